This design comes from an exercise in tuning for small area, a short achievable clock period and few clock cycles on the open sky130 flow, not from production work. Where RTL was checked, it was by simulation tests only, not by an equivalence proof against the original. The runs stand in the order in which they began. Some may have run side by side, so a run need not build on the results above it, and the first need not be the original design. Some runs may be left out. An edit can pass the tests and still lose a function that they never use. Only the layout flow was run in runs 1 to 4; the RTL was not checked for function there.

[run.sh]
#!/bin/bash
# synth_recipe.tcl (not shown) runs the flow's synth.tcl, then flattens the netlist and writes it again
# the make line also repeats each setting of config.mk as NAME=value (left out here)
make -C /OpenROAD-flow-scripts/flow DESIGN_CONFIG=/design/flow/config.mk WORK_HOME=/design/flow/orfs CLKGATE_MAP_FILE= SYNTH_SCRIPT=/design/flow/synth_recipe.tcl finish
[constraint.sdc]
create_clock -name core_clock -period 12.0 [get_ports {clk}]
set_input_delay 2.4000 -clock core_clock [delete_from_list [all_inputs] [get_ports {clk}]]
set_output_delay 2.4000 -clock core_clock [all_outputs]
set_load 0.01 [all_outputs]
[config.mk]
export PLATFORM = sky130hd
export DESIGN_NAME = RV32ICM
export DESIGN_NICKNAME = RV32ICM
export VERILOG_FILES = /design/flow/design.v
export SDC_FILE = /design/flow/constraint.sdc
export NUM_CORES = 4
export LEC_CHECK = 0
export CAP_MARGIN = 20
export CORE_MARGIN = 2
export CORE_UTILIZATION = 40
export PLACE_DENSITY = 0.6
export SLEW_MARGIN = 20
[design.v]
module Controller 
(input [6:0] i_Opcode,
 input [2:0] i_Funct3,
 output reg [2:0] o_ctrl_Mem_Mode,
 output reg o_ctrl_MemRead,
 output reg o_ctrl_MemWrite,
 output reg o_ctrl_RegWrite,
 output reg o_ctrl_MemToReg,
 output reg [2:0] o_ctrl_ImmSel,
 output reg [7:0] o_ctrl_Br_Mask,
 output reg [1:0] o_ctrl_ALUop,
 output reg o_ctrl_LUI,
 output reg o_ctrl_AUIPC,
 output reg o_ctrl_Imme
 );
 always@(*) begin
	o_ctrl_Mem_Mode = i_Funct3;
	o_ctrl_MemRead = (i_Opcode == 7'b0000011)?1'b1:1'b0;
	o_ctrl_MemWrite = (i_Opcode == 7'b0100011)?1'b1:1'b0;
	o_ctrl_RegWrite = (i_Opcode == 7'b1100011 || i_Opcode == 7'b0100011)?1'b0:1'b1;
	o_ctrl_MemToReg = (i_Opcode == 7'b0000011)?1'b1:1'b0;
	o_ctrl_ImmSel = (i_Opcode == 7'b0000011 || i_Opcode == 7'b1100111 || i_Opcode == 7'b0010011)?3'b000:(i_Opcode == 7'b0100011)?3'b001:(i_Opcode == 7'b1100011)?3'b010:(i_Opcode == 7'b0010111 || i_Opcode == 7'b0110111)?3'b011:(i_Opcode == 7'b1101111)?3'b100:3'b000;
	o_ctrl_Br_Mask[7] = (i_Opcode == 7'b1101111)?1'b1:1'b0;
	o_ctrl_Br_Mask[6] = (i_Opcode == 7'b1100111)?1'b1:1'b0;
	o_ctrl_Br_Mask[5] = (i_Opcode == 7'b1100011 && i_Funct3 == 3'b111)?1'b1:1'b0;
	o_ctrl_Br_Mask[4] = (i_Opcode == 7'b1100011 && i_Funct3 == 3'b110)?1'b1:1'b0;
	o_ctrl_Br_Mask[3] = (i_Opcode == 7'b1100011 && i_Funct3 == 3'b101)?1'b1:1'b0;
	o_ctrl_Br_Mask[2] = (i_Opcode == 7'b1100011 && i_Funct3 == 3'b001)?1'b1:1'b0;
	o_ctrl_Br_Mask[1] = (i_Opcode == 7'b1100011 && i_Funct3 == 3'b100)?1'b1:1'b0;
	o_ctrl_Br_Mask[0] = (i_Opcode == 7'b1100011 && i_Funct3 == 3'b000)?1'b1:1'b0;
	o_ctrl_ALUop = (i_Opcode == 7'b0000011 || i_Opcode == 7'b0100011 || i_Opcode == 7'b1100011 || i_Opcode == 7'b0010111 || i_Opcode == 7'b1100111)?2'b00:(i_Opcode == 7'b0110011)?2'b01:(i_Opcode == 7'b0010011)?2'b10:2'b00;
	o_ctrl_LUI = (i_Opcode == 7'b0110111)?1'b1:1'b0;
	o_ctrl_AUIPC = (i_Opcode == 7'b0010111)?1'b1:1'b0;
	o_ctrl_Imme = (i_Opcode == 7'b0110011)?1'b0:1'b1;
 end
endmodule 
module ALU_Control
(input [1:0] i_ctrl_ALUop,
 input [2:0] i_Funct3,
 input [6:0] i_Funct7,
 output reg [3:0] o_ctrl_ALU_Sel,
 output reg o_ctrl_Unsigned,
 output reg o_ctrl_HSU,
 output reg o_ctrl_Start_Mul,
 output reg o_ctrl_Start_Div
 );	
 wire w_ADD, w_SUB, w_XOR, w_OR, w_AND, w_SLL, w_SRL, w_SRA, w_SLT, w_SLTU, w_MUL, w_MULH, w_MULHSU, w_MULHU, w_DIV, w_DIVU, w_REM, w_REMU;
 assign w_ADD = ((i_ctrl_ALUop == 2'b01 && i_Funct7 == 7'b0000000 && i_Funct3 == 3'b000) || (i_ctrl_ALUop == 2'b10 && i_Funct3 == 3'b000));
 assign w_SUB = (i_ctrl_ALUop == 2'b01 && i_Funct7 == 7'b0100000 && i_Funct3 == 3'b000);
 assign w_XOR = ((i_ctrl_ALUop == 2'b01 && i_Funct7 == 7'b0000000 && i_Funct3 == 3'b100) || (i_ctrl_ALUop == 2'b10 && i_Funct3 == 3'b100));
 assign w_OR = ((i_ctrl_ALUop == 2'b01 && i_Funct7 == 7'b0000000 && i_Funct3 == 3'b110) || (i_ctrl_ALUop == 2'b10 && i_Funct3 == 3'b110));
 assign w_AND = ((i_ctrl_ALUop == 2'b01 && i_Funct7 == 7'b0000000 && i_Funct3 == 3'b111) || (i_ctrl_ALUop == 2'b10 && i_Funct3 == 3'b111));
 assign w_SLL = ((i_ctrl_ALUop == 2'b01 && i_Funct7 == 7'b0000000 && i_Funct3 == 3'b001) || (i_ctrl_ALUop == 2'b10 && i_Funct7 == 7'b0000000 && i_Funct3 == 3'b001));
 assign w_SRL = ((i_ctrl_ALUop == 2'b01 && i_Funct7 == 7'b0000000 && i_Funct3 == 3'b101) || (i_ctrl_ALUop == 2'b10 && i_Funct7 == 7'b0000000 && i_Funct3 == 3'b101));
 assign w_SRA = ((i_ctrl_ALUop == 2'b01 && i_Funct7 == 7'b0100000 && i_Funct3 == 3'b101) || (i_ctrl_ALUop == 2'b10 && i_Funct7 == 7'b0100000 && i_Funct3 == 3'b101));
 assign w_SLT = ((i_ctrl_ALUop == 2'b01 && i_Funct7 == 7'b0000000 && i_Funct3 == 3'b010) || (i_ctrl_ALUop == 2'b10 && i_Funct3 == 3'b010));
 assign w_SLTU = ((i_ctrl_ALUop == 2'b01 && i_Funct7 == 7'b0000000 && i_Funct3 == 3'b011) || (i_ctrl_ALUop == 2'b10 && i_Funct3 == 3'b011));
 assign w_MUL = (i_ctrl_ALUop == 2'b01 && i_Funct7 == 7'b0000001 && i_Funct3 == 3'b000);
 assign w_MULH = (i_ctrl_ALUop == 2'b01 && i_Funct7 == 7'b0000001 && i_Funct3 == 3'b001);
 assign w_MULHSU = (i_ctrl_ALUop == 2'b01 && i_Funct7 == 7'b0000001 && i_Funct3 == 3'b010);
 assign w_MULHU = (i_ctrl_ALUop == 2'b01 && i_Funct7 == 7'b0000001 && i_Funct3 == 3'b011);
 assign w_DIV = (i_ctrl_ALUop == 2'b01 && i_Funct7 == 7'b0000001 && i_Funct3 == 3'b100);
 assign w_DIVU = (i_ctrl_ALUop == 2'b01 && i_Funct7 == 7'b0000001 && i_Funct3 == 3'b101);
 assign w_REM = (i_ctrl_ALUop == 2'b01 && i_Funct7 == 7'b0000001 && i_Funct3 == 3'b110);
 assign w_REMU = (i_ctrl_ALUop == 2'b01 && i_Funct7 == 7'b0000001 && i_Funct3 == 3'b111);
 always@(*) begin
	if(i_ctrl_ALUop == 2'b00 || w_ADD) begin
		o_ctrl_ALU_Sel = 4'b0000;
	end else if (w_SUB) begin
		o_ctrl_ALU_Sel = 4'b0001;		
	end else if (w_XOR) begin
		o_ctrl_ALU_Sel = 4'b0010;
	end else if (w_OR) begin
		o_ctrl_ALU_Sel = 4'b0011;
	end else if (w_AND) begin 
		o_ctrl_ALU_Sel = 4'b0100;
	end else if (w_SLL) begin
		o_ctrl_ALU_Sel = 4'b0101;
	end else if (w_SRL) begin
		o_ctrl_ALU_Sel = 4'b0110;
	end else if (w_SRA) begin
		o_ctrl_ALU_Sel = 4'b0111;
	end else if (w_SLT) begin
		o_ctrl_ALU_Sel = 4'b1000;
	end else if (w_SLTU) begin
		o_ctrl_ALU_Sel = 4'b1001;
	end else if (w_MUL) begin 
		o_ctrl_ALU_Sel = 4'b1010;
	end else if(w_MULH) begin
		o_ctrl_ALU_Sel = 4'b1011;
	end else if(w_MULHSU) begin
		o_ctrl_ALU_Sel = 4'b1011;
	end else if(w_MULHU) begin
		o_ctrl_ALU_Sel = 4'b1011;
	end else if(w_DIV) begin
		o_ctrl_ALU_Sel = 4'b1100;
	end else if(w_DIVU) begin
		o_ctrl_ALU_Sel = 4'b1100;
	end else if(w_REM) begin
		o_ctrl_ALU_Sel = 4'b1101;
	end else if(w_REMU) begin
		o_ctrl_ALU_Sel = 4'b1101;
	end else begin
		o_ctrl_ALU_Sel = 4'b0000;
	end
	o_ctrl_Unsigned = w_MULHU | w_DIVU | w_REMU;
	o_ctrl_HSU = w_MULHSU | w_MULHU;
	o_ctrl_Start_Mul = w_MUL | w_MULH | w_MULHSU | w_MULHU;
	o_ctrl_Start_Div = w_DIV | w_DIVU | w_REM | w_REMU;
 end
endmodule
module ImmGen 
#(parameter WIDTH = 32)
(input wire [2:0] i_ctrl_ImmSel,
 input wire i_Funct7,
 input wire [31:7] i_Imme,
 output reg [31:0] o_Imme
 );
always @(*) begin
	case(i_ctrl_ImmSel)
	  3'b000: o_Imme = (i_Funct7)?{{22{i_Imme[31]}}, i_Imme[29:20]}:{{21{i_Imme[31]}}, i_Imme[30:20]};
	  3'b001: o_Imme = {{21{i_Imme[31]}}, i_Imme[30:25], i_Imme[11:8], i_Imme[7]};
	  3'b010: o_Imme = {{20{i_Imme[31]}}, i_Imme[7], i_Imme[30:25], i_Imme[11:8], 1'b0};
	  3'b011: o_Imme = {i_Imme[31:12], 12'h0};
	  3'b100: o_Imme = {{12{i_Imme[31]}}, i_Imme[19:12], i_Imme[20], i_Imme[30:21], 1'b0};
	  default: o_Imme = 32'h0;
	 endcase
end
endmodule
module Br_Comp 
#(parameter DATA_WIDTH = 32)
(input [DATA_WIDTH-1:0] i_Read1,
 input [DATA_WIDTH-1:0] i_Read2,
 output reg o_ctrl_LT,
 output reg o_ctrl_LTU,
 output reg o_ctrl_EQ
 );
 wire w_ctrl_EQ, w_ctrl_LTU, w_ctrl_LT;
 reg signed [DATA_WIDTH-1:0] r_sign_Read1, r_sign_Read2;
 assign w_ctrl_LTU = (i_Read1 < i_Read2)?1'b1:1'b0;
 assign w_ctrl_LT = (r_sign_Read1 < r_sign_Read2)?1'b1:1'b0;
 assign w_ctrl_EQ = (i_Read1 == i_Read2)?1'b1:1'b0;
 always@(*) begin
   r_sign_Read1 = i_Read1;
	r_sign_Read2 = i_Read2;
	o_ctrl_LTU = w_ctrl_LTU;
	o_ctrl_LT = w_ctrl_LT;
	o_ctrl_EQ = w_ctrl_EQ; 
 end
endmodule
module Forwarding_Unit
(input [4:0] i_Rs1,
 input [4:0] i_Rs2,
 input [4:0] i_MEM_Rd,
 input       i_ctrl_MEM_RegWrite,
 input [4:0] i_WB_Rd,
 input       i_ctrl_WB_RegWrite,
 output reg [1:0] o_ctrl_ForwardA,
 output reg [1:0] o_ctrl_ForwardB
 );
 always@(*) begin
	if (i_ctrl_MEM_RegWrite && (i_MEM_Rd != 0) && (i_MEM_Rd == i_Rs1)) begin
		o_ctrl_ForwardA = 2'b10;
	end else if (i_ctrl_WB_RegWrite && (i_WB_Rd != 0) && (i_WB_Rd == i_Rs1)) begin
		o_ctrl_ForwardA = 2'b11;
	end else begin
		o_ctrl_ForwardA = 2'b00;
	end
	if (i_ctrl_MEM_RegWrite && (i_MEM_Rd != 0) && (i_MEM_Rd == i_Rs2)) begin
		o_ctrl_ForwardB = 2'b10;
	end else if (i_ctrl_WB_RegWrite && (i_WB_Rd != 0) && (i_WB_Rd == i_Rs2)) begin
		o_ctrl_ForwardB = 2'b11;
	end else begin
		o_ctrl_ForwardB = 2'b00;
	end
 end
endmodule 
module Hazard_Detection 
(input [4:0] i_rs1,
 input [4:0] i_rs2,
 input i_ctrl_EX_MemRead,
 input i_ctrl_MEM_MemRead,
 input [4:0] i_EX_rd,
 input [4:0] i_MEM_rd,
 input i_ctrl_EX_Br_taken,
 input i_ctrl_Jump,
 input i_ctrl_Branch,
 input i_ctrl_JALR,
 input i_ctrl_EX_RegWrite,
 input i_ctrl_EX_Busy,
 output reg o_ctrl_PC_Write,
 output reg o_ctrl_IFID_Write,
 output reg o_ctrl_flush,
 output reg o_ctrl_kill,
 output reg o_ctrl_IDEX_Write,
 output reg o_ctrl_EXMEM_Write,
 output reg o_ctrl_MEMWB_Write 
 );
 wire w_ctrl_Branch_Hazard_EX_DataNotReady;
 wire w_ctrl_Branch_Hazard_MEM_MemDataNotReady;
 wire w_ctrl_JALR_Hazard_EX_DataNotReady;
 wire w_ctrl_JALR_Hazard_MEM_MemDataNotRead;
 wire w_ctrl_Br_taken, w_ctrl_DataNotReady;
 wire w_ctrl_Data_Hazard_EX_LoadNotReady;
 assign w_ctrl_Br_taken = (i_ctrl_EX_Br_taken || i_ctrl_Jump);
 assign w_ctrl_Branch_Hazard_MEM_MemDataNotReady = (i_ctrl_Branch && i_ctrl_MEM_MemRead && i_MEM_rd != 5'd0 && (i_MEM_rd == i_rs1 || i_MEM_rd == i_rs2));
 assign w_ctrl_Branch_Hazard_EX_DataNotReady = (i_ctrl_Branch && (i_ctrl_EX_RegWrite || i_ctrl_MEM_MemRead) && i_EX_rd != 5'd0 && (i_EX_rd == i_rs1 || i_EX_rd == i_rs2));
 assign w_ctrl_JALR_Hazard_EX_DataNotReady = (i_ctrl_JALR && i_ctrl_EX_RegWrite && i_EX_rd != 5'd0 && i_EX_rd == i_rs1);
 assign w_ctrl_JALR_Hazard_MEM_MemDataNotRead = (i_ctrl_JALR && i_ctrl_MEM_MemRead && i_MEM_rd != 5'd0 && i_MEM_rd == i_rs1);
 assign w_ctrl_Data_Hazard_EX_LoadNotReady = (i_ctrl_EX_MemRead && i_EX_rd != 5'd0 && (i_EX_rd == i_rs1 || i_EX_rd == i_rs2));
 assign w_ctrl_DataNotReady = w_ctrl_Data_Hazard_EX_LoadNotReady | w_ctrl_Branch_Hazard_MEM_MemDataNotReady | w_ctrl_Branch_Hazard_EX_DataNotReady | w_ctrl_JALR_Hazard_EX_DataNotReady | w_ctrl_JALR_Hazard_MEM_MemDataNotRead;
 always@(*) begin 
	if(i_ctrl_EX_Br_taken) begin
		o_ctrl_PC_Write = 1'b1;
		o_ctrl_IFID_Write = 1'b1;
		o_ctrl_flush = 1'b1;
		o_ctrl_kill = 1'b1;
	end else if(w_ctrl_DataNotReady) begin
		o_ctrl_PC_Write = 1'b0;
		o_ctrl_IFID_Write = 1'b0;
		o_ctrl_flush = 1'b1;
		o_ctrl_kill = 1'b0;
	end else if(w_ctrl_Br_taken && !i_ctrl_EX_Busy) begin
		o_ctrl_PC_Write = 1'b1;
		o_ctrl_IFID_Write = 1'b1;
		o_ctrl_flush = 1'b1;
		o_ctrl_kill = 1'b1;
	end else begin
		o_ctrl_PC_Write = ~i_ctrl_EX_Busy;
		o_ctrl_IFID_Write = ~i_ctrl_EX_Busy;
		o_ctrl_flush = 1'b0;
		o_ctrl_kill = 1'b0;
	end
	if(i_ctrl_EX_Busy) begin
		o_ctrl_IDEX_Write = 1'b0;
		o_ctrl_EXMEM_Write = 1'b0;
		o_ctrl_MEMWB_Write = 1'b0;
	end else begin
		o_ctrl_IDEX_Write = 1'b1;
		o_ctrl_EXMEM_Write = 1'b1;
		o_ctrl_MEMWB_Write = 1'b1;
	end
 end
endmodule 
module RegisterFile
#(parameter DATA_WIDTH = 32,
  parameter MEMORY_DEPTH = 32)
(input wire clk, n_rst,
 input wire [4:0] i_rs1,
 input wire [4:0] i_rs2,
 input wire [4:0] i_rd,
 input wire [DATA_WIDTH-1:0] i_WriteData,
 input wire i_ctrl_RegWrite,
 output reg [DATA_WIDTH-1:0] o_Read1,
 output reg [DATA_WIDTH-1:0] o_Read2
 );
reg [DATA_WIDTH-1:0] memory [1:MEMORY_DEPTH-1];
always@(*) begin
	o_Read1 = (i_rs1 == 5'h0) ? {DATA_WIDTH{1'b0}} : memory[i_rs1];
	o_Read2 = (i_rs2 == 5'h0) ? {DATA_WIDTH{1'b0}} : memory[i_rs2];
end
always@(posedge clk) begin
	if (n_rst) begin
		if(i_ctrl_RegWrite && i_rd != 5'h0) begin
			memory[i_rd] <= i_WriteData;
		end
	end
end
endmodule
module Decompression_Unit (input [15:0] i_low_inst,
									input [15:0] i_high_inst,
                           output reg [31:0] o_inst,
									output reg        o_ctrl_is_C_inst);
always @(*) begin
	if (i_low_inst[1:0] == 2'b00) begin 
		o_ctrl_is_C_inst = 1'b1;
		case (i_low_inst[15:13]) 
			3'b000: begin 
				if (i_low_inst[12:5] == 0) o_inst = 0;  
				else begin  
					o_inst[6:0] = 7'b0010011;  
					o_inst[11:7] = {2'b01,i_low_inst[4:2]};  
					o_inst[14:12] = 3'b000;  
					o_inst[19:15] = 5'b00010;  
					o_inst[31:20] = {2'b00, i_low_inst[10:7], i_low_inst[12:11], i_low_inst[5], i_low_inst[6], 2'b00};  
				end
			end
			3'b010: begin  
				o_inst[6:0] = 7'b0000011;  
				o_inst[11:7] = {2'b01,i_low_inst[4:2]};  
				o_inst[14:12] = 3'b010;  
				o_inst[19:15] = {2'b01,i_low_inst[9:7]};  
				o_inst[31:20] = {5'h0,i_low_inst[5], i_low_inst[12:10], i_low_inst[6], 2'b00};  
			end
			3'b110: begin  
				o_inst[6:0] = 7'b0100011;  
				o_inst[11:7] = {i_low_inst[11:10], i_low_inst[6], 2'b00};  
				o_inst[14:12] = 3'b010;  
				o_inst[19:15] = {2'b01,i_low_inst[9:7]};  
				o_inst[24:20] = {2'b01,i_low_inst[4:2]};  
				o_inst[31:25] = {5'h0,i_low_inst[5], i_low_inst[12]};  
			end
			default o_inst = 32'h0;
		endcase			
	end 
	else if (i_low_inst[1:0] == 2'b01) begin 
		o_ctrl_is_C_inst = 1'b1;
		case (i_low_inst[15:13]) 
			3'b000: begin  
				o_inst[6:0] = 7'b0010011;  
				o_inst[11:7] = i_low_inst[11:7];  
				o_inst[14:12] = 3'b000;  
				o_inst[19:15] = i_low_inst[11:7];  
				o_inst[31:20] = {{7{i_low_inst[12]}}, i_low_inst[6:2]};  
			end
			3'b001: begin  
				o_inst[6:0] = 7'b1101111;  
				o_inst[11:7] = 5'b00001;  
				o_inst[31:12] = {i_low_inst[12], i_low_inst[8], i_low_inst[10:9], i_low_inst[6], i_low_inst[7], i_low_inst[2], i_low_inst[11], i_low_inst[5:3], {9{i_low_inst[12]}}};
			end
			3'b010: begin  
				o_inst[6:0] = 7'b0010011;  
				o_inst[11:7] = i_low_inst[11:7];  
				o_inst[14:12] = 3'b000;  
				o_inst[19:15] = 5'h0;  
				o_inst[31:20] = {{7{i_low_inst[12]}}, i_low_inst[6:2]};  
			end
			3'b011: begin  
				if (i_low_inst[11:7] == 5'h2) begin  
					o_inst[6:0] = 7'b0010011;  
					o_inst[11:7] = i_low_inst[11:7];  
					o_inst[14:12] = 3'b000;  
					o_inst[19:15] = i_low_inst[11:7];  
					o_inst[31:20] = {{3{i_low_inst[12]}}, i_low_inst[4:3], i_low_inst[5], i_low_inst[2], i_low_inst[6], 4'h0};  
				end else begin  
					o_inst[6:0] = 7'b0110111;  
					o_inst[11:7] = i_low_inst[11:7];  
					o_inst[31:12] = {{15{i_low_inst[12]}}, i_low_inst[6:2]};  
				end
			end
			3'b100: begin  
				if (i_low_inst[11:10] == 2'b00) begin  
					o_inst[6:0] = 7'b0010011;  
					o_inst[11:7] = {2'b01,i_low_inst[9:7]};  
					o_inst[14:12] = 3'b101;  
					o_inst[19:15] = {2'b01,i_low_inst[9:7]};  
					o_inst[24:20] = i_low_inst[6:2];  
					o_inst[31:25] = 7'h0;  
				end else if (i_low_inst[11:10] == 2'b01) begin  
					o_inst[6:0] = 7'b0010011;  
					o_inst[11:7] = {2'b01,i_low_inst[9:7]};  
					o_inst[14:12] = 3'b101;  
					o_inst[19:15] = {2'b01,i_low_inst[9:7]};  
					o_inst[24:20] = {i_low_inst[6:2]};  
					o_inst[31:25] = 7'b0100000;  
				end else if (i_low_inst[11:10] == 2'b10) begin  
					o_inst[6:0] = 7'b0010011;  
					o_inst[11:7] = {2'b01,i_low_inst[9:7]};  
					o_inst[14:12] = 3'b111;  
					o_inst[19:15] = {2'b01,i_low_inst[9:7]};  
					o_inst[31:20] = {{7{i_low_inst[12]}}, i_low_inst[6:2]};  
				end else begin
					if (i_low_inst[12] == 1'b0) begin  
						if (i_low_inst[6:5] == 2'b00) begin  
							o_inst[6:0] = 7'b0110011;  
							o_inst[11:7] = {2'b01,i_low_inst[9:7]};  
							o_inst[14:12] = 3'b000;  
							o_inst[19:15] = {2'b01,i_low_inst[9:7]};  
							o_inst[24:20] = {2'b01,i_low_inst[4:2]};  
							o_inst[31:25] = 7'b0100000;  
						end else if (i_low_inst[6:5] == 2'b01) begin  
							o_inst[6:0] = 7'b0110011;  
							o_inst[11:7] = {2'b01,i_low_inst[9:7]};  
							o_inst[14:12] = 3'b100;  
							o_inst[19:15] = {2'b01,i_low_inst[9:7]};  
							o_inst[24:20] = {2'b01,i_low_inst[4:2]};  
							o_inst[31:25] = 7'b0000000;  
						end else if (i_low_inst[6:5] == 2'b10) begin  
							o_inst[6:0] = 7'b0110011;  
							o_inst[11:7] = {2'b01,i_low_inst[9:7]};  
							o_inst[14:12] = 3'b110;  
							o_inst[19:15] = {2'b01,i_low_inst[9:7]};  
							o_inst[24:20] = {2'b01,i_low_inst[4:2]};  
							o_inst[31:25] = 7'b0000000;  
						end else begin  
							o_inst[6:0] = 7'b0110011;  
							o_inst[11:7] = {2'b01,i_low_inst[9:7]};  
							o_inst[14:12] = 3'b111;  
							o_inst[19:15] = {2'b01,i_low_inst[9:7]};  
							o_inst[24:20] = {2'b01,i_low_inst[4:2]};  
							o_inst[31:25] = 7'b0000000;  
						end
					end else o_inst = 32'h0;
				end	
			end
			3'b101: begin  
				o_inst[6:0] = 7'b1101111;  
				o_inst[11:7] = 5'b00000;  
				o_inst[31:12] = {i_low_inst[12], i_low_inst[8], i_low_inst[10:9], i_low_inst[6], i_low_inst[7], i_low_inst[2], i_low_inst[11], i_low_inst[5:3], {9{i_low_inst[12]}}};
			end
			3'b110: begin  
				o_inst[6:0] = 7'b1100011;  
				o_inst[11:7] = {i_low_inst[11:10], i_low_inst[4:3], i_low_inst[12]};  
				o_inst[14:12] = 3'b000;  
				o_inst[19:15] = {2'b01,i_low_inst[9:7]};  
				o_inst[24:20] = 5'h0;  
				o_inst[31:25] = {{4{i_low_inst[12]}}, i_low_inst[6:5], i_low_inst[2]};  
			end
			3'b111: begin  
				o_inst[6:0] = 7'b1100011;  
				o_inst[11:7] = {i_low_inst[11:10], i_low_inst[4:3], i_low_inst[12]};  
				o_inst[14:12] = 3'b001;  
				o_inst[19:15] = {2'b01,i_low_inst[9:7]};  
				o_inst[24:20] = 5'h0;  
				o_inst[31:25] = {{4{i_low_inst[12]}}, i_low_inst[6:5], i_low_inst[2]};  
			end
			default o_inst = 32'h0;
		endcase
	end
	else if (i_low_inst[1:0] == 2'b10) begin  
		o_ctrl_is_C_inst = 1'b1;
		case (i_low_inst[15:13]) 
			3'b000: begin  
				o_inst[6:0] = 7'b0010011;  
				o_inst[11:7] = i_low_inst[11:7];  
				o_inst[14:12] = 3'b001;  
				o_inst[19:15] = i_low_inst[11:7];  
				o_inst[24:20] = {i_low_inst[6:2]};  
				o_inst[31:25] = 7'b0000000;  
			end
			3'b010: begin  
				o_inst[6:0] = 7'b0000011;  
				o_inst[11:7] = i_low_inst[11:7];  
				o_inst[14:12] = 3'b010;  
				o_inst[19:15] = 5'd2;  
				o_inst[31:20] = {4'b0, i_low_inst[3:2], i_low_inst[12], i_low_inst[6:4], 2'b00};  
			end
			3'b100: begin 
				if (i_low_inst[12] == 1'b0 && i_low_inst[6:2] == 5'd0) begin 
					o_inst[6:0] = 7'b1100111;  
					o_inst[11:7] = 5'd0;  
					o_inst[14:12] = 3'b000;  
					o_inst[19:15] = i_low_inst[11:7];  
					o_inst[31:20] = 12'h0;  
				end
				else if (i_low_inst[12] == 1'b0 && i_low_inst[6:2] != 5'd0) begin 
					o_inst[6:0] = 7'b0110011;  
					o_inst[11:7] = i_low_inst[11:7];  
					o_inst[14:12] = 3'b000;  
					o_inst[19:15] = 5'd0;  
					o_inst[24:20] = i_low_inst[6:2];  
					o_inst[31:25] = 7'b0000000;  
				end
				else if (i_low_inst[12] == 1'b1 && i_low_inst[6:2] == 5'd0) begin 
					o_inst[6:0] = 7'b1100111;  
					o_inst[11:7] = 5'd1;  
					o_inst[14:12] = 3'b000;  
					o_inst[19:15] = i_low_inst[11:7];  
					o_inst[31:20] = 12'h0;  
				end
				else begin  
					o_inst[6:0] = 7'b0110011;  
					o_inst[11:7] = i_low_inst[11:7];  
					o_inst[14:12] = 3'b000;  
					o_inst[19:15] = i_low_inst[11:7];  
					o_inst[24:20] = i_low_inst[6:2];  
					o_inst[31:25] = 7'b0000000;  
				end
			end
			3'b110: begin  
				o_inst[6:0] = 7'b0100011;  
				o_inst[11:7] = {i_low_inst[11:9], 2'b00};  
				o_inst[14:12] = 3'b010;  
				o_inst[19:15] = 5'd2;  
				o_inst[24:20] = i_low_inst[6:2];  
				o_inst[31:25] = {4'h0,i_low_inst[8:7], i_low_inst[12]};  
			end
			default o_inst = 32'h0;
		endcase
	end
	else begin
		o_ctrl_is_C_inst = 1'b0;
		o_inst = {i_high_inst,i_low_inst};
	end
end									
endmodule
module Multiplier
#(parameter DATA_WIDTH = 32)
(input clk,
 input n_rst,
 input i_ctrl_Start,
 input i_ctrl_Unsigned,
 input i_ctrl_HSU,
 input [DATA_WIDTH-1:0] i_A,
 input [DATA_WIDTH-1:0] i_B,
 output reg [2*DATA_WIDTH-1:0] o_Product,
 output reg o_ctrl_Done
 );
 reg [DATA_WIDTH-1:0] r_Multiplier;
 reg [2*DATA_WIDTH-1:0] r_Multiplicand;
 reg [6:0] r_Counter;
 wire w_ctrl_Start;
 wire [2*DATA_WIDTH-1:0] w_2s_Multiplicand;
 assign w_2s_Multiplicand = ~r_Multiplicand + {{(2*DATA_WIDTH-1){1'b0}}, 1'b1};
 always@(posedge clk or negedge n_rst) begin
	if(!n_rst) begin
		r_Counter <= 0;
	end else if(r_Counter == 0) begin
		r_Counter <= {6'b0, i_ctrl_Start};
	end else if(r_Counter + 7'd1 == 7'd34) begin
		r_Counter <= 0;
	end else begin
		r_Counter <= r_Counter + 7'd1;
	end
 end 
 always@(*) begin
	if(r_Counter == 0) begin
		o_ctrl_Done = ~i_ctrl_Start;
	end else if(r_Counter == 33) begin
		o_ctrl_Done = 1'b1;
	end else begin
		o_ctrl_Done = 1'b0;
	end 
 end
 always@(posedge clk or negedge n_rst) begin
	if(!n_rst) begin
		o_Product <= 0;
		r_Multiplier <= 0;
		r_Multiplicand <= 0;
	end else if(r_Counter == 0) begin
		r_Multiplicand <= (i_ctrl_Unsigned)?{{(DATA_WIDTH){1'b0}}, i_A}:{{(DATA_WIDTH){i_A[DATA_WIDTH-1]}}, i_A};
		r_Multiplier <= i_B;
		o_Product <= 0;
	end else begin
		r_Multiplicand <= r_Multiplicand << 1;
		r_Multiplier <= r_Multiplier >> 1;
		if(r_Counter == 33 && i_ctrl_HSU) begin
			if(r_Multiplier[0]) o_Product <= o_Product + w_2s_Multiplicand;
			else o_Product <= o_Product;	
		end else begin
			if(r_Multiplier[0]) o_Product <= o_Product + r_Multiplicand;
			else o_Product <= o_Product;
		end
	end
 end
endmodule 
module Divider 
#(parameter DATA_WIDTH = 32)
(input clk,
 input n_rst,
 input i_ctrl_Start,
 input i_ctrl_Unsigned,
 input [DATA_WIDTH-1:0] i_A,
 input [DATA_WIDTH-1:0] i_B,
 output reg [DATA_WIDTH-1:0] o_Remainder,
 output reg [DATA_WIDTH-1:0] o_Quotient,
 output reg o_ctrl_Done
 );
	reg [2*DATA_WIDTH-1:0] r_Divisor, r_Remainder;
	reg [DATA_WIDTH-1:0] r_Quotient;
	wire [DATA_WIDTH-1:0] w_absA, w_absB;
	reg [6:0] r_Counter;
	wire w_ctrl_Start;
	function signed [DATA_WIDTH-1:0] ABS;
		input signed [DATA_WIDTH-1:0] i_In;
		begin
			ABS = (i_In < 0)?-i_In:i_In;
		end
	endfunction 
	assign w_absA = ABS(i_A);
	assign w_absB = ABS(i_B);
	assign w_ctrl_Start = (r_Counter == 0)?i_ctrl_Start:1'b0;
	always@(posedge clk or negedge n_rst) begin
		if(!n_rst) begin
			r_Counter <= 0;
		end else if(w_ctrl_Start) begin
			r_Counter <= 7'd1;
		end else if(r_Counter != 0) begin
			if(r_Counter + 7'd1 == 7'd35) begin
				r_Counter <= 0;
			end else begin
				r_Counter <= r_Counter + 7'd1;
			end
		end
	end 
	 always@(*) begin
		if(r_Counter == 0) begin
			o_ctrl_Done = ~w_ctrl_Start;
		end else if(r_Counter == 7'd34) begin
			o_ctrl_Done = 1'b1;
		end else begin
			o_ctrl_Done = 1'b0;
		end 
	 end
	always@(posedge clk or negedge n_rst) begin
		if(!n_rst) begin
			r_Divisor <= 0;
			r_Remainder <= 0;
			r_Quotient <= 0;
		end else if(w_ctrl_Start) begin
			if(i_ctrl_Unsigned) begin
				r_Remainder <= {{DATA_WIDTH{1'b0}}, i_A};
				r_Divisor <= {i_B, {DATA_WIDTH{1'b0}}};
			end else begin
				r_Remainder <= (i_A[DATA_WIDTH-1])?{{DATA_WIDTH{1'b0}}, w_absA}:{{DATA_WIDTH{1'b0}}, i_A};
				r_Divisor <= (i_B[DATA_WIDTH-1])?{w_absB, {DATA_WIDTH{1'b0}}}:{i_B, {DATA_WIDTH{1'b0}}};
			end
		end else begin
			if(r_Remainder < r_Divisor) begin
				r_Quotient <= r_Quotient << 1;
				r_Divisor <= r_Divisor >> 1;
			end else begin
				r_Remainder <= r_Remainder - r_Divisor;
				r_Quotient <= {r_Quotient[DATA_WIDTH-2:0], 1'b1};
				r_Divisor <= r_Divisor >> 1;
			end
		end
	end
	always@(*) begin
		if(i_ctrl_Unsigned) begin
			o_Remainder = r_Remainder[DATA_WIDTH-1:0];
			o_Quotient = r_Quotient;
		end else begin
			o_Remainder = (i_A[DATA_WIDTH-1])?(-1*r_Remainder[DATA_WIDTH-1:0]):r_Remainder[DATA_WIDTH-1:0];
			o_Quotient = (i_A[DATA_WIDTH-1] ^ i_B[DATA_WIDTH-1])?(-1*r_Quotient):r_Quotient;
		end
	end
endmodule 
module ALU
#(parameter DATA_WIDTH = 32)
(input clk,
 input n_rst,
 input [3:0] i_ctrl_ALU_Sel,
 input [DATA_WIDTH-1:0] i_A,
 input [DATA_WIDTH-1:0] i_B,
 input i_ctrl_Unsigned,
 input i_ctrl_HSU,
 input i_ctrl_Start_Mul,
 input i_ctrl_Start_Div,
 output reg [DATA_WIDTH-1:0] o_ALU_Result,
 output reg o_ctrl_Done
 ); 
reg signed [DATA_WIDTH-1:0] r_sign_A, r_sign_B;
reg [DATA_WIDTH-1:0] r_mux1, r_mux2;
wire [2*DATA_WIDTH-1:0] w_Product;
wire [DATA_WIDTH-1:0] w_Remainder, w_Quotient;
wire w_ctrl_Done_Mul, w_ctrl_Done_Div;
 Multiplier mul1 (.clk(clk),
					   .n_rst(n_rst),
					   .i_ctrl_Start(i_ctrl_Start_Mul),
					   .i_ctrl_Unsigned(i_ctrl_Unsigned),
					   .i_ctrl_HSU(i_ctrl_HSU),
					   .i_A(i_A),
					   .i_B(i_B),
					   .o_Product(w_Product),
					   .o_ctrl_Done(w_ctrl_Done_Mul)
					   );
 Divider div1 (.clk(clk),
				   .n_rst(n_rst),
				   .i_ctrl_Start(i_ctrl_Start_Div),
				   .i_ctrl_Unsigned(i_ctrl_Unsigned),
				   .i_A(i_A),
				   .i_B(i_B),
				   .o_Remainder(w_Remainder),
				   .o_Quotient(w_Quotient),
				   .o_ctrl_Done(w_ctrl_Done_Div)
				   );
always@(*) begin
	r_sign_A = i_A;
	r_sign_B = i_B;
	case(i_ctrl_ALU_Sel) 
		4'b0000: o_ALU_Result = i_A + i_B;												 
		4'b0001: o_ALU_Result = i_A - i_B;												 
		4'b0010: o_ALU_Result = i_A ^ i_B;												 
		4'b0011: o_ALU_Result = i_A | i_B;												 
		4'b0100: o_ALU_Result = i_A & i_B;												 
		4'b0101: o_ALU_Result = i_A << i_B;												 
		4'b0110: o_ALU_Result = i_A >> i_B;												 
		4'b0111: o_ALU_Result = r_sign_A >>> i_B;										 
		4'b1000: o_ALU_Result = (r_sign_A < r_sign_B)?1:0;							 
		4'b1001: o_ALU_Result = (i_A < i_B)?1:0;										 
		4'b1010: o_ALU_Result = w_Product[DATA_WIDTH-1:0];							 
		4'b1011: o_ALU_Result = w_Product[2*DATA_WIDTH-1:DATA_WIDTH];			 
		4'b1100: o_ALU_Result = w_Quotient;												 
		4'b1101: o_ALU_Result = w_Remainder;											 
		default: o_ALU_Result = 32'd0;
	endcase
	o_ctrl_Done = w_ctrl_Done_Mul & w_ctrl_Done_Div;
end
endmodule
module DataMem
#(parameter DATA_WIDTH = 32)
(input clk,
 input n_rst,
 input i_ctrl_MemRead,
 input i_ctrl_MemWrite,
 input [2:0] i_ctrl_Mem_Mode,
 input [DATA_WIDTH-1:0] i_Addr,
 input [DATA_WIDTH-1:0] i_WriteData,
 output reg [DATA_WIDTH-1:0] o_MemOut,
 output [DATA_WIDTH-1:0] o_dmem_addr,
 output reg [DATA_WIDTH-1:0] o_dmem_wdata,
 output reg [3:0] o_dmem_wstrb,
 input [DATA_WIDTH-1:0] i_dmem_rdata
 );
wire [1:0] offset;
wire [DATA_WIDTH-1:0] word;
wire [1:0] w_ctrl_Mode;
wire w_ctrl_UnsignLoad;
assign offset = i_Addr[1:0];
assign w_ctrl_Mode = i_ctrl_Mem_Mode[1:0];
assign w_ctrl_UnsignLoad = i_ctrl_Mem_Mode[2];
assign o_dmem_addr = i_Addr;
assign word = i_dmem_rdata;
always@(*) begin
	if(i_ctrl_MemRead) begin
		case(w_ctrl_Mode)
			2'b00: 
				begin
					case(offset)
						2'b00: o_MemOut = (w_ctrl_UnsignLoad)?{24'b0, word[7:0]}:{{24{word[7]}}, word[7:0]};
						2'b01: o_MemOut = (w_ctrl_UnsignLoad)?{24'b0, word[15:8]}:{{24{word[15]}}, word[15:8]};
						2'b10: o_MemOut = (w_ctrl_UnsignLoad)?{24'b0, word[23:16]}:{{24{word[23]}}, word[23:16]};
						2'b11: o_MemOut = (w_ctrl_UnsignLoad)?{24'b0, word[31:24]}:{{24{word[31]}}, word[31:24]};
					endcase
				end
			2'b01: 
				begin
					case(offset[1])
						1'b0: o_MemOut = (w_ctrl_UnsignLoad)?{16'b0, word[15:0]}:{{16{word[15]}}, word[15:0]};
						1'b1: o_MemOut = (w_ctrl_UnsignLoad)?{16'b0, word[31:16]}:{{16{word[31]}}, word[31:16]};
					endcase
				end
			2'b10: o_MemOut = word;
			default: o_MemOut = 32'b0;
		endcase
	end else begin
		o_MemOut = 32'b0;
	end
end
always@(*) begin
	o_dmem_wstrb = 4'b0000;
	o_dmem_wdata = 32'b0;
	if(i_ctrl_MemWrite) begin
		case(w_ctrl_Mode)
			2'b00: 
				begin
					o_dmem_wdata = {4{i_WriteData[7:0]}};
					case(offset)
						2'b00: o_dmem_wstrb = 4'b0001;
						2'b01: o_dmem_wstrb = 4'b0010;
						2'b10: o_dmem_wstrb = 4'b0100;
						2'b11: o_dmem_wstrb = 4'b1000;
					endcase
				end
			2'b01: 
				begin
					o_dmem_wdata = {2{i_WriteData[15:0]}};
					case(offset[1])
						1'b0: o_dmem_wstrb = 4'b0011;
						1'b1: o_dmem_wstrb = 4'b1100;
					endcase
				end
			2'b10:
				begin
					o_dmem_wdata = i_WriteData;
					o_dmem_wstrb = 4'b1111;
				end
			default: o_dmem_wstrb = 4'b0000;
		endcase
	end
end
endmodule
module IF
#(parameter DATA_WIDTH = 32,
  parameter MEMORY_WIDTH = 16,
  parameter MEMORY_DEPTH = 2**10)
 (input clk, 
  input n_rst,
  input i_ctrl_PC_Write,
  input i_ctrl_Jump,
  input i_ctrl_EX_Br_taken,
  input [DATA_WIDTH-1:0] i_PC_Jump,
  input [DATA_WIDTH-1:0] i_PC_Branch,
  input i_ctrl_Busy,
  output reg [DATA_WIDTH-1:0] o_PC,
  output reg [DATA_WIDTH-1:0] o_Inst,
  output reg o_ctrl_is_C_inst,
  output [DATA_WIDTH-1:0] o_imem_addr,
  input  [DATA_WIDTH-1:0] i_imem_rdata
  );
  wire [DATA_WIDTH-1:0] w_Mux_Branch, w_Mux_Jump, w_not_branch_PC;
  wire [DATA_WIDTH-1:0] w_memout, w_Inst;
  wire w_ctrl_is_C_inst;
  assign w_not_branch_PC = o_PC + ((w_ctrl_is_C_inst)?2:4);
  assign w_Mux_Jump = (i_ctrl_Jump)?i_PC_Jump:w_not_branch_PC;
  assign w_Mux_Branch = (i_ctrl_EX_Br_taken)?i_PC_Branch:w_Mux_Jump;
  always@(posedge clk or negedge n_rst) begin
	 if (!n_rst) begin
		o_PC <= 0;
	 end else begin
		if (i_ctrl_PC_Write || ~i_ctrl_Busy) o_PC <= w_Mux_Branch;
	 end
  end
  assign o_imem_addr = o_PC;
  assign w_memout = i_imem_rdata;
  Decompression_Unit Decomp (.i_low_inst(w_memout[15:0]),
									  .i_high_inst(w_memout[31:16]),
									  .o_ctrl_is_C_inst(w_ctrl_is_C_inst),
									  .o_inst(w_Inst)
									  );
  always@(*) begin
	 o_Inst = w_Inst;
	 o_ctrl_is_C_inst = w_ctrl_is_C_inst;
  end
endmodule
module ID
#(parameter DATA_WIDTH = 32)
(input clk, n_rst,
 input [DATA_WIDTH-1:0] i_Inst,
 input [DATA_WIDTH-1:0] i_PC,
 input [DATA_WIDTH-1:0] i_WB_WriteData,
 input [DATA_WIDTH-1:0] i_MEM_WriteData,
 input i_ctrl_MEM_MemRead,
 input i_ctrl_MEM_RegWrite,
 input [4:0] i_MEM_Rd,
 input i_ctrl_WB_RegWrite,
 input [4:0] i_WB_Rd,
 input i_ctrl_EX_MemRead,
 input i_ctrl_EX_RegWrite,  
 input [4:0] i_EX_Rd,
 input i_ctrl_EX_Br_taken,
 input i_ctrl_is_C_inst,
 input i_ctrl_EX_Busy,
 output reg o_ctrl_PC_Write,
 output reg o_ctrl_IFID_Write,
 output reg o_ctrl_IDEX_Write,
 output reg o_ctrl_EXMEM_Write,
 output reg o_ctrl_MEMWB_Write,
 output reg o_ctrl_MemRead,
 output reg o_ctrl_MemWrite,
 output reg o_ctrl_RegWrite,
 output reg o_ctrl_MemToReg,
 output reg o_ctrl_LUI,
 output reg o_ctrl_AUIPC,
 output reg o_ctrl_Imme,
 output reg o_ctrl_LT,
 output reg o_ctrl_LTU,
 output reg o_ctrl_EQ,
 output reg o_ctrl_kill,
 output reg o_ctrl_Jump,
 output reg o_ctrl_is_C_inst,
 output reg [5:0] o_ctrl_Br_Mask,
 output reg [1:0] o_ctrl_ALUop,
 output reg [2:0] o_ctrl_Mem_Mode,
 output reg [4:0] o_Rs1,
 output reg [4:0] o_Rs2,
 output reg [4:0] o_Rd,
 output reg [2:0] o_Funct3,
 output reg [6:0] o_Funct7,
 output reg [DATA_WIDTH-1:0] o_PC_Jump,
 output reg [DATA_WIDTH-1:0] o_PC,
 output reg [DATA_WIDTH-1:0] o_Imme,
 output reg [DATA_WIDTH-1:0] o_Read1,
 output reg [DATA_WIDTH-1:0] o_Read2
 );
 wire [4:0] w_Rs1, w_Rs2, w_Rd;
 wire [31:7] w_Imme;
 wire [6:0] w_Opcode, w_Funct7;
 wire [2:0] w_Funct3;
 wire w_ctrl_PC_Sel, w_ctrl_MemRead, w_ctrl_MemWrite, w_ctrl_RegWrite, w_ctrl_MemToReg, w_ctrl_LUI, w_ctrl_AUIPC, w_ctrl_Imme;
 wire [1:0] w_ctrl_ALUop, w_ctrl_ForwardA, w_ctrl_ForwardB;
 wire [7:0] w_ctrl_Br_Mask;
 wire [2:0] w_ctrl_Mem_Mode, w_ctrl_ImmSel;
 wire w_ctrl_PC_Write, w_ctrl_IFID_Write, w_ctrl_flush, w_ctrl_LT, w_ctrl_LTU, w_ctrl_EQ, w_ctrl_kill, w_ctrl_Jump, w_ctrl_Branch;
 wire w_ctrl_IDEX_Write, w_ctrl_EXMEM_Write, w_ctrl_MEMWB_Write;
 wire [DATA_WIDTH-1:0] w_ImmeExtend, w_Read1, w_Read2, w_PC_Branch, w_Mux_JALR, w_PC_Jump;
 reg [DATA_WIDTH-1:0] r_ForwardA, r_ForwardB;
 assign w_Rs1 = i_Inst[19:15];
 assign w_Rs2 = i_Inst[24:20];
 assign w_Rd = i_Inst[11:7];
 assign w_Imme = i_Inst[31:7];
 assign w_Opcode = i_Inst[6:0];
 assign w_Funct7 = i_Inst[31:25];
 assign w_Funct3 = i_Inst[14:12];
 assign w_ctrl_Jump = (|w_ctrl_Br_Mask[7:6]) & ~i_ctrl_EX_Br_taken;
 assign w_ctrl_Branch = |w_ctrl_Br_Mask[5:0];
 assign w_Mux_JALR = (w_ctrl_Br_Mask[6])?r_ForwardA:i_PC;
 assign w_PC_Jump = w_ImmeExtend + w_Mux_JALR;
 always@(*) begin
	case(w_ctrl_ForwardA)
		2'b00: r_ForwardA = w_Read1;
		2'b10: r_ForwardA = i_MEM_WriteData;
		2'b11: r_ForwardA = i_WB_WriteData;
		default: r_ForwardA = w_Read1;
	endcase
	case(w_ctrl_ForwardB)
		2'b00: r_ForwardB = w_Read2;
		2'b10: r_ForwardB = i_MEM_WriteData;
		2'b11: r_ForwardB = i_WB_WriteData;
		default: r_ForwardB = w_Read2;
	endcase
 end
 Controller Ctrler (.i_Opcode(w_Opcode),
						  .i_Funct3(w_Funct3),
						  .o_ctrl_Mem_Mode(w_ctrl_Mem_Mode),
						  .o_ctrl_MemRead(w_ctrl_MemRead),
						  .o_ctrl_MemWrite(w_ctrl_MemWrite),
						  .o_ctrl_RegWrite(w_ctrl_RegWrite),
						  .o_ctrl_MemToReg(w_ctrl_MemToReg),
						  .o_ctrl_ImmSel(w_ctrl_ImmSel),
						  .o_ctrl_Br_Mask(w_ctrl_Br_Mask),
						  .o_ctrl_ALUop(w_ctrl_ALUop),
						  .o_ctrl_LUI(w_ctrl_LUI),
						  .o_ctrl_AUIPC(w_ctrl_AUIPC),
						  .o_ctrl_Imme(w_ctrl_Imme)
						  );
 ImmGen immgen1(.i_Imme(w_Imme),
					 .i_ctrl_ImmSel(w_ctrl_ImmSel),
					 .i_Funct7(w_Funct7[5]),
					 .o_Imme(w_ImmeExtend)
					 );
 RegisterFile RegFile1(.clk(clk),
							  .n_rst(n_rst),
							  .i_rs1(w_Rs1),
							  .i_rs2(w_Rs2),
							  .i_rd(i_WB_Rd),
							  .i_WriteData(i_WB_WriteData),
							  .i_ctrl_RegWrite(i_ctrl_WB_RegWrite),
							  .o_Read1(w_Read1),
							  .o_Read2(w_Read2)
							  );
 Hazard_Detection HazardDetection1 (.i_rs1(w_Rs1),
												.i_rs2(w_Rs2),
												.i_ctrl_EX_MemRead(i_ctrl_EX_MemRead),
												.i_ctrl_MEM_MemRead(i_ctrl_MEM_MemRead),
												.i_EX_rd(i_EX_Rd),
												.i_MEM_rd(i_MEM_Rd),
												.i_ctrl_EX_Br_taken(i_ctrl_EX_Br_taken),
												.i_ctrl_Jump(w_ctrl_Jump),
												.i_ctrl_Branch(w_ctrl_Branch),
												.i_ctrl_JALR(w_ctrl_Br_Mask[6]),
												.i_ctrl_EX_RegWrite(i_ctrl_EX_RegWrite),
												.i_ctrl_EX_Busy(i_ctrl_EX_Busy),
												.o_ctrl_PC_Write(w_ctrl_PC_Write),
												.o_ctrl_IFID_Write(w_ctrl_IFID_Write),
												.o_ctrl_flush(w_ctrl_flush),
												.o_ctrl_kill(w_ctrl_kill),
												.o_ctrl_IDEX_Write(w_ctrl_IDEX_Write),
												.o_ctrl_EXMEM_Write(w_ctrl_EXMEM_Write),
												.o_ctrl_MEMWB_Write(w_ctrl_MEMWB_Write)
												);
 Forwarding_Unit FU1 (.i_Rs1(w_Rs1),
							 .i_Rs2(w_Rs2),
							 .i_MEM_Rd(i_MEM_Rd),
							 .i_ctrl_MEM_RegWrite(i_ctrl_MEM_RegWrite),
							 .i_WB_Rd(i_WB_Rd),
							 .i_ctrl_WB_RegWrite(i_ctrl_WB_RegWrite),
							 .o_ctrl_ForwardA(w_ctrl_ForwardA),
							 .o_ctrl_ForwardB(w_ctrl_ForwardB)
							 );
 Br_Comp BrComp1 (.i_Read1(r_ForwardA),
						.i_Read2(r_ForwardB),
						.o_ctrl_LT(w_ctrl_LT),
						.o_ctrl_LTU(w_ctrl_LTU),
						.o_ctrl_EQ(w_ctrl_EQ)
						);
 always@(*) begin
	if(w_ctrl_flush) begin
		o_ctrl_Br_Mask = {6'b0};
		o_ctrl_ALUop = 2'b00;
		o_ctrl_LUI = 1'b0;
		o_ctrl_AUIPC = 1'b0;
		o_ctrl_Mem_Mode = 3'b000;
		o_ctrl_MemRead = 1'b0;
		o_ctrl_MemWrite = 1'b0;
		o_ctrl_MemToReg = 1'b0;
		o_ctrl_RegWrite = w_ctrl_Jump;
		o_ctrl_Imme = 1'b0;
		o_ctrl_LT = 1'b0;
		o_ctrl_LTU = 1'b0;
		o_ctrl_EQ = 1'b0;
		o_Funct3 = 3'b000;
		o_Funct7 = 7'b0000000;
	end else begin
		o_ctrl_Br_Mask = w_ctrl_Br_Mask[5:0];
		o_ctrl_ALUop = w_ctrl_ALUop;
		o_ctrl_LUI = w_ctrl_LUI;
		o_ctrl_AUIPC = w_ctrl_AUIPC;
		o_ctrl_Mem_Mode = w_ctrl_Mem_Mode;
		o_ctrl_MemRead = w_ctrl_MemRead;
		o_ctrl_MemWrite = w_ctrl_MemWrite;
		o_ctrl_MemToReg = w_ctrl_MemToReg;
		o_ctrl_RegWrite = w_ctrl_RegWrite;
		o_ctrl_Imme = w_ctrl_Imme;
		o_ctrl_LT = w_ctrl_LT;
		o_ctrl_LTU = w_ctrl_LTU;
		o_ctrl_EQ = w_ctrl_EQ;
		o_Funct3 = w_Funct3;
		o_Funct7 = w_Funct7;
	end
	o_Read1 = r_ForwardA;
	o_Read2 = r_ForwardB;
	o_Rs1 = w_Rs1;
	o_Rs2 = w_Rs2;
	o_Rd = w_Rd;
	o_Imme = w_ImmeExtend;
	o_PC = i_PC;
	o_ctrl_PC_Write = w_ctrl_PC_Write;
	o_ctrl_IFID_Write = w_ctrl_IFID_Write;
	o_ctrl_IDEX_Write = w_ctrl_IDEX_Write;
	o_ctrl_EXMEM_Write = w_ctrl_EXMEM_Write;
	o_ctrl_MEMWB_Write = w_ctrl_MEMWB_Write;
	o_PC_Jump = w_PC_Jump;
	o_ctrl_kill = w_ctrl_kill;
	o_ctrl_Jump = w_ctrl_Jump;
	o_ctrl_is_C_inst = i_ctrl_is_C_inst;
 end
endmodule
module EX
#(parameter DATA_WIDTH = 32)
(input clk,
 input n_rst,
 input [DATA_WIDTH-1:0] i_Read1,
 input [DATA_WIDTH-1:0] i_Read2,
 input [DATA_WIDTH-1:0] i_PC,
 input [DATA_WIDTH-1:0] i_Imme,
 input [DATA_WIDTH-1:0] i_MEM_WriteData,
 input [DATA_WIDTH-1:0] i_WB_WriteData,
 input [4:0] i_Rs1,
 input [4:0] i_Rs2,
 input [4:0] i_Rd,
 input [4:0] i_MEM_Rd,
 input [2:0] i_Funct3,
 input [6:0] i_Funct7,
 input i_ctrl_MEM_RegWrite,
 input i_ctrl_MemRead,
 input i_ctrl_MemWrite,
 input i_ctrl_RegWrite,
 input i_ctrl_MemToReg,
 input i_ctrl_LUI,
 input i_ctrl_AUIPC,
 input i_ctrl_Imme,
 input i_ctrl_LT,
 input i_ctrl_LTU,
 input i_ctrl_EQ,
 input i_ctrl_Jump,
 input i_ctrl_WB_RegWrite,
 input i_ctrl_is_C_inst,
 input [1:0] i_ctrl_ALUop,
 input [2:0] i_ctrl_Mem_Mode,
 input [5:0] i_ctrl_Br_Mask,
 input [4:0] i_WB_Rd,
 output reg [DATA_WIDTH-1:0] o_nPC,
 output reg [DATA_WIDTH-1:0] o_Imme,
 output reg o_ctrl_LUI,
 output reg o_ctrl_Br_taken,
 output reg [DATA_WIDTH-1:0] o_WriteData,
 output reg [DATA_WIDTH-1:0] o_PC_Branch,
 output reg [DATA_WIDTH-1:0] o_Mem_WriteData,
 output reg [4:0] o_Rd,
 output reg o_ctrl_MemRead,
 output reg o_ctrl_MemWrite,
 output reg o_ctrl_RegWrite,
 output reg o_ctrl_MemToReg,
 output reg o_ctrl_Jump,
 output reg [2:0] o_ctrl_Mem_Mode,
 output reg o_ctrl_Busy
 );
 wire w_ctrl_Br_taken, w_ctrl_BEQ, w_ctrl_BLT, w_ctrl_BNE, w_ctrl_BGE, w_ctrl_BLTU, w_ctrl_BGEU;
 wire w_ctrl_ALU_Done, w_ctrl_Start_Mul, w_ctrl_Start_Div, w_ctrl_Unsigned, w_ctrl_HSU;
 wire [1:0] w_ctrl_ForwardA, w_ctrl_ForwardB;
 wire [3:0] w_ctrl_ALU_Sel;
 wire [DATA_WIDTH-1:0] w_ALUresult, w_nPC;
 reg [DATA_WIDTH-1:0] r_ForwardA, r_ForwardB, r_ALU_OperandA, r_ALU_OperandB;
 assign w_nPC = i_PC + ((i_ctrl_is_C_inst)?2:4);
 assign w_ctrl_BEQ = i_ctrl_EQ & i_ctrl_Br_Mask[0];
 assign w_ctrl_BLT = i_ctrl_LT & i_ctrl_Br_Mask[1];
 assign w_ctrl_BNE = ~i_ctrl_EQ & i_ctrl_Br_Mask[2];
 assign w_ctrl_BGE = ~i_ctrl_LT & i_ctrl_Br_Mask[3];
 assign w_ctrl_BLTU = i_ctrl_LTU & i_ctrl_Br_Mask[4];
 assign w_ctrl_BGEU = ~i_ctrl_LTU & i_ctrl_Br_Mask[5];
 assign w_ctrl_Br_taken = w_ctrl_BEQ | w_ctrl_BLT | w_ctrl_BNE | w_ctrl_BGE | w_ctrl_BLTU | w_ctrl_BGEU;
 always@(*) begin
	case(w_ctrl_ForwardA)
		2'b00: r_ForwardA = i_Read1;
		2'b10: r_ForwardA = i_MEM_WriteData;
		2'b11: r_ForwardA = i_WB_WriteData;
		default: r_ForwardA = i_Read1;
	endcase
	case(w_ctrl_ForwardB)
		2'b00: r_ForwardB = i_Read2;
		2'b10: r_ForwardB = i_MEM_WriteData;
		2'b11: r_ForwardB = i_WB_WriteData;
		default: r_ForwardB = i_Read2;
	endcase
	case(i_ctrl_AUIPC)
		1'b0: r_ALU_OperandA = r_ForwardA;
		1'b1: r_ALU_OperandA = i_PC;
		default: r_ALU_OperandA = r_ForwardA;
	endcase
	case(i_ctrl_Imme)
		1'b0: r_ALU_OperandB = r_ForwardB;
		1'b1: r_ALU_OperandB = i_Imme;
		default: r_ALU_OperandB = r_ForwardB;
	endcase
 end
 ALU_Control ALUctrl1 (.i_ctrl_ALUop(i_ctrl_ALUop),
							  .i_Funct3(i_Funct3),
							  .i_Funct7(i_Funct7),
							  .o_ctrl_ALU_Sel(w_ctrl_ALU_Sel),
							  .o_ctrl_Unsigned(w_ctrl_Unsigned),
							  .o_ctrl_HSU(w_ctrl_HSU),
							  .o_ctrl_Start_Mul(w_ctrl_Start_Mul),
							  .o_ctrl_Start_Div(w_ctrl_Start_Div)
							  );
 ALU alu1 (.clk(clk),
			  .n_rst(n_rst),
			  .i_ctrl_ALU_Sel(w_ctrl_ALU_Sel),
			  .i_A(r_ALU_OperandA),
			  .i_B(r_ALU_OperandB),
			  .i_ctrl_Unsigned(w_ctrl_Unsigned),
			  .i_ctrl_HSU(w_ctrl_HSU),
			  .i_ctrl_Start_Mul(w_ctrl_Start_Mul),
			  .i_ctrl_Start_Div(w_ctrl_Start_Div),
			  .o_ALU_Result(w_ALUresult),
			  .o_ctrl_Done(w_ctrl_ALU_Done)
			  );
 Forwarding_Unit FU1 (.i_Rs1(i_Rs1),
							 .i_Rs2(i_Rs2),
							 .i_MEM_Rd(i_MEM_Rd),
							 .i_ctrl_MEM_RegWrite(i_ctrl_MEM_RegWrite),
							 .i_WB_Rd(i_WB_Rd),
							 .i_ctrl_WB_RegWrite(i_ctrl_WB_RegWrite),
							 .o_ctrl_ForwardA(w_ctrl_ForwardA),
							 .o_ctrl_ForwardB(w_ctrl_ForwardB)
							 );
 always@(*) begin
	o_nPC = w_nPC;
	o_Imme = i_Imme;
	o_ctrl_LUI = i_ctrl_LUI;
	o_ctrl_Br_taken = w_ctrl_Br_taken;
	o_WriteData = w_ALUresult;
	o_PC_Branch = i_PC + i_Imme;
	o_Rd = i_Rd;
	o_ctrl_MemRead = i_ctrl_MemRead;
	o_ctrl_MemWrite = i_ctrl_MemWrite;
	o_ctrl_RegWrite = i_ctrl_RegWrite;
	o_ctrl_MemToReg = i_ctrl_MemToReg;
	o_ctrl_Mem_Mode = i_ctrl_Mem_Mode;
	o_Mem_WriteData = r_ForwardB;
	o_ctrl_Jump = i_ctrl_Jump;
	o_ctrl_Busy = ~w_ctrl_ALU_Done;
 end
endmodule
module MEM 
#(parameter DATA_WIDTH = 32)
 (input             		clk,
  input             		n_rst,
  input 					i_ctrl_MemRead,
  input 					i_ctrl_MemWrite,
  input 					i_ctrl_RegWrite,
  input						i_ctrl_MemToReg,
  input [2:0]       		i_ctrl_Mem_Mode,
  input [4:0]       		i_Rd,
  input [DATA_WIDTH-1:0] 	i_Addr,
  input [DATA_WIDTH-1:0] 	i_WriteData,
  input [DATA_WIDTH-1:0] i_nPC,
  input [DATA_WIDTH-1:0] i_Imme,
  input i_ctrl_LUI,
  input i_ctrl_Jump,
  output reg [4:0]       	o_Rd,
  output reg [DATA_WIDTH-1:0] o_MemOut,
  output reg [DATA_WIDTH-1:0] o_DataOut,
  output reg				o_ctrl_RegWrite,
  output reg 				o_ctrl_MemToReg,
  output [DATA_WIDTH-1:0] o_dmem_addr,
  output [DATA_WIDTH-1:0] o_dmem_wdata,
  output [3:0] o_dmem_wstrb,
  input [DATA_WIDTH-1:0] i_dmem_rdata
 );
wire [DATA_WIDTH-1:0] w_MemOut, w_mux_LUI, w_Addr;
assign w_mux_LUI = (i_ctrl_LUI)?i_Imme:i_Addr;
assign w_Addr = (i_ctrl_Jump)?i_nPC:w_mux_LUI;
DataMem DMEM(.clk(clk),
			    .n_rst(n_rst),
			    .i_ctrl_MemRead(i_ctrl_MemRead),
			    .i_ctrl_MemWrite(i_ctrl_MemWrite),
			    .i_ctrl_Mem_Mode(i_ctrl_Mem_Mode),
			    .i_Addr(w_Addr),
			    .i_WriteData(i_WriteData),
			    .o_MemOut(w_MemOut),
			    .o_dmem_addr(o_dmem_addr),
			    .o_dmem_wdata(o_dmem_wdata),
			    .o_dmem_wstrb(o_dmem_wstrb),
			    .i_dmem_rdata(i_dmem_rdata)
			    );
always@(*) begin
	o_Rd = i_Rd;
	o_MemOut = w_MemOut;
	o_DataOut = w_Addr;
	o_ctrl_RegWrite = i_ctrl_RegWrite;
	o_ctrl_MemToReg = i_ctrl_MemToReg;
end
endmodule
module WB
#(parameter DATA_WIDTH = 32)
(input [DATA_WIDTH-1:0] i_ALU_Data,
 input [DATA_WIDTH-1:0] i_Mem_Data,
 input i_ctrl_MemToReg,
 input i_ctrl_RegWrite,
 input [4:0] i_Rd,
 output reg [DATA_WIDTH-1:0] o_WriteData,
 output reg o_ctrl_RegWrite,
 output reg [4:0] o_Rd
 );
 always@(*) begin
	o_WriteData = (i_ctrl_MemToReg)?i_Mem_Data:i_ALU_Data;
	o_Rd = i_Rd;
	o_ctrl_RegWrite = i_ctrl_RegWrite;
 end
endmodule 
module RV32ICM
#(parameter DATA_WIDTH = 32)
(input clk,
 input n_rst,
 output [DATA_WIDTH-1:0] o_imem_addr,
 input  [DATA_WIDTH-1:0] i_imem_rdata,
 output [DATA_WIDTH-1:0] o_dmem_addr,
 output [DATA_WIDTH-1:0] o_dmem_wdata,
 output [3:0] o_dmem_wstrb,
 input  [DATA_WIDTH-1:0] i_dmem_rdata
 );
 wire [DATA_WIDTH-1:0] w_IF_PC, w_IF_Inst;
 wire w_IF_ctrl_is_C_inst;
 reg  [DATA_WIDTH-1:0] r_IFID_PC, r_IFID_Inst;
 reg  r_IFID_ctrl_is_C_inst, r_IFID_Busy;
 wire w_ID_ctrl_PC_Write, w_ID_ctrl_IFID_Write, w_ID_ctrl_IDEX_Write, w_ID_ctrl_EXMEM_Write, w_ID_ctrl_MEMWB_Write, w_ID_ctrl_MemRead, w_ID_ctrl_MemWrite;
 wire w_ID_ctrl_RegWrite, w_ID_ctrl_MemToReg, w_ID_ctrl_LUI, w_ID_ctrl_AUIPC, w_ID_ctrl_Imme, w_ID_ctrl_LT;
 wire w_ID_ctrl_LTU, w_ID_ctrl_EQ, w_ID_ctrl_kill, w_ID_ctrl_Jump, w_ID_ctrl_is_C_inst;
 wire [5:0] w_ID_ctrl_Br_Mask;
 wire [1:0] w_ID_ctrl_ALUop;
 wire [2:0] w_ID_ctrl_Mem_Mode, w_ID_Funct3;
 wire [4:0] w_ID_Rs1, w_ID_Rs2, w_ID_Rd;
 wire [6:0] w_ID_Funct7;
 wire [DATA_WIDTH-1:0] w_ID_PC_Jump, w_ID_PC, w_ID_Imme, w_ID_Read1, w_ID_Read2;
 reg r_IDEX_ctrl_MemRead, r_IDEX_ctrl_MemWrite, r_IDEX_ctrl_RegWrite, r_IDEX_ctrl_MemToReg;
 reg r_IDEX_ctrl_LUI, r_IDEX_ctrl_AUIPC, r_IDEX_ctrl_Imme, r_IDEX_ctrl_LT, r_IDEX_ctrl_LTU, r_IDEX_ctrl_EQ, r_IDEX_ctrl_Jump, r_IDEX_ctrl_is_C_inst; 
 reg [1:0] r_IDEX_ctrl_ALUop;
 reg [2:0] r_IDEX_ctrl_Mem_Mode, r_IDEX_Funct3;
 reg [4:0] r_IDEX_Rs1, r_IDEX_Rs2, r_IDEX_Rd;
 reg [5:0] r_IDEX_ctrl_Br_Mask;
 reg [6:0] r_IDEX_Funct7;
 reg [DATA_WIDTH-1:0] r_IDEX_Read1, r_IDEX_Read2, r_IDEX_PC, r_IDEX_Imme;
 wire w_EX_ctrl_LUI, w_EX_ctrl_Br_taken, w_EX_ctrl_MemRead, w_EX_ctrl_MemWrite, w_EX_ctrl_RegWrite, w_EX_ctrl_MemToReg, w_EX_ctrl_Jump, w_EX_ctrl_Busy;
 wire [2:0] w_EX_ctrl_Mem_Mode;
 wire [4:0] w_EX_Rd; 
 wire [DATA_WIDTH-1:0] w_EX_nPC, w_EX_Imme, w_EX_WriteData, w_EX_PC_Branch, w_EX_Mem_WriteData;
 reg r_EXMEM_ctrl_MemRead, r_EXMEM_ctrl_MemWrite, r_EXMEM_ctrl_RegWrite, r_EXMEM_ctrl_MemToReg, r_EXMEM_ctrl_LUI, r_EXMEM_ctrl_Jump;
 reg [2:0] r_EXMEM_ctrl_Mem_Mode;
 reg [4:0] r_EXMEM_Rd; 
 reg [DATA_WIDTH-1:0] r_EXMEM_WriteData, r_EXMEM_Mem_WriteData, r_EXMEM_nPC, r_EXMEM_Imme;
 wire w_MEM_ctrl_RegWrite, w_MEM_ctrl_MemToReg;
 wire [4:0] w_MEM_Rd;
 wire [DATA_WIDTH-1:0] w_MEM_MemOut, w_MEM_DataOut;
 reg r_MEMWB_ctrl_RegWrite, r_MEMWB_ctrl_MemToReg;
 reg [4:0] r_MEMWB_Rd;
 reg [DATA_WIDTH-1:0] r_MEMWB_MemOut, r_MEMWB_DataOut;
 wire w_MEMWB_ctrl_RegWrite, w_MEMWB_ctrl_MemToReg;
 wire [4:0] w_MEMWB_Rd;
 wire [DATA_WIDTH-1:0] w_MEMWB_MemOut, w_MEMWB_DataOut;
 wire w_WB_ctrl_RegWrite;
 wire [4:0] w_WB_Rd;
 wire [DATA_WIDTH-1:0] w_WB_WriteData;
 always@(posedge clk or negedge n_rst) begin
    if(!n_rst) begin
        r_IFID_Inst <= 32'd0;
        r_IFID_PC <= 32'd0;
		  r_IFID_ctrl_is_C_inst <= 1'b0;
		  r_IFID_Busy <= 1'b0;
        r_IDEX_ctrl_MemRead <= 1'b0;
        r_IDEX_ctrl_MemWrite <= 1'b0; 
        r_IDEX_ctrl_Imme <= 1'b0;
        r_IDEX_ctrl_RegWrite <= 1'b0; 
        r_IDEX_ctrl_MemToReg <= 1'b0;
        r_IDEX_ctrl_LUI <= 1'b0;
        r_IDEX_ctrl_AUIPC <= 1'b0;
		  r_IDEX_ctrl_LT <= 1'b0;
		  r_IDEX_ctrl_LTU <= 1'b0;
		  r_IDEX_ctrl_EQ <= 1'b0;
		  r_IDEX_ctrl_Jump <= 1'b0;
		  r_IDEX_ctrl_is_C_inst <= 1'b0;
        r_IDEX_ctrl_ALUop <= 2'b00;
        r_IDEX_ctrl_Mem_Mode <= 3'b000;
        r_IDEX_Funct3 <= 3'b000;
        r_IDEX_Rs1 <= 5'b00000;
        r_IDEX_Rs2 <= 5'b00000;
        r_IDEX_Rd <= 5'b00000;
        r_IDEX_ctrl_Br_Mask <= 6'b000000;
        r_IDEX_Funct7 <= 7'b0000000;
        r_IDEX_Read1 <= 32'd0;
        r_IDEX_Read2 <= 32'd0;
        r_IDEX_PC <= 32'd0;
        r_IDEX_Imme <= 32'd0;
        r_EXMEM_ctrl_Mem_Mode <= 3'b000;
        r_EXMEM_ctrl_MemRead <= 1'b0;
        r_EXMEM_ctrl_MemToReg <= 1'b0;
        r_EXMEM_ctrl_MemWrite <= 1'b0;
        r_EXMEM_ctrl_RegWrite <= 1'b0;
        r_EXMEM_Mem_WriteData <= 32'd0;
        r_EXMEM_Rd <= 5'b00000;
        r_EXMEM_WriteData <= 32'd0;
		  r_EXMEM_nPC <= 32'd0;
		  r_EXMEM_Imme <= 32'd0;
		  r_EXMEM_ctrl_LUI <= 1'b0;
		  r_EXMEM_ctrl_Jump <= 1'b0;
        r_MEMWB_ctrl_MemToReg <= 1'b0;
        r_MEMWB_ctrl_RegWrite <= 1'b0;
        r_MEMWB_DataOut <= 32'd0;
        r_MEMWB_MemOut <= 32'd0;
        r_MEMWB_Rd <= 5'b00000;
    end else begin
        if (w_ID_ctrl_kill) begin
            r_IFID_Inst <= 32'd0;
            r_IFID_PC <= 32'd0;
				r_IFID_ctrl_is_C_inst <= 1'b0;
				r_IFID_Busy <= 1'b0;
        end else if (w_ID_ctrl_IFID_Write || ~r_IFID_Busy) begin
            r_IFID_Inst <= w_IF_Inst;
            r_IFID_PC <= w_IF_PC;
				r_IFID_ctrl_is_C_inst <= w_IF_ctrl_is_C_inst;
				r_IFID_Busy <= 1'b1;
        end
		  if(w_ID_ctrl_IDEX_Write) begin
			  r_IDEX_ctrl_MemRead <= w_ID_ctrl_MemRead; 
			  r_IDEX_ctrl_MemWrite <= w_ID_ctrl_MemWrite; 
			  r_IDEX_ctrl_Imme <= w_ID_ctrl_Imme;
			  r_IDEX_ctrl_RegWrite <= w_ID_ctrl_RegWrite; 
			  r_IDEX_ctrl_MemToReg <= w_ID_ctrl_MemToReg;
			  r_IDEX_ctrl_LUI <= w_ID_ctrl_LUI;
			  r_IDEX_ctrl_AUIPC <= w_ID_ctrl_AUIPC;
			  r_IDEX_ctrl_LT <= w_ID_ctrl_LT;
			  r_IDEX_ctrl_LTU <= w_ID_ctrl_LTU;
			  r_IDEX_ctrl_EQ <= w_ID_ctrl_EQ;
			  r_IDEX_ctrl_Jump <= w_ID_ctrl_Jump;
			  r_IDEX_ctrl_is_C_inst <= w_ID_ctrl_is_C_inst;
			  r_IDEX_ctrl_ALUop <= w_ID_ctrl_ALUop;
			  r_IDEX_ctrl_Mem_Mode <= w_ID_ctrl_Mem_Mode;
			  r_IDEX_Funct3 <= w_ID_Funct3;
			  r_IDEX_Rs1 <= w_ID_Rs1;
			  r_IDEX_Rs2 <= w_ID_Rs2;
			  r_IDEX_Rd <= w_ID_Rd;
			  r_IDEX_ctrl_Br_Mask <= w_ID_ctrl_Br_Mask;
			  r_IDEX_Funct7 <= w_ID_Funct7;
			  r_IDEX_Read1 <= w_ID_Read1;
			  r_IDEX_Read2 <= w_ID_Read2;
			  r_IDEX_PC <= w_ID_PC;
			  r_IDEX_Imme <= w_ID_Imme;
		  end
		  if(w_ID_ctrl_EXMEM_Write) begin
			  r_EXMEM_ctrl_Mem_Mode <= w_EX_ctrl_Mem_Mode;
			  r_EXMEM_ctrl_MemRead <= w_EX_ctrl_MemRead;
			  r_EXMEM_ctrl_MemToReg <= w_EX_ctrl_MemToReg;
			  r_EXMEM_ctrl_MemWrite <= w_EX_ctrl_MemWrite;
			  r_EXMEM_ctrl_RegWrite <= w_EX_ctrl_RegWrite;
			  r_EXMEM_Mem_WriteData <= w_EX_Mem_WriteData;
			  r_EXMEM_Rd <= w_EX_Rd;
			  r_EXMEM_WriteData <= w_EX_WriteData;
			  r_EXMEM_nPC <= w_EX_nPC;
			  r_EXMEM_Imme <= w_EX_Imme;
			  r_EXMEM_ctrl_LUI <= w_EX_ctrl_LUI;
			  r_EXMEM_ctrl_Jump <= w_EX_ctrl_Jump;
		  end
		  if(w_ID_ctrl_MEMWB_Write) begin
			  r_MEMWB_ctrl_MemToReg <= w_MEM_ctrl_MemToReg;
			  r_MEMWB_ctrl_RegWrite <= w_MEM_ctrl_RegWrite;
			  r_MEMWB_DataOut <= w_MEM_DataOut;
			  r_MEMWB_MemOut <= w_MEM_MemOut;
			  r_MEMWB_Rd <= w_MEM_Rd;
		  end	
    end
 end
 IF IF1 (.clk(clk),
         .n_rst(n_rst),
         .i_ctrl_PC_Write(w_ID_ctrl_PC_Write),
			.i_ctrl_Jump(w_ID_ctrl_Jump),
			.i_ctrl_EX_Br_taken(w_EX_ctrl_Br_taken),
         .i_PC_Jump(w_ID_PC_Jump),
			.i_PC_Branch(w_EX_PC_Branch),
			.i_ctrl_Busy(r_IFID_Busy),
         .o_PC(w_IF_PC),
         .o_Inst(w_IF_Inst),
			.o_ctrl_is_C_inst(w_IF_ctrl_is_C_inst),
			.o_imem_addr(o_imem_addr),
			.i_imem_rdata(i_imem_rdata)
         );
 ID ID1 (.clk(clk),
         .n_rst(n_rst),
         .i_Inst(r_IFID_Inst),
         .i_PC(r_IFID_PC),
         .i_WB_WriteData(w_WB_WriteData),
			.i_MEM_WriteData(w_MEM_DataOut),
			.i_ctrl_MEM_MemRead(r_EXMEM_ctrl_MemRead),
			.i_ctrl_MEM_RegWrite(w_MEM_ctrl_RegWrite),
			.i_MEM_Rd(w_MEM_Rd),
         .i_ctrl_WB_RegWrite(w_WB_ctrl_RegWrite),
         .i_WB_Rd(w_WB_Rd),
         .i_ctrl_EX_MemRead(r_IDEX_ctrl_MemRead),
			.i_ctrl_EX_RegWrite(r_IDEX_ctrl_RegWrite),
         .i_EX_Rd(r_IDEX_Rd),
			.i_ctrl_EX_Br_taken(w_EX_ctrl_Br_taken),
			.i_ctrl_is_C_inst(r_IFID_ctrl_is_C_inst),
			.i_ctrl_EX_Busy(w_EX_ctrl_Busy),
         .o_ctrl_PC_Write(w_ID_ctrl_PC_Write),
         .o_ctrl_IFID_Write(w_ID_ctrl_IFID_Write),
			.o_ctrl_IDEX_Write(w_ID_ctrl_IDEX_Write),
			.o_ctrl_EXMEM_Write(w_ID_ctrl_EXMEM_Write),
			.o_ctrl_MEMWB_Write(w_ID_ctrl_MEMWB_Write),
			.o_ctrl_MemRead(w_ID_ctrl_MemRead),
         .o_ctrl_MemWrite(w_ID_ctrl_MemWrite),
         .o_ctrl_RegWrite(w_ID_ctrl_RegWrite),
         .o_ctrl_MemToReg(w_ID_ctrl_MemToReg),
			.o_ctrl_LUI(w_ID_ctrl_LUI),
         .o_ctrl_AUIPC(w_ID_ctrl_AUIPC),
         .o_ctrl_Imme(w_ID_ctrl_Imme),
			.o_ctrl_LT(w_ID_ctrl_LT),
			.o_ctrl_LTU(w_ID_ctrl_LTU),
			.o_ctrl_EQ(w_ID_ctrl_EQ),
			.o_ctrl_kill(w_ID_ctrl_kill),
			.o_ctrl_Jump(w_ID_ctrl_Jump),
			.o_ctrl_is_C_inst(w_ID_ctrl_is_C_inst),
         .o_ctrl_Br_Mask(w_ID_ctrl_Br_Mask),
         .o_ctrl_ALUop(w_ID_ctrl_ALUop),
         .o_ctrl_Mem_Mode(w_ID_ctrl_Mem_Mode),
         .o_Rs1(w_ID_Rs1),
         .o_Rs2(w_ID_Rs2),
			.o_Rd(w_ID_Rd),
			.o_Funct3(w_ID_Funct3),
         .o_Funct7(w_ID_Funct7),
         .o_PC_Jump(w_ID_PC_Jump),
			.o_PC(w_ID_PC),
         .o_Imme(w_ID_Imme),
         .o_Read1(w_ID_Read1),
         .o_Read2(w_ID_Read2)
         );
 EX EX1 (.clk(clk),
			.n_rst(n_rst),
			.i_Read1(r_IDEX_Read1),
         .i_Read2(r_IDEX_Read2),
         .i_PC(r_IDEX_PC),
         .i_Imme(r_IDEX_Imme),
         .i_MEM_WriteData(w_MEM_DataOut),
			.i_WB_WriteData(w_WB_WriteData),
         .i_Rs1(r_IDEX_Rs1),
         .i_Rs2(r_IDEX_Rs2),
         .i_Rd(r_IDEX_Rd),
         .i_MEM_Rd(r_EXMEM_Rd),
         .i_Funct3(r_IDEX_Funct3),
         .i_Funct7(r_IDEX_Funct7),
         .i_ctrl_MEM_RegWrite(r_EXMEM_ctrl_RegWrite),
         .i_ctrl_MemRead(r_IDEX_ctrl_MemRead),
         .i_ctrl_MemWrite(r_IDEX_ctrl_MemWrite),
         .i_ctrl_RegWrite(r_IDEX_ctrl_RegWrite),
         .i_ctrl_MemToReg(r_IDEX_ctrl_MemToReg),
         .i_ctrl_LUI(r_IDEX_ctrl_LUI),
         .i_ctrl_AUIPC(r_IDEX_ctrl_AUIPC),
         .i_ctrl_Imme(r_IDEX_ctrl_Imme),
			.i_ctrl_LT(r_IDEX_ctrl_LT),
			.i_ctrl_LTU(r_IDEX_ctrl_LTU),
			.i_ctrl_EQ(r_IDEX_ctrl_EQ),
			.i_ctrl_Jump(r_IDEX_ctrl_Jump),
			.i_ctrl_WB_RegWrite(w_WB_ctrl_RegWrite),
			.i_ctrl_is_C_inst(r_IDEX_ctrl_is_C_inst),
         .i_ctrl_ALUop(r_IDEX_ctrl_ALUop),
         .i_ctrl_Mem_Mode(r_IDEX_ctrl_Mem_Mode),
         .i_ctrl_Br_Mask(r_IDEX_ctrl_Br_Mask[5:0]),
			.i_WB_Rd(w_WB_Rd),
			.o_nPC(w_EX_nPC),
			.o_Imme(w_EX_Imme),
			.o_ctrl_LUI(w_EX_ctrl_LUI),
         .o_ctrl_Br_taken(w_EX_ctrl_Br_taken),
         .o_WriteData(w_EX_WriteData),
         .o_PC_Branch(w_EX_PC_Branch),
         .o_Mem_WriteData(w_EX_Mem_WriteData),
         .o_Rd(w_EX_Rd),
         .o_ctrl_MemRead(w_EX_ctrl_MemRead),
         .o_ctrl_MemWrite(w_EX_ctrl_MemWrite),
         .o_ctrl_RegWrite(w_EX_ctrl_RegWrite),
         .o_ctrl_MemToReg(w_EX_ctrl_MemToReg),
			.o_ctrl_Jump(w_EX_ctrl_Jump),
         .o_ctrl_Mem_Mode(w_EX_ctrl_Mem_Mode),
			.o_ctrl_Busy(w_EX_ctrl_Busy)
         );
 MEM MEM1 (.clk(clk),
           .n_rst(n_rst),
           .i_ctrl_MemRead(r_EXMEM_ctrl_MemRead),
           .i_ctrl_MemWrite(r_EXMEM_ctrl_MemWrite),
           .i_ctrl_RegWrite(r_EXMEM_ctrl_RegWrite),
           .i_ctrl_MemToReg(r_EXMEM_ctrl_MemToReg),
           .i_ctrl_Mem_Mode(r_EXMEM_ctrl_Mem_Mode),
           .i_Rd(r_EXMEM_Rd),
           .i_Addr(r_EXMEM_WriteData),
           .i_WriteData(r_EXMEM_Mem_WriteData),
			  .i_nPC(r_EXMEM_nPC),
			  .i_Imme(r_EXMEM_Imme),
			  .i_ctrl_LUI(r_EXMEM_ctrl_LUI),
			  .i_ctrl_Jump(r_EXMEM_ctrl_Jump),
           .o_Rd(w_MEM_Rd),
           .o_MemOut(w_MEM_MemOut),
           .o_DataOut(w_MEM_DataOut),
           .o_ctrl_RegWrite(w_MEM_ctrl_RegWrite),
           .o_ctrl_MemToReg(w_MEM_ctrl_MemToReg),
           .o_dmem_addr(o_dmem_addr),
           .o_dmem_wdata(o_dmem_wdata),
           .o_dmem_wstrb(o_dmem_wstrb),
           .i_dmem_rdata(i_dmem_rdata)
           );
 WB WB1 (.i_ALU_Data(r_MEMWB_DataOut),
         .i_Mem_Data(r_MEMWB_MemOut),
         .i_ctrl_MemToReg(r_MEMWB_ctrl_MemToReg),
         .i_ctrl_RegWrite(r_MEMWB_ctrl_RegWrite),
         .i_Rd(r_MEMWB_Rd),
         .o_WriteData(w_WB_WriteData),
         .o_ctrl_RegWrite(w_WB_ctrl_RegWrite),
         .o_Rd(w_WB_Rd)
         );
endmodule 
==> results of run 1 <==
## state kept, by name, indices dropped and copies added, names as in the netlist, 64 cells and up
| register | cells |
|---|---|
| EX1.alu1.mul1.o_Product | 64 |
| EX1.alu1.div1.r_Remainder | 64 |
| EX1.alu1.div1.r_Divisor | 64 |
| ID1.RegFile1.memory | 992 |
| EX1.alu1.mul1.r_Multiplicand | 64 |
## worst min-delay path: stages (launching register included)
cell	delay (ns)
dfrtp_1	0.32
nand2_1	0.04
o21ai_0	0.08
## layout make-up
type                            count  area, um^2
Inverter                          444        1670
Clock inverter                    117        1080
Multi-Input combinational cell   7924       58800
Sequential cell                  1808       50300
Clock buffer                      270        5740
Tap cell                         3743        4680
Antenna cell                       23        57.6
Fill cell                       26500      155000
Timing Repair Buffer              494        4340
## worst paths after layout
path	to	cells after the start	start	slack, ns
worst max register to register	IF1.o_PC[30]$_DFFE_PN0P_	22	r_IFID_Inst[16]$_DFFE_PN0P_	4.22
worst min register to register	EX1.alu1.mul1.r_Multiplier[23]$_DFF_PN0_	2	EX1.alu1.mul1.r_Multiplier[24]$_DFF_PN0_	0.40
max in group asynchronous	EX1.alu1.div1.r_Quotient[24]$_DFFE_PN0N_	4	n_rst	7.96
worst max-delay path	IF1.o_PC[30]$_DFFE_PN0P_	22	r_IFID_Inst[16]$_DFFE_PN0P_	4.22
min in group asynchronous	r_MEMWB_MemOut[7]$_DFFE_PN0P_	1	n_rst	1.37
worst min-delay path	EX1.alu1.mul1.r_Multiplier[23]$_DFF_PN0_	2	EX1.alu1.mul1.r_Multiplier[24]$_DFF_PN0_	0.40
## kinds of logic after synthesis
kind of cell / after synthesis / share of synthesized area
AO/OA/AOI/OAI: 3026 / 0.174
XOR/XNOR: 392 / 0.0303
buffers and inverters: 1212 / 0.0435
adder cells (fa/ha/maj): 405 / 0.0453
AND/OR/NAND/NOR: 3116 / 0.122
flip-flops: 1808 / 0.443
multiplexers: 985 / 0.142
## placed cells by master (no fill, tap or decap), types with 112 or more instances in the layout
cell type	instances
a211oi_1	127
a21o_1	143
a21oi_1	749
buf_4	313
clkbuf_16	215
clkdlybuf4s50_1	164
dfrtp_1	800
edfxtp_1	992
ha_1	396
inv_1	414
mux2i_1	432
mux4_2	492
nand2_1	1432
nand3_1	171
nor2_1	743
nor3_1	170
o21ai_0	770
o221ai_1	137
o22ai_1	112
xnor2_1	288
## through the flow
stage                     std cells  area, um^2  utilization
final                         14800      127000        0.449
after global routing          14800      127000        0.449
after CTS                     14800      126000        0.448
after detailed placement      14400      120000        0.424
after global placement        14400      120000        0.424
after floorplan               10900      113000            -
## metal layers
| metal | wire length [um] | up-vias |
|---|---|---|
| li1 | - | 40800 |
| met1 | 193000 | 47900 |
| met2 | 230000 | 5346 |
| met3 | 43500 | 1402 |
| met4 | 46800 | 20 |
| met5 | 140 | - |
==> impl_metrics.tcl, run 1 <==
set metrics [dict create \
    run_status "no timing/DRC/antenna violations" \
    clock-skew-final_ns 0.0995 \
    route.detailed.vias_per_inst 6.44 \
    synth_common_cells "nand2_1 (1,436), edfxtp_1 (992), dfrtp_1 (816)" \
    grt_start_max_net_pins 151 \
    finalCriticalPeriod_ns 7.78 \
    design.core.area_um2 282000 \
    ctsHoldBuffers 0 \
    critical_path_buf_inv_count 2 \
    synth_seq_cells 1808 \
    setup.worst_path.end_class "flop" \
    ys_seq_area_frac 0.443 \
    max_freq_mhz 129 \
    die_width_um 536 \
    io_buffer_count 165 \
    finalSetupTns_ns 0 \
    netlist_instances 10900 \
    ctsRootBufferMaster "clkbuf_16" \
    hold_violations 0 \
    cts_post_setup_buffers_inserted 0 \
    tritoncts "done" \
    number_of_cts_inserted_buffers 210 \
    fin_nets 11400 \
    finalSetupViolations 0 \
    io_pins 166 \
    synth_top_cell_by_area "edfxtp_1" \
    path_cells "buf_4 > buf_4 > mux4_2 > mux4_2 > mux2i_1 > o221ai_1 > o21ai_0 > o21ai_0 > ha_1 > a21o_1 > a21oi_1 > nor2b_1 > o31ai_1 > a21oi_1 > a311o_1 > a31o_2 > o21a_1 > o21a_1 > nor2_1 > o21ai_0 > mux2_2 > a2bb2oi_1" \
    antenna_found_initial 38 \
    synthesis.area_um2 113000 \
    gp_congestion 1.04 \
    grt_util_met1 0.435 \
    globalRouteTotalUtil 0.349 \
    dieArea_um2 288000 \
    dp_hpwl_mm 364 \
    clock_latency_ns 0.93 \
    htreeDepth 4 \
    clock_sinks 1808 \
    busiest_layer "met2" \
    main_synth_ff_type "edfxtp_1" \
    netlist-cell-type-count 129 \
    cap_viol_max_count 0 \
    cts.clk_slew.worst_paths_ns 0.06 \
    drc_errors 0 \
    final_max_slew_viol_count 0 \
    synthDominantCellAreaShare 0.263 \
    post-route-period-util 0.648 \
    cts.repair.resized 0 \
    worst-endpoint-required_ns 12.85 \
    gr-usage-met2 0.542 \
    whs_ns 0.404 \
    groute.layer.met3.usage 0.0649 \
    critical-path-top-delay-family "compound AO/OA/AOI/OAI gates" \
    number_of_placement_rows 195 \
    tightest_slew_ns 1.20 \
    synth_enable_flop_cells 992 \
    buffers_from_clock_root_to_sink_at_most 4 \
    worst_path_largest_cell_delay_ns 0.77 \
    timing.critical_path.mode_cell "o21ai_0" \
    synth-async-reset-ratio 0.451 \
    avgRoutedWirePerCell_um 34.6 \
    postRouteAntennaNets 0 \
    number_of_warnings_printed_during_yosys_synthesis 18 \
    share_of_post_route_cells_with_drive_strength_above_1 0.132 \
    initial_utilization 0.402 \
    holdCritPathClass "reg2reg" \
    area.growth.synth_to_final_pct 11.6 \
    setup_slack_after_placement_ns 4.32 \
    yosysMostFrequentCell "nand2_1" \
    critical_path_start_end_classification "reg2reg" \
    postSynthAreaPerCell_um2 10.4 \
    crit_fanout 55 \
    fin_ws_ns 4.22 \
    vias 95400 \
    global_route_wire_length_before_repair_mm 718 \
    routed_wirelength_mm 513 \
    drt-initial-drc-count 12500 \
    grt_pass1_vias 92500 \
    grt.overflow.total 0 \
    timing.max_slew.rel_slack 0.192 \
    critical_path.slowest_cell "buf_4" \
    crit_arrival_ns 8.63 \
    drt_pre_antenna_iters 6 \
    die_height_um 536 \
    mappedNetlistNets 11400 \
    unrepaired_setup_endpoints_after_global_routing "no" \
    synth.top_cells.by_area "edfxtp_1 (26%), dfrtp_1 (18%), mux4_2 (9.8%), nand2_1 (4.8%), ha_1 (4.4%)" \
    setup.worst_path.start_class "flop" \
]
Power of run 1 is not shown: the default activity estimate is doubtful for this run.
==> run 2, diff against run 1 <==
==> design.v (replaced) <==
module Controller 
(input [6:0] i_Opcode,
 input [2:0] i_Funct3,
 output reg [2:0] o_ctrl_Mem_Mode,
 output reg o_ctrl_MemRead,
 output reg o_ctrl_MemWrite,
 output reg o_ctrl_RegWrite,
 output reg o_ctrl_MemToReg,
 output reg [2:0] o_ctrl_ImmSel,
 output reg [7:0] o_ctrl_Br_Mask,
 output reg [1:0] o_ctrl_ALUop,
 output reg o_ctrl_LUI,
 output reg o_ctrl_AUIPC,
 output reg o_ctrl_Imme
 );
 always@(*) begin
	o_ctrl_Mem_Mode = i_Funct3;
	o_ctrl_MemRead = (i_Opcode == 7'b0000011)?1'b1:1'b0;
	o_ctrl_MemWrite = (i_Opcode == 7'b0100011)?1'b1:1'b0;
	o_ctrl_RegWrite = (i_Opcode == 7'b1100011 || i_Opcode == 7'b0100011)?1'b0:1'b1;
	o_ctrl_MemToReg = (i_Opcode == 7'b0000011)?1'b1:1'b0;
	o_ctrl_ImmSel = (i_Opcode == 7'b0000011 || i_Opcode == 7'b1100111 || i_Opcode == 7'b0010011)?3'b000:(i_Opcode == 7'b0100011)?3'b001:(i_Opcode == 7'b1100011)?3'b010:(i_Opcode == 7'b0010111 || i_Opcode == 7'b0110111)?3'b011:(i_Opcode == 7'b1101111)?3'b100:3'b000;
	o_ctrl_Br_Mask[7] = (i_Opcode == 7'b1101111)?1'b1:1'b0;
	o_ctrl_Br_Mask[6] = (i_Opcode == 7'b1100111)?1'b1:1'b0;
	o_ctrl_Br_Mask[5] = (i_Opcode == 7'b1100011 && i_Funct3 == 3'b111)?1'b1:1'b0;
	o_ctrl_Br_Mask[4] = (i_Opcode == 7'b1100011 && i_Funct3 == 3'b110)?1'b1:1'b0;
	o_ctrl_Br_Mask[3] = (i_Opcode == 7'b1100011 && i_Funct3 == 3'b101)?1'b1:1'b0;
	o_ctrl_Br_Mask[2] = (i_Opcode == 7'b1100011 && i_Funct3 == 3'b001)?1'b1:1'b0;
	o_ctrl_Br_Mask[1] = (i_Opcode == 7'b1100011 && i_Funct3 == 3'b100)?1'b1:1'b0;
	o_ctrl_Br_Mask[0] = (i_Opcode == 7'b1100011 && i_Funct3 == 3'b000)?1'b1:1'b0;
	o_ctrl_ALUop = (i_Opcode == 7'b0000011 || i_Opcode == 7'b0100011 || i_Opcode == 7'b1100011 || i_Opcode == 7'b0010111 || i_Opcode == 7'b1100111)?2'b00:(i_Opcode == 7'b0110011)?2'b01:(i_Opcode == 7'b0010011)?2'b10:2'b00;
	o_ctrl_LUI = (i_Opcode == 7'b0110111)?1'b1:1'b0;
	o_ctrl_AUIPC = (i_Opcode == 7'b0010111)?1'b1:1'b0;
	o_ctrl_Imme = (i_Opcode == 7'b0110011)?1'b0:1'b1;
 end
endmodule 
module ALU_Control
(input [1:0] i_ctrl_ALUop,
 input [2:0] i_Funct3,
 input [6:0] i_Funct7,
 output reg [3:0] o_ctrl_ALU_Sel,
 output reg o_ctrl_Unsigned,
 output reg o_ctrl_HSU,
 output reg o_ctrl_Start_Mul,
 output reg o_ctrl_Start_Div
 );	
 wire w_ADD, w_SUB, w_XOR, w_OR, w_AND, w_SLL, w_SRL, w_SRA, w_SLT, w_SLTU, w_MUL, w_MULH, w_MULHSU, w_MULHU, w_DIV, w_DIVU, w_REM, w_REMU;
 assign w_ADD = ((i_ctrl_ALUop == 2'b01 && i_Funct7 == 7'b0000000 && i_Funct3 == 3'b000) || (i_ctrl_ALUop == 2'b10 && i_Funct3 == 3'b000));
 assign w_SUB = (i_ctrl_ALUop == 2'b01 && i_Funct7 == 7'b0100000 && i_Funct3 == 3'b000);
 assign w_XOR = ((i_ctrl_ALUop == 2'b01 && i_Funct7 == 7'b0000000 && i_Funct3 == 3'b100) || (i_ctrl_ALUop == 2'b10 && i_Funct3 == 3'b100));
 assign w_OR = ((i_ctrl_ALUop == 2'b01 && i_Funct7 == 7'b0000000 && i_Funct3 == 3'b110) || (i_ctrl_ALUop == 2'b10 && i_Funct3 == 3'b110));
 assign w_AND = ((i_ctrl_ALUop == 2'b01 && i_Funct7 == 7'b0000000 && i_Funct3 == 3'b111) || (i_ctrl_ALUop == 2'b10 && i_Funct3 == 3'b111));
 assign w_SLL = ((i_ctrl_ALUop == 2'b01 && i_Funct7 == 7'b0000000 && i_Funct3 == 3'b001) || (i_ctrl_ALUop == 2'b10 && i_Funct7 == 7'b0000000 && i_Funct3 == 3'b001));
 assign w_SRL = ((i_ctrl_ALUop == 2'b01 && i_Funct7 == 7'b0000000 && i_Funct3 == 3'b101) || (i_ctrl_ALUop == 2'b10 && i_Funct7 == 7'b0000000 && i_Funct3 == 3'b101));
 assign w_SRA = ((i_ctrl_ALUop == 2'b01 && i_Funct7 == 7'b0100000 && i_Funct3 == 3'b101) || (i_ctrl_ALUop == 2'b10 && i_Funct7 == 7'b0100000 && i_Funct3 == 3'b101));
 assign w_SLT = ((i_ctrl_ALUop == 2'b01 && i_Funct7 == 7'b0000000 && i_Funct3 == 3'b010) || (i_ctrl_ALUop == 2'b10 && i_Funct3 == 3'b010));
 assign w_SLTU = ((i_ctrl_ALUop == 2'b01 && i_Funct7 == 7'b0000000 && i_Funct3 == 3'b011) || (i_ctrl_ALUop == 2'b10 && i_Funct3 == 3'b011));
 assign w_MUL = (i_ctrl_ALUop == 2'b01 && i_Funct7 == 7'b0000001 && i_Funct3 == 3'b000);
 assign w_MULH = (i_ctrl_ALUop == 2'b01 && i_Funct7 == 7'b0000001 && i_Funct3 == 3'b001);
 assign w_MULHSU = (i_ctrl_ALUop == 2'b01 && i_Funct7 == 7'b0000001 && i_Funct3 == 3'b010);
 assign w_MULHU = (i_ctrl_ALUop == 2'b01 && i_Funct7 == 7'b0000001 && i_Funct3 == 3'b011);
 assign w_DIV = (i_ctrl_ALUop == 2'b01 && i_Funct7 == 7'b0000001 && i_Funct3 == 3'b100);
 assign w_DIVU = (i_ctrl_ALUop == 2'b01 && i_Funct7 == 7'b0000001 && i_Funct3 == 3'b101);
 assign w_REM = (i_ctrl_ALUop == 2'b01 && i_Funct7 == 7'b0000001 && i_Funct3 == 3'b110);
 assign w_REMU = (i_ctrl_ALUop == 2'b01 && i_Funct7 == 7'b0000001 && i_Funct3 == 3'b111);
 always@(*) begin
	if(i_ctrl_ALUop == 2'b00 || w_ADD) begin
		o_ctrl_ALU_Sel = 4'b0000;
	end else if (w_SUB) begin
		o_ctrl_ALU_Sel = 4'b0001;		
	end else if (w_XOR) begin
		o_ctrl_ALU_Sel = 4'b0010;
	end else if (w_OR) begin
		o_ctrl_ALU_Sel = 4'b0011;
	end else if (w_AND) begin 
		o_ctrl_ALU_Sel = 4'b0100;
	end else if (w_SLL) begin
		o_ctrl_ALU_Sel = 4'b0101;
	end else if (w_SRL) begin
		o_ctrl_ALU_Sel = 4'b0110;
	end else if (w_SRA) begin
		o_ctrl_ALU_Sel = 4'b0111;
	end else if (w_SLT) begin
		o_ctrl_ALU_Sel = 4'b1000;
	end else if (w_SLTU) begin
		o_ctrl_ALU_Sel = 4'b1001;
	end else if (w_MUL) begin 
		o_ctrl_ALU_Sel = 4'b1010;
	end else if(w_MULH) begin
		o_ctrl_ALU_Sel = 4'b1011;
	end else if(w_MULHSU) begin
		o_ctrl_ALU_Sel = 4'b1011;
	end else if(w_MULHU) begin
		o_ctrl_ALU_Sel = 4'b1011;
	end else if(w_DIV) begin
		o_ctrl_ALU_Sel = 4'b1100;
	end else if(w_DIVU) begin
		o_ctrl_ALU_Sel = 4'b1100;
	end else if(w_REM) begin
		o_ctrl_ALU_Sel = 4'b1101;
	end else if(w_REMU) begin
		o_ctrl_ALU_Sel = 4'b1101;
	end else begin
		o_ctrl_ALU_Sel = 4'b0000;
	end
	o_ctrl_Unsigned = w_MULHU | w_DIVU | w_REMU;
	o_ctrl_HSU = w_MULHSU | w_MULHU;
	o_ctrl_Start_Mul = w_MUL | w_MULH | w_MULHSU | w_MULHU;
	o_ctrl_Start_Div = w_DIV | w_DIVU | w_REM | w_REMU;
 end
endmodule
module ImmGen 
#(parameter WIDTH = 32)
(input wire [2:0] i_ctrl_ImmSel,
 input wire i_Funct7,
 input wire [31:7] i_Imme,
 output reg [31:0] o_Imme
 );
always @(*) begin
	case(i_ctrl_ImmSel)
	  3'b000: o_Imme = (i_Funct7)?{{22{i_Imme[31]}}, i_Imme[29:20]}:{{21{i_Imme[31]}}, i_Imme[30:20]};
	  3'b001: o_Imme = {{21{i_Imme[31]}}, i_Imme[30:25], i_Imme[11:8], i_Imme[7]};
	  3'b010: o_Imme = {{20{i_Imme[31]}}, i_Imme[7], i_Imme[30:25], i_Imme[11:8], 1'b0};
	  3'b011: o_Imme = {i_Imme[31:12], 12'h0};
	  3'b100: o_Imme = {{12{i_Imme[31]}}, i_Imme[19:12], i_Imme[20], i_Imme[30:21], 1'b0};
	  default: o_Imme = 32'h0;
	 endcase
end
endmodule
module RegisterFile
#(parameter DATA_WIDTH = 32,
  parameter MEMORY_DEPTH = 32)
(input wire clk, n_rst,
 input wire [4:0] i_rs1,
 input wire [4:0] i_rs2,
 input wire [4:0] i_rd,
 input wire [DATA_WIDTH-1:0] i_WriteData,
 input wire i_ctrl_RegWrite,
 output reg [DATA_WIDTH-1:0] o_Read1,
 output reg [DATA_WIDTH-1:0] o_Read2
 );
reg [DATA_WIDTH-1:0] memory [1:MEMORY_DEPTH-1];
always@(*) begin
	o_Read1 = (i_rs1 == 5'h0) ? {DATA_WIDTH{1'b0}} : memory[i_rs1];
	o_Read2 = (i_rs2 == 5'h0) ? {DATA_WIDTH{1'b0}} : memory[i_rs2];
end
always@(posedge clk) begin
	if (n_rst) begin
		if(i_ctrl_RegWrite && i_rd != 5'h0) begin
			memory[i_rd] <= i_WriteData;
		end
	end
end
endmodule
module Decompression_Unit (input [15:0] i_low_inst,
									input [15:0] i_high_inst,
                           output reg [31:0] o_inst,
									output reg        o_ctrl_is_C_inst);
always @(*) begin
	if (i_low_inst[1:0] == 2'b00) begin 
		o_ctrl_is_C_inst = 1'b1;
		case (i_low_inst[15:13]) 
			3'b000: begin 
				if (i_low_inst[12:5] == 0) o_inst = 0;  
				else begin  
					o_inst[6:0] = 7'b0010011;  
					o_inst[11:7] = {2'b01,i_low_inst[4:2]};  
					o_inst[14:12] = 3'b000;  
					o_inst[19:15] = 5'b00010;  
					o_inst[31:20] = {2'b00, i_low_inst[10:7], i_low_inst[12:11], i_low_inst[5], i_low_inst[6], 2'b00};  
				end
			end
			3'b010: begin  
				o_inst[6:0] = 7'b0000011;  
				o_inst[11:7] = {2'b01,i_low_inst[4:2]};  
				o_inst[14:12] = 3'b010;  
				o_inst[19:15] = {2'b01,i_low_inst[9:7]};  
				o_inst[31:20] = {5'h0,i_low_inst[5], i_low_inst[12:10], i_low_inst[6], 2'b00};  
			end
			3'b110: begin  
				o_inst[6:0] = 7'b0100011;  
				o_inst[11:7] = {i_low_inst[11:10], i_low_inst[6], 2'b00};  
				o_inst[14:12] = 3'b010;  
				o_inst[19:15] = {2'b01,i_low_inst[9:7]};  
				o_inst[24:20] = {2'b01,i_low_inst[4:2]};  
				o_inst[31:25] = {5'h0,i_low_inst[5], i_low_inst[12]};  
			end
			default o_inst = 32'h0;
		endcase			
	end 
	else if (i_low_inst[1:0] == 2'b01) begin 
		o_ctrl_is_C_inst = 1'b1;
		case (i_low_inst[15:13]) 
			3'b000: begin  
				o_inst[6:0] = 7'b0010011;  
				o_inst[11:7] = i_low_inst[11:7];  
				o_inst[14:12] = 3'b000;  
				o_inst[19:15] = i_low_inst[11:7];  
				o_inst[31:20] = {{7{i_low_inst[12]}}, i_low_inst[6:2]};  
			end
			3'b001: begin  
				o_inst[6:0] = 7'b1101111;  
				o_inst[11:7] = 5'b00001;  
				o_inst[31:12] = {i_low_inst[12], i_low_inst[8], i_low_inst[10:9], i_low_inst[6], i_low_inst[7], i_low_inst[2], i_low_inst[11], i_low_inst[5:3], {9{i_low_inst[12]}}};
			end
			3'b010: begin  
				o_inst[6:0] = 7'b0010011;  
				o_inst[11:7] = i_low_inst[11:7];  
				o_inst[14:12] = 3'b000;  
				o_inst[19:15] = 5'h0;  
				o_inst[31:20] = {{7{i_low_inst[12]}}, i_low_inst[6:2]};  
			end
			3'b011: begin  
				if (i_low_inst[11:7] == 5'h2) begin  
					o_inst[6:0] = 7'b0010011;  
					o_inst[11:7] = i_low_inst[11:7];  
					o_inst[14:12] = 3'b000;  
					o_inst[19:15] = i_low_inst[11:7];  
					o_inst[31:20] = {{3{i_low_inst[12]}}, i_low_inst[4:3], i_low_inst[5], i_low_inst[2], i_low_inst[6], 4'h0};  
				end else begin  
					o_inst[6:0] = 7'b0110111;  
					o_inst[11:7] = i_low_inst[11:7];  
					o_inst[31:12] = {{15{i_low_inst[12]}}, i_low_inst[6:2]};  
				end
			end
			3'b100: begin  
				if (i_low_inst[11:10] == 2'b00) begin  
					o_inst[6:0] = 7'b0010011;  
					o_inst[11:7] = {2'b01,i_low_inst[9:7]};  
					o_inst[14:12] = 3'b101;  
					o_inst[19:15] = {2'b01,i_low_inst[9:7]};  
					o_inst[24:20] = i_low_inst[6:2];  
					o_inst[31:25] = 7'h0;  
				end else if (i_low_inst[11:10] == 2'b01) begin  
					o_inst[6:0] = 7'b0010011;  
					o_inst[11:7] = {2'b01,i_low_inst[9:7]};  
					o_inst[14:12] = 3'b101;  
					o_inst[19:15] = {2'b01,i_low_inst[9:7]};  
					o_inst[24:20] = {i_low_inst[6:2]};  
					o_inst[31:25] = 7'b0100000;  
				end else if (i_low_inst[11:10] == 2'b10) begin  
					o_inst[6:0] = 7'b0010011;  
					o_inst[11:7] = {2'b01,i_low_inst[9:7]};  
					o_inst[14:12] = 3'b111;  
					o_inst[19:15] = {2'b01,i_low_inst[9:7]};  
					o_inst[31:20] = {{7{i_low_inst[12]}}, i_low_inst[6:2]};  
				end else begin
					if (i_low_inst[12] == 1'b0) begin  
						if (i_low_inst[6:5] == 2'b00) begin  
							o_inst[6:0] = 7'b0110011;  
							o_inst[11:7] = {2'b01,i_low_inst[9:7]};  
							o_inst[14:12] = 3'b000;  
							o_inst[19:15] = {2'b01,i_low_inst[9:7]};  
							o_inst[24:20] = {2'b01,i_low_inst[4:2]};  
							o_inst[31:25] = 7'b0100000;  
						end else if (i_low_inst[6:5] == 2'b01) begin  
							o_inst[6:0] = 7'b0110011;  
							o_inst[11:7] = {2'b01,i_low_inst[9:7]};  
							o_inst[14:12] = 3'b100;  
							o_inst[19:15] = {2'b01,i_low_inst[9:7]};  
							o_inst[24:20] = {2'b01,i_low_inst[4:2]};  
							o_inst[31:25] = 7'b0000000;  
						end else if (i_low_inst[6:5] == 2'b10) begin  
							o_inst[6:0] = 7'b0110011;  
							o_inst[11:7] = {2'b01,i_low_inst[9:7]};  
							o_inst[14:12] = 3'b110;  
							o_inst[19:15] = {2'b01,i_low_inst[9:7]};  
							o_inst[24:20] = {2'b01,i_low_inst[4:2]};  
							o_inst[31:25] = 7'b0000000;  
						end else begin  
							o_inst[6:0] = 7'b0110011;  
							o_inst[11:7] = {2'b01,i_low_inst[9:7]};  
							o_inst[14:12] = 3'b111;  
							o_inst[19:15] = {2'b01,i_low_inst[9:7]};  
							o_inst[24:20] = {2'b01,i_low_inst[4:2]};  
							o_inst[31:25] = 7'b0000000;  
						end
					end else o_inst = 32'h0;
				end	
			end
			3'b101: begin  
				o_inst[6:0] = 7'b1101111;  
				o_inst[11:7] = 5'b00000;  
				o_inst[31:12] = {i_low_inst[12], i_low_inst[8], i_low_inst[10:9], i_low_inst[6], i_low_inst[7], i_low_inst[2], i_low_inst[11], i_low_inst[5:3], {9{i_low_inst[12]}}};
			end
			3'b110: begin  
				o_inst[6:0] = 7'b1100011;  
				o_inst[11:7] = {i_low_inst[11:10], i_low_inst[4:3], i_low_inst[12]};  
				o_inst[14:12] = 3'b000;  
				o_inst[19:15] = {2'b01,i_low_inst[9:7]};  
				o_inst[24:20] = 5'h0;  
				o_inst[31:25] = {{4{i_low_inst[12]}}, i_low_inst[6:5], i_low_inst[2]};  
			end
			3'b111: begin  
				o_inst[6:0] = 7'b1100011;  
				o_inst[11:7] = {i_low_inst[11:10], i_low_inst[4:3], i_low_inst[12]};  
				o_inst[14:12] = 3'b001;  
				o_inst[19:15] = {2'b01,i_low_inst[9:7]};  
				o_inst[24:20] = 5'h0;  
				o_inst[31:25] = {{4{i_low_inst[12]}}, i_low_inst[6:5], i_low_inst[2]};  
			end
			default o_inst = 32'h0;
		endcase
	end
	else if (i_low_inst[1:0] == 2'b10) begin  
		o_ctrl_is_C_inst = 1'b1;
		case (i_low_inst[15:13]) 
			3'b000: begin  
				o_inst[6:0] = 7'b0010011;  
				o_inst[11:7] = i_low_inst[11:7];  
				o_inst[14:12] = 3'b001;  
				o_inst[19:15] = i_low_inst[11:7];  
				o_inst[24:20] = {i_low_inst[6:2]};  
				o_inst[31:25] = 7'b0000000;  
			end
			3'b010: begin  
				o_inst[6:0] = 7'b0000011;  
				o_inst[11:7] = i_low_inst[11:7];  
				o_inst[14:12] = 3'b010;  
				o_inst[19:15] = 5'd2;  
				o_inst[31:20] = {4'b0, i_low_inst[3:2], i_low_inst[12], i_low_inst[6:4], 2'b00};  
			end
			3'b100: begin 
				if (i_low_inst[12] == 1'b0 && i_low_inst[6:2] == 5'd0) begin 
					o_inst[6:0] = 7'b1100111;  
					o_inst[11:7] = 5'd0;  
					o_inst[14:12] = 3'b000;  
					o_inst[19:15] = i_low_inst[11:7];  
					o_inst[31:20] = 12'h0;  
				end
				else if (i_low_inst[12] == 1'b0 && i_low_inst[6:2] != 5'd0) begin 
					o_inst[6:0] = 7'b0110011;  
					o_inst[11:7] = i_low_inst[11:7];  
					o_inst[14:12] = 3'b000;  
					o_inst[19:15] = 5'd0;  
					o_inst[24:20] = i_low_inst[6:2];  
					o_inst[31:25] = 7'b0000000;  
				end
				else if (i_low_inst[12] == 1'b1 && i_low_inst[6:2] == 5'd0) begin 
					o_inst[6:0] = 7'b1100111;  
					o_inst[11:7] = 5'd1;  
					o_inst[14:12] = 3'b000;  
					o_inst[19:15] = i_low_inst[11:7];  
					o_inst[31:20] = 12'h0;  
				end
				else begin  
					o_inst[6:0] = 7'b0110011;  
					o_inst[11:7] = i_low_inst[11:7];  
					o_inst[14:12] = 3'b000;  
					o_inst[19:15] = i_low_inst[11:7];  
					o_inst[24:20] = i_low_inst[6:2];  
					o_inst[31:25] = 7'b0000000;  
				end
			end
			3'b110: begin  
				o_inst[6:0] = 7'b0100011;  
				o_inst[11:7] = {i_low_inst[11:9], 2'b00};  
				o_inst[14:12] = 3'b010;  
				o_inst[19:15] = 5'd2;  
				o_inst[24:20] = i_low_inst[6:2];  
				o_inst[31:25] = {4'h0,i_low_inst[8:7], i_low_inst[12]};  
			end
			default o_inst = 32'h0;
		endcase
	end
	else begin
		o_ctrl_is_C_inst = 1'b0;
		o_inst = {i_high_inst,i_low_inst};
	end
end									
endmodule
module MulDiv
(input clk,
 input n_rst,
 input i_start_mul,
 input i_start_div,
 input [2:0] i_funct3,
 input [31:0] i_A,
 input [31:0] i_B,
 output [31:0] o_result,
 output o_busy
 );
 localparam S_IDLE = 3'd0, S_MUL = 3'd1, S_DNORM = 3'd2, S_DITER = 3'd3, S_FIN = 3'd4;
 reg [2:0] r_state;
 reg [4:0] r_cnt;
 reg [33:0] r_acc;    
 reg [31:0] r_lo;     
 reg [31:0] r_D;      
 assign o_busy = (i_start_mul | i_start_div) & (r_state != S_FIN);
 wire w_mul_signed = (i_funct3[1:0] != 2'b11);
 wire [32:0] w_A33 = {w_mul_signed & i_A[31], i_A};
 wire w_first = (r_state == S_IDLE);
 wire [1:0] w_bsel = w_first ? 2'd0 : r_cnt[1:0];
 reg [7:0] w_byte;
 always @(*) begin
	case (w_bsel)
		2'd0: w_byte = i_B[7:0];
		2'd1: w_byte = i_B[15:8];
		2'd2: w_byte = i_B[23:16];
		default: w_byte = i_B[31:24];
	endcase
 end
 wire [41:0] w_Aext = {{9{w_A33[32]}}, w_A33};
 wire [41:0] w_accin = w_first ? 42'd0 : {{8{r_acc[33]}}, r_acc};
 wire [41:0] pp0 = w_byte[0] ? w_Aext       : 42'd0;
 wire [41:0] pp1 = w_byte[1] ? w_Aext << 1  : 42'd0;
 wire [41:0] pp2 = w_byte[2] ? w_Aext << 2  : 42'd0;
 wire [41:0] pp3 = w_byte[3] ? w_Aext << 3  : 42'd0;
 wire [41:0] pp4 = w_byte[4] ? w_Aext << 4  : 42'd0;
 wire [41:0] pp5 = w_byte[5] ? w_Aext << 5  : 42'd0;
 wire [41:0] pp6 = w_byte[6] ? w_Aext << 6  : 42'd0;
 wire [41:0] pp7 = w_byte[7] ? w_Aext << 7  : 42'd0;
 wire [41:0] s1 = w_accin ^ pp0 ^ pp1;
 wire [41:0] c1 = ((w_accin & pp0) | (w_accin & pp1) | (pp0 & pp1)) << 1;
 wire [41:0] s2 = pp2 ^ pp3 ^ pp4;
 wire [41:0] c2 = ((pp2 & pp3) | (pp2 & pp4) | (pp3 & pp4)) << 1;
 wire [41:0] s3 = pp5 ^ pp6 ^ pp7;
 wire [41:0] c3 = ((pp5 & pp6) | (pp5 & pp7) | (pp6 & pp7)) << 1;
 wire [41:0] s4 = s1 ^ c1 ^ s2;
 wire [41:0] c4 = ((s1 & c1) | (s1 & s2) | (c1 & s2)) << 1;
 wire [41:0] s5 = c2 ^ s3 ^ c3;
 wire [41:0] c5 = ((c2 & s3) | (c2 & c3) | (s3 & c3)) << 1;
 wire [41:0] s6 = s4 ^ c4 ^ s5;
 wire [41:0] c6 = ((s4 & c4) | (s4 & s5) | (c4 & s5)) << 1;
 wire [41:0] s7 = s6 ^ c6 ^ c5;
 wire [41:0] c7 = ((s6 & c6) | (s6 & c5) | (c6 & c5)) << 1;
 wire [41:0] w_msum = s7 + c7;
 wire w_div_signed = ~i_funct3[0];
 wire [31:0] w_absA = (w_div_signed & i_A[31]) ? -i_A : i_A;
 wire [31:0] w_absB = (w_div_signed & i_B[31]) ? -i_B : i_B;
 reg [5:0] w_zr, w_zd;
 integer k;
 always @(*) begin
	w_zr = 6'd32;
	for (k = 0; k < 32; k = k + 1) if (r_acc[k]) w_zr = 6'd31 - k;
	w_zd = 6'd32;
	for (k = 0; k < 32; k = k + 1) if (r_D[k]) w_zd = 6'd31 - k;
 end
 wire [5:0] w_shift = w_zd - w_zr;
 wire [32:0] w_diff = {1'b0, r_acc[31:0]} - {1'b0, r_D};
 always @(posedge clk or negedge n_rst) begin
	if (!n_rst) begin
		r_state <= S_IDLE;
		r_cnt <= 5'd0;
	end else begin
		case (r_state)
			S_IDLE: begin
				if (i_start_mul) begin
					r_state <= S_MUL;
					r_cnt <= 5'd1;
				end else if (i_start_div) begin
					r_state <= S_DNORM;
				end
			end
			S_MUL: begin
				r_cnt <= r_cnt + 5'd1;
				if (r_cnt[1:0] == 2'd3) r_state <= S_FIN;
			end
			S_DNORM: begin
				r_cnt <= w_shift[4:0];
				if (r_D == 32'd0 || w_zd < w_zr) r_state <= S_FIN;
				else r_state <= S_DITER;
			end
			S_DITER: begin
				r_cnt <= r_cnt - 5'd1;
				if (r_cnt == 5'd0) r_state <= S_FIN;
			end
			default: r_state <= S_IDLE;
		endcase
	end
 end
 always @(posedge clk) begin
	case (r_state)
		S_IDLE: begin
			if (i_start_mul) begin
				r_acc <= w_msum[41:8];
				r_lo <= {w_msum[7:0], r_lo[31:8]};
			end else begin
				r_acc <= {2'b00, w_absA};
				r_D <= w_absB;
			end
		end
		S_MUL: begin
			r_acc <= w_msum[41:8];
			r_lo <= {w_msum[7:0], r_lo[31:8]};
		end
		S_DNORM: begin
			r_D <= r_D << w_shift[4:0];
			r_lo <= (r_D == 32'd0) ? 32'hFFFFFFFF : 32'd0;
		end
		S_DITER: begin
			if (!w_diff[32]) r_acc[31:0] <= w_diff[31:0];
			r_lo <= {r_lo[30:0], ~w_diff[32]};
			r_D <= r_D >> 1;
		end
		default: ;
	endcase
 end
 wire [31:0] w_dval = i_funct3[1] ? r_acc[31:0] : r_lo;
 wire w_dneg = w_div_signed & (i_funct3[1] ? i_A[31] : (i_A[31] ^ i_B[31]));
 wire [31:0] w_dres = w_dneg ? -w_dval : w_dval;
 assign o_result = i_funct3[2] ? w_dres : ((i_funct3[1:0] == 2'b00) ? r_lo : r_acc[31:0]);
endmodule
module ALU
#(parameter DATA_WIDTH = 32)
(input [3:0] i_ctrl_ALU_Sel,
 input i_ctrl_Sub,
 input [DATA_WIDTH-1:0] i_A,
 input [DATA_WIDTH-1:0] i_B,
 input [DATA_WIDTH-1:0] i_MD_Result,
 output reg [DATA_WIDTH-1:0] o_ALU_Result,
 output [DATA_WIDTH-1:0] o_Sum,
 output o_EQ,
 output o_LT,
 output o_LTU
 );
 wire [DATA_WIDTH:0] w_sum = {1'b0, i_A} + {1'b0, i_B ^ {DATA_WIDTH{i_ctrl_Sub}}} + {{DATA_WIDTH{1'b0}}, i_ctrl_Sub};
 assign o_Sum = w_sum[DATA_WIDTH-1:0];
 assign o_LTU = ~w_sum[DATA_WIDTH];
 assign o_LT = (i_A[DATA_WIDTH-1] ^ i_B[DATA_WIDTH-1]) ? i_A[DATA_WIDTH-1] : w_sum[DATA_WIDTH-1];
 assign o_EQ = (i_A == i_B);
 wire w_left = (i_ctrl_ALU_Sel == 4'b0101);
 wire w_fill = (i_ctrl_ALU_Sel == 4'b0111) & i_A[DATA_WIDTH-1];
 reg [DATA_WIDTH-1:0] w_shin, w_shres;
 wire [DATA_WIDTH-1:0] w_shout;
 integer k;
 always @(*) begin
	for (k = 0; k < DATA_WIDTH; k = k + 1) w_shin[k] = w_left ? i_A[DATA_WIDTH-1-k] : i_A[k];
 end
 wire [2*DATA_WIDTH-1:0] w_shext = {{DATA_WIDTH{w_fill}}, w_shin} >> i_B[4:0];
 assign w_shout = (|i_B[DATA_WIDTH-1:5]) ? {DATA_WIDTH{w_fill}} : w_shext[DATA_WIDTH-1:0];
 always @(*) begin
	for (k = 0; k < DATA_WIDTH; k = k + 1) w_shres[k] = w_left ? w_shout[DATA_WIDTH-1-k] : w_shout[k];
 end
 always @(*) begin
	case (i_ctrl_ALU_Sel)
		4'b0000, 4'b0001: o_ALU_Result = o_Sum;
		4'b0010: o_ALU_Result = i_A ^ i_B;
		4'b0011: o_ALU_Result = i_A | i_B;
		4'b0100: o_ALU_Result = i_A & i_B;
		4'b0101, 4'b0110, 4'b0111: o_ALU_Result = w_shres;
		4'b1000: o_ALU_Result = {{(DATA_WIDTH-1){1'b0}}, o_LT};
		4'b1001: o_ALU_Result = {{(DATA_WIDTH-1){1'b0}}, o_LTU};
		4'b1010, 4'b1011, 4'b1100, 4'b1101: o_ALU_Result = i_MD_Result;
		default: o_ALU_Result = {DATA_WIDTH{1'b0}};
	endcase
 end
endmodule
module DataMem
#(parameter DATA_WIDTH = 32)
(input clk,
 input n_rst,
 input i_ctrl_MemRead,
 input i_ctrl_MemWrite,
 input [2:0] i_ctrl_Mem_Mode,
 input [DATA_WIDTH-1:0] i_Addr,
 input [DATA_WIDTH-1:0] i_WriteData,
 output reg [DATA_WIDTH-1:0] o_MemOut,
 output [DATA_WIDTH-1:0] o_dmem_addr,
 output reg [DATA_WIDTH-1:0] o_dmem_wdata,
 output reg [3:0] o_dmem_wstrb,
 input [DATA_WIDTH-1:0] i_dmem_rdata
 );
wire [1:0] offset;
wire [DATA_WIDTH-1:0] word;
wire [1:0] w_ctrl_Mode;
wire w_ctrl_UnsignLoad;
assign offset = i_Addr[1:0];
assign w_ctrl_Mode = i_ctrl_Mem_Mode[1:0];
assign w_ctrl_UnsignLoad = i_ctrl_Mem_Mode[2];
assign o_dmem_addr = i_Addr;
assign word = i_dmem_rdata;
always@(*) begin
	if(i_ctrl_MemRead) begin
		case(w_ctrl_Mode)
			2'b00: 
				begin
					case(offset)
						2'b00: o_MemOut = (w_ctrl_UnsignLoad)?{24'b0, word[7:0]}:{{24{word[7]}}, word[7:0]};
						2'b01: o_MemOut = (w_ctrl_UnsignLoad)?{24'b0, word[15:8]}:{{24{word[15]}}, word[15:8]};
						2'b10: o_MemOut = (w_ctrl_UnsignLoad)?{24'b0, word[23:16]}:{{24{word[23]}}, word[23:16]};
						2'b11: o_MemOut = (w_ctrl_UnsignLoad)?{24'b0, word[31:24]}:{{24{word[31]}}, word[31:24]};
					endcase
				end
			2'b01: 
				begin
					case(offset[1])
						1'b0: o_MemOut = (w_ctrl_UnsignLoad)?{16'b0, word[15:0]}:{{16{word[15]}}, word[15:0]};
						1'b1: o_MemOut = (w_ctrl_UnsignLoad)?{16'b0, word[31:16]}:{{16{word[31]}}, word[31:16]};
					endcase
				end
			2'b10: o_MemOut = word;
			default: o_MemOut = 32'b0;
		endcase
	end else begin
		o_MemOut = 32'b0;
	end
end
always@(*) begin
	o_dmem_wstrb = 4'b0000;
	o_dmem_wdata = 32'b0;
	if(i_ctrl_MemWrite) begin
		case(w_ctrl_Mode)
			2'b00: 
				begin
					o_dmem_wdata = {4{i_WriteData[7:0]}};
					case(offset)
						2'b00: o_dmem_wstrb = 4'b0001;
						2'b01: o_dmem_wstrb = 4'b0010;
						2'b10: o_dmem_wstrb = 4'b0100;
						2'b11: o_dmem_wstrb = 4'b1000;
					endcase
				end
			2'b01: 
				begin
					o_dmem_wdata = {2{i_WriteData[15:0]}};
					case(offset[1])
						1'b0: o_dmem_wstrb = 4'b0011;
						1'b1: o_dmem_wstrb = 4'b1100;
					endcase
				end
			2'b10:
				begin
					o_dmem_wdata = i_WriteData;
					o_dmem_wstrb = 4'b1111;
				end
			default: o_dmem_wstrb = 4'b0000;
		endcase
	end
end
endmodule
module RV32ICM
#(parameter DATA_WIDTH = 32)
(input clk,
 input n_rst,
 output [DATA_WIDTH-1:0] o_imem_addr,
 input  [DATA_WIDTH-1:0] i_imem_rdata,
 output [DATA_WIDTH-1:0] o_dmem_addr,
 output [DATA_WIDTH-1:0] o_dmem_wdata,
 output [3:0] o_dmem_wstrb,
 input  [DATA_WIDTH-1:0] i_dmem_rdata
 );
 wire w_busy;
 wire w_ex_redirect;
 wire [31:0] w_ex_target;
 wire w_id_stall;
 wire w_id_predict;
 wire [31:0] w_id_pcimm, w_id_pcnext;
 reg [31:0] r_PC;
 wire [31:0] w_IF_inst;
 wire w_IF_isC;
 Decompression_Unit Decomp (.i_low_inst(i_imem_rdata[15:0]),
                            .i_high_inst(i_imem_rdata[31:16]),
                            .o_inst(w_IF_inst),
                            .o_ctrl_is_C_inst(w_IF_isC));
 assign o_imem_addr = r_PC;
 wire [31:0] w_PC2 = r_PC + 32'd2;
 wire [31:0] w_PC4 = r_PC + 32'd4;
 wire [31:0] w_PC_seq = w_IF_isC ? w_PC2 : w_PC4;
 always @(posedge clk or negedge n_rst) begin
	if (!n_rst) r_PC <= 32'd0;
	else if (!w_busy) begin
		if (w_ex_redirect) r_PC <= w_ex_target;
		else if (w_id_stall) r_PC <= r_PC;
		else if (w_id_predict) r_PC <= w_id_pcimm;
		else r_PC <= w_PC_seq;
	end
 end
 reg r_IFID_valid;
 reg [31:0] r_IFID_inst, r_IFID_PC;
 reg r_IFID_isC;
 always @(posedge clk or negedge n_rst) begin
	if (!n_rst) r_IFID_valid <= 1'b0;
	else if (!w_busy) begin
		if (w_ex_redirect || (!w_id_stall && w_id_predict)) r_IFID_valid <= 1'b0;
		else if (!w_id_stall) r_IFID_valid <= 1'b1;
	end
 end
 always @(posedge clk) begin
	if (!w_busy && !w_id_stall) begin
		r_IFID_inst <= w_IF_inst;
		r_IFID_PC <= r_PC;
		r_IFID_isC <= w_IF_isC;
	end
 end
 wire [31:0] I = r_IFID_inst;
 wire [6:0] w_op = I[6:0];
 wire [2:0] w_f3 = I[14:12];
 wire [6:0] w_f7 = I[31:25];
 wire [4:0] w_rs1 = I[19:15];
 wire [4:0] w_rs2 = I[24:20];
 wire [4:0] w_rd = I[11:7];
 wire [2:0] w_Mem_Mode, w_ImmSel;
 wire w_MemRead, w_MemWrite, w_RegWrite, w_MemToReg, w_LUI, w_AUIPC, w_Imme;
 wire [7:0] w_Br_Mask;
 wire [1:0] w_ALUop;
 Controller Ctrler (.i_Opcode(w_op), .i_Funct3(w_f3),
                    .o_ctrl_Mem_Mode(w_Mem_Mode), .o_ctrl_MemRead(w_MemRead),
                    .o_ctrl_MemWrite(w_MemWrite), .o_ctrl_RegWrite(w_RegWrite),
                    .o_ctrl_MemToReg(w_MemToReg), .o_ctrl_ImmSel(w_ImmSel),
                    .o_ctrl_Br_Mask(w_Br_Mask), .o_ctrl_ALUop(w_ALUop),
                    .o_ctrl_LUI(w_LUI), .o_ctrl_AUIPC(w_AUIPC), .o_ctrl_Imme(w_Imme));
 wire [31:0] w_imm;
 ImmGen immgen1 (.i_Imme(I[31:7]), .i_ctrl_ImmSel(w_ImmSel), .i_Funct7(I[30]), .o_Imme(w_imm));
 wire [3:0] w_ALU_Sel;
 wire w_Unsigned, w_HSU, w_Start_Mul, w_Start_Div;
 ALU_Control ALUctrl1 (.i_ctrl_ALUop(w_ALUop), .i_Funct3(w_f3), .i_Funct7(w_f7),
                       .o_ctrl_ALU_Sel(w_ALU_Sel), .o_ctrl_Unsigned(w_Unsigned), .o_ctrl_HSU(w_HSU),
                       .o_ctrl_Start_Mul(w_Start_Mul), .o_ctrl_Start_Div(w_Start_Div));
 wire w_is_branch = |w_Br_Mask[5:0];
 wire w_is_jal = w_Br_Mask[7];
 wire w_is_jalr = w_Br_Mask[6];
 wire w_is_op = (w_op == 7'b0110011);
 wire w_use_rs1 = ~(w_LUI | w_AUIPC | w_is_jal);
 wire w_use_rs2 = w_is_op | w_MemWrite | (w_op == 7'b1100011);
 wire w_we = w_RegWrite & (w_rd != 5'd0);
 wire w_sub = (w_ALU_Sel == 4'b0001) | (w_ALU_Sel == 4'b1000) | (w_ALU_Sel == 4'b1001) | w_is_branch;
 wire w_use_alt = w_LUI | w_AUIPC | w_is_jal | w_is_jalr;
 assign w_id_pcimm = r_IFID_PC + w_imm;
 assign w_id_pcnext = r_IFID_PC + (r_IFID_isC ? 32'd2 : 32'd4);
 assign w_id_predict = r_IFID_valid & (w_is_jal | (w_is_branch & I[31]));
 wire [31:0] w_alt = w_LUI ? w_imm : ((w_AUIPC | (w_is_branch & ~I[31])) ? w_id_pcimm : w_id_pcnext);
 reg r_MEMWB_we;
 reg [4:0] r_MEMWB_rd;
 reg [31:0] r_MEMWB_data;
 wire [31:0] w_rf1, w_rf2;
 RegisterFile RegFile1 (.clk(clk), .n_rst(n_rst), .i_rs1(w_rs1), .i_rs2(w_rs2),
                        .i_rd(r_MEMWB_rd), .i_WriteData(r_MEMWB_data), .i_ctrl_RegWrite(r_MEMWB_we),
                        .o_Read1(w_rf1), .o_Read2(w_rf2));
 wire [31:0] w_r1 = (r_MEMWB_we && r_MEMWB_rd == w_rs1) ? r_MEMWB_data : w_rf1;
 wire [31:0] w_r2 = (r_MEMWB_we && r_MEMWB_rd == w_rs2) ? r_MEMWB_data : w_rf2;
 reg r_IDEX_valid;
 reg r_IDEX_we, r_IDEX_MemRead, r_IDEX_MemWrite, r_IDEX_Start_Mul, r_IDEX_Start_Div;
 reg r_IDEX_is_branch, r_IDEX_is_jalr, r_IDEX_pred, r_IDEX_use_alt, r_IDEX_use_imm, r_IDEX_sub;
 reg [2:0] r_IDEX_f3;
 reg [3:0] r_IDEX_ALU_Sel;
 reg [4:0] r_IDEX_rd;
 reg r_IDEX_fa_mem, r_IDEX_fa_wb, r_IDEX_fb_mem, r_IDEX_fb_wb;
 reg [31:0] r_IDEX_r1, r_IDEX_r2, r_IDEX_imm, r_IDEX_alt;
 reg r_EXMEM_we, r_EXMEM_MemRead, r_EXMEM_MemWrite;
 reg [2:0] r_EXMEM_f3;
 reg [4:0] r_EXMEM_rd;
 reg [31:0] r_EXMEM_result, r_EXMEM_sdata;
 wire w_IDEX_we_v = r_IDEX_valid & r_IDEX_we;
 assign w_id_stall = r_IFID_valid & r_IDEX_valid & r_IDEX_MemRead & r_IDEX_we &
                     ((w_use_rs1 & (r_IDEX_rd == w_rs1)) | (w_use_rs2 & (r_IDEX_rd == w_rs2)));
 always @(posedge clk or negedge n_rst) begin
	if (!n_rst) r_IDEX_valid <= 1'b0;
	else if (!w_busy) r_IDEX_valid <= r_IFID_valid & ~w_ex_redirect & ~w_id_stall;
 end
 always @(posedge clk) begin
	if (!w_busy) begin
		r_IDEX_we <= w_we;
		r_IDEX_MemRead <= w_MemRead;
		r_IDEX_MemWrite <= w_MemWrite;
		r_IDEX_Start_Mul <= w_Start_Mul;
		r_IDEX_Start_Div <= w_Start_Div;
		r_IDEX_is_branch <= w_is_branch;
		r_IDEX_is_jalr <= w_is_jalr;
		r_IDEX_pred <= I[31];
		r_IDEX_use_alt <= w_use_alt;
		r_IDEX_use_imm <= ~(w_is_op | (w_op == 7'b1100011));
		r_IDEX_sub <= w_sub;
		r_IDEX_f3 <= w_f3;
		r_IDEX_ALU_Sel <= w_ALU_Sel;
		r_IDEX_rd <= w_rd;
		r_IDEX_fa_mem <= w_IDEX_we_v & (r_IDEX_rd == w_rs1);
		r_IDEX_fa_wb <= r_EXMEM_we & (r_EXMEM_rd == w_rs1);
		r_IDEX_fb_mem <= w_IDEX_we_v & (r_IDEX_rd == w_rs2);
		r_IDEX_fb_wb <= r_EXMEM_we & (r_EXMEM_rd == w_rs2);
		r_IDEX_r1 <= w_r1;
		r_IDEX_r2 <= w_r2;
		r_IDEX_imm <= w_imm;
		r_IDEX_alt <= w_alt;
	end
 end
 wire [31:0] w_A = r_IDEX_fa_mem ? r_EXMEM_result : (r_IDEX_fa_wb ? r_MEMWB_data : r_IDEX_r1);
 wire [31:0] w_B = r_IDEX_fb_mem ? r_EXMEM_result : (r_IDEX_fb_wb ? r_MEMWB_data : r_IDEX_r2);
 wire [31:0] w_opB = r_IDEX_use_imm ? r_IDEX_imm : w_B;
 wire [31:0] w_MD_Result;
 wire w_MD_Busy;
 MulDiv md1 (.clk(clk), .n_rst(n_rst),
             .i_start_mul(r_IDEX_valid & r_IDEX_Start_Mul),
             .i_start_div(r_IDEX_valid & r_IDEX_Start_Div),
             .i_funct3(r_IDEX_f3), .i_A(w_A), .i_B(w_B),
             .o_result(w_MD_Result), .o_busy(w_MD_Busy));
 assign w_busy = w_MD_Busy;
 wire [31:0] w_ALU_Result, w_Sum;
 wire w_EQ, w_LT, w_LTU;
 ALU alu1 (.i_ctrl_ALU_Sel(r_IDEX_ALU_Sel), .i_ctrl_Sub(r_IDEX_sub), .i_A(w_A), .i_B(w_opB),
           .i_MD_Result(w_MD_Result), .o_ALU_Result(w_ALU_Result), .o_Sum(w_Sum),
           .o_EQ(w_EQ), .o_LT(w_LT), .o_LTU(w_LTU));
 reg w_cond;
 always @(*) begin
	case (r_IDEX_f3)
		3'b000: w_cond = w_EQ;
		3'b001: w_cond = ~w_EQ;
		3'b100: w_cond = w_LT;
		3'b101: w_cond = ~w_LT;
		3'b110: w_cond = w_LTU;
		default: w_cond = ~w_LTU;
	endcase
 end
 assign w_ex_redirect = r_IDEX_valid & (r_IDEX_is_jalr | (r_IDEX_is_branch & (w_cond ^ r_IDEX_pred)));
 assign w_ex_target = r_IDEX_is_jalr ? w_Sum : r_IDEX_alt;
 wire [31:0] w_EX_result = r_IDEX_use_alt ? r_IDEX_alt : w_ALU_Result;
 always @(posedge clk or negedge n_rst) begin
	if (!n_rst) begin
		r_EXMEM_we <= 1'b0;
		r_EXMEM_MemRead <= 1'b0;
		r_EXMEM_MemWrite <= 1'b0;
	end else if (!w_busy) begin
		r_EXMEM_we <= w_IDEX_we_v;
		r_EXMEM_MemRead <= r_IDEX_valid & r_IDEX_MemRead;
		r_EXMEM_MemWrite <= r_IDEX_valid & r_IDEX_MemWrite;
	end
 end
 always @(posedge clk) begin
	if (!w_busy) begin
		r_EXMEM_f3 <= r_IDEX_f3;
		r_EXMEM_rd <= r_IDEX_rd;
		r_EXMEM_result <= w_EX_result;
		r_EXMEM_sdata <= w_B;
	end
 end
 wire [31:0] w_MemOut;
 DataMem DMEM (.clk(clk), .n_rst(n_rst),
               .i_ctrl_MemRead(r_EXMEM_MemRead), .i_ctrl_MemWrite(r_EXMEM_MemWrite),
               .i_ctrl_Mem_Mode(r_EXMEM_f3), .i_Addr(r_EXMEM_result), .i_WriteData(r_EXMEM_sdata),
               .o_MemOut(w_MemOut), .o_dmem_addr(o_dmem_addr), .o_dmem_wdata(o_dmem_wdata),
               .o_dmem_wstrb(o_dmem_wstrb), .i_dmem_rdata(i_dmem_rdata));
 always @(posedge clk or negedge n_rst) begin
	if (!n_rst) r_MEMWB_we <= 1'b0;
	else if (!w_busy) r_MEMWB_we <= r_EXMEM_we;
 end
 always @(posedge clk) begin
	if (!w_busy) begin
		r_MEMWB_rd <= r_EXMEM_rd;
		r_MEMWB_data <= r_EXMEM_MemRead ? w_MemOut : r_EXMEM_result;
	end
 end
endmodule
==> run 2 against run 1 <==
Register-to-register slack worse by 0.84 ns. Still clean on timing, DRC and antenna. Synthesized area is 15% lower. Routed wire length is 27% lower. Die area is 15% lower.
==> impl_metrics.tcl, run 2 <==
set metrics [dict create \
    run_status "no timing/DRC/antenna violations" \
    io_buffer_count 165 \
    holdCritPathClass "reg2reg" \
    die_height_um 494 \
    yosysMostFrequentCell "edfxtp_1" \
    ys_seq_area_frac 0.457 \
    final_max_slew_viol_count 0 \
    instances_no_fill 11300 \
    cts_post_setup_buffers_inserted 0 \
    hold_violations 0 \
    reg_top3 "RegFile1.memory (992), md1.r_acc (34)" \
    regArea_um2 43900 \
    route.detailed.vias_per_inst 6.39 \
    grt_start_max_net_pins 135 \
    gp_congestion 1.03 \
    vias 72200 \
    routed_wirelength_mm 373 \
    netlist-cell-type-count 104 \
    crit_fanout 33 \
    max_freq_mhz 116 \
    critical_path_start_end_classification "reg2reg" \
    post-route-period-util 0.719 \
    dieArea_um2 244000 \
    tightest_slew_ns 1.21 \
    io_pins 166 \
    crit_arrival_ns 9.27 \
    multi_input_area_um2 48700 \
    tritoncts "done" \
    setup.worst_path.start_class "flop" \
    layout_common_cells "edfxtp_1 (1,419), nor2_1 (650), nand2_1 (624), mux4_2 (584), a21oi_1 (546)" \
    synth-async-reset-ratio 0.0313 \
    grt.overflow.total 0 \
    drc_errors 0 \
    buffers_from_clock_root_to_sink_at_most 3 \
    synth.top_cells.by_area "edfxtp_1 (44%), mux4_2 (14%), fa_1 (5.2%), mux2i_1 (4.3%), ha_1 (2.9%)" \
    worstSetupEndpoint "md1.r_acc[24]$_DFFE_PP_" \
    main_synth_ff_type "edfxtp_1" \
    reg2reg_depth 24 \
    antenna_found_initial 14 \
    top_register "RegFile1.memory" \
    synthDominantCellAreaShare 0.444 \
    critPathLaunch "r_IDEX_fb_wb$_DFFE_PN_" \
    dp_hpwl_mm 259 \
    cts.clk_slew.worst_paths_ns 0.06 \
    netlist_instances 7978 \
    fin_nets 8535 \
    synth_common_cells "edfxtp_1 (1,419), nor2_1 (683), nand2_1 (625)" \
    clock-skew-final_ns 0.0734 \
    initial_utilization 0.403 \
    ctsHoldBuffers 0 \
    reg2reg_from "r_IDEX_fb_wb$_DFFE_PN_" \
    groute.layer.met3.usage 0.0558 \
    number_of_placement_rows 179 \
    design.core.area_um2 238000 \
    htreeDepth 4 \
    synthesis.area_um2 96000 \
    postSynthAreaPerCell_um2 12.0 \
    ctsRootBufferMaster "clkbuf_16" \
    timing.max_slew.rel_slack 0.188 \
    grt_util_met1 0.407 \
    busiest_layer "met2" \
    worst-endpoint-required_ns 12.65 \
    largest_register_ffs 992 \
    avgRoutedWirePerCell_um 33.0 \
    area.growth.synth_to_final_pct 11.7 \
    final.fill_count 21700 \
    grt_pass1_vias 70500 \
    global_route_wire_length_before_repair_mm 526 \
    synth_seq_cells 1470 \
    synth_top_cell_by_area "edfxtp_1" \
    finalCriticalPeriod_ns 8.63 \
    post-place-cells 11000 \
    finalSetupViolations 0 \
    share_of_post_route_cells_with_drive_strength_above_1 0.151 \
    die_width_um 494 \
    drt-initial-drc-count 9590 \
    cts.repair.resized 0 \
    cap_viol_max_count 0 \
    layout_commonest_cell "edfxtp_1" \
    capture_point_of_the_worst_reg_to_reg_path "md1.r_acc[24]$_DFFE_PP_" \
    finalSetupTns_ns 0 \
    setup.worst_path.end_class "flop" \
    clock_sinks 1470 \
    postRouteAntennaNets 0 \
    globalRouteTotalUtil 0.301 \
    clock_latency_ns 0.86 \
    unrepaired_setup_endpoints_after_global_routing "no" \
    number_of_warnings_printed_during_yosys_synthesis 9 \
    drt_pre_antenna_iters 8 \
    number_of_cts_inserted_buffers 159 \
    synth_enable_flop_cells 1419 \
    mappedNetlistNets 8513 \
    ff2ff_setup_slack_ns 3.37 \
    gr-usage-met2 0.466 \
]
==> run 2: changes by cell type in the layout (fill, tap and decap cells not counted), moves of 92 or more <==
cell,change
a21oi_1,-203
nor2_1,-93
ha_1,-174
fa_1,+237
mux4_2,+92
edfxtp_1,+427
o221ai_1,-106
o21ai_0,-395
nand2_1,-808
buf_4,-97
dfrtp_1,-755
==> run 2: cells by family (layout without fill, tap and decap cells) <==
logic type | Yosys count | in the layout | share of synthesized area
compound gates | 1743 | 1743 | 0.116
xor+xnor | 332 | 332 | 0.0303
fa+ha+maj | 469 | 469 | 0.0805
buf+inv | 1000 | 1151 | 0.0401
flops | 1470 | 1470 | 0.457
mux | 1064 | 1064 | 0.188
other cells | 0 | 9 | 0
simple gates | 1900 | 1900 | 0.0884
==> run 2: per-stage QoR <==
step	instance area, um^2	util	hold WS (ns)	setup slack (ns)
floorplan	96000	-	0.421	3.26
global placement	102000	0.427	0.468	3.56
detailed placement	102000	0.427	0.469	3.54
CTS	107000	0.449	0.517	3.50
global route	107000	0.450	0.523	3.03
finish	107000	0.450	0.515	3.37
==> run 2: worst min-delay path by stage <==
stage,depth (start not counted),to,slack (ns),start
6_report,2,r_EXMEM_MemWrite$_DFFE_PN0N_,0.52,r_IDEX_MemWrite$_DFFE_PN_
5_1_grt,2,r_EXMEM_MemWrite$_DFFE_PN0N_,0.52,r_IDEX_MemWrite$_DFFE_PN_
4_1_cts,0,r_EXMEM_rd[1]$_DFFE_PN_,0.52,r_IDEX_rd[1]$_DFFE_PN_
3_5_place_dp,2,r_EXMEM_MemWrite$_DFFE_PN0N_,0.47,r_IDEX_MemWrite$_DFFE_PN_
3_3_place_gp,2,r_EXMEM_MemWrite$_DFFE_PN0N_,0.47,r_IDEX_MemWrite$_DFFE_PN_
2_1_floorplan,0,r_EXMEM_f3[1]$_DFFE_PN_,0.42,r_IDEX_f3[1]$_DFFE_PN_
==> run 2: layer usage <==
layer | part of all wire | up-vias | wire [um]
met1 | 0.39 | 37000 | 147000
met2 | 0.45 | 4084 | 169000
met5 | 0.00010 | - | 39
met3 | 0.095 | 815 | 35400
li1 | - | 30300 | -
met4 | 0.059 | 6 | 21800
==> run 2: final cells by class <==
cell class	count	share of cell area
clock inverter	92	0.00935
inverter	456	0.0160
timing repair buffer	405	0.0343
sequential	1470	0.409
clock buffer	198	0.0393
tap	3167	0.0370
multi-input combinational	5508	0.455
antenna	9	0.000210
==> run 2: critical path: stages (launching register included) <==
cell and delay (ns):
edfxtp_1 0.75, buf_4 0.45, mux2i_1 0.14, o21ai_1 0.84, nor2b_1 0.24, a211oi_1 0.09, a221oi_4 0.23, buf_4 0.39
and2_1 0.22, fa_1 0.45, fa_1 0.57, fa_1 0.42, ha_1 0.29, ha_1 0.24, fa_1 0.47, a21o_1 0.18
a21oi_1 0.21, o21bai_1 0.12, a2111o_1 0.49, a2111o_1 0.39, a41o_1 0.29, a21boi_0 0.36, o21bai_1 0.13, xnor2_1 0.15
a222oi_1 0.33
Power of run 2 is left out: the tool's default activity adds up to more than one toggle a clock period on the data nets, which glitch-free logic cannot reach.
==> run 3, diff against run 2 <==
--- a/design.v
+++ b/design.v
@@ -388,18 +388,8 @@
  reg [31:0] r_D;      
+ reg [32:0] r_X;      
  assign o_busy = (i_start_mul | i_start_div) & (r_state != S_FIN);
  wire w_mul_signed = (i_funct3[1:0] != 2'b11);
- wire [32:0] w_A33 = {w_mul_signed & i_A[31], i_A};
- wire w_first = (r_state == S_IDLE);
- wire [1:0] w_bsel = w_first ? 2'd0 : r_cnt[1:0];
- reg [7:0] w_byte;
- always @(*) begin
-	case (w_bsel)
-		2'd0: w_byte = i_B[7:0];
-		2'd1: w_byte = i_B[15:8];
-		2'd2: w_byte = i_B[23:16];
-		default: w_byte = i_B[31:24];
-	endcase
- end
- wire [41:0] w_Aext = {{9{w_A33[32]}}, w_A33};
- wire [41:0] w_accin = w_first ? 42'd0 : {{8{r_acc[33]}}, r_acc};
+ wire [7:0] w_byte = r_D[7:0];
+ wire [41:0] w_Aext = {{9{r_X[32]}}, r_X};
+ wire [41:0] w_accin = {{8{r_acc[33]}}, r_acc};
  wire [41:0] pp0 = w_byte[0] ? w_Aext       : 42'd0;
@@ -449,3 +439,3 @@
 					r_state <= S_MUL;
-					r_cnt <= 5'd1;
+					r_cnt <= 5'd0;
 				end else if (i_start_div) begin
@@ -475,4 +465,5 @@
 			if (i_start_mul) begin
-				r_acc <= w_msum[41:8];
-				r_lo <= {w_msum[7:0], r_lo[31:8]};
+				r_X <= {w_mul_signed & i_A[31], i_A};
+				r_D <= i_B;
+				r_acc <= 34'd0;
 			end else begin
@@ -485,2 +476,3 @@
 			r_lo <= {w_msum[7:0], r_lo[31:8]};
+			r_D <= r_D >> 8;
 		end
--- a/config.mk
+++ b/config.mk
@@ -11,2 +11,3 @@
 export PLACE_DENSITY = 0.6
+export SETUP_SLACK_MARGIN = 5
 export SLEW_MARGIN = 20
==> run 3 against run 2 <==
Final area is 0.82% higher. Clock skew is 0.0067 ns higher. Utilization is 0.053 points lower. Sequential cell count is 33 higher. Critical path depth is 5 lower. Cell count is 1.3% higher. Highest routed layer unchanged. Maximum frequency is 27% higher. Via count is 1.2% higher. Die area is 0.79% higher. Hold slack worse by 0.0065 ns. Clock-buffer cell count is 7 higher. Critical path type unchanged. Synthesized area is 0.80% higher.
==> impl_metrics.tcl, run 3 <==
set metrics [dict create \
    setup.worst_path.end_class "flop" \
    ff2ff_setup_slack_ns 5.21 \
    route.detailed.vias_per_inst 6.38 \
    number_of_warnings_printed_during_yosys_synthesis 9 \
    regArea_um2 44900 \
    avgRoutedWirePerCell_um 32.2 \
    clock_latency_ns 0.87 \
    critical-path-top-delay-family "adder cells" \
    netlist-cell-type-count 90 \
    dieArea_um2 246000 \
    synth_top_cell_by_area "edfxtp_1" \
    finalSetupViolations 0 \
    postRouteAntennaNets 0 \
    globalRouteTotalUtil 0.294 \
    global_route_wire_length_before_repair_mm 521 \
    gp_congestion 1.06 \
    ctsHoldBuffers 0 \
    critPathLaunch "md1.r_D[3]$_DFFE_PN_" \
    worstSetupEndpoint "md1.r_acc[31]$_DFFE_PP_" \
    cts.clk_slew.worst_paths_ns 0.06 \
    critical_path_start_end_classification "reg2reg" \
    tightest_slew_ns 1.26 \
    tritoncts "done" \
    worst_path_largest_cell_delay_ns 0.61 \
    path_depth 19 \
    multi_input_area_um2 48500 \
    finalSetupTns_ns 0 \
    grt_pass1_vias 70900 \
    reg2reg_from "md1.r_D[3]$_DFFE_PN_" \
    reg2reg_depth 19 \
    synthDominantCellAreaShare 0.451 \
    critical_path.slowest_cell "or4b_2" \
    hold_violations 0 \
    largest_register_ffs 992 \
    postSynthAreaPerCell_um2 11.9 \
    timing.critical_path.mode_cell "fa_1" \
    critical_path_buf_inv_count 2 \
    io_buffer_count 165 \
    synth_enable_flop_cells 1452 \
    number_of_cells_on_the_worst_hold_path 0 \
    synth_seq_cells 1503 \
    antenna_found_initial 18 \
    final_max_slew_viol_count 0 \
    top_register "RegFile1.memory" \
    grt.overflow.total 0 \
    buffers_from_clock_root_to_sink_at_most 3 \
    finalCriticalPeriod_ns 6.79 \
    max_freq_mhz 147 \
    main_synth_ff_type "edfxtp_1" \
    timing.max_slew.rel_slack 0.158 \
    post-route-period-util 0.566 \
    setup.worst_path.start_class "flop" \
    crit_fanout 40 \
    netlist_instances 8110 \
    vias 73100 \
    run_status "no timing/DRC/antenna violations" \
    design.core.area_um2 241000 \
    cap_viol_max_count 0 \
    final.fill_count 21800 \
    capture_point_of_the_worst_reg_to_reg_path "md1.r_acc[31]$_DFFE_PP_" \
    synth.top_cells.by_area "edfxtp_1 (45%), mux4_2 (12%), fa_1 (5.1%), mux2i_1 (4.1%), a21oi_1 (3.2%)" \
    htreeDepth 4 \
    die_height_um 496 \
    number_of_placement_rows 180 \
    layout_commonest_cell "edfxtp_1" \
    area.growth.synth_to_final_pct 11.7 \
    unrepaired_setup_endpoints_after_global_routing "no" \
    fin_nets 8667 \
    number_of_cts_inserted_buffers 162 \
    dp_hpwl_mm 251 \
    holdCritPathClass "reg2reg" \
    die_width_um 496 \
    share_of_post_route_cells_with_drive_strength_above_1 0.144 \
    ys_seq_area_frac 0.464 \
    synth_common_cells "edfxtp_1 (1,452), nand2_1 (693), a21oi_1 (617)" \
    crit_arrival_ns 7.43 \
    synth-async-reset-ratio 0.0306 \
    path_cells "buf_4 > nand2_1 > fa_1 > fa_1 > fa_1 > fa_1 > inv_1 > ha_1 > a21o_1 > a2111oi_0 > o21bai_1 > nand3_1 > nand2_1 > o21ai_0 > o21ai_0 > a41o_1 > or4b_2 > a21o_1 > o211ai_1" \
    drc_errors 0 \
    mappedNetlistNets 8645 \
    yosysMostFrequentCell "edfxtp_1" \
    worst-endpoint-required_ns 12.64 \
    grt_start_max_net_pins 154 \
    drt_pre_antenna_iters 10 \
    reg_top3 "RegFile1.memory (992), md1.r_acc (34), md1.r_X (33)" \
    ctsRootBufferMaster "clkbuf_16" \
    drt-initial-drc-count 9381 \
    io_pins 166 \
    clock_sinks 1503 \
    initial_utilization 0.402 \
    clock-skew-final_ns 0.0801 \
    synthesis.area_um2 96700 \
    layout_common_cells "edfxtp_1 (1,452), nand2_1 (690), a21oi_1 (613), mux4_2 (509), o21ai_0 (454)" \
    routed_wirelength_mm 368 \
]
run 3: cell count changes in the layout (fill, tap and decap cells not counted), sizes merged, moves of 32 or more:
cell / change
edfxtp: +33
nand2: +66
a21oi: +69
mux2: +32
nor2: -222
o211ai: +51
o21ai: +55
and2: +136
mux4: -75
run 3: area by class of cell:
class	count	area share
diodes	3	0.0000695
clock inverters	92	0.00913
inverters	443	0.0154
flip-flops and latches	1503	0.415
multi-input cells	5615	0.449
clock buffers	205	0.0398
repair buffers	407	0.0348
well taps	3185	0.0369
run 3: what timing repair did:
action | in CTS | in global routing
setup buffers | 0 | 1
gates resized for setup | 0 | 2
endpoints found under the setup margin | 0 | 23
run 3: layer usage:
layer,GRT usage,routed length [um]
met4,0.179,26900
met1,0.374,138000
met5,0,32
met2,0.465,170000
met3,0.0562,33200
run 3: worst min-delay path by stage:
stage / from / endpoint
finish: r_IFID_inst[9]$_DFFE_PP_ / r_IDEX_rd[2]$_DFFE_PN_
global route: r_IFID_inst[9]$_DFFE_PP_ / r_IDEX_rd[2]$_DFFE_PN_
CTS: r_IFID_inst[9]$_DFFE_PP_ / r_IDEX_rd[2]$_DFFE_PN_
detailed placement: r_IFID_inst[9]$_DFFE_PP_ / r_IDEX_rd[2]$_DFFE_PN_
global placement: r_IDEX_MemRead$_DFFE_PN_ / r_EXMEM_MemRead$_DFFE_PN0N_
floorplan: r_IFID_inst[31]$_SDFFCE_PP0P_ / r_IDEX_pred$_DFFE_PN_
run 3: per-stage QoR:
step,setup WS (ns),std cells,instance area [um^2],utilization,hold WS (ns)
6_report,5.21,11500,108000,0.449,0.509
5_1_grt,5.00,11500,108000,0.449,0.513
4_1_cts,5.26,11400,108000,0.448,0.510
3_5_place_dp,5.22,11100,102000,0.426,0.494
3_3_place_gp,5.32,11100,102000,0.426,0.498
2_1_floorplan,5.60,8110,96700,-,0.424
run 3: cells by family (layout without fill, tap and decap cells):
| family | after synthesis | in the layout | synth area share |
|---|---|---|---|
| AOI/OAI and AO/OA | 1972 | 1972 | 0.129 |
| and+or+nand+nor | 1869 | 1869 | 0.0896 |
| DFF | 1503 | 1503 | 0.464 |
| muxes | 1006 | 1006 | 0.171 |
| buffers and inverters | 992 | 1147 | 0.0395 |
| adders and majority gates | 469 | 469 | 0.0798 |
| xor gates and xnor gates | 299 | 299 | 0.0271 |
| other | 0 | 3 | 0 |
Power of run 3 is left out for the same reason.
==> run 4, diff against run 3 <==
--- a/design.v
+++ b/design.v
@@ -638,3 +638,2 @@
  wire w_id_stall;
- wire w_id_predict;
  wire [31:0] w_id_pcimm, w_id_pcnext;
@@ -651,2 +650,19 @@
  wire [31:0] w_PC_seq = w_IF_isC ? w_PC2 : w_PC4;
+ wire [31:0] w_raw = i_imem_rdata;
+ wire w_q1 = (w_raw[1:0] == 2'b01);
+ wire w_jal32 = (w_raw[6:0] == 7'b1101111);
+ wire w_br32 = (w_raw[6:0] == 7'b1100011) & (w_raw[14:13] != 2'b01) & w_raw[31];
+ wire w_cj = w_q1 & (w_raw[14:13] == 2'b01);
+ wire w_cbr = w_q1 & (w_raw[15:14] == 2'b11) & w_raw[12];
+ wire w_IF_pred = w_jal32 | w_br32 | w_cj | w_cbr;
+ reg [31:0] w_pimm;
+ always @(*) begin
+	case ({w_q1, w_raw[2]})
+		2'b00, 2'b01: w_pimm = w_raw[2] ? {{12{w_raw[31]}}, w_raw[19:12], w_raw[20], w_raw[30:21], 1'b0}
+		                                : {{20{w_raw[31]}}, w_raw[7], w_raw[30:25], w_raw[11:8], 1'b0};
+		default: w_pimm = w_raw[14] ? {{24{w_raw[12]}}, w_raw[6:5], w_raw[2], w_raw[11:10], w_raw[4:3], 1'b0}
+		                            : {{21{w_raw[12]}}, w_raw[8], w_raw[10:9], w_raw[6], w_raw[7], w_raw[2], w_raw[11], w_raw[5:3], 1'b0};
+	endcase
+ end
+ wire [31:0] w_PC_pred = r_PC + w_pimm;
  always @(posedge clk or negedge n_rst) begin
@@ -656,3 +672,3 @@
 		else if (w_id_stall) r_PC <= r_PC;
-		else if (w_id_predict) r_PC <= w_id_pcimm;
+		else if (w_IF_pred) r_PC <= w_PC_pred;
 		else r_PC <= w_PC_seq;
@@ -662,3 +678,3 @@
  reg [31:0] r_IFID_inst, r_IFID_PC;
- reg r_IFID_isC;
+ reg r_IFID_isC, r_IFID_pred;
  always @(posedge clk or negedge n_rst) begin
@@ -666,3 +682,3 @@
 	else if (!w_busy) begin
-		if (w_ex_redirect || (!w_id_stall && w_id_predict)) r_IFID_valid <= 1'b0;
+		if (w_ex_redirect) r_IFID_valid <= 1'b0;
 		else if (!w_id_stall) r_IFID_valid <= 1'b1;
@@ -675,2 +691,3 @@
 		r_IFID_isC <= w_IF_isC;
+		r_IFID_pred <= w_IF_pred;
 	end
@@ -712,4 +729,3 @@
  assign w_id_pcnext = r_IFID_PC + (r_IFID_isC ? 32'd2 : 32'd4);
- assign w_id_predict = r_IFID_valid & (w_is_jal | (w_is_branch & I[31]));
- wire [31:0] w_alt = w_LUI ? w_imm : ((w_AUIPC | (w_is_branch & ~I[31])) ? w_id_pcimm : w_id_pcnext);
+ wire [31:0] w_alt = w_LUI ? w_imm : ((w_AUIPC | (w_is_branch & ~r_IFID_pred)) ? w_id_pcimm : w_id_pcnext);
  reg r_MEMWB_we;
@@ -751,3 +767,3 @@
 		r_IDEX_is_jalr <= w_is_jalr;
-		r_IDEX_pred <= I[31];
+		r_IDEX_pred <= r_IFID_pred;
 		r_IDEX_use_alt <= w_use_alt;
==> flow/run.sh (new file) <==
#!/bin/bash
# The standard layout (standard.sh: ORFS synthesis to finish), with
# timing repair asked to leave 7 ns of setup margin at the design's clock
# period, so that the repair sizes and buffers the critical paths further.
# The clock period, constraints and synthesis are unchanged.
export SETUP_SLACK_MARGIN=7
bash standard.sh > standard.log 2>&1
==> standard.sh (new file) <==
#!/bin/bash
# synth_recipe.tcl (not shown) runs the flow's synth.tcl, then flattens the netlist and writes it again
# the make line also repeats each setting of config.mk as NAME=value (left out here)
make -C /OpenROAD-flow-scripts/flow DESIGN_CONFIG=/design/flow/config.mk WORK_HOME=/design/flow/orfs CLKGATE_MAP_FILE= SYNTH_SCRIPT=/design/flow/synth_recipe.tcl "${@:-finish}"
--- a/config.mk
+++ b/config.mk
@@ -11,3 +11,2 @@
 export PLACE_DENSITY = 0.6
-export SETUP_SLACK_MARGIN = 5
 export SLEW_MARGIN = 20
removed: run.sh
==> run 4 against run 3 <==
Synthesized area grew 1.0%. Synthesized cell count shrank 0.31%. Cell count grew 4.0%. Utilization grew 3.4 points. Sequential share of layout area shrank 3.3 points. Via count grew 3.8%. Sequential cell count grew 1. Still clean. Clock skew shrank 0.017 ns. Critical path depth grew 11. Hold slack lost 0.0049 ns.
==> impl_metrics.tcl, run 4 <==
set metrics [dict create \
    run_status "no timing/DRC/antenna violations" \
    largest_register_ffs 992 \
    synthesis.area_um2 97700 \
    route.detailed.vias_per_inst 6.37 \
    ctsHoldBuffers 0 \
    global_route_wire_length_before_repair_mm 545 \
    ys_seq_area_frac 0.459 \
    postRouteAntennaNets 0 \
    area.growth.synth_to_final_pct 20.2 \
    holdCritPathClass "reg2reg" \
    fin_nets 9124 \
    critical_path_start_end_classification "reg2reg" \
    synth_seq_cells 1504 \
    number_of_placement_rows 181 \
    netlist-cell-type-count 99 \
    htreeDepth 4 \
    finalCriticalPeriod_ns 5.61 \
    netlist_instances 8085 \
    die_height_um 498 \
    drt_pre_antenna_iters 7 \
    finalSetupTns_ns 0 \
    drt-initial-drc-count 9603 \
    design.core.area_um2 243000 \
    worst-endpoint-required_ns 12.52 \
    synth_common_cells "edfxtp_1 (1,453), nand2_1 (622), mux4_2 (559)" \
    drc_errors 0 \
    max_freq_mhz 178 \
    io_buffer_count 165 \
    synth_enable_flop_cells 1453 \
    hold_violations 0 \
    ctsRootBufferMaster "clkbuf_16" \
    antenna_found_initial 20 \
    crit_arrival_ns 6.13 \
    crit_fanout 5 \
    reg_top3 "RegFile1.memory (992), md1.r_acc (34), md1.r_X (33)" \
    layout_common_cells "edfxtp_1 (1,453), nand2_1 (602), mux4_2 (559), a21oi_1 (481), buf_4 (456)" \
    unrepaired_setup_endpoints_after_global_routing "yes" \
    layout_commonest_cell "edfxtp_1" \
    synthDominantCellAreaShare 0.446 \
    number_of_cts_inserted_buffers 164 \
    setup.worst_path.start_class "flop" \
    whs_ns 0.504 \
    timing.max_slew.rel_slack 0.219 \
    yosysMostFrequentCell "edfxtp_1" \
    cts.clk_slew.worst_paths_ns 0.07 \
    grt_pass1_vias 74300 \
    number_of_warnings_printed_during_yosys_synthesis 9 \
    post-route-period-util 0.467 \
    setup.worst_path.end_class "flop" \
    grt_start_max_net_pins 137 \
    synth.top_cells.by_area "edfxtp_1 (45%), mux4_2 (13%), fa_1 (5.1%), mux2i_1 (4.3%), ha_1 (3.2%)" \
    final_max_slew_viol_count 0 \
    vias 75800 \
    dp_hpwl_mm 247 \
    main_synth_ff_type "edfxtp_1" \
    dieArea_um2 248000 \
    tritoncts "done" \
    clock-skew-final_ns 0.0634 \
    timing.critical_path.mode_cell "buf_6" \
    top_register "RegFile1.memory" \
    critical_path.slowest_cell "fa_2" \
    globalRouteTotalUtil 0.303 \
    initial_utilization 0.402 \
    buffers_from_clock_root_to_sink_at_most 3 \
    tightest_slew_ns 1.17 \
    mappedNetlistNets 8648 \
    routed_wirelength_mm 388 \
    synth-async-reset-ratio 0.0306 \
    cap_viol_max_count 0 \
    share_of_post_route_cells_with_drive_strength_above_1 0.244 \
    synth_top_cell_by_area "edfxtp_1" \
    postSynthAreaPerCell_um2 12.1 \
    die_width_um 498 \
    avgRoutedWirePerCell_um 32.6 \
    grt.overflow.total 0 \
    worst_path_largest_cell_delay_ns 0.60 \
    clock_sinks 1504 \
    finalSetupViolations 0 \
    io_pins 166 \
    gp_congestion 0.996 \
    final_core_util 0.483 \
    clock_latency_ns 0.86 \
]
==> run 4: area by class of cell <==
cell class | instances | area (um^2)
clock buffer | 199 | 4330
antenna | 7 | 17.5
sequential | 1504 | 44900
timing repair buffer | 831 | 8660
fill | 21100 | 126000
tap | 3202 | 4010
timing repair inverter | 1 | 5.00
inverter | 450 | 1770
multi-input combinational | 5609 | 52700
clock inverter | 103 | 1000
==> run 4: worst paths after layout <==
path / depth (start not counted) / to / slack [ns] / start
worst min register to register: 0 / r_IDEX_rd[2]$_DFFE_PN_ / 0.50 / r_IFID_inst[9]$_DFFE_PP_
worst min-delay path: 0 / r_IDEX_rd[2]$_DFFE_PN_ / 0.50 / r_IFID_inst[9]$_DFFE_PP_
worst max register to register: 30 / md1.r_D[16]$_DFFE_PN_ / 6.39 / md1.r_D[3]$_DFFE_PN_
max in group asynchronous: 2 / r_EXMEM_MemWrite$_DFFE_PN0N_ / 9.56 / n_rst
min in group asynchronous: 2 / r_MEMWB_we$_DFFE_PN0N_ / 1.79 / n_rst
worst max-delay path: 30 / md1.r_D[16]$_DFFE_PN_ / 6.39 / md1.r_D[3]$_DFFE_PN_
==> run 4: metrics by stage <==
step                worst slack, ns  instances  cell area [um^2]
global route                   6.23      11900            117000
detailed placement             3.62      11200            104000
CTS                            6.38      11800            116000
global placement               3.54      11200            104000
finish                         6.39      11900            117000
floorplan                      5.99       8085             98500
==> run 4: logic make-up (layout without fill, tap and decap cells) <==
kind of cell	after synthesis	count (layout)	share of synthesized area
AND/OR/NAND/NOR	1915	1917	0.0922
AO/OA/AOI/OAI	1838	1839	0.120
flip-flops	1504	1504	0.459
multiplexers	1061	1061	0.181
buffers and inverters	975	1584	0.0380
adder cells (fa/ha/maj)	497	497	0.0826
XOR/XNOR	294	294	0.0263
other	1	8	0.0000384
==> run 4: metal layers <==
| layer | part of all wire | vias to the layer above | GRT usage |
|---|---|---|---|
| met5 | 0.00026 | - | 0 |
| met4 | 0.067 | 14 | 0.173 |
| met3 | 0.092 | 995 | 0.0554 |
| met2 | 0.47 | 4265 | 0.486 |
| met1 | 0.37 | 38800 | 0.387 |
| li1 | - | 31800 | - |
==> run 4: critical path, delay by kind of cell (launching register included) <==
family                   cells  cell delay, ns
AO/OA/AOI/OAI               16            2.27
adder cells (fa/ha/maj)      2            0.83
multiplexers                 2            0.76
flip-flops                   1            0.39
buffers and inverters       10            1.05
==> run 4: repair_timing <==
| item | in CTS | in global routing |
|---|---|---|
| endpoints found under the setup margin | 213 | 176 |
| resized for setup | 629 | 238 |
| pin swaps | 172 | 131 |
| setup buffers | 309 | 82 |
| cloned | 42 | 6 |
Power of run 4 is left out for the same reason.
==> run 5, diff against run 4 <==
--- a/design.v
+++ b/design.v
@@ -382,37 +382,45 @@
  );
- localparam S_IDLE = 3'd0, S_MUL = 3'd1, S_DNORM = 3'd2, S_DITER = 3'd3, S_FIN = 3'd4;
+ localparam S_IDLE = 3'd0, S_MUL = 3'd1, S_DCLZ = 3'd2, S_DSHIFT = 3'd3, S_DITER = 3'd4, S_FIN = 3'd5;
  reg [2:0] r_state;
  reg [4:0] r_cnt;
- reg [33:0] r_acc;    
+ reg [32:0] r_S;      
+ reg [32:0] r_C;      
+ reg r_cin;           
  reg [31:0] r_lo;     
  reg [31:0] r_D;      
- reg [32:0] r_X;      
+ reg [31:0] r_X;      
  assign o_busy = (i_start_mul | i_start_div) & (r_state != S_FIN);
- wire w_mul_signed = (i_funct3[1:0] != 2'b11);
- wire [7:0] w_byte = r_D[7:0];
- wire [41:0] w_Aext = {{9{r_X[32]}}, r_X};
- wire [41:0] w_accin = {{8{r_acc[33]}}, r_acc};
- wire [41:0] pp0 = w_byte[0] ? w_Aext       : 42'd0;
- wire [41:0] pp1 = w_byte[1] ? w_Aext << 1  : 42'd0;
- wire [41:0] pp2 = w_byte[2] ? w_Aext << 2  : 42'd0;
- wire [41:0] pp3 = w_byte[3] ? w_Aext << 3  : 42'd0;
- wire [41:0] pp4 = w_byte[4] ? w_Aext << 4  : 42'd0;
- wire [41:0] pp5 = w_byte[5] ? w_Aext << 5  : 42'd0;
- wire [41:0] pp6 = w_byte[6] ? w_Aext << 6  : 42'd0;
- wire [41:0] pp7 = w_byte[7] ? w_Aext << 7  : 42'd0;
- wire [41:0] s1 = w_accin ^ pp0 ^ pp1;
- wire [41:0] c1 = ((w_accin & pp0) | (w_accin & pp1) | (pp0 & pp1)) << 1;
- wire [41:0] s2 = pp2 ^ pp3 ^ pp4;
- wire [41:0] c2 = ((pp2 & pp3) | (pp2 & pp4) | (pp3 & pp4)) << 1;
- wire [41:0] s3 = pp5 ^ pp6 ^ pp7;
- wire [41:0] c3 = ((pp5 & pp6) | (pp5 & pp7) | (pp6 & pp7)) << 1;
- wire [41:0] s4 = s1 ^ c1 ^ s2;
- wire [41:0] c4 = ((s1 & c1) | (s1 & s2) | (c1 & s2)) << 1;
- wire [41:0] s5 = c2 ^ s3 ^ c3;
- wire [41:0] c5 = ((c2 & s3) | (c2 & c3) | (s3 & c3)) << 1;
- wire [41:0] s6 = s4 ^ c4 ^ s5;
- wire [41:0] c6 = ((s4 & c4) | (s4 & s5) | (c4 & s5)) << 1;
- wire [41:0] s7 = s6 ^ c6 ^ c5;
- wire [41:0] c7 = ((s6 & c6) | (s6 & c5) | (c6 & c5)) << 1;
- wire [41:0] w_msum = s7 + c7;
+ wire [40:0] w_X = {9'd0, r_X};
+ wire [40:0] pp0 = r_D[0] ? w_X       : 41'd0;
+ wire [40:0] pp1 = r_D[1] ? w_X << 1  : 41'd0;
+ wire [40:0] pp2 = r_D[2] ? w_X << 2  : 41'd0;
+ wire [40:0] pp3 = r_D[3] ? w_X << 3  : 41'd0;
+ wire [40:0] pp4 = r_D[4] ? w_X << 4  : 41'd0;
+ wire [40:0] pp5 = r_D[5] ? w_X << 5  : 41'd0;
+ wire [40:0] pp6 = r_D[6] ? w_X << 6  : 41'd0;
+ wire [40:0] pp7 = r_D[7] ? w_X << 7  : 41'd0;
+ wire [40:0] a0 = {8'd0, r_S};
+ wire [40:0] a1 = {8'd0, r_C};
+ wire [40:0] s1 = pp0 ^ pp1 ^ pp2;
+ wire [40:0] c1 = ((pp0 & pp1) | (pp0 & pp2) | (pp1 & pp2)) << 1;
+ wire [40:0] s2 = pp3 ^ pp4 ^ pp5;
+ wire [40:0] c2 = ((pp3 & pp4) | (pp3 & pp5) | (pp4 & pp5)) << 1;
+ wire [40:0] s3 = pp6 ^ pp7 ^ a0;
+ wire [40:0] c3 = ((pp6 & pp7) | (pp6 & a0) | (pp7 & a0)) << 1;
+ wire [40:0] s4 = s1 ^ c1 ^ s2;
+ wire [40:0] c4 = ((s1 & c1) | (s1 & s2) | (c1 & s2)) << 1;
+ wire [40:0] s5 = c2 ^ s3 ^ c3;
+ wire [40:0] c5 = ((c2 & s3) | (c2 & c3) | (s3 & c3)) << 1;
+ wire [40:0] s6 = s4 ^ c4 ^ s5;
+ wire [40:0] c6 = ((s4 & c4) | (s4 & s5) | (c4 & s5)) << 1;
+ wire [40:0] s7 = c5 ^ a1 ^ s6;
+ wire [40:0] c7 = ((c5 & a1) | (c5 & s6) | (a1 & s6)) << 1;
+ wire [40:0] s8 = s7 ^ c7 ^ c6;
+ wire [40:0] c8 = ((s7 & c7) | (s7 & c6) | (c7 & c6)) << 1;
+ wire [8:0] w_lowsum = {1'b0, s8[7:0]} + {1'b0, c8[7:0]} + {8'd0, r_cin};
+ wire w_mul_neg = (i_funct3[1:0] != 2'b11) & r_X[31];
+ wire [31:0] w_nb = w_mul_neg ? ~i_B : 32'd0;
+ wire [31:0] w_ht = r_S[31:0] ^ r_C[31:0] ^ w_nb;
+ wire [31:0] w_hc = {((r_S[30:0] & r_C[30:0]) | (r_S[30:0] & w_nb[30:0]) | (r_C[30:0] & w_nb[30:0])), r_cin};
+ wire [31:0] w_mhi = w_ht + w_hc + {31'd0, w_mul_neg};
  wire w_div_signed = ~i_funct3[0];
@@ -420,12 +428,7 @@
  wire [31:0] w_absB = (w_div_signed & i_B[31]) ? -i_B : i_B;
- reg [5:0] w_zr, w_zd;
- integer k;
- always @(*) begin
-	w_zr = 6'd32;
-	for (k = 0; k < 32; k = k + 1) if (r_acc[k]) w_zr = 6'd31 - k;
-	w_zd = 6'd32;
-	for (k = 0; k < 32; k = k + 1) if (r_D[k]) w_zd = 6'd31 - k;
- end
+ wire [5:0] w_zr, w_zd;
+ LZC32 lzr (.i_x(r_S[31:0]), .o_z(w_zr));
+ LZC32 lzd (.i_x(r_D), .o_z(w_zd));
  wire [5:0] w_shift = w_zd - w_zr;
- wire [32:0] w_diff = {1'b0, r_acc[31:0]} - {1'b0, r_D};
+ wire [32:0] w_diff = {1'b0, r_S[31:0]} - {1'b0, r_D};
  always @(posedge clk or negedge n_rst) begin
@@ -437,8 +440,5 @@
 			S_IDLE: begin
-				if (i_start_mul) begin
-					r_state <= S_MUL;
-					r_cnt <= 5'd0;
-				end else if (i_start_div) begin
-					r_state <= S_DNORM;
-				end
+				r_cnt <= 5'd0;
+				if (i_start_mul) r_state <= S_MUL;
+				else if (i_start_div) r_state <= S_DCLZ;
 			end
@@ -448,7 +448,8 @@
 			end
-			S_DNORM: begin
+			S_DCLZ: begin
 				r_cnt <= w_shift[4:0];
-				if (r_D == 32'd0 || w_zd < w_zr) r_state <= S_FIN;
-				else r_state <= S_DITER;
+				if (w_zd[5] || w_zd < w_zr) r_state <= S_FIN;
+				else r_state <= S_DSHIFT;
 			end
+			S_DSHIFT: r_state <= S_DITER;
 			S_DITER: begin
@@ -464,8 +465,10 @@
 		S_IDLE: begin
+			r_C <= 33'd0;
+			r_cin <= 1'b0;
 			if (i_start_mul) begin
-				r_X <= {w_mul_signed & i_A[31], i_A};
+				r_X <= i_A;
 				r_D <= i_B;
-				r_acc <= 34'd0;
+				r_S <= 33'd0;
 			end else begin
-				r_acc <= {2'b00, w_absA};
+				r_S <= {1'b0, w_absA};
 				r_D <= w_absB;
@@ -474,12 +477,16 @@
 		S_MUL: begin
-			r_acc <= w_msum[41:8];
-			r_lo <= {w_msum[7:0], r_lo[31:8]};
+			r_S <= s8[40:8];
+			r_C <= c8[40:8];
+			r_cin <= w_lowsum[8];
+			r_lo <= {w_lowsum[7:0], r_lo[31:8]};
 			r_D <= r_D >> 8;
 		end
-		S_DNORM: begin
-			r_D <= r_D << w_shift[4:0];
-			r_lo <= (r_D == 32'd0) ? 32'hFFFFFFFF : 32'd0;
+		S_DCLZ: begin
+			r_lo <= w_zd[5] ? 32'hFFFFFFFF : 32'd0;
+		end
+		S_DSHIFT: begin
+			r_D <= r_D << r_cnt;
 		end
 		S_DITER: begin
-			if (!w_diff[32]) r_acc[31:0] <= w_diff[31:0];
+			if (!w_diff[32]) r_S[31:0] <= w_diff[31:0];
 			r_lo <= {r_lo[30:0], ~w_diff[32]};
@@ -490,6 +497,46 @@
  end
- wire [31:0] w_dval = i_funct3[1] ? r_acc[31:0] : r_lo;
+ wire [31:0] w_dval = i_funct3[1] ? r_S[31:0] : r_lo;
  wire w_dneg = w_div_signed & (i_funct3[1] ? i_A[31] : (i_A[31] ^ i_B[31]));
  wire [31:0] w_dres = w_dneg ? -w_dval : w_dval;
- assign o_result = i_funct3[2] ? w_dres : ((i_funct3[1:0] == 2'b00) ? r_lo : r_acc[31:0]);
+ assign o_result = i_funct3[2] ? w_dres : ((i_funct3[1:0] == 2'b00) ? r_lo : w_mhi);
+endmodule
+module LZC32
+(input [31:0] i_x,
+ output [5:0] o_z
+ );
+ wire [15:0] v1;
+ wire [15:0] z1;
+ genvar g;
+ generate
+	for (g = 0; g < 16; g = g + 1) begin : l1
+		assign v1[g] = i_x[2*g+1] | i_x[2*g];
+		assign z1[g] = ~i_x[2*g+1];
+	end
+ endgenerate
+ wire [7:0] v2;
+ wire [15:0] z2;
+ generate
+	for (g = 0; g < 8; g = g + 1) begin : l2
+		assign v2[g] = v1[2*g+1] | v1[2*g];
+		assign z2[2*g+1:2*g] = v1[2*g+1] ? {1'b0, z1[2*g+1]} : {1'b1, z1[2*g]};
+	end
+ endgenerate
+ wire [3:0] v3;
+ wire [11:0] z3;
+ generate
+	for (g = 0; g < 4; g = g + 1) begin : l3
+		assign v3[g] = v2[2*g+1] | v2[2*g];
+		assign z3[3*g+2:3*g] = v2[2*g+1] ? {1'b0, z2[4*g+3:4*g+2]} : {1'b1, z2[4*g+1:4*g]};
+	end
+ endgenerate
+ wire [1:0] v4;
+ wire [7:0] z4;
+ generate
+	for (g = 0; g < 2; g = g + 1) begin : l4
+		assign v4[g] = v3[2*g+1] | v3[2*g];
+		assign z4[4*g+3:4*g] = v3[2*g+1] ? {1'b0, z3[6*g+5:6*g+3]} : {1'b1, z3[6*g+2:6*g]};
+	end
+ endgenerate
+ wire [4:0] z5 = v4[1] ? {1'b0, z4[7:4]} : {1'b1, z4[3:0]};
+ assign o_z = (v4[1] | v4[0]) ? {1'b0, z5} : 6'd32;
 endmodule
@@ -542,24 +589,12 @@
 #(parameter DATA_WIDTH = 32)
-(input clk,
- input n_rst,
- input i_ctrl_MemRead,
- input i_ctrl_MemWrite,
+(input i_ctrl_MemRead,
  input [2:0] i_ctrl_Mem_Mode,
- input [DATA_WIDTH-1:0] i_Addr,
- input [DATA_WIDTH-1:0] i_WriteData,
- output reg [DATA_WIDTH-1:0] o_MemOut,
- output [DATA_WIDTH-1:0] o_dmem_addr,
- output reg [DATA_WIDTH-1:0] o_dmem_wdata,
- output reg [3:0] o_dmem_wstrb,
- input [DATA_WIDTH-1:0] i_dmem_rdata
+ input [1:0] i_Offset,
+ input [DATA_WIDTH-1:0] i_dmem_rdata,
+ output reg [DATA_WIDTH-1:0] o_MemOut
  );
-wire [1:0] offset;
-wire [DATA_WIDTH-1:0] word;
-wire [1:0] w_ctrl_Mode;
-wire w_ctrl_UnsignLoad;
-assign offset = i_Addr[1:0];
-assign w_ctrl_Mode = i_ctrl_Mem_Mode[1:0];
-assign w_ctrl_UnsignLoad = i_ctrl_Mem_Mode[2];
-assign o_dmem_addr = i_Addr;
-assign word = i_dmem_rdata;
+wire [1:0] offset = i_Offset;
+wire [1:0] w_ctrl_Mode = i_ctrl_Mem_Mode[1:0];
+wire w_ctrl_UnsignLoad = i_ctrl_Mem_Mode[2];
+wire [DATA_WIDTH-1:0] word = i_dmem_rdata;
 always@(*) begin
@@ -567,3 +602,3 @@
 		case(w_ctrl_Mode)
-			2'b00: 
+			2'b00:
 				begin
@@ -576,3 +611,3 @@
 				end
-			2'b01: 
+			2'b01:
 				begin
@@ -590,31 +625,31 @@
 end
+endmodule
+module StoreFormat
+#(parameter DATA_WIDTH = 32)
+(input i_ctrl_MemWrite,
+ input [2:0] i_ctrl_Mem_Mode,
+ input [1:0] i_Offset,
+ input [DATA_WIDTH-1:0] i_WriteData,
+ output reg [DATA_WIDTH-1:0] o_wdata,
+ output reg [3:0] o_wstrb
+ );
 always@(*) begin
-	o_dmem_wstrb = 4'b0000;
-	o_dmem_wdata = 32'b0;
+	case(i_ctrl_Mem_Mode[1:0])
+		2'b00: o_wdata = {4{i_WriteData[7:0]}};
+		2'b01: o_wdata = {2{i_WriteData[15:0]}};
+		default: o_wdata = i_WriteData;
+	endcase
+	o_wstrb = 4'b0000;
 	if(i_ctrl_MemWrite) begin
-		case(w_ctrl_Mode)
-			2'b00: 
-				begin
-					o_dmem_wdata = {4{i_WriteData[7:0]}};
-					case(offset)
-						2'b00: o_dmem_wstrb = 4'b0001;
-						2'b01: o_dmem_wstrb = 4'b0010;
-						2'b10: o_dmem_wstrb = 4'b0100;
-						2'b11: o_dmem_wstrb = 4'b1000;
-					endcase
-				end
-			2'b01: 
-				begin
-					o_dmem_wdata = {2{i_WriteData[15:0]}};
-					case(offset[1])
-						1'b0: o_dmem_wstrb = 4'b0011;
-						1'b1: o_dmem_wstrb = 4'b1100;
-					endcase
-				end
-			2'b10:
-				begin
-					o_dmem_wdata = i_WriteData;
-					o_dmem_wstrb = 4'b1111;
-				end
-			default: o_dmem_wstrb = 4'b0000;
+		case(i_ctrl_Mem_Mode[1:0])
+			2'b00:
+				case(i_Offset)
+					2'b00: o_wstrb = 4'b0001;
+					2'b01: o_wstrb = 4'b0010;
+					2'b10: o_wstrb = 4'b0100;
+					2'b11: o_wstrb = 4'b1000;
+				endcase
+			2'b01: o_wstrb = i_Offset[1] ? 4'b1100 : 4'b0011;
+			2'b10: o_wstrb = 4'b1111;
+			default: o_wstrb = 4'b0000;
 		endcase
@@ -729,15 +764,16 @@
  assign w_id_pcnext = r_IFID_PC + (r_IFID_isC ? 32'd2 : 32'd4);
- wire [31:0] w_alt = w_LUI ? w_imm : ((w_AUIPC | (w_is_branch & ~r_IFID_pred)) ? w_id_pcimm : w_id_pcnext);
- reg r_MEMWB_we;
- reg [4:0] r_MEMWB_rd;
- reg [31:0] r_MEMWB_data;
+ wire [31:0] w_alt = (w_LUI | w_MemWrite) ? w_imm : ((w_AUIPC | (w_is_branch & ~r_IFID_pred)) ? w_id_pcimm : w_id_pcnext);
+ wire w_MEM_we;
+ wire [4:0] w_MEM_rd;
+ wire [31:0] w_MEM_data;
  wire [31:0] w_rf1, w_rf2;
  RegisterFile RegFile1 (.clk(clk), .n_rst(n_rst), .i_rs1(w_rs1), .i_rs2(w_rs2),
-                        .i_rd(r_MEMWB_rd), .i_WriteData(r_MEMWB_data), .i_ctrl_RegWrite(r_MEMWB_we),
+                        .i_rd(w_MEM_rd), .i_WriteData(w_MEM_data), .i_ctrl_RegWrite(w_MEM_we),
                         .o_Read1(w_rf1), .o_Read2(w_rf2));
- wire [31:0] w_r1 = (r_MEMWB_we && r_MEMWB_rd == w_rs1) ? r_MEMWB_data : w_rf1;
- wire [31:0] w_r2 = (r_MEMWB_we && r_MEMWB_rd == w_rs2) ? r_MEMWB_data : w_rf2;
+ wire [31:0] w_r1 = (w_MEM_we && w_MEM_rd == w_rs1) ? w_MEM_data : w_rf1;
+ wire [31:0] w_r2 = (w_MEM_we && w_MEM_rd == w_rs2) ? w_MEM_data : w_rf2;
+ wire w_use_imm = ~(w_is_op | (w_op == 7'b1100011) | w_MemWrite);
  reg r_IDEX_valid;
  reg r_IDEX_we, r_IDEX_MemRead, r_IDEX_MemWrite, r_IDEX_Start_Mul, r_IDEX_Start_Div;
- reg r_IDEX_is_branch, r_IDEX_is_jalr, r_IDEX_pred, r_IDEX_use_alt, r_IDEX_use_imm, r_IDEX_sub;
+ reg r_IDEX_is_branch, r_IDEX_is_jalr, r_IDEX_pred, r_IDEX_use_alt, r_IDEX_sub;
  reg [2:0] r_IDEX_f3;
@@ -745,5 +781,6 @@
  reg [4:0] r_IDEX_rd;
- reg r_IDEX_fa_mem, r_IDEX_fa_wb, r_IDEX_fb_mem, r_IDEX_fb_wb;
- reg [31:0] r_IDEX_r1, r_IDEX_r2, r_IDEX_imm, r_IDEX_alt;
- reg r_EXMEM_we, r_EXMEM_MemRead, r_EXMEM_MemWrite;
+ reg r_IDEX_fa_mem, r_IDEX_fb_mem;
+ reg [31:0] r_IDEX_r1, r_IDEX_r2, r_IDEX_alt;   
+ reg r_EXMEM_we, r_EXMEM_MemRead;
+ reg [3:0] r_EXMEM_wstrb;
  reg [2:0] r_EXMEM_f3;
@@ -769,3 +806,2 @@
 		r_IDEX_use_alt <= w_use_alt;
-		r_IDEX_use_imm <= ~(w_is_op | (w_op == 7'b1100011));
 		r_IDEX_sub <= w_sub;
@@ -775,8 +811,5 @@
 		r_IDEX_fa_mem <= w_IDEX_we_v & (r_IDEX_rd == w_rs1);
-		r_IDEX_fa_wb <= r_EXMEM_we & (r_EXMEM_rd == w_rs1);
-		r_IDEX_fb_mem <= w_IDEX_we_v & (r_IDEX_rd == w_rs2);
-		r_IDEX_fb_wb <= r_EXMEM_we & (r_EXMEM_rd == w_rs2);
+		r_IDEX_fb_mem <= w_IDEX_we_v & (r_IDEX_rd == w_rs2) & ~w_use_imm;
 		r_IDEX_r1 <= w_r1;
-		r_IDEX_r2 <= w_r2;
-		r_IDEX_imm <= w_imm;
+		r_IDEX_r2 <= w_use_imm ? w_imm : w_r2;
 		r_IDEX_alt <= w_alt;
@@ -784,5 +817,5 @@
  end
- wire [31:0] w_A = r_IDEX_fa_mem ? r_EXMEM_result : (r_IDEX_fa_wb ? r_MEMWB_data : r_IDEX_r1);
- wire [31:0] w_B = r_IDEX_fb_mem ? r_EXMEM_result : (r_IDEX_fb_wb ? r_MEMWB_data : r_IDEX_r2);
- wire [31:0] w_opB = r_IDEX_use_imm ? r_IDEX_imm : w_B;
+ wire [31:0] w_A = r_IDEX_fa_mem ? r_EXMEM_result : r_IDEX_r1;
+ wire [31:0] w_B = r_IDEX_fb_mem ? r_EXMEM_result : r_IDEX_r2;
+ wire [31:0] w_opB = r_IDEX_MemWrite ? r_IDEX_alt : w_B;
  wire [31:0] w_MD_Result;
@@ -814,2 +847,6 @@
  wire [31:0] w_EX_result = r_IDEX_use_alt ? r_IDEX_alt : w_ALU_Result;
+ wire [31:0] w_EX_wdata;
+ wire [3:0] w_EX_wstrb;
+ StoreFormat SF (.i_ctrl_MemWrite(r_IDEX_valid & r_IDEX_MemWrite), .i_ctrl_Mem_Mode(r_IDEX_f3),
+                 .i_Offset(w_Sum[1:0]), .i_WriteData(w_B), .o_wdata(w_EX_wdata), .o_wstrb(w_EX_wstrb));
  always @(posedge clk or negedge n_rst) begin
@@ -818,3 +855,3 @@
 		r_EXMEM_MemRead <= 1'b0;
-		r_EXMEM_MemWrite <= 1'b0;
+		r_EXMEM_wstrb <= 4'b0000;
 	end else if (!w_busy) begin
@@ -822,3 +859,3 @@
 		r_EXMEM_MemRead <= r_IDEX_valid & r_IDEX_MemRead;
-		r_EXMEM_MemWrite <= r_IDEX_valid & r_IDEX_MemWrite;
+		r_EXMEM_wstrb <= w_EX_wstrb;
 	end
@@ -830,3 +867,3 @@
 		r_EXMEM_result <= w_EX_result;
-		r_EXMEM_sdata <= w_B;
+		r_EXMEM_sdata <= w_EX_wdata;
 	end
@@ -834,17 +871,10 @@
  wire [31:0] w_MemOut;
- DataMem DMEM (.clk(clk), .n_rst(n_rst),
-               .i_ctrl_MemRead(r_EXMEM_MemRead), .i_ctrl_MemWrite(r_EXMEM_MemWrite),
-               .i_ctrl_Mem_Mode(r_EXMEM_f3), .i_Addr(r_EXMEM_result), .i_WriteData(r_EXMEM_sdata),
-               .o_MemOut(w_MemOut), .o_dmem_addr(o_dmem_addr), .o_dmem_wdata(o_dmem_wdata),
-               .o_dmem_wstrb(o_dmem_wstrb), .i_dmem_rdata(i_dmem_rdata));
- always @(posedge clk or negedge n_rst) begin
-	if (!n_rst) r_MEMWB_we <= 1'b0;
-	else if (!w_busy) r_MEMWB_we <= r_EXMEM_we;
- end
- always @(posedge clk) begin
-	if (!w_busy) begin
-		r_MEMWB_rd <= r_EXMEM_rd;
-		r_MEMWB_data <= r_EXMEM_MemRead ? w_MemOut : r_EXMEM_result;
-	end
- end
+ DataMem DMEM (.i_ctrl_MemRead(r_EXMEM_MemRead), .i_ctrl_Mem_Mode(r_EXMEM_f3),
+               .i_Offset(r_EXMEM_result[1:0]), .i_dmem_rdata(i_dmem_rdata), .o_MemOut(w_MemOut));
+ assign o_dmem_addr = r_EXMEM_result;
+ assign o_dmem_wdata = r_EXMEM_sdata;
+ assign o_dmem_wstrb = r_EXMEM_wstrb;
+ assign w_MEM_we = r_EXMEM_we;
+ assign w_MEM_rd = r_EXMEM_rd;
+ assign w_MEM_data = r_EXMEM_MemRead ? w_MemOut : r_EXMEM_result;
 endmodule
==> run 5 against run 4 <==
Still clean. Synthesized area decreased by 0.63%. Via count decreased by 0.89%. Global-route usage increased by 1.4 points. Cell count decreased by 2.5%. Utilization decreased by 0.93 points. Non-clock buffer count decreased by 186. Die area decreased by 0.62%. First-iteration DRC count increased by 3.3%. Critical endpoint is now r_PC[30]$_DFFE_PN0P_. Largest cell class unchanged.
==> impl_metrics.tcl, run 5 <==
set metrics [dict create \
    synth_top_cell_by_area "edfxtp_1" \
    drc_errors 0 \
    post-route-period-util 0.444 \
    synth_common_cells "edfxtp_1 (1,412), mux4_2 (588), nor2_1 (584)" \
    netlist_instances 7943 \
    setup.worst_path.start_class "input port" \
    tritoncts "done" \
    ctsRootBufferMaster "clkbuf_16" \
    netlist-cell-type-count 101 \
    io_buffer_count 165 \
    synth-async-reset-ratio 0.0328 \
    antenna_found_initial 34 \
    synth.top_cells.by_area "edfxtp_1 (44%), mux4_2 (14%), fa_1 (5.8%), mux2i_1 (4.0%), ha_1 (3.5%)" \
    dp_hpwl_mm 275 \
    vias 75200 \
    holdCritPathClass "reg2reg" \
    top_register "RegFile1.memory" \
    finalSetupTns_ns 0 \
    global_route_wire_length_before_repair_mm 557 \
    avgRoutedWirePerCell_um 34.6 \
    buffers_from_clock_root_to_sink_at_most 3 \
    io_pins 166 \
    routed_wirelength_mm 402 \
    crit_arrival_ns 6.04 \
    regArea_um2 43700 \
    fin_nets 8887 \
    gp_congestion 1.05 \
    timing.max_slew.rel_slack 0.203 \
    route.detailed.vias_per_inst 6.47 \
    max_freq_mhz 188 \
    finalSetupViolations 0 \
    tightest_slew_ns 1.19 \
    area.growth.synth_to_final_pct 17.6 \
    number_of_placement_rows 180 \
    drt_pre_antenna_iters 8 \
    dieArea_um2 247000 \
    synth_seq_cells 1465 \
    postRouteAntennaNets 0 \
    unrepaired_setup_endpoints_after_global_routing "yes" \
    layout_common_cells "edfxtp_1 (1,412), mux4_2 (588), nand2_1 (550), nor2_1 (514), a21oi_1 (462)" \
    finalCriticalPeriod_ns 5.33 \
    synth_enable_flop_cells 1412 \
    die_width_um 497 \
    synthesis.area_um2 97100 \
    clock_sinks 1465 \
    die_height_um 497 \
    share_of_post_route_cells_with_drive_strength_above_1 0.225 \
    clock-skew-final_ns 0.0512 \
    ys_seq_area_frac 0.450 \
    layout_commonest_cell "edfxtp_1" \
    whs_ns 0.475 \
    mappedNetlistNets 8566 \
    number_of_warnings_printed_during_yosys_synthesis 10 \
    grt_pass1_vias 72800 \
    cap_viol_max_count 0 \
    final_max_slew_viol_count 0 \
    grt.overflow.total 0 \
    multi_input_area_um2 52900 \
    critical_path_start_end_classification "in2reg" \
    final.fill_count 21500 \
    globalRouteTotalUtil 0.318 \
    cts.clk_slew.worst_paths_ns 0.05 \
    number_of_cts_inserted_buffers 161 \
    drt-initial-drc-count 9920 \
    hold_violations 0 \
    clock_latency_ns 0.86 \
    fin_ws_ns 6.67 \
    worst-endpoint-required_ns 12.71 \
    reg_top3 "RegFile1.memory (992), md1.r_C (33)" \
    run_status "no timing/DRC/antenna violations" \
    grt_start_max_net_pins 137 \
    main_synth_ff_type "edfxtp_1" \
    design.core.area_um2 241000 \
    synthDominantCellAreaShare 0.437 \
    postSynthAreaPerCell_um2 12.2 \
    setup.worst_path.end_class "flop" \
    initial_utilization 0.403 \
    crit_fanout 5 \
    yosysMostFrequentCell "edfxtp_1" \
    largest_register_ffs 992 \
    htreeDepth 4 \
    setup_slack_after_placement_ns 4.58 \
]
run 5: stage by stage:
| step | instance area (um^2) | std cells | util |
|---|---|---|---|
| final | 114000 | 11600 | 0.474 |
| after detailed placement | 103000 | 11000 | 0.428 |
| after global placement | 103000 | 11000 | 0.428 |
| after global routing | 114000 | 11600 | 0.474 |
| after floorplan | 97400 | 7943 | - |
| after CTS | 112000 | 11500 | 0.465 |
run 5: critical path, cell delays in order:
cell and delay [ns]:
buf_8 0.08, buf_12 0.12, buf_6 0.10, buf_12 0.12, nand2_8 0.08, buf_6 0.14, a21oi_4 0.20, ha_4 0.24
a211o_1 0.24, or3_1 0.30, o211ai_1 0.17, buf_4 0.16, o21ai_4 0.06, a211o_1 0.34, nand2_2 0.14, o211ai_1 0.16
a31o_2 0.29, a21oi_2 0.14, xor2_1 0.15, o21ai_1 0.07, a221o_1 0.32
run 5: path summary, 6_finish.rpt:
check	startpoint	end	slack [ns]	cells past startpoint
setup / recovery	i_imem_rdata[0]	r_PC[30]$_DFFE_PN0P_	6.67	21
hold / removal	r_EXMEM_wstrb[2]$_DFFE_PN0N_	r_EXMEM_wstrb[2]$_DFFE_PN0N_	0.48	2
setup reg to reg	r_EXMEM_result[11]$_DFFE_PN_	r_EXMEM_result[28]$_DFFE_PN_	6.76	17
hold reg to reg	r_EXMEM_wstrb[2]$_DFFE_PN0N_	r_EXMEM_wstrb[2]$_DFFE_PN0N_	0.48	2
max in group asynchronous	n_rst	r_EXMEM_we$_DFFE_PN0N_	10.08	2
min in group asynchronous	n_rst	md1.r_state[1]$_DFFE_PN0P_	1.49	2
run 5: cell families after synthesis:
family / after synthesis / share of synthesized area
multiplexers: 1053 / 0.186
AND/OR/NAND/NOR: 1848 / 0.0889
flip-flops: 1465 / 0.450
AO/OA/AOI/OAI: 1742 / 0.116
buffers and inverters: 977 / 0.0391
other: 1 / 0.0000386
XOR/XNOR: 300 / 0.0271
adder cells (fa/ha/maj): 557 / 0.0936
run 5: layer usage:
metal	GRT usage	wire length (um)	up-vias	part of all wire
li1	-	-	31100	-
met1	0.413	152000	38600	0.38
met2	0.489	181000	4365	0.45
met3	0.0663	38400	1120	0.096
met4	0.195	30600	12	0.076
met5	0	82	-	0.00020
run 5: layout make-up:
class / instances / share of cell area
diodes: 36 / 0.000789
repair buffers: 645 / 0.0551
clock buffers: 205 / 0.0372
clock inverters: 87 / 0.00907
multi-input cells: 5508 / 0.463
repair inverters: 4 / 0.000263
inverters: 479 / 0.0164
well taps: 3185 / 0.0349
flip-flops and latches: 1465 / 0.383
run 5: what timing repair did:
| action | in CTS | in global routing |
|---|---|---|
| pin swaps | 70 | 130 |
| resized for setup | 448 | 248 |
| setup buffers | 144 | 95 |
| hold buffers | 0 | 0 |
| gates cloned | 19 | 9 |
| endpoints found under the setup margin | 254 | 297 |
Testbench counts for the RTL of run 5, summed over its fixed seeds: cycles 34,891.
Power of run 5 is left out for the same reason.
==> run 6, diff against run 5 <==
--- a/design.v
+++ b/design.v
@@ -424,3 +424,2 @@
  wire [31:0] w_hc = {((r_S[30:0] & r_C[30:0]) | (r_S[30:0] & w_nb[30:0]) | (r_C[30:0] & w_nb[30:0])), r_cin};
- wire [31:0] w_mhi = w_ht + w_hc + {31'd0, w_mul_neg};
  wire w_div_signed = ~i_funct3[0];
@@ -499,4 +498,6 @@
  wire w_dneg = w_div_signed & (i_funct3[1] ? i_A[31] : (i_A[31] ^ i_B[31]));
- wire [31:0] w_dres = w_dneg ? -w_dval : w_dval;
- assign o_result = i_funct3[2] ? w_dres : ((i_funct3[1:0] == 2'b00) ? r_lo : w_mhi);
+ wire [31:0] w_fa = i_funct3[2] ? (w_dval ^ {32{w_dneg}}) : w_ht;
+ wire [31:0] w_fb = i_funct3[2] ? 32'd0 : w_hc;
+ wire [31:0] w_fsum = w_fa + w_fb + {31'd0, i_funct3[2] ? w_dneg : w_mul_neg};
+ assign o_result = (i_funct3 == 3'b000) ? r_lo : w_fsum;
 endmodule
@@ -682,5 +683,5 @@
  assign o_imem_addr = r_PC;
- wire [31:0] w_PC2 = r_PC + 32'd2;
- wire [31:0] w_PC4 = r_PC + 32'd4;
- wire [31:0] w_PC_seq = w_IF_isC ? w_PC2 : w_PC4;
+ wire [29:0] w_PC_inc = r_PC[31:2] + 30'd1;
+ wire w_PC_carry = w_IF_isC ? r_PC[1] : 1'b1;
+ wire [31:0] w_PC_seq = {w_PC_carry ? w_PC_inc : r_PC[31:2], r_PC[1] ^ w_IF_isC, r_PC[0]};
  wire [31:0] w_raw = i_imem_rdata;
--- a/config.mk
+++ b/config.mk
@@ -9,4 +9,4 @@
 export CORE_MARGIN = 2
-export CORE_UTILIZATION = 40
-export PLACE_DENSITY = 0.6
+export CORE_UTILIZATION = 60
+export PLACE_DENSITY = 0.75
 export SLEW_MARGIN = 20
==> run 6 against run 5 <==
Largest cell class unchanged. Global-route usage rose by 16 points. Synthesized cell count fell by 1.5%. Maximum frequency fell by 1.5%. Sequential cell count did not move. Sequential share of layout area rose by 1.0 points. Critical path depth fell by 7. Register-to-register slack got worse by 0.17 ns. Critical path type is now reg2reg. Utilization rose by 23 points. Hold slack improved by 0.012 ns.
==> impl_metrics.tcl, run 6 <==
set metrics [dict create \
    run_status "no timing/DRC/antenna violations" \
    ff2ff_setup_slack_ns 6.59 \
    route.detailed.vias_per_inst 7.49 \
    min-delay-start "r_IFID_inst[10]$_DFFE_PP_" \
    htreeDepth 4 \
    drc_errors 0 \
    antenna_found_initial 19 \
    final.fill_count 10900 \
    setup.worst_path.end_class "flop" \
    netlist_instances 7827 \
    vias 77300 \
    crit_fanout 7 \
    synth.top_cells.by_area "edfxtp_1 (44%), mux4_2 (14%), fa_1 (5.9%), mux2i_1 (4.0%), ha_1 (3.6%)" \
    io_pins 166 \
    unrepaired_setup_endpoints_after_global_routing "yes" \
    postSynthAreaPerCell_um2 12.3 \
    die_height_um 404 \
    dominant_combinational_cell_family_by_area_after_synthesis "multiplexers" \
    initial_utilization 0.606 \
    netlist-cell-type-count 90 \
    yosysMostFrequentCell "edfxtp_1" \
    cts.clk_slew.worst_paths_ns 0.07 \
    design.core.area_um2 159000 \
    synth_common_cells "edfxtp_1 (1,412), mux4_2 (579), nand2_1 (557)" \
    number_of_placement_rows 146 \
    share_of_post_route_cells_with_drive_strength_above_1 0.223 \
    worst_path_largest_cell_delay_ns 1.05 \
    clock_sinks 1465 \
    ctsHoldBuffers 0 \
    drt_pre_antenna_iters 12 \
    area.growth.synth_to_final_pct 15.5 \
    clock_latency_ns 0.86 \
    path_cells "mux2i_4 > clkinv_4 > nor2_4 > fa_1 > mux2_4 > fa_2 > fa_2 > a21oi_4 > o21bai_4 > a211oi_4 > nor2_2 > o31ai_1 > a211oi_1 > o21ai_0" \
    synth-xor-area-share 0.0282 \
    ys_seq_area_frac 0.454 \
    reg2reg_from "r_EXMEM_result[0]$_DFFE_PN_" \
    postRouteAntennaNets 0 \
    critical_path_start_end_classification "reg2reg" \
    synth_top_cell_by_area "edfxtp_1" \
    grt_start_max_net_pins 125 \
    ctsRootBufferMaster "clkbuf_16" \
    critPathLaunch "r_EXMEM_result[0]$_DFFE_PN_" \
    timing.critical_path.mode_cell "fa_2" \
    synth-async-reset-ratio 0.0328 \
    tritoncts "done" \
    post_synthesis_compound_gate_area_fraction 0.112 \
    finalSetupViolations 0 \
    number_of_cts_inserted_buffers 154 \
    final_core_util 0.700 \
    hold_violations 0 \
    max_freq_mhz 185 \
    grt.overflow.total 0 \
    number_of_warnings_printed_during_yosys_synthesis 10 \
    main_synth_ff_type "edfxtp_1" \
    top_register "RegFile1.memory" \
    drt-initial-drc-count 12500 \
    synthesis.area_um2 96200 \
    cap_viol_max_count 0 \
    layout_common_cells "edfxtp_1 (1,412), mux4_2 (579), nand2_1 (530), a21oi_1 (489), nor2_1 (487)" \
    final_max_slew_viol_count 0 \
    synth_seq_cells 1465 \
    synthAdderAreaFrac 0.0944 \
    post_synthesis_share_of_cell_area_spent_on_and_or_nand_and_nor_gates 0.0857 \
    critical_path.slowest_cell "o31ai_1" \
    holdCritPathClass "reg2reg" \
    synth_enable_flop_cells 1412 \
    tightest_slew_ns 1.28 \
    whs_ns 0.487 \
    avgRoutedWirePerCell_um 37.9 \
    worst-endpoint-required_ns 12.64 \
    reg_top3 "RegFile1.memory (992), md1.r_C (33)" \
    mappedNetlistNets 8449 \
    global_route_wire_length_before_repair_mm 550 \
    post-route-period-util 0.451 \
    globalRouteTotalUtil 0.473 \
    routed_wirelength_mm 392 \
    crit_arrival_ns 6.05 \
    layout_commonest_cell "edfxtp_1" \
    clock-skew-final_ns 0.0855 \
    gp_congestion 1.09 \
    buffers_from_clock_root_to_sink_at_most 3 \
    dp_hpwl_mm 258 \
    grt_pass1_vias 74900 \
    synthDominantCellAreaShare 0.441 \
    setup.worst_path.start_class "flop" \
    finalCriticalPeriod_ns 5.41 \
    fin_nets 8744 \
    timing.max_slew.rel_slack 0.137 \
    multiplexer_area_fraction_after_synthesis 0.188 \
    dieArea_um2 164000 \
    die_width_um 404 \
    io_buffer_count 165 \
    largest_register_ffs 992 \
    finalSetupTns_ns 0 \
]
[run 6: cell types whose count changed after synthesis, moves of 30 or more]
cell / previous run / this run
inv_1: 470 / 440
and3_1: 30 / 67
mux2_2: 70 / 105
and2_1: 221 / 178
nor2_1: 584 / 552
nor2b_1: 38 / 73
[run 6: logic make-up (layout without fill, tap and decap cells)]
kind of cell               count (synthesis)  after routing
buffers and inverters                    955           1366
AOI/OAI and AO/OA                       1690           1690
muxes                                   1069           1069
xor gates and xnor gates                 310            310
adders and majority gates                557            557
DFF                                     1465           1465
and+or+nand+nor                         1780           1784
other                                      1             11
[run 6: layout make-up]
class,count,area [um^2],area share
clock buffers,186,4000,0.0360
flip-flops and latches,1465,43700,0.393
repair buffers,632,6200,0.0557
inverters,453,1790,0.0161
repair inverters,5,28.8,0.000259
multi-input cells,5411,51700,0.465
well taps,2072,2590,0.0233
diodes,10,25.0,0.000225
clock inverters,90,1140,0.0102
[run 6: timing repair]
item	4_1_cts	5_1_grt
resized for setup	328	322
setup buffers	110	115
setup endpoints to repair	152	380
gates cloned	21	13
pin swaps	59	151
[run 6: final timing paths]
path,endpoint,cells after the start
hold / removal,r_IDEX_rd[3]$_DFFE_PN_,0
min in group asynchronous,r_PC[10]$_DFFE_PN0P_,2
hold reg to reg,r_IDEX_rd[3]$_DFFE_PN_,0
max in group asynchronous,md1.r_cnt[1]$_DFFE_PN0P_,3
setup reg to reg,r_EXMEM_result[6]$_DFFE_PN_,14
setup / recovery,r_EXMEM_result[6]$_DFFE_PN_,14
[run 6: metal layers]
metal | vias up | share of wire | GRT usage
met4 | 16 | 0.088 | 0.317
met3 | 1835 | 0.15 | 0.162
met1 | 38100 | 0.33 | 0.594
li1 | 30400 | - | -
met2 | 6953 | 0.43 | 0.696
met5 | - | 0.00070 | 0.00624
[run 6: critical path: cells and delay by family (launching register included)]
kind / cells / cell delay (ns)
buffers and inverters: 1 / 0.18
adders and majority gates: 3 / 1.18
DFF: 1 / 0.69
muxes: 2 / 0.68
and+or+nand+nor: 2 / 0.22
AOI/OAI and AO/OA: 6 / 2.27
[run 6: through the flow]
stage,instances,setup WS (ns),cell area [um^2]
2_1_floorplan,7827,6.57,96600
3_3_place_gp,9777,4.89,101000
3_5_place_dp,9779,4.69,101000
4_1_cts,10200,6.88,109000
5_1_grt,10300,6.74,111000
6_report,10300,6.59,111000
Testbench counts for the RTL of run 6, summed over its fixed seeds: cycles 34,891.
Power of run 6 is left out for the same reason.
==> run 7, diff against run 6 <==
--- a/design.v
+++ b/design.v
@@ -141,13 +141,19 @@
  );
-reg [DATA_WIDTH-1:0] memory [1:MEMORY_DEPTH-1];
-always@(*) begin
-	o_Read1 = (i_rs1 == 5'h0) ? {DATA_WIDTH{1'b0}} : memory[i_rs1];
-	o_Read2 = (i_rs2 == 5'h0) ? {DATA_WIDTH{1'b0}} : memory[i_rs2];
-end
-always@(posedge clk) begin
-	if (n_rst) begin
-		if(i_ctrl_RegWrite && i_rd != 5'h0) begin
-			memory[i_rd] <= i_WriteData;
+reg [DATA_WIDTH-1:0] r_x [1:MEMORY_DEPTH-1];
+genvar g;
+generate
+	for (g = 1; g < MEMORY_DEPTH; g = g + 1) begin : regs
+		always@(posedge clk) begin
+			if (n_rst && i_ctrl_RegWrite && i_rd == g) r_x[g] <= i_WriteData;
 		end
 	end
+endgenerate
+integer k;
+always@(*) begin
+	o_Read1 = {DATA_WIDTH{1'b0}};
+	o_Read2 = {DATA_WIDTH{1'b0}};
+	for (k = 1; k < MEMORY_DEPTH; k = k + 1) begin
+		o_Read1 = o_Read1 | ({DATA_WIDTH{i_rs1 == k}} & r_x[k]);
+		o_Read2 = o_Read2 | ({DATA_WIDTH{i_rs2 == k}} & r_x[k]);
+	end
 end
@@ -500,3 +506,4 @@
  wire [31:0] w_fb = i_funct3[2] ? 32'd0 : w_hc;
- wire [31:0] w_fsum = w_fa + w_fb + {31'd0, i_funct3[2] ? w_dneg : w_mul_neg};
+ wire [32:0] w_fsum1 = {w_fa, 1'b1} + {w_fb, i_funct3[2] ? w_dneg : w_mul_neg};
+ wire [31:0] w_fsum = w_fsum1[32:1];
  assign o_result = (i_funct3 == 3'b000) ? r_lo : w_fsum;
@@ -556,6 +563,6 @@
  );
- wire [DATA_WIDTH:0] w_sum = {1'b0, i_A} + {1'b0, i_B ^ {DATA_WIDTH{i_ctrl_Sub}}} + {{DATA_WIDTH{1'b0}}, i_ctrl_Sub};
- assign o_Sum = w_sum[DATA_WIDTH-1:0];
- assign o_LTU = ~w_sum[DATA_WIDTH];
- assign o_LT = (i_A[DATA_WIDTH-1] ^ i_B[DATA_WIDTH-1]) ? i_A[DATA_WIDTH-1] : w_sum[DATA_WIDTH-1];
+ wire [DATA_WIDTH+1:0] w_sum = {1'b0, i_A, 1'b1} + {1'b0, i_B ^ {DATA_WIDTH{i_ctrl_Sub}}, i_ctrl_Sub};
+ assign o_Sum = w_sum[DATA_WIDTH:1];
+ assign o_LTU = ~w_sum[DATA_WIDTH+1];
+ assign o_LT = (i_A[DATA_WIDTH-1] ^ i_B[DATA_WIDTH-1]) ? i_A[DATA_WIDTH-1] : w_sum[DATA_WIDTH];
  assign o_EQ = (i_A == i_B);
--- a/config.mk
+++ b/config.mk
@@ -9,4 +9,6 @@
 export CORE_MARGIN = 2
-export CORE_UTILIZATION = 60
-export PLACE_DENSITY = 0.75
+export CORE_UTILIZATION = 50
+export CTS_CLUSTER_DIAMETER = 70
+export CTS_CLUSTER_SIZE = 30
+export PLACE_DENSITY = 0.65
 export SLEW_MARGIN = 20
==> run 7 against run 6 <==
Register-to-register slack improved by 0.22 ns. Die area is 14% higher. Still clean on timing, DRC and antenna. Routed wire length grew 22%. First-iteration DRC count is 39% higher. Synthesized cell count increased by 6.8%. Sequential cell count fell by 5. Synthesized area shrank 4.7%. Utilization is 12 points lower. Hold slack got worse by 0.014 ns. Worst setup slack improved by 0.22 ns. Maximum frequency increased by 4.3%.
==> impl_metrics.tcl, run 7 <==
set metrics [dict create \
    vias 86100 \
    area.growth.synth_to_final_pct 16.6 \
    post-route-period-util 0.432 \
    netlist-cell-type-count 96 \
    reg2reg_from "r_IFID_inst[21]$_DFFE_PP_" \
    routed_wirelength_mm 476 \
    finalSetupViolations 0 \
    reg_top3 "RegFile1.r_x (992), md1.r_C (33)" \
    yosysMostFrequentCell "edfxtp_1" \
    whs_ns 0.473 \
    cap_viol_max_count 0 \
    final_max_slew_viol_count 0 \
    synthDominantCellAreaShare 0.463 \
    gp_congestion 1.10 \
    synth_seq_cells 1460 \
    grt_pass1_vias 78700 \
    drc_errors 0 \
    critical_path_start_end_classification "reg2reg" \
    synth_top_cell_by_area "edfxtp_1" \
    worst_path_largest_cell_delay_ns 1.08 \
    dr.max_layer_used "met5" \
    final_area_um2 107000 \
    initial_utilization 0.502 \
    largest_register_ffs 992 \
    crit_arrival_ns 5.77 \
    share_of_post_route_cells_with_drive_strength_above_1 0.159 \
    synth.top_cells.by_area "edfxtp_1 (46%), fa_1 (6.1%), a22oi_1 (3.9%), ha_1 (3.8%), mux2i_1 (2.9%)" \
    number_of_placement_rows 157 \
    io_pins 166 \
    postSynthAreaPerCell_um2 11.0 \
    global_route_wire_length_before_repair_mm 638 \
    hold_violations 0 \
    ff2ff_setup_slack_ns 6.81 \
    htreeDepth 3 \
    timing.critical_path.mode_cell "a21oi_1" \
    number_of_cells_on_the_worst_hold_path 0 \
    clock-skew-final_ns 0.109 \
    mappedNetlistNets 8980 \
    dp_hpwl_mm 312 \
    tritoncts "done" \
    netlist_instances 8358 \
    synthesis.area_um2 91700 \
    die_height_um 432 \
    clock_sinks 1460 \
    crit_fanout 17 \
    fin_nets 9294 \
    setup.worst_path.end_class "flop" \
    ctsHoldBuffers 0 \
    ctsRootBufferMaster "clkbuf_16" \
    globalRouteTotalUtil 0.493 \
    layout_common_cells "edfxtp_1 (1,412), nand2_1 (509), buf_4 (499), nor2_1 (484), a22oi_1 (475)" \
    clock_latency_ns 0.87 \
    avgRoutedWirePerCell_um 42.7 \
    design.core.area_um2 183000 \
    cts.clk_slew.worst_paths_ns 0.10 \
    route.detailed.vias_per_inst 7.71 \
    drt-initial-drc-count 17400 \
    postRouteAntennaNets 0 \
    run_status "no timing/DRC/antenna violations" \
    main_synth_ff_type "edfxtp_1" \
    wl_met3_mm 82.0 \
    antenna_found_initial 17 \
    ys_seq_area_frac 0.476 \
    grt_start_max_net_pins 70 \
    synth_enable_flop_cells 1412 \
    critPathLaunch "r_IFID_inst[21]$_DFFE_PP_" \
    layout_commonest_cell "edfxtp_1" \
    grt.overflow.total 0 \
    min-delay-start "r_PC[9]$_DFFE_PN0P_" \
    number_of_warnings_printed_during_yosys_synthesis 11 \
    capture_point_of_the_worst_reg_to_reg_path "r_IDEX_r2[24]$_DFFE_PN_" \
    critical-path-top-delay-family "simple AND/OR/NAND/NOR gates" \
    wl_met2_mm 185 \
    drt_pre_antenna_iters 15 \
    timing.max_slew.rel_slack 0.0918 \
    top_register "RegFile1.r_x" \
    synth_common_cells "edfxtp_1 (1,412), nor2_1 (603), nand2_1 (522)" \
    critical_path_buf_inv_count 1 \
    io_buffer_count 165 \
    drt-met1-wl_mm 159 \
    holdCritPathClass "reg2reg" \
    reg2reg_depth 10 \
    placed_standard_cell_area_um2 97800 \
    setup.worst_path.start_class "flop" \
    finalSetupTns_ns 0 \
    die_width_um 432 \
    worst-endpoint-required_ns 12.58 \
    finalCriticalPeriod_ns 5.19 \
    buffers_from_clock_root_to_sink_at_most 3 \
    hold-path-endpoint "r_IFID_PC[9]$_DFFE_PP_" \
    number_of_cts_inserted_buffers 101 \
    dieArea_um2 187000 \
    critical_path.slowest_cell "nor3_1" \
    unrepaired_setup_endpoints_after_global_routing "yes" \
    synth-async-reset-ratio 0.0329 \
    tightest_slew_ns 1.36 \
    path_cells "nand2b_1 > nor2_4 > buf_4 > a22o_1 > a221oi_1 > nand3_1 > nor3_1 > a21oi_1 > nor2_1 > a21oi_1" \
    max_freq_mhz 193 \
]
run 7: worst max path at each step:
stage,end,cells after the start,slack (ns)
2_1_floorplan,r_PC[1]$_DFFE_PN0P_,9,6.32
3_3_place_gp,r_PC[26]$_DFFE_PN0P_,17,4.96
3_5_place_dp,r_PC[30]$_DFFE_PN0P_,18,5.09
4_1_cts,r_EXMEM_result[30]$_DFFE_PN_,21,6.88
5_1_grt,r_EXMEM_result[30]$_DFFE_PN_,25,6.82
6_report,r_IDEX_r2[24]$_DFFE_PN_,10,6.81
run 7: metrics by stage:
step           worst slack (ns)  std cells   util
4_1_cts                    6.88      11000  0.571
3_5_place_dp               5.09      10700  0.536
6_report                   6.81      11200  0.585
5_1_grt                    6.82      11100  0.585
2_1_floorplan              6.32       8358      -
3_3_place_gp               4.96      10700  0.536
run 7: what timing repair did:
action                                  CTS  global route
cloned                                   21            13
setup buffers                            95           155
pin swaps                                52           150
endpoints found under the setup margin  139           112
gates resized for setup                 288           264
run 7: area by class of cell:
type | instances | area, um^2
Sequential cell | 1460 | 43600
Multi-Input combinational cell | 5900 | 47400
Timing Repair Buffer | 752 | 7120
Tap cell | 2385 | 2980
Fill cell | 15100 | 75800
Timing Repair inverter | 1 | 7.51
Antenna cell | 20 | 50.0
Inverter | 456 | 1760
Clock inverter | 90 | 1410
Clock buffer | 102 | 2530
run 7: per-layer routing:
metal,track usage,vias up
met3,0.224,2524
met5,0.0148,-
met4,0.374,16
met2,0.663,9004
met1,0.613,41700
li1,-,32900
run 7: worst register-to-register path: stages, from the launching register on:
cell	delay (ns)
edfxtp_1	0.56
nand2b_1	0.75
nor2_4	0.48
buf_4	0.49
a22o_1	0.30
a221oi_1	0.23
nand3_1	0.12
nor3_1	1.08
a21oi_1	0.36
nor2_1	0.45
a21oi_1	0.11
run 7: cell families (layout without fill, tap and decap cells):
group,Yosys count,in the layout,synth area share
other,1,21,0.0000409
flip-flops,1460,1460,0.476
XOR/XNOR,290,290,0.0277
AO/OA/AOI/OAI,2571,2571,0.201
multiplexers,368,368,0.0448
AND/OR/NAND/NOR,2109,2114,0.111
buffers and inverters,1003,1401,0.0417
adder cells (fa/ha/maj),556,556,0.0988
Testbench counts for the RTL of run 7, summed over its fixed seeds: cycles 34,891.
Power of run 7 is not shown: the default activity estimate is doubtful for this run.
==> run 8, diff against run 7 <==
--- a/design.v
+++ b/design.v
@@ -385,2 +385,5 @@
  input [31:0] i_B,
+ input i_pre_load,         
+ input [31:0] i_pre_A,
+ input [31:0] i_pre_B,
  output [31:0] o_result,
@@ -397,2 +400,3 @@
  reg [31:0] r_X;      
+ reg r_pre;           
  assign o_busy = (i_start_mul | i_start_div) & (r_state != S_FIN);
@@ -425,2 +429,3 @@
  wire [40:0] c8 = ((s7 & c7) | (s7 & c6) | (c7 & c6)) << 1;
+ wire w_step = (r_state == S_MUL) | ((r_state == S_IDLE) & i_start_mul & r_pre);
  wire [8:0] w_lowsum = {1'b0, s8[7:0]} + {1'b0, c8[7:0]} + {8'd0, r_cin};
@@ -442,6 +447,8 @@
 		r_cnt <= 5'd0;
+		r_pre <= 1'b0;
 	end else begin
+		if (!o_busy) r_pre <= i_pre_load;
 		case (r_state)
 			S_IDLE: begin
-				r_cnt <= 5'd0;
+				r_cnt <= {4'd0, r_pre};
 				if (i_start_mul) r_state <= S_MUL;
@@ -468,3 +475,15 @@
  always @(posedge clk) begin
-	case (r_state)
+	if (!o_busy && i_pre_load) begin
+		r_X <= i_pre_A;
+		r_D <= i_pre_B;
+		r_S <= 33'd0;
+		r_C <= 33'd0;
+		r_cin <= 1'b0;
+	end else if (w_step) begin
+		r_S <= s8[40:8];
+		r_C <= c8[40:8];
+		r_cin <= w_lowsum[8];
+		r_lo <= {w_lowsum[7:0], r_lo[31:8]};
+		r_D <= r_D >> 8;
+	end else case (r_state)
 		S_IDLE: begin
@@ -481,9 +500,2 @@
 		end
-		S_MUL: begin
-			r_S <= s8[40:8];
-			r_C <= c8[40:8];
-			r_cin <= w_lowsum[8];
-			r_lo <= {w_lowsum[7:0], r_lo[31:8]};
-			r_D <= r_D >> 8;
-		end
 		S_DCLZ: begin
@@ -797,2 +809,3 @@
  wire w_IDEX_we_v = r_IDEX_valid & r_IDEX_we;
+ wire w_pre_load = w_Start_Mul & ~(w_IDEX_we_v & ((r_IDEX_rd == w_rs1) | (r_IDEX_rd == w_rs2)));
  assign w_id_stall = r_IFID_valid & r_IDEX_valid & r_IDEX_MemRead & r_IDEX_we &
@@ -834,2 +847,3 @@
              .i_funct3(r_IDEX_f3), .i_A(w_A), .i_B(w_B),
+             .i_pre_load(w_pre_load), .i_pre_A(w_r1), .i_pre_B(w_r2),
              .o_result(w_MD_Result), .o_busy(w_MD_Busy));
--- a/config.mk
+++ b/config.mk
@@ -9,6 +9,6 @@
 export CORE_MARGIN = 2
-export CORE_UTILIZATION = 50
+export CORE_UTILIZATION = 45
 export CTS_CLUSTER_DIAMETER = 70
 export CTS_CLUSTER_SIZE = 30
-export PLACE_DENSITY = 0.65
+export PLACE_DENSITY = 0.6
 export SLEW_MARGIN = 20
==> run 8 against run 7 <==
Utilization decreased by 5.5 points. Routed wire length up 5.1%. Critical path type is now in2reg. Largest cell class unchanged. Synthesized cell count up 3.8%.
==> impl_metrics.tcl, run 8 <==
set metrics [dict create \
    hold_violations 0 \
    yosysMostFrequentCell "edfxtp_1" \
    synth_enable_flop_cells 1346 \
    synth_top_cell_by_area "edfxtp_1" \
    finalSetupViolations 0 \
    main_synth_ff_type "edfxtp_1" \
    largest_register_ffs 992 \
    run_status "no timing/DRC/antenna violations" \
    crit_fanout 10 \
    layout_common_cells "edfxtp_1 (1,346), nand2_1 (572), nor2_1 (531), a22oi_1 (497), a21oi_1 (490)" \
    post-route-period-util 0.446 \
    io_pins 166 \
    initial_utilization 0.454 \
    synth.top_cells.by_area "edfxtp_1 (43%), fa_1 (6.0%), a22oi_1 (4.0%), ha_1 (3.7%), a21oi_1 (2.9%)" \
    clock_sinks 1461 \
    drt-initial-drc-count 15600 \
    grt_start_max_net_pins 157 \
    clock_latency_ns 0.87 \
    die_width_um 459 \
    number_of_warnings_printed_during_yosys_synthesis 11 \
    layout_commonest_cell "edfxtp_1" \
    finalSetupTns_ns 0 \
    synthesis.area_um2 93000 \
    netlist_instances 8675 \
    antenna_found_initial 48 \
    synth_common_cells "edfxtp_1 (1,346), nor2_1 (638), nand2_1 (586)" \
    synthDominantCellAreaShare 0.434 \
    area.growth.synth_to_final_pct 16.7 \
    htreeDepth 3 \
    max_freq_mhz 187 \
    buffers_from_clock_root_to_sink_at_most 3 \
    reg2reg_depth 21 \
    reg_top3 "RegFile1.r_x (992), md1.r_C (33)" \
    netlist-cell-type-count 106 \
    number_of_cells_on_the_worst_hold_path 2 \
    regArea_um2 43000 \
    number_of_placement_rows 166 \
    postRouteAntennaNets 0 \
    postSynthAreaPerCell_um2 10.7 \
    setup.worst_path.start_class "input port" \
    vias 86600 \
    timing.max_slew.rel_slack 0.0912 \
    synth-async-reset-ratio 0.0335 \
    cap_viol_max_count 0 \
    multi_input_area_um2 49800 \
    share_of_post_route_cells_with_drive_strength_above_1 0.161 \
    design.core.area_um2 205000 \
    number_of_cts_inserted_buffers 99 \
    clock-skew-final_ns 0.110 \
    synth_seq_cells 1461 \
    holdCritPathClass "reg2reg" \
    avgRoutedWirePerCell_um 42.6 \
    die_height_um 459 \
    capture_point_of_the_worst_reg_to_reg_path "r_PC[29]$_DFFE_PN0P_" \
    top_register "RegFile1.r_x" \
    reg2reg_from "r_IDEX_fb_mem$_DFFE_PN_" \
    tritoncts "done" \
    route.detailed.vias_per_inst 7.37 \
    routed_wirelength_mm 501 \
    critical_path_start_end_classification "in2reg" \
    globalRouteTotalUtil 0.461 \
    crit_arrival_ns 6.07 \
    dieArea_um2 210000 \
    ff2ff_setup_slack_ns 6.70 \
    min-delay-start "r_EXMEM_wstrb[2]$_DFFE_PN0N_" \
    io_buffer_count 165 \
    drt_pre_antenna_iters 9 \
    dp_hpwl_mm 319 \
    unrepaired_setup_endpoints_after_global_routing "yes" \
    fin_nets 9571 \
    ctsRootBufferMaster "clkbuf_16" \
    worst-endpoint-required_ns 12.71 \
    finalCriticalPeriod_ns 5.36 \
    setup.worst_path.end_class "flop" \
    hold-path-endpoint "r_EXMEM_wstrb[2]$_DFFE_PN0N_" \
    cts.clk_slew.worst_paths_ns 0.07 \
    tightest_slew_ns 1.35 \
    gp_congestion 1.06 \
    final.fill_count 18000 \
    ys_seq_area_frac 0.462 \
    final_max_slew_viol_count 0 \
    grt_pass1_vias 81100 \
    drc_errors 0 \
    grt.overflow.total 0 \
    mappedNetlistNets 9297 \
    global_route_wire_length_before_repair_mm 672 \
]
run 8: cell count changes after synthesis, moves of 35 or more:
cell	before	now
edfxtp_1	1412	1346
o21ai_1	2	42
dfxtp_1	0	66
nand2_1	522	586
nor2_1	603	638
a21oi_1	454	546
a221o_1	57	18
run 8: timing repair:
item,CTS,global route
pin swaps,67,119
setup endpoints to repair,254,126
gates cloned,26,10
resized for setup,352,270
hold buffers,0,0
buffers inserted,120,126
run 8: worst max path at each step:
stage | startpoint | endpoint | slack (ns) | depth (start not counted)
after floorplan | i_imem_rdata[0] | r_PC[31]$_DFFE_PN0P_ | 6.15 | 19
after global placement | i_imem_rdata[1] | r_PC[31]$_DFFE_PN0P_ | 4.18 | 19
after detailed placement | i_imem_rdata[1] | r_PC[31]$_DFFE_PN0P_ | 4.21 | 18
after CTS | i_imem_rdata[0] | r_PC[31]$_DFFE_PN0P_ | 6.66 | 20
after global routing | i_imem_rdata[7] | r_PC[31]$_DFFE_PN0P_ | 6.52 | 16
final | i_imem_rdata[7] | r_PC[31]$_DFFE_PN0P_ | 6.64 | 17
run 8: worst max-delay path: stages:
cell and delay [ns]:
dlygate4sd2_1 0.55, mux2i_1 0.14, a21oi_1 0.26, ha_1 0.31, o21ai_0 0.17, nand2b_1 0.16, a311oi_2 0.29, nor3_2 0.07
buf_4 0.16, a2111oi_4 0.40, buf_4 0.19, o31ai_4 0.07, a31oi_4 0.22, o211ai_1 0.15, nand3_1 0.15, o22ai_1 0.10
a221oi_2 0.27
run 8: logic make-up (layout without fill, tap and decap cells):
kind of cell | count (synthesis) | count (layout) | share of synthesized area
muxes | 437 | 437 | 0.0534
xor gates and xnor gates | 310 | 310 | 0.0292
and+or+nand+nor | 2201 | 2207 | 0.113
AOI/OAI and AO/OA | 2675 | 2682 | 0.202
other | 1 | 28 | 0.0000403
buffers and inverters | 1034 | 1381 | 0.0432
adders and majority gates | 556 | 556 | 0.0974
DFF | 1461 | 1461 | 0.462
run 8: cell type report:
type                       instances  area share
clock inverter                    81      0.0107
timing repair inverter             2    0.000115
clock buffer                     106      0.0233
multi-input combinational       6193       0.458
sequential                      1461       0.396
antenna                           27    0.000622
inverter                         469      0.0170
timing repair buffer             723      0.0633
tap                             2688      0.0310
run 8: metrics by stage:
step	util	area (um^2)	worst slack [ns]	hold WS, ns	instances
after detailed placement	0.484	99200	4.21	0.509	11300
after CTS	0.517	106000	6.66	0.534	11600
after global placement	0.484	99200	4.18	0.493	11300
after global routing	0.529	109000	6.52	0.563	11700
after floorplan	-	93400	6.15	0.424	8675
final	0.530	109000	6.64	0.518	11800
run 8: layer usage:
metal  GRT usage  vias up  share of wire
li1            -    33800              -
met1       0.560    42300           0.34
met2       0.662     7957           0.41
met3       0.158     2445           0.14
met4       0.376       26           0.11
met5     0.00138        -        0.00041
Testbench counts for the RTL of run 8, summed over its fixed seeds: cycles 34,269.
Power of run 8 is not shown: the default activity estimate is doubtful for this run.
==> run 9, diff against run 8 <==
--- a/config.mk
+++ b/config.mk
@@ -9,6 +9,4 @@
 export CORE_MARGIN = 2
-export CORE_UTILIZATION = 45
-export CTS_CLUSTER_DIAMETER = 70
-export CTS_CLUSTER_SIZE = 30
-export PLACE_DENSITY = 0.6
+export CORE_UTILIZATION = 50
+export PLACE_DENSITY = 0.65
 export SLEW_MARGIN = 20
==> run 9 against run 8 <==
Register-to-register slack lost 0.07 ns. Still clean. Global-route usage up 4.0 points. Routed wire length down 1.1%. Utilization increased by 6.5 points. Critical path depth decreased by 8. Via count rose by 2.7%. Hold slack worse by 0.027 ns. Sequential cell count unchanged.
==> impl_metrics.tcl, run 9 <==
set metrics [dict create \
    post-route-period-util 0.448 \
    synth-async-reset-ratio 0.0335 \
    drt-initial-drc-count 17600 \
    run_status "no timing/DRC/antenna violations" \
    netlist-cell-type-count 106 \
    vias 88900 \
    largest_register_ffs 992 \
    synth_seq_cells 1461 \
    crit_arrival_ns 6.06 \
    grt.overflow.total 0 \
    postSynthAreaPerCell_um2 10.7 \
    ys_seq_area_frac 0.462 \
    gp_congestion 1.12 \
    number_of_warnings_printed_during_yosys_synthesis 11 \
    dieArea_um2 190000 \
    main_synth_ff_type "edfxtp_1" \
    layout_common_cells "edfxtp_1 (1,346), nand2_1 (573), nor2_1 (530), a22oi_1 (498), a21oi_1 (482)" \
    buffers_from_clock_root_to_sink_at_most 3 \
    final.fill_count 15400 \
    tritoncts "done" \
    synth_common_cells "edfxtp_1 (1,346), nor2_1 (638), nand2_1 (586)" \
    finalSetupViolations 0 \
    reg_top3 "RegFile1.r_x (992), md1.r_C (33)" \
    design.core.area_um2 185000 \
    reg2reg_from "r_IFID_inst[20]$_DFFE_PP_" \
    die_width_um 435 \
    synthesis.area_um2 93000 \
    clock_sinks 1461 \
    holdCritPathClass "reg2reg" \
    drc_errors 0 \
    routed_wirelength_mm 495 \
    unrepaired_setup_endpoints_after_global_routing "yes" \
    setup.worst_path.end_class "flop" \
    drt_pre_antenna_iters 12 \
    grt_pass1_vias 82500 \
    ctsHoldBuffers 0 \
    max_freq_mhz 186 \
    critPathLaunch "r_IFID_inst[20]$_DFFE_PP_" \
    min-delay-start "r_EXMEM_wstrb[0]$_DFFE_PN0N_" \
    worst-endpoint-required_ns 12.68 \
    final_max_slew_viol_count 0 \
    grt_start_max_net_pins 175 \
    cap_viol_max_count 0 \
    htreeDepth 4 \
    ctsRootBufferMaster "clkbuf_16" \
    dp_hpwl_mm 316 \
    fin_nets 9626 \
    finalCriticalPeriod_ns 5.37 \
    netlist_instances 8675 \
    initial_utilization 0.502 \
    timing.max_slew.rel_slack 0.0705 \
    synth_enable_flop_cells 1346 \
    antenna_found_initial 43 \
    globalRouteTotalUtil 0.501 \
    cts.clk_slew.worst_paths_ns 0.06 \
    layout_commonest_cell "edfxtp_1" \
    clock_latency_ns 0.90 \
    synth.top_cells.by_area "edfxtp_1 (43%), fa_1 (6.0%), a22oi_1 (4.0%), ha_1 (3.7%), a21oi_1 (2.9%)" \
    io_pins 166 \
    synth_top_cell_by_area "edfxtp_1" \
    hold_violations 0 \
    avgRoutedWirePerCell_um 42.5 \
    yosysMostFrequentCell "edfxtp_1" \
    setup.worst_path.start_class "flop" \
    final_core_util 0.595 \
    critical_path_start_end_classification "reg2reg" \
    route.detailed.vias_per_inst 7.63 \
    number_of_cts_inserted_buffers 158 \
    clock-skew-final_ns 0.0906 \
    top_register "RegFile1.r_x" \
    global_route_wire_length_before_repair_mm 663 \
    finalSetupTns_ns 0 \
    postRouteAntennaNets 0 \
    crit_fanout 22 \
    die_height_um 435 \
    io_buffer_count 165 \
    share_of_post_route_cells_with_drive_strength_above_1 0.167 \
    synthDominantCellAreaShare 0.434 \
    number_of_placement_rows 158 \
    area.growth.synth_to_final_pct 18.5 \
    tightest_slew_ns 1.39 \
    mappedNetlistNets 9297 \
]
run 9: cell count changes in the layout (fill, tap and decap cells not counted), sizes merged, moves of 4 or more:
| cell | delta |
|---|---|
| clkbuf | +79 |
| dlygate4sd2 | -4 |
| clkinvlp | -5 |
| diode | +5 |
| inv | -27 |
| buf | -8 |
| clkinv | +42 |
| bufinv | +15 |
run 9: kinds of logic after synthesis:
| kind of cell | share of synthesized area |
|---|---|
| AND/OR/NAND/NOR | 0.113 |
| buffers and inverters | 0.0432 |
| AO/OA/AOI/OAI | 0.202 |
| adder cells (fa/ha/maj) | 0.0974 |
| XOR/XNOR | 0.0292 |
| other | 0.0000403 |
| flip-flops | 0.462 |
| multiplexers | 0.0534 |
run 9: repair_timing:
item	CTS	global route
pin swaps	53	129
gates cloned	21	17
setup buffers	97	147
resized for setup	322	307
endpoints found under the setup margin	142	112
run 9: per-stage QoR:
stage                     worst slack [ns]  hold WS [ns]  std cells  area, um^2
final                                 6.63         0.490      11600      110000
after global routing                  6.67         0.526      11600      110000
after CTS                             6.79         0.500      11400      107000
after detailed placement              4.09         0.487      11000       98900
after global placement                4.20         0.483      11000       98900
after floorplan                       6.15         0.424       8675       93400
run 9: area by class of cell:
type                       instances  area (um^2)  share of cell area
antenna                           32         80.1            0.000727
clock buffer                     182         4100              0.0372
clock inverter                   107         1400              0.0127
inverter                         469         1820              0.0165
multi-input combinational       6193        49800               0.452
sequential                      1461        43000               0.390
tap                             2480         3100              0.0282
timing repair buffer             720         6890              0.0625
timing repair inverter             1         5.00           0.0000454
run 9: worst paths after layout:
check | end | slack, ns | cells past startpoint
setup / recovery | md1.r_D[0]$_DFFE_PP_ | 6.63 | 9
hold reg to reg | r_EXMEM_wstrb[0]$_DFFE_PN0N_ | 0.49 | 2
min in group asynchronous | r_PC[7]$_DFFE_PN0P_ | 1.61 | 2
setup reg to reg | md1.r_D[0]$_DFFE_PP_ | 6.63 | 9
max in group asynchronous | r_EXMEM_MemRead$_DFFE_PN0N_ | 9.39 | 3
hold / removal | r_EXMEM_wstrb[0]$_DFFE_PN0N_ | 0.49 | 2
run 9: routing by layer:
layer  GRT usage  share of wire  up-vias
met2       0.694           0.40     9150
li1            -              -    34000
met5     0.00277         0.0012        -
met3       0.233           0.17     3041
met1       0.592           0.32    42700
met4       0.406           0.11       47
run 9: worst max-delay path: stages (launching register included):
cell and delay (ns):
edfxtp_1 0.58, nand2b_1 0.64, nor2_4 1.03, buf_4 0.71
a222oi_1 0.18, nand4_1 0.17, nor3_1 0.15, a21oi_1 1.12
nor2_1 0.36, a21oi_1 0.24
Power of run 9 is not shown: the default activity estimate is doubtful for this run.
==> run 10, diff against run 9 <==
--- a/design.v
+++ b/design.v
@@ -385,5 +385,2 @@
  input [31:0] i_B,
- input i_pre_load,         
- input [31:0] i_pre_A,
- input [31:0] i_pre_B,
  output [31:0] o_result,
@@ -400,3 +397,2 @@
  reg [31:0] r_X;      
- reg r_pre;           
  assign o_busy = (i_start_mul | i_start_div) & (r_state != S_FIN);
@@ -429,3 +425,2 @@
  wire [40:0] c8 = ((s7 & c7) | (s7 & c6) | (c7 & c6)) << 1;
- wire w_step = (r_state == S_MUL) | ((r_state == S_IDLE) & i_start_mul & r_pre);
  wire [8:0] w_lowsum = {1'b0, s8[7:0]} + {1'b0, c8[7:0]} + {8'd0, r_cin};
@@ -447,8 +442,6 @@
 		r_cnt <= 5'd0;
-		r_pre <= 1'b0;
 	end else begin
-		if (!o_busy) r_pre <= i_pre_load;
 		case (r_state)
 			S_IDLE: begin
-				r_cnt <= {4'd0, r_pre};
+				r_cnt <= 5'd0;
 				if (i_start_mul) r_state <= S_MUL;
@@ -475,15 +468,3 @@
  always @(posedge clk) begin
-	if (!o_busy && i_pre_load) begin
-		r_X <= i_pre_A;
-		r_D <= i_pre_B;
-		r_S <= 33'd0;
-		r_C <= 33'd0;
-		r_cin <= 1'b0;
-	end else if (w_step) begin
-		r_S <= s8[40:8];
-		r_C <= c8[40:8];
-		r_cin <= w_lowsum[8];
-		r_lo <= {w_lowsum[7:0], r_lo[31:8]};
-		r_D <= r_D >> 8;
-	end else case (r_state)
+	case (r_state)
 		S_IDLE: begin
@@ -500,2 +481,9 @@
 		end
+		S_MUL: begin
+			r_S <= s8[40:8];
+			r_C <= c8[40:8];
+			r_cin <= w_lowsum[8];
+			r_lo <= {w_lowsum[7:0], r_lo[31:8]};
+			r_D <= r_D >> 8;
+		end
 		S_DCLZ: begin
@@ -809,3 +797,2 @@
  wire w_IDEX_we_v = r_IDEX_valid & r_IDEX_we;
- wire w_pre_load = w_Start_Mul & ~(w_IDEX_we_v & ((r_IDEX_rd == w_rs1) | (r_IDEX_rd == w_rs2)));
  assign w_id_stall = r_IFID_valid & r_IDEX_valid & r_IDEX_MemRead & r_IDEX_we &
@@ -847,3 +834,2 @@
              .i_funct3(r_IDEX_f3), .i_A(w_A), .i_B(w_B),
-             .i_pre_load(w_pre_load), .i_pre_A(w_r1), .i_pre_B(w_r2),
              .o_result(w_MD_Result), .o_busy(w_MD_Busy));
--- a/config.mk
+++ b/config.mk
@@ -9,4 +9,6 @@
 export CORE_MARGIN = 2
-export CORE_UTILIZATION = 50
-export PLACE_DENSITY = 0.65
+export CORE_UTILIZATION = 55
+export CTS_CLUSTER_DIAMETER = 70
+export CTS_CLUSTER_SIZE = 30
+export PLACE_DENSITY = 0.7
 export SLEW_MARGIN = 20
==> run 10 against run 9 <==
Still clean. Via count shrank 3.4%. Clock-buffer cell count fell by 75. Hold slack lost 0.0063 ns. Critical path depth rose by 2. Worst setup slack gained 0.16 ns. Non-clock buffer count down 76. Routed wire length decreased by 8.6%. Maximum frequency rose by 3.0%. Highest routed layer unchanged.
==> impl_metrics.tcl, run 10 <==
set metrics [dict create \
    timing.max_slew.rel_slack 0.166 \
    cap_viol_max_count 0 \
    globalRouteTotalUtil 0.513 \
    run_status "no timing/DRC/antenna violations" \
    fin_ws_ns 6.78 \
    path_cells "clkdlybuf4s50_1 > mux2_2 > nor2_1 > or3_1 > a211oi_2 > buf_4 > a21oi_1 > o22ai_2 > buf_4 > o22ai_2 > o21ai_0" \
    max_freq_mhz 192 \
    clock-skew-final_ns 0.0890 \
    route.detailed.vias_per_inst 7.89 \
    avgRoutedWirePerCell_um 41.6 \
    reg2reg_depth 13 \
    dp_hpwl_mm 291 \
    number_of_warnings_printed_during_yosys_synthesis 11 \
    drc_errors 0 \
    share_of_post_route_cells_with_drive_strength_above_1 0.146 \
    worst_path_largest_cell_delay_ns 0.62 \
    number_of_cts_inserted_buffers 103 \
    grt.overflow.total 0 \
    finalSetupTns_ns 0 \
    post-place-cells 10400 \
    global_route_wire_length_before_repair_mm 608 \
    crit_fanout 33 \
    setup.worst_path.start_class "input port" \
    number_of_placement_rows 149 \
    grt_pass1_vias 78300 \
    clock_latency_ns 0.84 \
    finalSetupViolations 0 \
    cts.clk_slew.worst_paths_ns 0.09 \
    tightest_slew_ns 1.24 \
    ctsRootBufferMaster "clkbuf_16" \
    die_height_um 412 \
    synth.top_cells.by_area "edfxtp_1 (46%), fa_1 (6.1%), a22oi_1 (3.9%), ha_1 (3.8%), mux2i_1 (2.9%)" \
    netlist-cell-type-count 96 \
    reg2reg_from "r_IDEX_fb_mem$_DFFE_PN_" \
    hold_violations 0 \
    area.growth.synth_to_final_pct 15.0 \
    netlist_instances 8358 \
    setup_slack_after_placement_ns 4.99 \
    clock_sinks 1460 \
    fin_nets 9192 \
    layout_commonest_cell "edfxtp_1" \
    unrepaired_setup_endpoints_after_global_routing "yes" \
    hold-path-endpoint "r_EXMEM_wstrb[2]$_DFFE_PN0N_" \
    synthDominantCellAreaShare 0.463 \
    ff2ff_setup_slack_ns 6.79 \
    design.core.area_um2 165000 \
    setup.worst_path.end_class "flop" \
    htreeDepth 3 \
    drt-initial-drc-count 19200 \
    main_synth_ff_type "edfxtp_1" \
    synthesis.area_um2 91700 \
    reg_top3 "RegFile1.r_x (992), md1.r_C (33)" \
    synth_enable_flop_cells 1412 \
    io_buffer_count 165 \
    postSynthAreaPerCell_um2 11.0 \
    postRouteAntennaNets 0 \
    yosysMostFrequentCell "edfxtp_1" \
    crit_arrival_ns 5.78 \
    final_max_slew_viol_count 0 \
    die_width_um 412 \
    synth-async-reset-ratio 0.0329 \
    largest_register_ffs 992 \
    mappedNetlistNets 8980 \
    tritoncts "done" \
    ys_seq_area_frac 0.476 \
    buffers_from_clock_root_to_sink_at_most 3 \
    critical_path.slowest_cell "a21oi_1" \
    number_of_cells_on_the_worst_hold_path 2 \
    synth_common_cells "edfxtp_1 (1,412), nor2_1 (603), nand2_1 (522)" \
    antenna_found_initial 24 \
    final_area_um2 105000 \
    layout_common_cells "edfxtp_1 (1,412), nand2_1 (513), nor2_1 (490), a22oi_1 (476), inv_1 (437)" \
    capture_point_of_the_worst_reg_to_reg_path "r_EXMEM_result[19]$_DFFE_PN_" \
    worst-endpoint-required_ns 12.56 \
    initial_utilization 0.555 \
    synth_seq_cells 1460 \
    holdCritPathClass "reg2reg" \
    vias 85800 \
    grt_util_met1 0.656 \
    gp_congestion 1.10 \
    io_pins 166 \
    drt_pre_antenna_iters 14 \
    post-route-period-util 0.435 \
    groute.layer.met3.usage 0.255 \
    placed_standard_cell_area_um2 97400 \
    dieArea_um2 170000 \
    busiest_layer "met2" \
    top_register "RegFile1.r_x" \
    synth_top_cell_by_area "edfxtp_1" \
    finalCriticalPeriod_ns 5.22 \
    min-delay-start "r_EXMEM_wstrb[2]$_DFFE_PN0N_" \
    routed_wirelength_mm 453 \
    critical_path_start_end_classification "in2reg" \
    gr-usage-met2 0.682 \
    instances_no_fill 10900 \
    grt_start_max_net_pins 80 \
]
[run 10: cell types whose count changed after synthesis, moves of 34 or more]
cell,delta
nor2_1,-35
dfxtp_1,-66
a221o_1,+39
a21oi_1,-92
edfxtp_1,+66
mux2_2,-34
o21ai_1,-40
nand2_1,-64
[run 10: worst max-delay path by stage]
stage	cells past startpoint	from	slack (ns)	to
floorplan	9	md1.r_state[2]$_DFFE_PN0P_	6.32	r_PC[1]$_DFFE_PN0P_
CTS	19	r_IDEX_fb_mem$_DFFE_PN_	6.85	r_EXMEM_result[30]$_DFFE_PN_
finish	11	i_dmem_rdata[31]	6.78	r_IDEX_r2[31]$_DFFE_PN_
global route	18	i_imem_rdata[1]	6.82	r_PC[25]$_DFFE_PN0P_
global placement	18	i_imem_rdata[0]	4.91	r_PC[30]$_DFFE_PN0P_
detailed placement	18	i_imem_rdata[0]	4.99	r_PC[30]$_DFFE_PN0P_
[run 10: area by class of cell]
cell class	instances	area [um^2]
diodes	31	77.6
clock buffers	107	2640
clock inverters	87	1190
fillers	12900	59700
inverters	456	1750
multi-input cells	5904	47400
flip-flops and latches	1460	43600
well taps	2189	2740
repair buffers	644	6040
repair inverters	1	5.00
[run 10: kinds of logic after synthesis]
| group | count (synthesis) | synth area share |
|---|---|---|
| adders and majority gates | 556 | 0.0988 |
| AOI/OAI and AO/OA | 2571 | 0.201 |
| xor gates and xnor gates | 290 | 0.0277 |
| muxes | 368 | 0.0448 |
| DFF | 1460 | 0.476 |
| other | 1 | 0.0000409 |
| and+or+nand+nor | 2109 | 0.111 |
| buffers and inverters | 1003 | 0.0417 |
[run 10: per-layer routing]
metal / vias to the layer above / part of all wire / wire, um
li1: 32700 / - / -
met1: 41100 / 0.33 / 151000
met2: 9406 / 0.38 / 172000
met3: 2590 / 0.19 / 85400
met4: 31 / 0.095 / 42900
met5: - / 0.0013 / 589
[run 10: stage by stage]
stage,utilization,hold WS [ns]
floorplan,-,0.424
CTS,0.624,0.486
finish,0.638,0.484
global placement,0.590,0.468
detailed placement,0.590,0.474
global route,0.638,0.516
[run 10: critical path: cells and delay by family]
| family | cells | cell delay, ns |
|---|---|---|
| multiplexers | 1 | 0.37 |
| buffers and inverters | 3 | 1.05 |
| AO/OA/AOI/OAI | 5 | 1.59 |
| AND/OR/NAND/NOR | 2 | 0.32 |
[run 10: timing repair]
item	4_1_cts	5_1_grt
endpoints found under the setup margin	160	101
buffers inserted	51	125
hold buffers	0	0
hold endpoints to repair	0	0
gates resized for setup	260	221
cloned	16	17
pin swaps	40	77
Testbench counts for the RTL of run 10, summed over its fixed seeds: cycles 34,891.
Power of run 10 is not shown: the default activity estimate is doubtful for this run.
==> run 11, diff against run 10 <==
--- a/config.mk
+++ b/config.mk
@@ -9,6 +9,4 @@
 export CORE_MARGIN = 2
-export CORE_UTILIZATION = 55
-export CTS_CLUSTER_DIAMETER = 70
-export CTS_CLUSTER_SIZE = 30
-export PLACE_DENSITY = 0.7
+export CORE_UTILIZATION = 50
+export PLACE_DENSITY = 0.65
 export SLEW_MARGIN = 20
==> run 11 against run 10 <==
Hold slack lost 0.013 ns. Non-clock buffer count grew 66. Routed wire length grew 5.6%. Clock skew grew 0.015 ns. Synthesized area is the same. Sequential share of layout area shrank 0.75 points. Cell count grew 3.2%. Sequential cell count is the same. Via count grew 0.57%. Worst setup slack gained 0.052 ns. Synthesized cell count is the same. Largest cell class unchanged. Highest routed layer unchanged.
==> impl_metrics.tcl, run 11 <==
set metrics [dict create \
    max_freq_mhz 194 \
    synth_enable_flop_cells 1412 \
    gp_congestion 1.10 \
    grt_start_max_net_pins 70 \
    clock-skew-final_ns 0.104 \
    ctsHoldBuffers 0 \
    globalRouteTotalUtil 0.496 \
    unrepaired_setup_endpoints_after_global_routing "yes" \
    layout_common_cells "edfxtp_1 (1,412), nand2_1 (511), nor2_1 (494), a22oi_1 (475), buf_4 (468)" \
    hold_violations 0 \
    design.core.area_um2 183000 \
    post-route-period-util 0.430 \
    fin_nets 9311 \
    drt_pre_antenna_iters 13 \
    crit_arrival_ns 5.87 \
    largest_register_ffs 992 \
    number_of_cts_inserted_buffers 158 \
    top_register "RegFile1.r_x" \
    yosysMostFrequentCell "edfxtp_1" \
    drt-initial-drc-count 17900 \
    synth.top_cells.by_area "edfxtp_1 (46%), fa_1 (6.1%), a22oi_1 (3.9%), ha_1 (3.8%), mux2i_1 (2.9%)" \
    antenna_found_initial 28 \
    clock_sinks 1460 \
    dieArea_um2 187000 \
    setup_slack_after_placement_ns 5.09 \
    postSynthAreaPerCell_um2 11.0 \
    synth_seq_cells 1460 \
    avgRoutedWirePerCell_um 42.6 \
    postRouteAntennaNets 0 \
    dp_hpwl_mm 312 \
    netlist-cell-type-count 96 \
    number_of_warnings_printed_during_yosys_synthesis 11 \
    drt-met1-wl_mm 159 \
    area.growth.synth_to_final_pct 17.1 \
    synth-async-reset-ratio 0.0329 \
    synth_top_cell_by_area "edfxtp_1" \
    cts.clk_slew.worst_paths_ns 0.06 \
    reg_top3 "RegFile1.r_x (992), md1.r_C (33)" \
    finalSetupViolations 0 \
    setup.worst_path.start_class "flop" \
    cap_viol_max_count 0 \
    wl_met3_mm 82.9 \
    timing.max_slew.rel_slack 0.116 \
    grt.overflow.total 0 \
    routed_wirelength_mm 478 \
    vias 86300 \
    number_of_placement_rows 157 \
    die_width_um 432 \
    clock_latency_ns 0.88 \
    mappedNetlistNets 8980 \
    synthDominantCellAreaShare 0.463 \
    worst_path_largest_cell_delay_ns 0.45 \
    synthesis.area_um2 91700 \
    buffers_from_clock_root_to_sink_at_most 3 \
    layout_commonest_cell "edfxtp_1" \
    synth_common_cells "edfxtp_1 (1,412), nor2_1 (603), nand2_1 (522)" \
    htreeDepth 4 \
    critical_path_start_end_classification "reg2reg" \
    io_buffer_count 165 \
    reg2reg_depth 19 \
    finalSetupTns_ns 0 \
    final_max_slew_viol_count 0 \
    main_synth_ff_type "edfxtp_1" \
    worst-endpoint-required_ns 12.71 \
    share_of_post_route_cells_with_drive_strength_above_1 0.153 \
    drc_errors 0 \
    tritoncts "done" \
    holdCritPathClass "reg2reg" \
    critical_path.slowest_cell "o311ai_4" \
    run_status "no timing/DRC/antenna violations" \
    dr.max_layer_used "met5" \
    initial_utilization 0.502 \
    fin_ws_ns 6.84 \
    grt_pass1_vias 79500 \
    setup.worst_path.end_class "flop" \
    timing.critical_path.mode_cell "buf_6" \
    netlist_instances 8358 \
    tightest_slew_ns 1.32 \
    wl_met2_mm 184 \
    route.detailed.vias_per_inst 7.69 \
    ff2ff_setup_slack_ns 6.84 \
    global_route_wire_length_before_repair_mm 641 \
    crit_fanout 8 \
    die_height_um 432 \
    ctsRootBufferMaster "clkbuf_16" \
    finalCriticalPeriod_ns 5.16 \
    path_cells "buf_6 > buf_12 > buf_6 > mux2_4 > mux2i_4 > xnor2_2 > ha_4 > a2111o_1 > o21bai_4 > a211oi_2 > nand3_2 > or3_4 > and4_4 > or3_4 > o311ai_4 > buf_6 > buf_6 > nor2_4 > a221o_1" \
    io_pins 166 \
    ys_seq_area_frac 0.476 \
    number_of_cells_on_the_worst_hold_path 0 \
]
run 11: stage by stage:
stage                     area (um^2)  hold WS [ns]   util  std cells
after floorplan                 92300         0.424      -       8358
after global placement          97800         0.454  0.536      10700
after detailed placement        97800         0.462  0.536      10700
after CTS                      105000         0.479  0.576      11100
after global routing           107000         0.483  0.588      11200
final                          107000         0.471  0.588      11200
run 11: area by class of cell:
type / instances / area, um^2
multi-input combinational: 5902 / 47100
inverter: 456 / 1760
clock buffer: 192 / 4170
timing repair inverter: 1 / 7.51
antenna: 22 / 55.1
sequential: 1460 / 43600
timing repair buffer: 710 / 6680
clock inverter: 97 / 1060
tap: 2385 / 2980
fill: 15100 / 75300
run 11: worst paths after layout:
check | start | to
setup / recovery | r_IDEX_fb_mem$_DFFE_PN_ | r_PC[2]$_DFFE_PN0P_
hold / removal | r_PC[9]$_DFFE_PN0P_ | r_IFID_PC[9]$_DFFE_PP_
setup reg to reg | r_IDEX_fb_mem$_DFFE_PN_ | r_PC[2]$_DFFE_PN0P_
hold reg to reg | r_PC[9]$_DFFE_PN0P_ | r_IFID_PC[9]$_DFFE_PP_
max in group asynchronous | n_rst | r_PC[16]$_DFFE_PN0P_
min in group asynchronous | n_rst | md1.r_cnt[3]$_DFFE_PN0P_
run 11: cell families after synthesis:
logic type,count (synthesis),share of synthesized area
simple gates,2109,0.111
other cells,1,0.0000409
fa+ha+maj,556,0.0988
compound gates,2571,0.201
buf+inv,1003,0.0417
flops,1460,0.476
xor+xnor,290,0.0277
mux,368,0.0448
run 11: layer usage:
layer,vias up,global-route usage
li1,32900,-
met3,2612,0.232
met4,31,0.371
met5,-,0.0172
met1,41600,0.614
met2,9088,0.665
run 11: repair_timing:
action | 4_1_cts | 5_1_grt
pin swaps | 38 | 105
gates cloned | 17 | 15
setup buffers | 83 | 129
resized for setup | 259 | 208
endpoints found under the setup margin | 133 | 109
run 11: worst max-delay path, delay by kind of cell (launching register included):
| family | cells | cell delay [ns] |
|---|---|---|
| flops | 1 | 0.38 |
| buf+inv | 5 | 0.74 |
| mux | 2 | 0.59 |
| xor+xnor | 1 | 0.18 |
| simple gates | 5 | 1.32 |
| fa+ha+maj | 1 | 0.24 |
| compound gates | 5 | 1.63 |
Power of run 11 is not shown: the default activity estimate is doubtful for this run.

re-timing with driven ports:
Ports are ideal in the flow. The routed layouts listed here were re-timed in OpenROAD. Step 1 assumes that a clkbuf_16 drives the clock port and a buf_2 every other input. Step 2 moves the port delays by t, midway between the first and last clock arrival at a register: inputs arrive t later, outputs are due t later. That takes back most of the time a late clock gives input paths. a / b / c = ideal / step 1 / step 2; a / b = the first two.
| run | t, ns | setup WS [ns] | worst hold slack (ns) | worst slew at a driven data input, ns | pins driven straight from the clock port |
|---|---|---|---|---|---|
| run 1 | 0.988 | 4.219 / 4.219 / 4.219 | 0.404 / 0.404 / 0.404 | 0.11 | 1 |
| run 2 | 0.911 | 3.375 / 3.375 / 3.375 | 0.515 / 0.515 / 0.515 | 0.08 | 1 |
| run 3 | 0.921 | 5.212 / 5.212 / 5.212 | 0.509 / 0.509 / 0.509 | 0.17 | 1 |
| run 4 | 0.916 | 6.392 / 6.392 / 5.773 | 0.504 / 0.504 / 0.504 | 0.15 | 1 |
| run 5 | 0.930 | 6.671 / 6.708 / 5.778 | 0.475 / 0.475 / 0.475 | 0.16 | 1 |
| run 6 | 0.910 | 6.591 / 6.591 / 6.012 | 0.487 / 0.487 / 0.487 | 0.06 | 1 |
| run 7 | 0.911 | 6.812 / 6.812 / 6.193 | 0.473 / 0.473 / 0.473 | 0.12 | 1 |
| run 8 | 0.911 | 6.643 / 6.702 / 5.809 | 0.518 / 0.518 / 0.518 | 0.16 | 1 |
| run 9 | 0.951 | 6.626 / 6.626 / 5.721 | 0.490 / 0.490 / 0.490 | 0.39 | 1 |
| run 10 | 0.893 | 6.783 / 6.787 / 5.913 | 0.484 / 0.484 / 0.484 | 0.10 | 1 |
| run 11 | 0.923 | 6.835 / 6.835 / 6.084 | 0.471 / 0.471 / 0.471 | 0.13 | 1 |
After both steps every run listed still meets setup and hold. The setup slack of run 9, which loses most, moves by 0.000 ns with the drivers and by -0.905 ns with both steps.
